Context: an optimization exercise on an open-source flow, tuned for small area. The choices shown serve that exercise and are no tape-out recipe.
In this exercise RTL edits were held to simulation tests only and were not proved equivalent to the original.
Runs are listed by start time; runs that overlapped did not see each other's results, and the first one shown may already differ from the original design.
Some runs may be left out. An edit can pass the tests and still lose a function that they never use.

### design/flow/design.v
module diff_network (
		     input wire [6:0]   i,
		     output wire [6:0]  o,
		     input wire [6:0]   k
		     );
   assign o[0] = k[0] ^      ^ i[1] ^ i[2] ^ i[3] ^ i[4] ^ i[5] ^ i[6];
   assign o[1] = k[1] ^ i[0] ^      ^ i[2] ^ i[3] ^ i[4] ^ i[5] ^ i[6];
   assign o[2] = k[2] ^ i[0] ^ i[1] ^      ^ i[3] ^ i[4] ^ i[5] ^ i[6];
   assign o[3] = k[3] ^ i[0] ^ i[1] ^ i[2] ^      ^ i[4] ^ i[5] ^ i[6];
   assign o[4] = k[4] ^ i[0] ^ i[1] ^ i[2] ^ i[3] ^      ^ i[5] ^ i[6];
   assign o[5] = k[5] ^ i[0] ^ i[1] ^ i[2] ^ i[3] ^ i[4] ^      ^ i[6];
   assign o[6] = k[6] ^ i[0] ^ i[1] ^ i[2] ^ i[3] ^ i[4] ^ i[5] ^ i[6];
endmodule  
module shuffle_network (
			input wire clk,
			input wire reset,
			input wire din,
			input wire sel,
			input wire advance,
			input wire init_iv,
			output wire dout
			);
   reg 				    a, b;
   always @(posedge clk or posedge reset) begin
      if( reset == 1 ) begin
	 a <= 1'b0;
	 b <= 1'b1;
      end else begin
	 if( init_iv ) begin
	    a <= 1'b0;
	    b <= 1'b1;
	 end else if( advance ) begin
	    a <= sel ? din : b;
	    b <= sel ? a : din;
	 end else begin
	    a <= a;
	    b <= b;
	 end
      end  
   end  
   assign dout = sel ? b : a;
endmodule  
module hdcp_lfsr(
		   input wire    clk,
		   input wire    reset,            
		   input wire [55:0]  iv,               
		   input  wire   init_iv,          
		   input  wire   advance,          
		   output wire   onebit            
		   );
   reg [12:0] 			 lfsr0;
   reg [13:0] 			 lfsr1;
   reg [15:0] 			 lfsr2;
   reg [16:0] 			 lfsr3;
   wire [3:0] 			 comb_tap0;
   wire [3:0] 			 comb_tap1;
   wire [3:0] 			 comb_tap2;
   always @(posedge clk or posedge reset) begin
      if( reset == 1 ) begin
	 lfsr0 <= 13'b0;
	 lfsr1 <= 14'b0;
	 lfsr2 <= 16'b0;
	 lfsr3 <= 17'b0;
      end else begin
	 if( init_iv ) begin
	    lfsr0[12:0] <= {~iv[6],iv[11:0]};
	    lfsr1[13:0] <= {~iv[18],iv[24:12]};
	    lfsr2[15:0] <= {~iv[32],iv[39:25]};
	    lfsr3[16:0] <= {~iv[47],iv[55:40]};
	 end else if( advance ) begin
	    lfsr0[0 ] <= lfsr0[4] ^ lfsr0[8] ^ lfsr0[10] ^ lfsr0[12];
	    lfsr0[1 ] <= lfsr0[0 ];
	    lfsr0[2 ] <= lfsr0[1 ];
	    lfsr0[3 ] <= lfsr0[2 ];
	    lfsr0[4 ] <= lfsr0[3 ];
	    lfsr0[5 ] <= lfsr0[4 ];
	    lfsr0[6 ] <= lfsr0[5 ];
	    lfsr0[7 ] <= lfsr0[6 ];
	    lfsr0[8 ] <= lfsr0[7 ];
	    lfsr0[9 ] <= lfsr0[8 ];
	    lfsr0[10] <= lfsr0[9 ];
	    lfsr0[11] <= lfsr0[10];
	    lfsr0[12] <= lfsr0[11];
	    lfsr1[0 ] <= lfsr1[3] ^ lfsr1[5] ^ lfsr1[6] ^ lfsr1[9] ^ lfsr1[10] ^ lfsr1[13];
	    lfsr1[1 ] <= lfsr1[0 ];
	    lfsr1[2 ] <= lfsr1[1 ];
	    lfsr1[3 ] <= lfsr1[2 ];
	    lfsr1[4 ] <= lfsr1[3 ];
	    lfsr1[5 ] <= lfsr1[4 ];
	    lfsr1[6 ] <= lfsr1[5 ];
	    lfsr1[7 ] <= lfsr1[6 ];
	    lfsr1[8 ] <= lfsr1[7 ];
	    lfsr1[9 ] <= lfsr1[8 ];
	    lfsr1[10] <= lfsr1[9 ];
	    lfsr1[11] <= lfsr1[10];
	    lfsr1[12] <= lfsr1[11];
	    lfsr1[13] <= lfsr1[12];
	    lfsr2[0 ] <= lfsr2[4] ^ lfsr2[6] ^ lfsr2[7] ^ lfsr2[11] ^ lfsr2[14] ^ lfsr2[15];
	    lfsr2[1 ] <= lfsr2[0 ];
	    lfsr2[2 ] <= lfsr2[1 ];
	    lfsr2[3 ] <= lfsr2[2 ];
	    lfsr2[4 ] <= lfsr2[3 ];
	    lfsr2[5 ] <= lfsr2[4 ];
	    lfsr2[6 ] <= lfsr2[5 ];
	    lfsr2[7 ] <= lfsr2[6 ];
	    lfsr2[8 ] <= lfsr2[7 ];
	    lfsr2[9 ] <= lfsr2[8 ];
	    lfsr2[10] <= lfsr2[9 ];
	    lfsr2[11] <= lfsr2[10];
	    lfsr2[12] <= lfsr2[11];
	    lfsr2[13] <= lfsr2[12];
	    lfsr2[14] <= lfsr2[13];
	    lfsr2[15] <= lfsr2[14];
	    lfsr3[0 ] <= lfsr3[4] ^ lfsr3[10] ^ lfsr3[14] ^ lfsr3[16];
	    lfsr3[1 ] <= lfsr3[0 ];
	    lfsr3[2 ] <= lfsr3[1 ];
	    lfsr3[3 ] <= lfsr3[2 ];
	    lfsr3[4 ] <= lfsr3[3 ];
	    lfsr3[5 ] <= lfsr3[4 ];
	    lfsr3[6 ] <= lfsr3[5 ];
	    lfsr3[7 ] <= lfsr3[6 ];
	    lfsr3[8 ] <= lfsr3[7 ];
	    lfsr3[9 ] <= lfsr3[8 ];
	    lfsr3[10] <= lfsr3[9 ];
	    lfsr3[11] <= lfsr3[10];
	    lfsr3[12] <= lfsr3[11];
	    lfsr3[13] <= lfsr3[12];
	    lfsr3[14] <= lfsr3[13];
	    lfsr3[15] <= lfsr3[14];
	    lfsr3[16] <= lfsr3[15];
	 end else begin
	    lfsr0 <= lfsr0;
	    lfsr1 <= lfsr1;
	    lfsr2 <= lfsr2;
	    lfsr3 <= lfsr3;
	 end
      end  
   end  
   assign comb_tap0[0] = lfsr0[3];
   assign comb_tap0[1] = lfsr1[4];
   assign comb_tap0[2] = lfsr2[5];
   assign comb_tap0[3] = lfsr3[5];
   assign comb_tap1[0] = lfsr0[7];
   assign comb_tap1[1] = lfsr1[8];
   assign comb_tap1[2] = lfsr2[9];
   assign comb_tap1[3] = lfsr3[11];
   assign comb_tap2[0] = lfsr0[12];
   assign comb_tap2[1] = lfsr1[13];
   assign comb_tap2[2] = lfsr2[15];
   assign comb_tap2[3] = lfsr3[16];
   wire [3:0] sh_dout;
   shuffle_network sh0 ( .clk(clk), .reset(reset),
			 .din(comb_tap0[0] ^ comb_tap0[1] ^ comb_tap0[2] ^ comb_tap0[3]),
			 .sel(comb_tap1[0]),
			 .advance(advance),
			 .init_iv(init_iv),
			 .dout(sh_dout[0])
			 );
   shuffle_network sh1 ( .clk(clk), .reset(reset),
			 .din(sh_dout[0]),
			 .sel(comb_tap1[1]),
			 .advance(advance),
			 .init_iv(init_iv),
			 .dout(sh_dout[1])
			 );
   shuffle_network sh2 ( .clk(clk), .reset(reset),
			 .din(sh_dout[1]),
			 .sel(comb_tap1[2]),
			 .advance(advance),
			 .init_iv(init_iv),
			 .dout(sh_dout[2])
			 );
   shuffle_network sh3 ( .clk(clk), .reset(reset),
			 .din(sh_dout[2]),
			 .sel(comb_tap1[3]),
			 .advance(advance),
			 .init_iv(init_iv),
			 .dout(sh_dout[3])
			 );
   assign onebit = sh_dout[3] ^ comb_tap2[0] ^ comb_tap2[1] ^ comb_tap2[2] ^ comb_tap2[3];
endmodule  
module hdcp_block (
		   input wire clk,
		   input wire reset,
		   input wire load,
		   input wire [83:0] B,
		   input wire [83:0] K,
		   output wire [83:0] Bo,
		   input wire rekey,
		   input wire lfsr_in,
		   output reg [23:0] ostream,
		   input wire advance
		   );
   reg [27:0] 		      Bx;
   reg [27:0]		      By;
   reg [27:0] 		      Bz;
   wire [27:0] 		      o_Bx;
   wire [27:0]		      o_By;
   wire [27:0] 		      o_Bz;
   reg [27:0] 		      Kx;
   reg [27:0] 		      Ky;
   reg [27:0] 		      Kz;
   wire [27:0] 		      o_Kx;
   wire [27:0] 		      o_Ky;
   wire 		      o_Ky13;  
   wire [27:0] 		      o_Kz;
   wire [23:0] 		      ostream_r;
   wire [3:0] 		      SK0_in;
   wire [3:0] 		      SK1_in;
   wire [3:0] 		      SK2_in;
   wire [3:0] 		      SK3_in;
   wire [3:0] 		      SK4_in;
   wire [3:0] 		      SK5_in;
   wire [3:0] 		      SK6_in;
   reg [3:0] 		      SK0;
   reg [3:0] 		      SK1;
   reg [3:0] 		      SK2;
   reg [3:0] 		      SK3;
   reg [3:0] 		      SK4;
   reg [3:0] 		      SK5;
   reg [3:0] 		      SK6;
   wire [3:0] 		      SB0_in;
   wire [3:0] 		      SB1_in;
   wire [3:0] 		      SB2_in;
   wire [3:0] 		      SB3_in;
   wire [3:0] 		      SB4_in;
   wire [3:0] 		      SB5_in;
   wire [3:0] 		      SB6_in;
   reg [3:0] 		      SB0;
   reg [3:0] 		      SB1;
   reg [3:0] 		      SB2;
   reg [3:0] 		      SB3;
   reg [3:0] 		      SB4;
   reg [3:0] 		      SB5;
   reg [3:0] 		      SB6;
   assign Bo = {Bz[27:0],By[27:0],Bx[27:0]};
   always @(posedge clk or posedge reset) begin
      if( reset ) begin
	 Bx <= 28'b0;
	 By <= 28'b0;
	 Bz <= 28'b0;
	 Kx <= 28'b0;
	 Ky <= 28'b0;
	 Kz <= 28'b0;
	 ostream <= 24'b0;
      end else begin
	 if( load ) begin
	    Bz <= {19'b0,1'b0,B[63:56]};  
	    By <= B[55:28];
	    Bx <= B[27:0];
	    Kz <= K[83:56];
	    Ky <= K[55:28];
	    Kx <= K[27:0];
	    ostream <= 24'b0;
	 end else if( advance ) begin
	    Bx <= o_Bx;
	    By <= o_By;
	    Bz <= o_Bz;
	    Kx <= o_Kx;
	    Ky <= o_Ky;
	    Kz <= o_Kz;
	    ostream <= ostream_r;
	 end else begin
	    Bx <= Bx;
	    By <= By;
	    Bz <= Bz;
	    Kx <= Kx;
	    Ky <= Ky;
	    Kz <= Kz;
	    ostream <= ostream;
	 end
      end  
   end  
   diff_network bround1 ( .o({o_Bx[24],o_Bx[20],o_Bx[16],o_Bx[12],o_Bx[8],o_Bx[4],o_Bx[0]}),
			  .k({Ky[6],Ky[5],Ky[4],Ky[3],Ky[2],Ky[1],Ky[0]}),
			  .i({Bz[6],Bz[5],Bz[4],Bz[3],Bz[2],Bz[1],Bz[0]}) );
   diff_network bround2 ( .o({o_By[24],o_By[20],o_By[16],o_By[12],o_By[8],o_By[4],o_By[0]}),
			  .k({1'b0,1'b0,1'b0,1'b0,1'b0,1'b0,1'b0}),
			  .i({By[12],By[2],By[1],By[0],Bz[9],Bz[8],Bz[7]}) );
   diff_network bround3 ( .o({o_By[25],o_By[21],o_By[17],o_By[13],o_By[9],o_By[5],o_By[1]}),
			  .k({1'b0,1'b0,1'b0,1'b0,1'b0,1'b0,1'b0}),
			  .i({By[13],By[5],By[4],By[3],Bz[12],Bz[11],Bz[10]}) );
   diff_network bround4 ( .o({o_By[26],o_By[22],o_By[18],o_By[14],o_By[10],o_By[6],o_By[2]}),
			  .k({1'b0,1'b0,1'b0,1'b0,1'b0,1'b0,1'b0}),
			  .i({By[14],By[8],By[7],By[6],Bz[15],Bz[14],Bz[13]}) );
   diff_network bround5 ( .o({o_By[27],o_By[23],o_By[19],o_By[15],o_By[11],o_By[7],o_By[3]}),
			  .k({1'b0,1'b0,1'b0,1'b0,1'b0,1'b0,1'b0}),
			  .i({By[15],By[11],By[10],By[9],Bz[18],Bz[17],Bz[16]}) );
   diff_network bround6 ( .o({o_Bx[25],o_Bx[21],o_Bx[17],o_Bx[13],o_Bx[9],o_Bx[5],o_Bx[1]}),
			  .k({Ky[13],Ky[12],Ky[11],Ky[10],Ky[9],Ky[8],Ky[7]}),
			  .i({Bz[21],Bz[20],Bz[19],By[19],By[18],By[17],By[16]}) );
   diff_network bround7 ( .o({o_Bx[26],o_Bx[22],o_Bx[18],o_Bx[14],o_Bx[10],o_Bx[6],o_Bx[2]}),
			  .k({Ky[20],Ky[19],Ky[18],Ky[17],Ky[16],Ky[15],Ky[14]}),
			  .i({Bz[24],Bz[23],Bz[22],By[23],By[22],By[21],By[20]}) );
   diff_network bround8 ( .o({o_Bx[27],o_Bx[23],o_Bx[19],o_Bx[15],o_Bx[11],o_Bx[7],o_Bx[3]}),
			  .k({Ky[27],Ky[26],Ky[25],Ky[24],Ky[23],Ky[22],Ky[21]}),
			  .i({Bz[27],Bz[26],Bz[25],By[27],By[26],By[25],By[24]}) );
   diff_network kround1 ( .o({o_Kx[24],o_Kx[20],o_Kx[16],o_Kx[12],o_Kx[8],o_Kx[4],o_Kx[0]}),
			  .i({Kz[6],Kz[5],Kz[4],Kz[3],Kz[2],Kz[1],Kz[0]}),
			  .k(7'b0) );
   diff_network kround2 ( .o({o_Ky[24],o_Ky[20],o_Ky[16],o_Ky[12],o_Ky[8],o_Ky[4],o_Ky[0]}),
			  .i({Ky[12],Ky[2],Ky[1],Ky[0],Kz[9],Kz[8],Kz[7]}),
			  .k(7'b0) );
   diff_network kround3 ( .o({o_Ky[25],o_Ky[21],o_Ky[17],o_Ky13,o_Ky[9],o_Ky[5],o_Ky[1]}),
			  .i({Ky[13],Ky[5],Ky[4],Ky[3],Kz[12],Kz[11],Kz[10]}),
			  .k(7'b0) );
   assign o_Ky[13] = rekey ? lfsr_in : o_Ky13;
   diff_network kround4 ( .o({o_Ky[26],o_Ky[22],o_Ky[18],o_Ky[14],o_Ky[10],o_Ky[6],o_Ky[2]}),
			  .i({Ky[14],Ky[8],Ky[7],Ky[6],Kz[15],Kz[14],Kz[13]}),
			  .k(7'b0) );
   diff_network kround5 ( .o({o_Ky[27],o_Ky[23],o_Ky[19],o_Ky[15],o_Ky[11],o_Ky[7],o_Ky[3]}),
			  .i({Ky[15],Ky[11],Ky[10],Ky[9],Kz[18],Kz[17],Kz[16]}),
			  .k(7'b0) );
   diff_network kround6 ( .o({o_Kx[25],o_Kx[21],o_Kx[17],o_Kx[13],o_Kx[9],o_Kx[5],o_Kx[1]}),
			  .i({Kz[21],Kz[20],Kz[19],Ky[19],Ky[18],Ky[17],Ky[16]}),
			  .k(7'b0) );
   diff_network kround7 ( .o({o_Kx[26],o_Kx[22],o_Kx[18],o_Kx[14],o_Kx[10],o_Kx[6],o_Kx[2]}),
			  .i({Kz[24],Kz[23],Kz[22],Ky[23],Ky[22],Ky[21],Ky[20]}),
			  .k(7'b0) );
   diff_network kround8 ( .o({o_Kx[27],o_Kx[23],o_Kx[19],o_Kx[15],o_Kx[11],o_Kx[7],o_Kx[3]}),
			  .i({Kz[27],Kz[26],Kz[25],Ky[27],Ky[26],Ky[25],Ky[24]}),
			  .k(7'b0) );
   always @(SK0_in[3:0]) begin
      case (SK0_in[3:0])
	4'h0: SK0 = 4'd8;
	4'h1: SK0 = 4'd14;
	4'h2: SK0 = 4'd5;
	4'h3: SK0 = 4'd9;
	4'h4: SK0 = 4'd3;
	4'h5: SK0 = 4'd0;
	4'h6: SK0 = 4'd12;
	4'h7: SK0 = 4'd6;
	4'h8: SK0 = 4'd1;
	4'h9: SK0 = 4'd11;
	4'hA: SK0 = 4'd15;
	4'hB: SK0 = 4'd2;
	4'hC: SK0 = 4'd4;
	4'hD: SK0 = 4'd7;
	4'hE: SK0 = 4'd10;
	4'hF: SK0 = 4'd13;
      endcase  
   end  
   always @(SK1_in[3:0]) begin
      case (SK1_in[3:0])
	4'h0: SK1 = 4'd1;
	4'h1: SK1 = 4'd6;
	4'h2: SK1 = 4'd4;
	4'h3: SK1 = 4'd15;
	4'h4: SK1 = 4'd8;
	4'h5: SK1 = 4'd3;
	4'h6: SK1 = 4'd11;
	4'h7: SK1 = 4'd5;
	4'h8: SK1 = 4'd10;
	4'h9: SK1 = 4'd0;
	4'hA: SK1 = 4'd9;
	4'hB: SK1 = 4'd12;
	4'hC: SK1 = 4'd7;
	4'hD: SK1 = 4'd13;
	4'hE: SK1 = 4'd14;
	4'hF: SK1 = 4'd2;
      endcase  
   end  
   always @(SK2_in[3:0]) begin
      case (SK2_in[3:0])
	4'h0: SK2 = 4'd13;
	4'h1: SK2 = 4'd11;
	4'h2: SK2 = 4'd8;
	4'h3: SK2 = 4'd6;
	4'h4: SK2 = 4'd7;
	4'h5: SK2 = 4'd4;
	4'h6: SK2 = 4'd2;
	4'h7: SK2 = 4'd15;
	4'h8: SK2 = 4'd1;
	4'h9: SK2 = 4'd12;
	4'hA: SK2 = 4'd14;
	4'hB: SK2 = 4'd0;
	4'hC: SK2 = 4'd10;
	4'hD: SK2 = 4'd3;
	4'hE: SK2 = 4'd9;
	4'hF: SK2 = 4'd5;
      endcase  
   end  
   always @(SK3_in[3:0]) begin
      case (SK3_in[3:0])
	4'h0: SK3 = 4'd0;
	4'h1: SK3 = 4'd14;
	4'h2: SK3 = 4'd11;
	4'h3: SK3 = 4'd7;
	4'h4: SK3 = 4'd12;
	4'h5: SK3 = 4'd3;
	4'h6: SK3 = 4'd2;
	4'h7: SK3 = 4'd13;
	4'h8: SK3 = 4'd15;
	4'h9: SK3 = 4'd4;
	4'hA: SK3 = 4'd8;
	4'hB: SK3 = 4'd1;
	4'hC: SK3 = 4'd9;
	4'hD: SK3 = 4'd10;
	4'hE: SK3 = 4'd5;
	4'hF: SK3 = 4'd6;
      endcase  
   end  
   always @(SK4_in[3:0]) begin
      case (SK4_in[3:0])
	4'h0: SK4 = 4'd12;
	4'h1: SK4 = 4'd7;
	4'h2: SK4 = 4'd15;
	4'h3: SK4 = 4'd8;
	4'h4: SK4 = 4'd11;
	4'h5: SK4 = 4'd14;
	4'h6: SK4 = 4'd1;
	4'h7: SK4 = 4'd4;
	4'h8: SK4 = 4'd6;
	4'h9: SK4 = 4'd10;
	4'hA: SK4 = 4'd3;
	4'hB: SK4 = 4'd5;
	4'hC: SK4 = 4'd0;
	4'hD: SK4 = 4'd9;
	4'hE: SK4 = 4'd13;
	4'hF: SK4 = 4'd2;
      endcase  
   end  
   always @(SK5_in[3:0]) begin
      case (SK5_in[3:0])
	4'h0: SK5 = 4'd1;
	4'h1: SK5 = 4'd12;
	4'h2: SK5 = 4'd7;
	4'h3: SK5 = 4'd2;
	4'h4: SK5 = 4'd8;
	4'h5: SK5 = 4'd3;
	4'h6: SK5 = 4'd4;
	4'h7: SK5 = 4'd14;
	4'h8: SK5 = 4'd11;
	4'h9: SK5 = 4'd5;
	4'hA: SK5 = 4'd0;
	4'hB: SK5 = 4'd15;
	4'hC: SK5 = 4'd13;
	4'hD: SK5 = 4'd6;
	4'hE: SK5 = 4'd10;
	4'hF: SK5 = 4'd9;
      endcase  
   end  
   always @(SK6_in[3:0]) begin
      case (SK6_in[3:0])
	4'h0: SK6 = 4'd10;
	4'h1: SK6 = 4'd7;
	4'h2: SK6 = 4'd6;
	4'h3: SK6 = 4'd1;
	4'h4: SK6 = 4'd0;
	4'h5: SK6 = 4'd14;
	4'h6: SK6 = 4'd3;
	4'h7: SK6 = 4'd13;
	4'h8: SK6 = 4'd12;
	4'h9: SK6 = 4'd9;
	4'hA: SK6 = 4'd11;
	4'hB: SK6 = 4'd2;
	4'hC: SK6 = 4'd15;
	4'hD: SK6 = 4'd5;
	4'hE: SK6 = 4'd4;
	4'hF: SK6 = 4'd8;
      endcase  
   end  
   always @(SB0_in[3:0]) begin
      case (SB0_in[3:0])
	4'h0: SB0 = 4'd12;
	4'h1: SB0 = 4'd9;
	4'h2: SB0 = 4'd3;
	4'h3: SB0 = 4'd0;
	4'h4: SB0 = 4'd11;
	4'h5: SB0 = 4'd5;
	4'h6: SB0 = 4'd13;
	4'h7: SB0 = 4'd6;
	4'h8: SB0 = 4'd2;
	4'h9: SB0 = 4'd4;
	4'hA: SB0 = 4'd14;
	4'hB: SB0 = 4'd7;
	4'hC: SB0 = 4'd8;
	4'hD: SB0 = 4'd15;
	4'hE: SB0 = 4'd1;
	4'hF: SB0 = 4'd10;
      endcase  
   end  
   always @(SB1_in[3:0]) begin
      case (SB1_in[3:0])
	4'h0: SB1 = 4'd3;
	4'h1: SB1 = 4'd8;
	4'h2: SB1 = 4'd14;
	4'h3: SB1 = 4'd1;
	4'h4: SB1 = 4'd5;
	4'h5: SB1 = 4'd2;
	4'h6: SB1 = 4'd11;
	4'h7: SB1 = 4'd13;
	4'h8: SB1 = 4'd10;
	4'h9: SB1 = 4'd4;
	4'hA: SB1 = 4'd9;
	4'hB: SB1 = 4'd7;
	4'hC: SB1 = 4'd6;
	4'hD: SB1 = 4'd15;
	4'hE: SB1 = 4'd12;
	4'hF: SB1 = 4'd0;
      endcase  
   end  
   always @(SB2_in[3:0]) begin
      case (SB2_in[3:0])
	4'h0: SB2 = 4'd7;
	4'h1: SB2 = 4'd4;
	4'h2: SB2 = 4'd1;
	4'h3: SB2 = 4'd10;
	4'h4: SB2 = 4'd11;
	4'h5: SB2 = 4'd13;
	4'h6: SB2 = 4'd14;
	4'h7: SB2 = 4'd3;
	4'h8: SB2 = 4'd12;
	4'h9: SB2 = 4'd15;
	4'hA: SB2 = 4'd6;
	4'hB: SB2 = 4'd0;
	4'hC: SB2 = 4'd2;
	4'hD: SB2 = 4'd8;
	4'hE: SB2 = 4'd9;
	4'hF: SB2 = 4'd5;
      endcase  
   end  
   always @(SB3_in[3:0]) begin
      case (SB3_in[3:0])
	4'h0: SB3 = 4'd6;
	4'h1: SB3 = 4'd3;
	4'h2: SB3 = 4'd1;
	4'h3: SB3 = 4'd4;
	4'h4: SB3 = 4'd10;
	4'h5: SB3 = 4'd12;
	4'h6: SB3 = 4'd15;
	4'h7: SB3 = 4'd2;
	4'h8: SB3 = 4'd5;
	4'h9: SB3 = 4'd14;
	4'hA: SB3 = 4'd11;
	4'hB: SB3 = 4'd8;
	4'hC: SB3 = 4'd9;
	4'hD: SB3 = 4'd7;
	4'hE: SB3 = 4'd0;
	4'hF: SB3 = 4'd13;
      endcase  
   end  
   always @(SB4_in[3:0]) begin
      case (SB4_in[3:0])
	4'h0: SB4 = 4'd3;
	4'h1: SB4 = 4'd6;
	4'h2: SB4 = 4'd15;
	4'h3: SB4 = 4'd12;
	4'h4: SB4 = 4'd4;
	4'h5: SB4 = 4'd1;
	4'h6: SB4 = 4'd9;
	4'h7: SB4 = 4'd2;
	4'h8: SB4 = 4'd5;
	4'h9: SB4 = 4'd8;
	4'hA: SB4 = 4'd10;
	4'hB: SB4 = 4'd7;
	4'hC: SB4 = 4'd11;
	4'hD: SB4 = 4'd13;
	4'hE: SB4 = 4'd0;
	4'hF: SB4 = 4'd14;
      endcase  
   end  
   always @(SB5_in[3:0]) begin
      case (SB5_in[3:0])
	4'h0: SB5 = 4'd11;
	4'h1: SB5 = 4'd14;
	4'h2: SB5 = 4'd6;
	4'h3: SB5 = 4'd8;
	4'h4: SB5 = 4'd5;
	4'h5: SB5 = 4'd2;
	4'h6: SB5 = 4'd12;
	4'h7: SB5 = 4'd7;
	4'h8: SB5 = 4'd1;
	4'h9: SB5 = 4'd4;
	4'hA: SB5 = 4'd15;
	4'hB: SB5 = 4'd3;
	4'hC: SB5 = 4'd10;
	4'hD: SB5 = 4'd13;
	4'hE: SB5 = 4'd9;
	4'hF: SB5 = 4'd0;
      endcase  
   end  
   always @(SB6_in[3:0]) begin
      case (SB6_in[3:0])
	4'h0: SB6 = 4'd1;
	4'h1: SB6 = 4'd11;
	4'h2: SB6 = 4'd7;
	4'h3: SB6 = 4'd4;
	4'h4: SB6 = 4'd2;
	4'h5: SB6 = 4'd5;
	4'h6: SB6 = 4'd12;
	4'h7: SB6 = 4'd9;
	4'h8: SB6 = 4'd13;
	4'h9: SB6 = 4'd6;
	4'hA: SB6 = 4'd8;
	4'hB: SB6 = 4'd15;
	4'hC: SB6 = 4'd14;
	4'hD: SB6 = 4'd0;
	4'hE: SB6 = 4'd3;
	4'hF: SB6 = 4'd10;
      endcase  
   end  
   assign SB0_in[0] = Bx[0];
   assign SB0_in[1] = Bx[7];
   assign SB0_in[2] = Bx[14];
   assign SB0_in[3] = Bx[21];
   assign SK0_in[0] = Kx[0];
   assign SK0_in[1] = Kx[7];
   assign SK0_in[2] = Kx[14];
   assign SK0_in[3] = Kx[21];
   assign o_Bz[0] = SB0[0];
   assign o_Bz[7] = SB0[1];
   assign o_Bz[14] = SB0[2];
   assign o_Bz[21] = SB0[3];
   assign o_Kz[0] = SK0[0];
   assign o_Kz[7] = SK0[1];
   assign o_Kz[14] = SK0[2];
   assign o_Kz[21] = SK0[3];
   assign SB1_in[0] = Bx[1];
   assign SB1_in[1] = Bx[8];
   assign SB1_in[2] = Bx[15];
   assign SB1_in[3] = Bx[22];
   assign SK1_in[0] = Kx[1];
   assign SK1_in[1] = Kx[8];
   assign SK1_in[2] = Kx[15];
   assign SK1_in[3] = Kx[22];
   assign o_Bz[1] = SB1[0];
   assign o_Bz[8] = SB1[1];
   assign o_Bz[15] = SB1[2];
   assign o_Bz[22] = SB1[3];
   assign o_Kz[1] = SK1[0];
   assign o_Kz[8] = SK1[1];
   assign o_Kz[15] = SK1[2];
   assign o_Kz[22] = SK1[3];
   assign SB2_in[0] = Bx[2];
   assign SB2_in[1] = Bx[9];
   assign SB2_in[2] = Bx[16];
   assign SB2_in[3] = Bx[23];
   assign SK2_in[0] = Kx[2];
   assign SK2_in[1] = Kx[9];
   assign SK2_in[2] = Kx[16];
   assign SK2_in[3] = Kx[23];
   assign o_Bz[2] = SB2[0];
   assign o_Bz[9] = SB2[1];
   assign o_Bz[16] = SB2[2];
   assign o_Bz[23] = SB2[3];
   assign o_Kz[2] = SK2[0];
   assign o_Kz[9] = SK2[1];
   assign o_Kz[16] = SK2[2];
   assign o_Kz[23] = SK2[3];
   assign SB3_in[0] = Bx[3];
   assign SB3_in[1] = Bx[10];
   assign SB3_in[2] = Bx[17];
   assign SB3_in[3] = Bx[24];
   assign SK3_in[0] = Kx[3];
   assign SK3_in[1] = Kx[10];
   assign SK3_in[2] = Kx[17];
   assign SK3_in[3] = Kx[24];
   assign o_Bz[3] = SB3[0];
   assign o_Bz[10] = SB3[1];
   assign o_Bz[17] = SB3[2];
   assign o_Bz[24] = SB3[3];
   assign o_Kz[3] = SK3[0];
   assign o_Kz[10] = SK3[1];
   assign o_Kz[17] = SK3[2];
   assign o_Kz[24] = SK3[3];
   assign SB4_in[0] = Bx[4];
   assign SB4_in[1] = Bx[11];
   assign SB4_in[2] = Bx[18];
   assign SB4_in[3] = Bx[25];
   assign SK4_in[0] = Kx[4];
   assign SK4_in[1] = Kx[11];
   assign SK4_in[2] = Kx[18];
   assign SK4_in[3] = Kx[25];
   assign o_Bz[4] = SB4[0];
   assign o_Bz[11] = SB4[1];
   assign o_Bz[18] = SB4[2];
   assign o_Bz[25] = SB4[3];
   assign o_Kz[4] = SK4[0];
   assign o_Kz[11] = SK4[1];
   assign o_Kz[18] = SK4[2];
   assign o_Kz[25] = SK4[3];
   assign SB5_in[0] = Bx[5];
   assign SB5_in[1] = Bx[12];
   assign SB5_in[2] = Bx[19];
   assign SB5_in[3] = Bx[26];
   assign SK5_in[0] = Kx[5];
   assign SK5_in[1] = Kx[12];
   assign SK5_in[2] = Kx[19];
   assign SK5_in[3] = Kx[26];
   assign o_Bz[5] = SB5[0];
   assign o_Bz[12] = SB5[1];
   assign o_Bz[19] = SB5[2];
   assign o_Bz[26] = SB5[3];
   assign o_Kz[5] = SK5[0];
   assign o_Kz[12] = SK5[1];
   assign o_Kz[19] = SK5[2];
   assign o_Kz[26] = SK5[3];
   assign SB6_in[0] = Bx[6];
   assign SB6_in[1] = Bx[13];
   assign SB6_in[2] = Bx[20];
   assign SB6_in[3] = Bx[27];
   assign SK6_in[0] = Kx[6];
   assign SK6_in[1] = Kx[13];
   assign SK6_in[2] = Kx[20];
   assign SK6_in[3] = Kx[27];
   assign o_Bz[6] = SB6[0];
   assign o_Bz[13] = SB6[1];
   assign o_Bz[20] = SB6[2];
   assign o_Bz[27] = SB6[3];
   assign o_Kz[6] = SK6[0];
   assign o_Kz[13] = SK6[1];
   assign o_Kz[20] = SK6[2];
   assign o_Kz[27] = SK6[3];
assign ostream_r[0] = (Bz[17] & Kz[3]) ^ (Bz[26] & Kz[6]) ^ (Bz[22] & Kz[0]) ^ (Bz[27] & Kz[9]) ^ (Bz[21] & Kz[4]) ^ (Bz[18] & Kz[22]) ^ (Bz[2] & Kz[5]) ^ By[5] ^ Ky[10];
assign ostream_r[1] = (Bz[5] & Kz[20]) ^ (Bz[20] & Kz[18]) ^ (Bz[15] & Kz[7]) ^ (Bz[24] & Kz[23]) ^ (Bz[2] & Kz[15]) ^ (Bz[25] & Kz[5]) ^ (Bz[0] & Kz[3]) ^ By[16] ^ Ky[25];
assign ostream_r[2] = (Bz[22] & Kz[7]) ^ (Bz[5] & Kz[19]) ^ (Bz[14] & Kz[2]) ^ (Bz[16] & Kz[10]) ^ (Bz[25] & Kz[22]) ^ (Bz[17] & Kz[4]) ^ (Bz[20] & Kz[13]) ^ By[11] ^ Ky[21];
assign ostream_r[3] = (Bz[19] & Kz[6]) ^ (Bz[3] & Kz[14]) ^ (Bz[15] & Kz[9]) ^ (Bz[11] & Kz[8]) ^ (Bz[21] & Kz[17]) ^ (Bz[16] & Kz[18]) ^ (Bz[27] & Kz[12]) ^ By[1] ^ Ky[24];
assign ostream_r[4] = (Bz[19] & Kz[25]) ^ (Bz[6] & Kz[6]) ^ (Bz[17] & Kz[5]) ^ (Bz[18] & Kz[2]) ^ (Bz[22] & Kz[10]) ^ (Bz[7] & Kz[15]) ^ (Bz[9] & Kz[21]) ^ By[12] ^ Ky[8];
assign ostream_r[5] = (Bz[3] & Kz[27]) ^ (Bz[7] & Kz[14]) ^ (Bz[4] & Kz[2]) ^ (Bz[8] & Kz[4]) ^ (Bz[16] & Kz[24]) ^ (Bz[6] & Kz[19]) ^ (Bz[5] & Kz[1]) ^ By[17] ^ Ky[12];
assign ostream_r[6] = (Bz[8] & Kz[17]) ^ (Bz[21] & Kz[26]) ^ (Bz[27] & Kz[4]) ^ (Bz[2] & Kz[16]) ^ (Bz[11] & Kz[27]) ^ (Bz[24] & Kz[7]) ^ (Bz[12] & Kz[22]) ^ By[3] ^ Ky[11];
assign ostream_r[7] = (Bz[9] & Kz[9]) ^ (Bz[5] & Kz[10]) ^ (Bz[7] & Kz[19]) ^ (Bz[4] & Kz[11]) ^ (Bz[8] & Kz[7]) ^ (Bz[13] & Kz[6]) ^ (Bz[3] & Kz[8]) ^ By[15] ^ Ky[23];
assign ostream_r[8] = (Bz[26] & Kz[13]) ^ (Bz[13] & Kz[12]) ^ (Bz[23] & Kz[18]) ^ (Bz[10] & Kz[24]) ^ (Bz[11] & Kz[15]) ^ (Bz[7] & Kz[23]) ^ (Bz[15] & Kz[7]) ^ By[19] ^ Ky[16];
assign ostream_r[9] = (Bz[1] & Kz[0]) ^ (Bz[0] & Kz[5]) ^ (Bz[19] & Kz[20]) ^ (Bz[11] & Kz[25]) ^ (Bz[13] & Kz[1]) ^ (Bz[16] & Kz[24]) ^ (Bz[24] & Kz[9]) ^ By[18] ^ Ky[27];
assign ostream_r[10] = (Bz[26] & Kz[14]) ^ (Bz[13] & Kz[23]) ^ (Bz[9] & Kz[27]) ^ (Bz[14] & Kz[25]) ^ (Bz[10] & Kz[17]) ^ (Bz[4] & Kz[19]) ^ (Bz[1] & Kz[1]) ^ By[2] ^ Ky[22];
assign ostream_r[11] = (Bz[21] & Kz[6]) ^ (Bz[15] & Kz[21]) ^ (Bz[5] & Kz[17]) ^ (Bz[3] & Kz[15]) ^ (Bz[13] & Kz[26]) ^ (Bz[25] & Kz[11]) ^ (Bz[16] & Kz[16]) ^ By[27] ^ Ky[7];
assign ostream_r[12] = (Bz[20] & Kz[11]) ^ (Bz[7] & Kz[22]) ^ (Bz[18] & Kz[20]) ^ (Bz[12] & Kz[0]) ^ (Bz[17] & Kz[26]) ^ (Bz[1] & Kz[23]) ^ (Bz[16] & Kz[17]) ^ By[0] ^ Ky[2];
assign ostream_r[13] = (Bz[14] & Kz[8]) ^ (Bz[23] & Kz[4]) ^ (Bz[1] & Kz[3]) ^ (Bz[12] & Kz[14]) ^ (Bz[24] & Kz[20]) ^ (Bz[6] & Kz[26]) ^ (Bz[18] & Kz[23]) ^ By[9] ^ Ky[15];
assign ostream_r[14] = (Bz[19] & Kz[19]) ^ (Bz[6] & Kz[0]) ^ (Bz[21] & Kz[18]) ^ (Bz[25] & Kz[2]) ^ (Bz[23] & Kz[13]) ^ (Bz[1] & Kz[8]) ^ (Bz[10] & Kz[24]) ^ By[8] ^ Ky[14];
assign ostream_r[15] = (Bz[3] & Kz[16]) ^ (Bz[0] & Kz[21]) ^ (Bz[27] & Kz[24]) ^ (Bz[23] & Kz[25]) ^ (Bz[19] & Kz[12]) ^ (Bz[8] & Kz[27]) ^ (Bz[4] & Kz[15]) ^ By[7] ^ Ky[18];
assign ostream_r[16] = (Bz[6] & Kz[3]) ^ (Bz[5] & Kz[5]) ^ (Bz[14] & Kz[8]) ^ (Bz[22] & Kz[25]) ^ (Bz[24] & Kz[7]) ^ (Bz[18] & Kz[27]) ^ (Bz[2] & Kz[2]) ^ By[21] ^ Ky[26];
assign ostream_r[17] = (Bz[3] & Kz[11]) ^ (Bz[4] & Kz[14]) ^ (Bz[2] & Kz[23]) ^ (Bz[6] & Kz[17]) ^ (Bz[22] & Kz[22]) ^ (Bz[14] & Kz[13]) ^ (Bz[12] & Kz[19]) ^ By[26] ^ Ky[4];
assign ostream_r[18] = (Bz[25] & Kz[1]) ^ (Bz[21] & Kz[16]) ^ (Bz[19] & Kz[14]) ^ (Bz[9] & Kz[11]) ^ (Bz[10] & Kz[12]) ^ (Bz[15] & Kz[6]) ^ (Bz[13] & Kz[10]) ^ By[22] ^ Ky[19];
assign ostream_r[19] = (Bz[23] & Kz[21]) ^ (Bz[11] & Kz[1]) ^ (Bz[10] & Kz[10]) ^ (Bz[20] & Kz[20]) ^ (Bz[1] & Kz[18]) ^ (Bz[12] & Kz[26]) ^ (Bz[14] & Kz[9]) ^ By[4] ^ Ky[13];
assign ostream_r[20] = (Bz[11] & Kz[20]) ^ (Bz[26] & Kz[21]) ^ (Bz[20] & Kz[9]) ^ (Bz[17] & Kz[25]) ^ (Bz[8] & Kz[12]) ^ (Bz[23] & Kz[3]) ^ (Bz[0] & Kz[15]) ^ By[24] ^ Ky[0];
assign ostream_r[21] = (Bz[9] & Kz[18]) ^ (Bz[17] & Kz[12]) ^ (Bz[26] & Kz[21]) ^ (Bz[4] & Kz[27]) ^ (Bz[27] & Kz[1]) ^ (Bz[0] & Kz[16]) ^ (Bz[15] & Kz[24]) ^ By[6] ^ Ky[20];
assign ostream_r[22] = (Bz[22] & Kz[13]) ^ (Bz[12] & Kz[0]) ^ (Bz[2] & Kz[3]) ^ (Bz[10] & Kz[16]) ^ (Bz[7] & Kz[22]) ^ (Bz[20] & Kz[11]) ^ (Bz[25] & Kz[26]) ^ By[13] ^ Ky[9];
assign ostream_r[23] = (Bz[27] & Kz[2]) ^ (Bz[24] & Kz[0]) ^ (Bz[26] & Kz[13]) ^ (Bz[8] & Kz[5]) ^ (Bz[0] & Kz[4]) ^ (Bz[9] & Kz[8]) ^ (Bz[18] & Kz[10]) ^ By[23] ^ Ky[3];
endmodule  
module hdcp_cipher(
		   input wire    clk,
		   input         reset,
		   input [55:0]  Km,               
		   input [63:0]  An,               
		   input         hdcpBlockCipher_init,  
		   input         authentication,   
		   input         hdcpRekeyCipher,  
		   input         hdcpStreamCipher, 
		   output [23:0] pr_data,          
		   output reg    stream_ready      
		   );
   wire 			 lfsr_out;
   wire [23:0] 			 ostream;
   wire [83:0] 			 Bo_wire;
   parameter INIT =       12'b1 << 0;    
   parameter BLOCK_1 =    12'b1 << 1;    
   parameter BLOCK_2 =    12'b1 << 2;    
   parameter BLOCK_3 =    12'b1 << 3;    
   parameter BLOCK_4 =    12'b1 << 4;    
   parameter BLOCK_5 =    12'b1 << 5;    
   parameter BLOCK_6 =    12'b1 << 6;    
   parameter BLOCK_7 =    12'b1 << 7;    
   parameter BLOCK_8 =    12'b1 << 8;    
   parameter BLOCK_9 =    12'b1 << 9;    
   parameter GET_M   =    12'b1 << 10;   
   parameter STREAM  =    12'b1 << 11;   
   parameter REKEY   =    12'b1 << 12;   
   parameter nSTATES = 13;
   reg [(nSTATES-1):0] cstate;
   reg [(nSTATES-1):0] nstate;
   reg [5:0] 	       statecnt;
   reg 		       rekey;
   reg 		       load_block;
   reg 		       load_56;  
   reg 		       load_lfsr;
   reg 		       advance_lfsr;
   reg 		       advance_block;
   reg [83:0] 	       Ks;
   reg [83:0] 	       Ki;
   reg [63:0] 	       Mi;
   reg 		       load_ks;
   reg 		       auth_mode;
   reg [83:0] 	       Kmod;
   always @ (posedge clk or posedge reset) begin
      if (reset)
	cstate <= INIT;
            else
	cstate <= nstate;
   end
   hdcp_lfsr  lfsr( .clk(clk), .reset(reset),
		    .iv(auth_mode ? Ks[55:0] : Ki[55:0]),
		    .init_iv(load_lfsr),
		    .advance(advance_lfsr),
		    .onebit(lfsr_out));
   hdcp_block block( .clk(clk), .reset(reset),
		     .load(load_block),
		     .B(auth_mode ? {20'b0,An} : {20'b0,Mi}),
		     .K(Kmod),
		     .Bo(Bo_wire),
		     .rekey(rekey),
		     .lfsr_in(lfsr_out),
		     .ostream(ostream),
		     .advance(advance_block));
   assign pr_data = ostream;
   always @ (*) begin
      case ({auth_mode,load_56})  
	2'b00: begin   
	   Kmod = Ki;
	end
	2'b01: begin   
	   Kmod = {28'b0,Ks[55:0]};
	end
	2'b10: begin  
	   Kmod = Ks;
	end
	2'b11: begin  
	   Kmod = {28'b0,Km[55:0]};
	end
      endcase  
   end  
   always @ (*) begin
      case (cstate)  
	INIT: begin
	   nstate = hdcpBlockCipher_init ? BLOCK_1 : INIT;
	end
	BLOCK_1: begin
	   nstate = BLOCK_2;
	end
	BLOCK_2: begin
	   nstate = (statecnt >= 6'd47) ? BLOCK_3: BLOCK_2;
	end
	BLOCK_3: begin
	   nstate = BLOCK_4;
	end
	BLOCK_4: begin
	   nstate = BLOCK_5;
	end
	BLOCK_5: begin
	   nstate = BLOCK_6;
	end
	BLOCK_6: begin
	   nstate = BLOCK_7;
	end
	BLOCK_7: begin
	   nstate = BLOCK_8;
	end
	BLOCK_8: begin
	   nstate = (statecnt >= 6'd55) ? BLOCK_9: BLOCK_8;
	end
	BLOCK_9: begin
	   nstate = GET_M;
	end
	GET_M: begin
	   nstate = STREAM;
	end
	STREAM: begin
	   if( hdcpBlockCipher_init ) begin
	      nstate = BLOCK_1;
	   end else if( hdcpRekeyCipher ) begin
	      nstate = REKEY;
	   end else begin
	      nstate = STREAM;
	   end
	end
	REKEY: begin
	   if( hdcpBlockCipher_init ) begin
	      nstate = BLOCK_1;
	   end else begin
	      nstate = (statecnt >= 6'd55) ? STREAM : REKEY;
	   end
	end
	default: begin
	   nstate = INIT;
	end
      endcase  
   end
   always @ (posedge clk or posedge reset) begin
      if( reset ) begin
	 statecnt <= 6'b0;
	 rekey <= 1'b0;
	 load_block <= 1'b0;
	 advance_lfsr <= 1'b0;
	 advance_block <= 1'b0;
	 load_ks <= 1'b0;
	 auth_mode <= 1'b0;
	 load_lfsr <= 1'b0;
	 stream_ready <= 1'b0;
	 load_56 <= 1'b0;
      end else begin
	 case (cstate)  
	   INIT: begin
	      statecnt <= 6'b0;
	      rekey <= 1'b0;
	      load_block <= 1'b0;
	      advance_lfsr <= 1'b0;
	      advance_block <= 1'b0;
	      load_ks <= 1'b0;
	      auth_mode <= authentication;
	      load_lfsr <= 1'b0;
	      stream_ready <= 1'b0;
	      load_56 <= 1'b0;
	   end
	   BLOCK_1: begin
	      statecnt <= 6'b0;   
	      rekey <= 1'b0;
	      load_block <= 1'b1;  
	      advance_lfsr <= 1'b0;
	      advance_block <= 1'b0;
	      load_ks <= 1'b0;
	      auth_mode <= auth_mode;
	      load_lfsr <= 1'b0;
	      stream_ready <= 1'b0;
	      load_56 <= 1'b1;
	   end
	   BLOCK_2: begin
	      statecnt <= statecnt + 1;  
	      rekey <= 1'b0;
	      load_block <= 1'b0;
	      advance_lfsr <= 1'b0;
	      advance_block <= 1'b1;
	      load_ks <= 1'b0;
	      auth_mode <= auth_mode;
	      load_lfsr <= 1'b0;
	      stream_ready <= 1'b0;
	      load_56 <= 1'b0;
	   end
	   BLOCK_3: begin
	      statecnt <= 0;
	      rekey <= 1'b0;
	      load_block <= 1'b0;
	      advance_lfsr <= 1'b0;
	      advance_block <= 1'b0;
	      load_ks <= 1'b1;   
	      auth_mode <= auth_mode;
	      load_lfsr <= 1'b0;
	      stream_ready <= 1'b0;
	      load_56 <= 1'b0;
	   end
	   BLOCK_4: begin
	      statecnt <= 0;
	      rekey <= 1'b0;
	      load_block <= 1'b0;
	      advance_lfsr <= 1'b0;
	      advance_block <= 1'b0;
	      load_ks <= 1'b1;  
	      auth_mode <= auth_mode;
	      load_lfsr <= 1'b0;
	      stream_ready <= 1'b0;
	      load_56 <= 1'b0;
	   end
	   BLOCK_5: begin
	      statecnt <= 0;
	      rekey <= 1'b0;
	      load_block <= 1'b1;    
	      advance_lfsr <= 1'b0;
	      advance_block <= 1'b0;
	      load_ks <= 1'b0;
	      auth_mode <= auth_mode;
	      load_lfsr <= 1'b0;
	      stream_ready <= 1'b0;
	      load_56 <= 1'b0;
	   end
	   BLOCK_6: begin
	      statecnt <= 0;
	      rekey <= 1'b0;   
	      load_block <= 1'b0;
	      advance_lfsr <= 1'b0;
	      advance_block <= 1'b0;
	      load_ks <= 1'b0;
	      auth_mode <= auth_mode;
	      load_lfsr <= 1'b1;     
	      stream_ready <= 1'b0;
	      load_56 <= 1'b0;
	   end
	   BLOCK_7: begin
	      statecnt <= 0;
	      rekey <= 1'b1;          
	      load_block <= 1'b0;
	      advance_lfsr <= 1'b0;
	      advance_block <= 1'b0;
	      load_ks <= 1'b0;
	      auth_mode <= auth_mode;
	      load_lfsr <= 1'b0;
	      stream_ready <= 1'b0;
	      load_56 <= 1'b0;
	   end
	   BLOCK_8: begin
	      statecnt <= statecnt + 1;  
	      rekey <= 1'b1; 
	      load_block <= 1'b0;
	      advance_lfsr <= 1'b1;
	      advance_block <= 1'b1;
	      load_ks <= 1'b0;
	      auth_mode <= auth_mode;
	      load_lfsr <= 1'b0;
	      stream_ready <= 1'b0;
	      load_56 <= 1'b0;
	   end
	   BLOCK_9: begin
	      statecnt <= 0;
	      rekey <= 1'b0;     
	      load_block <= 1'b0;
	      advance_lfsr <= 1'b0;
	      advance_block <= 1'b0;
	      load_ks <= 1'b0;
	      auth_mode <= auth_mode;
	      load_lfsr <= 1'b0;
	      stream_ready <= 1'b0;
	      load_56 <= 1'b0;
	   end  
	   GET_M: begin    
	      statecnt <= 0;
	      rekey <= 1'b0;
	      load_block <= 1'b0;
	      advance_lfsr <= 1'b0;
	      advance_block <= 1'b0;
	      load_ks <= 1'b0;
	      auth_mode <= 1'b0;
	      load_lfsr <= 1'b0;
	      stream_ready <= 1'b0;
	      load_56 <= 1'b0;
	   end
	   STREAM: begin
	      if( !hdcpBlockCipher_init && hdcpRekeyCipher ) begin
		 statecnt <= statecnt + 1;
		 rekey <= 1'b1;
		 load_block <= 1'b0;
		 advance_lfsr <= 1'b1;
		 advance_block <= 1'b1;
		 load_ks <= 1'b0;
		 auth_mode <= auth_mode;
		 load_lfsr <= 1'b0;
		 stream_ready <= 1'b0;
		 load_56 <= 1'b0;
	      end else begin  
		 statecnt <= 0;
		 rekey <= 1'b0;
		 load_block <= 1'b0;
		 advance_lfsr <= hdcpStreamCipher;
		 advance_block <= hdcpStreamCipher;
		 load_ks <= 1'b0;
		 auth_mode <= authentication;
		 load_lfsr <= 1'b0;
		 stream_ready <= 1'b1;
		 load_56 <= 1'b0;
	      end
	   end
	   REKEY: begin
	      statecnt <= statecnt + 1;
	      rekey <= 1'b1;
	      load_block <= 1'b0;
	      advance_lfsr <= 1'b1;
	      advance_block <= 1'b1;
	      load_ks <= 1'b0;
	      auth_mode <= auth_mode;
	      load_lfsr <= 1'b0;
	      stream_ready <= 1'b0;
	      load_56 <= 1'b0;
	   end
	 endcase  
      end
   end  
   always @(posedge clk or posedge reset) begin
      if( reset ) begin
	 Ks <= 80'b0;
	 Ki <= 80'b0;
      end else begin
	 if( load_ks && auth_mode ) begin
	    Ks <= Bo_wire;
	    Ki <= 80'b0;
	 end else if( load_ks && !auth_mode ) begin
	    Ks <= Ks;
	    Ki <= Bo_wire;
	 end else begin
	    Ks <= Ks;
	    Ki <= Ki;
	 end
      end
   end  
   always @(posedge clk or posedge reset) begin
      if( reset ) begin
	 Mi <= 80'b0;
      end else begin
	 if( (cstate == BLOCK_8) || (cstate == BLOCK_9) || (cstate == GET_M) ) begin
	    Mi[15:0] <= ostream[15:0];
	    Mi[31:16] <= Mi[15:0];
	    Mi[47:32] <= Mi[31:16];
	    Mi[63:48] <= Mi[47:32];
	 end else begin
	    Mi <= Mi;
	 end
      end  
   end  
endmodule  
### design/flow/run.sh
#!/bin/bash
# synth_recipe.tcl (not shown) runs the flow's synth.tcl, then flattens the netlist and writes it again
# the make line also repeats each setting of config.mk as NAME=value (left out here)
make -C /OpenROAD-flow-scripts/flow DESIGN_CONFIG=/design/flow/config.mk WORK_HOME=/design/flow/orfs CLKGATE_MAP_FILE= SYNTH_SCRIPT=/design/flow/synth_recipe.tcl finish
### design/flow/config.mk
export PLATFORM = sky130hd
export DESIGN_NAME = hdcp_cipher
export DESIGN_NICKNAME = hdcp_cipher
export VERILOG_FILES = /design/flow/design.v
export SDC_FILE = /design/flow/constraint.sdc
export NUM_CORES = 4
export LEC_CHECK = 0
export CAP_MARGIN = 20
export CORE_MARGIN = 2
export CORE_UTILIZATION = 40
export SLEW_MARGIN = 20
### design/flow/constraint.sdc
create_clock -name core_clock -period 4.0 [get_ports {clk}]
set_input_delay 0.8000 -clock core_clock [delete_from_list [all_inputs] [get_ports {clk}]]
set_output_delay 0.8000 -clock core_clock [all_outputs]
set_load 0.01 [all_outputs]
==> reports/qor.csv, run 1 <==
stage;metric;value;unit
worst_setup_path;cells along the critical path;nor4_1 -> o2111ai_1 -> a21boi_0 -> or3_1 -> mux2_1;
sta;Fmax;369;MHz
worst_setup_path;crit-path max cell delay;700;ps
floorplan;std cell rows;105;
clock_network;clock latency (worst-skew pair);640;ps
synthesis;syn avg cell area;9.59;um2
worst_setup_path;CP max FO;9;
route;drt wl/cell;24.0;um
synthesis;ys flop type;dfrtp_1;
cells_and_area;synthesis-to-finish area growth;12.7;%
sta;final setup fails;0;
synthesis;share of the synthesized area in the top cell type;0.389;
sta;Worst Max-Slew Pin Slew;1170;ps
flow_run;max-cap viol count;0;
sta;fin. max-slew vios;0;
sta;minimum clock period;2710;ps
route;DR DRC count;0;
global_routing;largest net degree at the start of global routing;201;
clock_network;Longest Clk Path Bufs;3;
global_routing;first-pass GRT wire length;160000;um
clock_network;Clock transition at path regs;70;ps
clock_network;root buf cell;clkbuf_16;
global_routing;Total GRT Usage;0.250;
synthesis;register area share after synthesis;0.393;
floorplan;I/O pin count;151;
synthesis;post-synth top area cell;dfrtp_1;
cells_and_area;layout cell share with drive strength beyond 1;0.110;
cells_and_area;Fill cells;7818;
synthesis;number of distinct library cells after synthesis;59;
worst_setup_path;CP max-delay cell;nor4_1;
hold_path;min-delay worst type;reg -> reg;
global_routing;GRT overflow;0;
floorplan;die height;292;um
route;antenna-violating nets left;0;
clock_network;Sink Count;519;
clock_network;hold buffer count at cts;0;
floorplan;DIE AREA;85000;um2
global_routing;initial antenna violation count;5;
sta;setup tns final;0;ps
worst_setup_path;critical path type;reg -> reg;
floorplan;Die Width;292;um
route;Starting DRT DRC Count;2240;
synthesis;Post-synth ARST share;1.00;
worst_setup_path;Worst Path Arrival;3230;ps
clock_network;TritonCTS clock tree;done;
clock_network;post-CTS setup buffer count;0;
placed_design;Port Buffer Count;150;
floorplan;core area;82000;um2
route;vias per cell;5.59;
synthesis;Synth warnings;4;
synthesis;top cells by count, synth;514 x dfrtp_1, 377 x xnor2_1, 294 x nand2_1;
global_routing;via count of the first global-routing pass;24000;
synthesis;Post-synth EDFFs;0;
sta;Clock Skew;30.9;ps
cells_and_area;Ant. Diodes;0;
cells_and_area;Layout Nets;3570;
route;DRT Wirelength;108000;um
clock_network;H-tree level count;2;
floorplan;Initial Util;0.404;
clock_network;cts bufs inserted;57;
sta;final hold violations;0;
route;via count;25100;
route;DRT Pass-1 Iters;6;
sta;Worst slew margin;0.217;
clock_network;post-cts sizing count;0;
synthesis;Mapped Area;33100;um2
synthesis;largest cells by area after synthesis;dfrtp_1 39%, xnor2_1 10%, mux2i_1 6.8%;
synthesis;cells after synthesis;3450;
placed_design;DP Wirelength;76700;um
sta;worst setup slack after layout;1290;ps
synthesis;top-count cell post-synth;dfrtp_1;
synthesis;Syn Nets;3648;
sta;RSZ-0062 raised after global routing;no;
sta;Tcrit/Tclk final;0.678;
run_status;outcome;finished clean;
placed_design;routability cong.;0.973;
worst_setup_path;Worst setup SP type;register;
placed_design;Setup WS pre-CTS;1320;ps
synthesis;FF+latch count, synth;519;
worst_setup_path;endpoint class of the critical path;register;
worst_setup_path;CP required;4520;ps
[worst paths after layout]
| path | startpoint | end | slack [ps] | cells after the start |
|---|---|---|---|---|
| setup reg to reg | cstate[5] | advance_block | 1290 | 5 |
| min in group asynchronous | reset | advance_lfsr | 530 | 2 |
| setup / recovery | cstate[5] | advance_block | 1290 | 5 |
| max in group asynchronous | reset | block.Kz[4] | 2370 | 3 |
| hold reg to reg | Mi[63] | Mi[63] | 490 | 1 |
| hold / removal | Mi[63] | Mi[63] | 490 | 1 |
[cell type report]
| cell class | instances | area [um2] | share of cell area |
|---|---|---|---|
| inverters | 140 | 529 | 0.0142 |
| repair buffers | 190 | 2000 | 0.0537 |
| clock inverters | 28 | 429 | 0.0115 |
| multi-input cells | 2464 | 18300 | 0.491 |
| well taps | 1070 | 1340 | 0.0359 |
| flip-flops and latches | 519 | 13000 | 0.349 |
| clock buffers | 79 | 1650 | 0.0443 |
[worst max-delay path, delay by kind of cell (launching register included)]
| family | cells | cell delay [ps] |
|---|---|---|
| flip-flops | 1 | 450 |
| AND/OR/NAND/NOR | 2 | 1100 |
| multiplexers | 1 | 350 |
| AO/OA/AOI/OAI | 2 | 700 |
[cell usage in the layout, fill, tap and decap left out, drive strengths merged, types with 42 or more instances in the layout]
master | synthesis | final
nand3b | 84 | 84
ha | 72 | 72
o21ai | 291 | 291
inv | 139 | 139
mux2i | 224 | 224
nor2b | 96 | 96
xnor2 | 377 | 377
clkbuf | 275 | 79
xor2 | 93 | 93
clkdlybuf4s50 | 0 | 150
nor2 | 67 | 67
dfrtp | 514 | 514
nand2 | 294 | 294
a211oi | 120 | 120
nand2b | 42 | 42
mux2 | 196 | 196
nor3b | 57 | 57
a21oi | 214 | 214
o22ai | 47 | 47
[layer usage]
layer | global-route usage | vias up | wire length [um]
met4 | 0.0922 | 0 | 4300
met3 | 0.0419 | 195 | 6830
met2 | 0.404 | 763 | 50100
met5 | 0 | - | 0
li1 | - | 11600 | -
met1 | 0.337 | 12500 | 46600
[flip-flops by register name, indices dropped and copies added (netlist names), 24 cells and up]
name and cells:
Ki 84, Ks 84, Mi 64, block.Bx 28, block.By 28, block.Bz 28
block.Kx 28, block.Ky 28, block.Kz 28, block.ostream 24
[metrics by stage]
step	cell area [um2]	hold WS [ps]	instances	util
global route	37300	509	4490	0.455
finish	37300	494	4490	0.455
floorplan	33100	464	3450	-
detailed placement	35200	482	4383	0.430
CTS	37300	498	4490	0.455
global placement	35200	473	4383	0.430
[cells by family after synthesis]
logic type,after synthesis,share of synthesized area
adders and majority gates,72,0.0272
buffers and inverters,467,0.0537
DFF,519,0.393
xor gates and xnor gates,490,0.138
and+or+nand+nor,720,0.114
muxes,433,0.143
AOI/OAI and AO/OA,749,0.130
Power of run 1 is not shown: the default activity estimate is doubtful for this run.
==> run 2, diff against run 1 <==
==> design/flow/design.v (replaced) <==
module diff_network (
		     input wire [6:0]   i,
		     output wire [6:0]  o,
		     input wire [6:0]   k
		     );
   wire p = i[0] ^ i[1] ^ i[2] ^ i[3] ^ i[4] ^ i[5] ^ i[6];
   assign o[0] = k[0] ^ p ^ i[0];
   assign o[1] = k[1] ^ p ^ i[1];
   assign o[2] = k[2] ^ p ^ i[2];
   assign o[3] = k[3] ^ p ^ i[3];
   assign o[4] = k[4] ^ p ^ i[4];
   assign o[5] = k[5] ^ p ^ i[5];
   assign o[6] = k[6] ^ p;
endmodule  
module shuffle_network (
			input wire clk,
			input wire din,
			input wire sel,
			input wire advance,
			input wire init_iv,
			output wire dout
			);
   reg 				    a, b;
   always @(posedge clk) begin
      if( init_iv ) begin
	 a <= 1'b0;
	 b <= 1'b1;
      end else if( advance ) begin
	 a <= sel ? din : b;
	 b <= sel ? a : din;
      end
   end
   assign dout = sel ? b : a;
endmodule  
module hdcp_lfsr(
		   input wire    clk,
		   input wire [55:0]  iv,               
		   input  wire   init_iv,          
		   input  wire   advance,          
		   output wire   onebit            
		   );
   reg [12:0] 			 lfsr0;
   reg [13:0] 			 lfsr1;
   reg [15:0] 			 lfsr2;
   reg [16:0] 			 lfsr3;
   always @(posedge clk) begin
      if( init_iv ) begin
	 lfsr0[12:0] <= {~iv[6],iv[11:0]};
	 lfsr1[13:0] <= {~iv[18],iv[24:12]};
	 lfsr2[15:0] <= {~iv[32],iv[39:25]};
	 lfsr3[16:0] <= {~iv[47],iv[55:40]};
      end else if( advance ) begin
	 lfsr0 <= {lfsr0[11:0], lfsr0[4] ^ lfsr0[8] ^ lfsr0[10] ^ lfsr0[12]};
	 lfsr1 <= {lfsr1[12:0], lfsr1[3] ^ lfsr1[5] ^ lfsr1[6] ^ lfsr1[9] ^ lfsr1[10] ^ lfsr1[13]};
	 lfsr2 <= {lfsr2[14:0], lfsr2[4] ^ lfsr2[6] ^ lfsr2[7] ^ lfsr2[11] ^ lfsr2[14] ^ lfsr2[15]};
	 lfsr3 <= {lfsr3[15:0], lfsr3[4] ^ lfsr3[10] ^ lfsr3[14] ^ lfsr3[16]};
      end
   end
   wire [3:0] sh_dout;
   shuffle_network sh0 ( .clk(clk),
			 .din(lfsr0[3] ^ lfsr1[4] ^ lfsr2[5] ^ lfsr3[5]),
			 .sel(lfsr0[7]),
			 .advance(advance),
			 .init_iv(init_iv),
			 .dout(sh_dout[0])
			 );
   shuffle_network sh1 ( .clk(clk),
			 .din(sh_dout[0]),
			 .sel(lfsr1[8]),
			 .advance(advance),
			 .init_iv(init_iv),
			 .dout(sh_dout[1])
			 );
   shuffle_network sh2 ( .clk(clk),
			 .din(sh_dout[1]),
			 .sel(lfsr2[9]),
			 .advance(advance),
			 .init_iv(init_iv),
			 .dout(sh_dout[2])
			 );
   shuffle_network sh3 ( .clk(clk),
			 .din(sh_dout[2]),
			 .sel(lfsr3[11]),
			 .advance(advance),
			 .init_iv(init_iv),
			 .dout(sh_dout[3])
			 );
   assign onebit = sh_dout[3] ^ lfsr0[12] ^ lfsr1[13] ^ lfsr2[15] ^ lfsr3[16];
endmodule  
module hdcp_block (
		   input wire clk,
		   input wire load,          
		   input wire load56,        
		   input wire [63:0] bsrc,
		   input wire [55:0] ksrc,
		   output wire [55:0] Bo,    
		   output wire [55:0] Kcur,  
		   input wire rekey,
		   input wire lfsr_in,
		   output wire [23:0] ostream,
		   input wire advance
		   );
   reg [27:0] 		      Bx;
   reg [27:0]		      By;
   reg [27:0] 		      Bz;
   wire [27:0] 		      o_Bx;
   wire [27:0]		      o_By;
   wire [27:0] 		      o_Bz;
   reg [27:0] 		      Kx;
   reg [27:0] 		      Ky;
   reg [27:0] 		      Kz;
   wire [27:0] 		      o_Kx;
   wire [27:0] 		      o_Ky;
   wire 		      o_Ky13;  
   wire [27:0] 		      o_Kz;
   reg 			      st;      
   reg 			      rk_d;    
   reg 			      lf_d;    
   wire [23:0] 		      ostream_r;
   wire [3:0] 		      SK0_in;
   wire [3:0] 		      SK1_in;
   wire [3:0] 		      SK2_in;
   wire [3:0] 		      SK3_in;
   wire [3:0] 		      SK4_in;
   wire [3:0] 		      SK5_in;
   wire [3:0] 		      SK6_in;
   wire [3:0] 		      SK0;
   wire [3:0] 		      SK1;
   wire [3:0] 		      SK2;
   wire [3:0] 		      SK3;
   wire [3:0] 		      SK4;
   wire [3:0] 		      SK5;
   wire [3:0] 		      SK6;
   wire [3:0] 		      SB0_in;
   wire [3:0] 		      SB1_in;
   wire [3:0] 		      SB2_in;
   wire [3:0] 		      SB3_in;
   wire [3:0] 		      SB4_in;
   wire [3:0] 		      SB5_in;
   wire [3:0] 		      SB6_in;
   wire [3:0] 		      SB0;
   wire [3:0] 		      SB1;
   wire [3:0] 		      SB2;
   wire [3:0] 		      SB3;
   wire [3:0] 		      SB4;
   wire [3:0] 		      SB5;
   wire [3:0] 		      SB6;
   assign Bo = {o_By[27:0],o_Bx[27:0]};
   assign Kcur = {Ky[27:0],Kx[27:0]};
   assign ostream = ostream_r;
   always @(posedge clk) begin
      if( load ) begin
	 Bz <= {19'b0,1'b0,bsrc[63:56]};  
	 By <= bsrc[55:28];
	 Bx <= bsrc[27:0];
	 if( load56 ) begin
	    Kz <= 28'b0;
	    Ky <= ksrc[55:28];
	    Kx <= ksrc[27:0];
	 end else begin
	    Kz <= o_Bz;
	    Ky <= o_By;
	    Kx <= o_Bx;
	 end
	 st <= 1'b0;
      end else if( advance ) begin
	 if( st ) begin
	    Bx <= o_Bx;
	    By <= o_By;
	    Bz <= o_Bz;
	    Kx <= o_Kx;
	    Ky <= o_Ky;
	    Kz <= o_Kz;
	 end
	 st <= 1'b1;
	 rk_d <= rekey;
	 lf_d <= lfsr_in;
      end
   end
   diff_network bround1 ( .o({o_Bx[24],o_Bx[20],o_Bx[16],o_Bx[12],o_Bx[8],o_Bx[4],o_Bx[0]}),
			  .k({Ky[6],Ky[5],Ky[4],Ky[3],Ky[2],Ky[1],Ky[0]}),
			  .i({Bz[6],Bz[5],Bz[4],Bz[3],Bz[2],Bz[1],Bz[0]}) );
   diff_network bround2 ( .o({o_By[24],o_By[20],o_By[16],o_By[12],o_By[8],o_By[4],o_By[0]}),
			  .k({1'b0,1'b0,1'b0,1'b0,1'b0,1'b0,1'b0}),
			  .i({By[12],By[2],By[1],By[0],Bz[9],Bz[8],Bz[7]}) );
   diff_network bround3 ( .o({o_By[25],o_By[21],o_By[17],o_By[13],o_By[9],o_By[5],o_By[1]}),
			  .k({1'b0,1'b0,1'b0,1'b0,1'b0,1'b0,1'b0}),
			  .i({By[13],By[5],By[4],By[3],Bz[12],Bz[11],Bz[10]}) );
   diff_network bround4 ( .o({o_By[26],o_By[22],o_By[18],o_By[14],o_By[10],o_By[6],o_By[2]}),
			  .k({1'b0,1'b0,1'b0,1'b0,1'b0,1'b0,1'b0}),
			  .i({By[14],By[8],By[7],By[6],Bz[15],Bz[14],Bz[13]}) );
   diff_network bround5 ( .o({o_By[27],o_By[23],o_By[19],o_By[15],o_By[11],o_By[7],o_By[3]}),
			  .k({1'b0,1'b0,1'b0,1'b0,1'b0,1'b0,1'b0}),
			  .i({By[15],By[11],By[10],By[9],Bz[18],Bz[17],Bz[16]}) );
   diff_network bround6 ( .o({o_Bx[25],o_Bx[21],o_Bx[17],o_Bx[13],o_Bx[9],o_Bx[5],o_Bx[1]}),
			  .k({Ky[13],Ky[12],Ky[11],Ky[10],Ky[9],Ky[8],Ky[7]}),
			  .i({Bz[21],Bz[20],Bz[19],By[19],By[18],By[17],By[16]}) );
   diff_network bround7 ( .o({o_Bx[26],o_Bx[22],o_Bx[18],o_Bx[14],o_Bx[10],o_Bx[6],o_Bx[2]}),
			  .k({Ky[20],Ky[19],Ky[18],Ky[17],Ky[16],Ky[15],Ky[14]}),
			  .i({Bz[24],Bz[23],Bz[22],By[23],By[22],By[21],By[20]}) );
   diff_network bround8 ( .o({o_Bx[27],o_Bx[23],o_Bx[19],o_Bx[15],o_Bx[11],o_Bx[7],o_Bx[3]}),
			  .k({Ky[27],Ky[26],Ky[25],Ky[24],Ky[23],Ky[22],Ky[21]}),
			  .i({Bz[27],Bz[26],Bz[25],By[27],By[26],By[25],By[24]}) );
   diff_network kround1 ( .o({o_Kx[24],o_Kx[20],o_Kx[16],o_Kx[12],o_Kx[8],o_Kx[4],o_Kx[0]}),
			  .i({Kz[6],Kz[5],Kz[4],Kz[3],Kz[2],Kz[1],Kz[0]}),
			  .k(7'b0) );
   diff_network kround2 ( .o({o_Ky[24],o_Ky[20],o_Ky[16],o_Ky[12],o_Ky[8],o_Ky[4],o_Ky[0]}),
			  .i({Ky[12],Ky[2],Ky[1],Ky[0],Kz[9],Kz[8],Kz[7]}),
			  .k(7'b0) );
   diff_network kround3 ( .o({o_Ky[25],o_Ky[21],o_Ky[17],o_Ky13,o_Ky[9],o_Ky[5],o_Ky[1]}),
			  .i({Ky[13],Ky[5],Ky[4],Ky[3],Kz[12],Kz[11],Kz[10]}),
			  .k(7'b0) );
   assign o_Ky[13] = rk_d ? lf_d : o_Ky13;
   diff_network kround4 ( .o({o_Ky[26],o_Ky[22],o_Ky[18],o_Ky[14],o_Ky[10],o_Ky[6],o_Ky[2]}),
			  .i({Ky[14],Ky[8],Ky[7],Ky[6],Kz[15],Kz[14],Kz[13]}),
			  .k(7'b0) );
   diff_network kround5 ( .o({o_Ky[27],o_Ky[23],o_Ky[19],o_Ky[15],o_Ky[11],o_Ky[7],o_Ky[3]}),
			  .i({Ky[15],Ky[11],Ky[10],Ky[9],Kz[18],Kz[17],Kz[16]}),
			  .k(7'b0) );
   diff_network kround6 ( .o({o_Kx[25],o_Kx[21],o_Kx[17],o_Kx[13],o_Kx[9],o_Kx[5],o_Kx[1]}),
			  .i({Kz[21],Kz[20],Kz[19],Ky[19],Ky[18],Ky[17],Ky[16]}),
			  .k(7'b0) );
   diff_network kround7 ( .o({o_Kx[26],o_Kx[22],o_Kx[18],o_Kx[14],o_Kx[10],o_Kx[6],o_Kx[2]}),
			  .i({Kz[24],Kz[23],Kz[22],Ky[23],Ky[22],Ky[21],Ky[20]}),
			  .k(7'b0) );
   diff_network kround8 ( .o({o_Kx[27],o_Kx[23],o_Kx[19],o_Kx[15],o_Kx[11],o_Kx[7],o_Kx[3]}),
			  .i({Kz[27],Kz[26],Kz[25],Ky[27],Ky[26],Ky[25],Ky[24]}),
			  .k(7'b0) );
   function [3:0] sbox(input [63:0] table_, input [3:0] n);
      sbox = table_[n*4 +: 4];
   endfunction
   assign SK0 = sbox(64'hda742fb16c0395e8, SK0_in);
   assign SK1 = sbox(64'h2ed7c90a5b38f461, SK1_in);
   assign SK2 = sbox(64'h593a0ec1f24768bd, SK2_in);
   assign SK3 = sbox(64'h65a9184fd23c7be0, SK3_in);
   assign SK4 = sbox(64'h2d9053a641eb8f7c, SK4_in);
   assign SK5 = sbox(64'h9a6df05be43827c1, SK5_in);
   assign SK6 = sbox(64'h845f2b9cd3e0167a, SK6_in);
   assign SB0 = sbox(64'ha1f87e426d5b039c, SB0_in);
   assign SB1 = sbox(64'h0cf6794adb251e83, SB1_in);
   assign SB2 = sbox(64'h598206fc3edba147, SB2_in);
   assign SB3 = sbox(64'hd0798be52fca4136, SB3_in);
   assign SB4 = sbox(64'he0db7a852914cf63, SB4_in);
   assign SB5 = sbox(64'h09da3f417c2586eb, SB5_in);
   assign SB6 = sbox(64'ha30ef86d9c5247b1, SB6_in);
   assign SB0_in[0] = Bx[0];
   assign SB0_in[1] = Bx[7];
   assign SB0_in[2] = Bx[14];
   assign SB0_in[3] = Bx[21];
   assign SK0_in[0] = Kx[0];
   assign SK0_in[1] = Kx[7];
   assign SK0_in[2] = Kx[14];
   assign SK0_in[3] = Kx[21];
   assign o_Bz[0] = SB0[0];
   assign o_Bz[7] = SB0[1];
   assign o_Bz[14] = SB0[2];
   assign o_Bz[21] = SB0[3];
   assign o_Kz[0] = SK0[0];
   assign o_Kz[7] = SK0[1];
   assign o_Kz[14] = SK0[2];
   assign o_Kz[21] = SK0[3];
   assign SB1_in[0] = Bx[1];
   assign SB1_in[1] = Bx[8];
   assign SB1_in[2] = Bx[15];
   assign SB1_in[3] = Bx[22];
   assign SK1_in[0] = Kx[1];
   assign SK1_in[1] = Kx[8];
   assign SK1_in[2] = Kx[15];
   assign SK1_in[3] = Kx[22];
   assign o_Bz[1] = SB1[0];
   assign o_Bz[8] = SB1[1];
   assign o_Bz[15] = SB1[2];
   assign o_Bz[22] = SB1[3];
   assign o_Kz[1] = SK1[0];
   assign o_Kz[8] = SK1[1];
   assign o_Kz[15] = SK1[2];
   assign o_Kz[22] = SK1[3];
   assign SB2_in[0] = Bx[2];
   assign SB2_in[1] = Bx[9];
   assign SB2_in[2] = Bx[16];
   assign SB2_in[3] = Bx[23];
   assign SK2_in[0] = Kx[2];
   assign SK2_in[1] = Kx[9];
   assign SK2_in[2] = Kx[16];
   assign SK2_in[3] = Kx[23];
   assign o_Bz[2] = SB2[0];
   assign o_Bz[9] = SB2[1];
   assign o_Bz[16] = SB2[2];
   assign o_Bz[23] = SB2[3];
   assign o_Kz[2] = SK2[0];
   assign o_Kz[9] = SK2[1];
   assign o_Kz[16] = SK2[2];
   assign o_Kz[23] = SK2[3];
   assign SB3_in[0] = Bx[3];
   assign SB3_in[1] = Bx[10];
   assign SB3_in[2] = Bx[17];
   assign SB3_in[3] = Bx[24];
   assign SK3_in[0] = Kx[3];
   assign SK3_in[1] = Kx[10];
   assign SK3_in[2] = Kx[17];
   assign SK3_in[3] = Kx[24];
   assign o_Bz[3] = SB3[0];
   assign o_Bz[10] = SB3[1];
   assign o_Bz[17] = SB3[2];
   assign o_Bz[24] = SB3[3];
   assign o_Kz[3] = SK3[0];
   assign o_Kz[10] = SK3[1];
   assign o_Kz[17] = SK3[2];
   assign o_Kz[24] = SK3[3];
   assign SB4_in[0] = Bx[4];
   assign SB4_in[1] = Bx[11];
   assign SB4_in[2] = Bx[18];
   assign SB4_in[3] = Bx[25];
   assign SK4_in[0] = Kx[4];
   assign SK4_in[1] = Kx[11];
   assign SK4_in[2] = Kx[18];
   assign SK4_in[3] = Kx[25];
   assign o_Bz[4] = SB4[0];
   assign o_Bz[11] = SB4[1];
   assign o_Bz[18] = SB4[2];
   assign o_Bz[25] = SB4[3];
   assign o_Kz[4] = SK4[0];
   assign o_Kz[11] = SK4[1];
   assign o_Kz[18] = SK4[2];
   assign o_Kz[25] = SK4[3];
   assign SB5_in[0] = Bx[5];
   assign SB5_in[1] = Bx[12];
   assign SB5_in[2] = Bx[19];
   assign SB5_in[3] = Bx[26];
   assign SK5_in[0] = Kx[5];
   assign SK5_in[1] = Kx[12];
   assign SK5_in[2] = Kx[19];
   assign SK5_in[3] = Kx[26];
   assign o_Bz[5] = SB5[0];
   assign o_Bz[12] = SB5[1];
   assign o_Bz[19] = SB5[2];
   assign o_Bz[26] = SB5[3];
   assign o_Kz[5] = SK5[0];
   assign o_Kz[12] = SK5[1];
   assign o_Kz[19] = SK5[2];
   assign o_Kz[26] = SK5[3];
   assign SB6_in[0] = Bx[6];
   assign SB6_in[1] = Bx[13];
   assign SB6_in[2] = Bx[20];
   assign SB6_in[3] = Bx[27];
   assign SK6_in[0] = Kx[6];
   assign SK6_in[1] = Kx[13];
   assign SK6_in[2] = Kx[20];
   assign SK6_in[3] = Kx[27];
   assign o_Bz[6] = SB6[0];
   assign o_Bz[13] = SB6[1];
   assign o_Bz[20] = SB6[2];
   assign o_Bz[27] = SB6[3];
   assign o_Kz[6] = SK6[0];
   assign o_Kz[13] = SK6[1];
   assign o_Kz[20] = SK6[2];
   assign o_Kz[27] = SK6[3];
assign ostream_r[0] = (Bz[17] & Kz[3]) ^ (Bz[26] & Kz[6]) ^ (Bz[22] & Kz[0]) ^ (Bz[27] & Kz[9]) ^ (Bz[21] & Kz[4]) ^ (Bz[18] & Kz[22]) ^ (Bz[2] & Kz[5]) ^ By[5] ^ Ky[10];
assign ostream_r[1] = (Bz[5] & Kz[20]) ^ (Bz[20] & Kz[18]) ^ (Bz[15] & Kz[7]) ^ (Bz[24] & Kz[23]) ^ (Bz[2] & Kz[15]) ^ (Bz[25] & Kz[5]) ^ (Bz[0] & Kz[3]) ^ By[16] ^ Ky[25];
assign ostream_r[2] = (Bz[22] & Kz[7]) ^ (Bz[5] & Kz[19]) ^ (Bz[14] & Kz[2]) ^ (Bz[16] & Kz[10]) ^ (Bz[25] & Kz[22]) ^ (Bz[17] & Kz[4]) ^ (Bz[20] & Kz[13]) ^ By[11] ^ Ky[21];
assign ostream_r[3] = (Bz[19] & Kz[6]) ^ (Bz[3] & Kz[14]) ^ (Bz[15] & Kz[9]) ^ (Bz[11] & Kz[8]) ^ (Bz[21] & Kz[17]) ^ (Bz[16] & Kz[18]) ^ (Bz[27] & Kz[12]) ^ By[1] ^ Ky[24];
assign ostream_r[4] = (Bz[19] & Kz[25]) ^ (Bz[6] & Kz[6]) ^ (Bz[17] & Kz[5]) ^ (Bz[18] & Kz[2]) ^ (Bz[22] & Kz[10]) ^ (Bz[7] & Kz[15]) ^ (Bz[9] & Kz[21]) ^ By[12] ^ Ky[8];
assign ostream_r[5] = (Bz[3] & Kz[27]) ^ (Bz[7] & Kz[14]) ^ (Bz[4] & Kz[2]) ^ (Bz[8] & Kz[4]) ^ (Bz[16] & Kz[24]) ^ (Bz[6] & Kz[19]) ^ (Bz[5] & Kz[1]) ^ By[17] ^ Ky[12];
assign ostream_r[6] = (Bz[8] & Kz[17]) ^ (Bz[21] & Kz[26]) ^ (Bz[27] & Kz[4]) ^ (Bz[2] & Kz[16]) ^ (Bz[11] & Kz[27]) ^ (Bz[24] & Kz[7]) ^ (Bz[12] & Kz[22]) ^ By[3] ^ Ky[11];
assign ostream_r[7] = (Bz[9] & Kz[9]) ^ (Bz[5] & Kz[10]) ^ (Bz[7] & Kz[19]) ^ (Bz[4] & Kz[11]) ^ (Bz[8] & Kz[7]) ^ (Bz[13] & Kz[6]) ^ (Bz[3] & Kz[8]) ^ By[15] ^ Ky[23];
assign ostream_r[8] = (Bz[26] & Kz[13]) ^ (Bz[13] & Kz[12]) ^ (Bz[23] & Kz[18]) ^ (Bz[10] & Kz[24]) ^ (Bz[11] & Kz[15]) ^ (Bz[7] & Kz[23]) ^ (Bz[15] & Kz[7]) ^ By[19] ^ Ky[16];
assign ostream_r[9] = (Bz[1] & Kz[0]) ^ (Bz[0] & Kz[5]) ^ (Bz[19] & Kz[20]) ^ (Bz[11] & Kz[25]) ^ (Bz[13] & Kz[1]) ^ (Bz[16] & Kz[24]) ^ (Bz[24] & Kz[9]) ^ By[18] ^ Ky[27];
assign ostream_r[10] = (Bz[26] & Kz[14]) ^ (Bz[13] & Kz[23]) ^ (Bz[9] & Kz[27]) ^ (Bz[14] & Kz[25]) ^ (Bz[10] & Kz[17]) ^ (Bz[4] & Kz[19]) ^ (Bz[1] & Kz[1]) ^ By[2] ^ Ky[22];
assign ostream_r[11] = (Bz[21] & Kz[6]) ^ (Bz[15] & Kz[21]) ^ (Bz[5] & Kz[17]) ^ (Bz[3] & Kz[15]) ^ (Bz[13] & Kz[26]) ^ (Bz[25] & Kz[11]) ^ (Bz[16] & Kz[16]) ^ By[27] ^ Ky[7];
assign ostream_r[12] = (Bz[20] & Kz[11]) ^ (Bz[7] & Kz[22]) ^ (Bz[18] & Kz[20]) ^ (Bz[12] & Kz[0]) ^ (Bz[17] & Kz[26]) ^ (Bz[1] & Kz[23]) ^ (Bz[16] & Kz[17]) ^ By[0] ^ Ky[2];
assign ostream_r[13] = (Bz[14] & Kz[8]) ^ (Bz[23] & Kz[4]) ^ (Bz[1] & Kz[3]) ^ (Bz[12] & Kz[14]) ^ (Bz[24] & Kz[20]) ^ (Bz[6] & Kz[26]) ^ (Bz[18] & Kz[23]) ^ By[9] ^ Ky[15];
assign ostream_r[14] = (Bz[19] & Kz[19]) ^ (Bz[6] & Kz[0]) ^ (Bz[21] & Kz[18]) ^ (Bz[25] & Kz[2]) ^ (Bz[23] & Kz[13]) ^ (Bz[1] & Kz[8]) ^ (Bz[10] & Kz[24]) ^ By[8] ^ Ky[14];
assign ostream_r[15] = (Bz[3] & Kz[16]) ^ (Bz[0] & Kz[21]) ^ (Bz[27] & Kz[24]) ^ (Bz[23] & Kz[25]) ^ (Bz[19] & Kz[12]) ^ (Bz[8] & Kz[27]) ^ (Bz[4] & Kz[15]) ^ By[7] ^ Ky[18];
assign ostream_r[16] = (Bz[6] & Kz[3]) ^ (Bz[5] & Kz[5]) ^ (Bz[14] & Kz[8]) ^ (Bz[22] & Kz[25]) ^ (Bz[24] & Kz[7]) ^ (Bz[18] & Kz[27]) ^ (Bz[2] & Kz[2]) ^ By[21] ^ Ky[26];
assign ostream_r[17] = (Bz[3] & Kz[11]) ^ (Bz[4] & Kz[14]) ^ (Bz[2] & Kz[23]) ^ (Bz[6] & Kz[17]) ^ (Bz[22] & Kz[22]) ^ (Bz[14] & Kz[13]) ^ (Bz[12] & Kz[19]) ^ By[26] ^ Ky[4];
assign ostream_r[18] = (Bz[25] & Kz[1]) ^ (Bz[21] & Kz[16]) ^ (Bz[19] & Kz[14]) ^ (Bz[9] & Kz[11]) ^ (Bz[10] & Kz[12]) ^ (Bz[15] & Kz[6]) ^ (Bz[13] & Kz[10]) ^ By[22] ^ Ky[19];
assign ostream_r[19] = (Bz[23] & Kz[21]) ^ (Bz[11] & Kz[1]) ^ (Bz[10] & Kz[10]) ^ (Bz[20] & Kz[20]) ^ (Bz[1] & Kz[18]) ^ (Bz[12] & Kz[26]) ^ (Bz[14] & Kz[9]) ^ By[4] ^ Ky[13];
assign ostream_r[20] = (Bz[11] & Kz[20]) ^ (Bz[26] & Kz[21]) ^ (Bz[20] & Kz[9]) ^ (Bz[17] & Kz[25]) ^ (Bz[8] & Kz[12]) ^ (Bz[23] & Kz[3]) ^ (Bz[0] & Kz[15]) ^ By[24] ^ Ky[0];
assign ostream_r[21] = (Bz[9] & Kz[18]) ^ (Bz[17] & Kz[12]) ^ (Bz[26] & Kz[21]) ^ (Bz[4] & Kz[27]) ^ (Bz[27] & Kz[1]) ^ (Bz[0] & Kz[16]) ^ (Bz[15] & Kz[24]) ^ By[6] ^ Ky[20];
assign ostream_r[22] = (Bz[22] & Kz[13]) ^ (Bz[12] & Kz[0]) ^ (Bz[2] & Kz[3]) ^ (Bz[10] & Kz[16]) ^ (Bz[7] & Kz[22]) ^ (Bz[20] & Kz[11]) ^ (Bz[25] & Kz[26]) ^ By[13] ^ Ky[9];
assign ostream_r[23] = (Bz[27] & Kz[2]) ^ (Bz[24] & Kz[0]) ^ (Bz[26] & Kz[13]) ^ (Bz[8] & Kz[5]) ^ (Bz[0] & Kz[4]) ^ (Bz[9] & Kz[8]) ^ (Bz[18] & Kz[10]) ^ By[23] ^ Ky[3];
endmodule  
module hdcp_cipher(
		   input wire    clk,
		   input         reset,
		   input [55:0]  Km,               
		   input [63:0]  An,               
		   input         hdcpBlockCipher_init,  
		   input         authentication,   
		   input         hdcpRekeyCipher,  
		   input         hdcpStreamCipher, 
		   output [23:0] pr_data,          
		   output reg    stream_ready      
		   );
   wire 			 lfsr_out;
   wire [23:0] 			 ostream;
   wire [55:0] 			 Bo;
   wire [55:0] 			 Kcur;
   reg 				 run;        
   reg 				 is_init;    
   reg [6:0] 			 cnt;
   reg 				 adv_s;      
   reg 				 auth_mode;
   reg [55:0] 			 Ks;
   reg 				 ks_v;       
   reg [63:0] 			 Mi;
   reg 				 mi_v;       
   wire start_init  = hdcpBlockCipher_init & ~run;
   wire start_rekey = hdcpRekeyCipher & ~hdcpBlockCipher_init & stream_ready & ~run;
   wire start = start_init | start_rekey;
   wire k_ge56 = cnt[6] | (cnt[5] & cnt[4] & cnt[3]);
   wire win_init = (cnt >= 7'd3) & (cnt <= 7'd50);
   wire win_rekey = k_ge56 & (cnt <= 7'd111);
   wire advance = adv_s | (run & (win_init | win_rekey));
   wire rekey = run & k_ge56;
   wire load = run & ((cnt == 7'd2) | (cnt == 7'd53));
   wire load56 = ~cnt[5];
   wire ks_we = run & auth_mode & (cnt == 7'd51);
   wire load_lfsr = run & (cnt == 7'd54);
   wire mi_sh = run & is_init & (cnt >= 7'd109) & (cnt <= 7'd112);
   wire fin = run & (is_init ? (cnt == 7'd113) : (cnt == 7'd111));
   wire ready_nx = run ? fin : (stream_ready & ~start_rekey);
   always @(posedge clk or posedge reset) begin
      if( reset ) begin
	 run <= 1'b0;
	 stream_ready <= 1'b0;
	 adv_s <= 1'b0;
	 ks_v <= 1'b0;
	 mi_v <= 1'b0;
      end else begin
	 if( start )
	   run <= 1'b1;
	 else if( fin )
	   run <= 1'b0;
	 stream_ready <= ready_nx;
	 adv_s <= hdcpStreamCipher & ready_nx;
	 if( ks_we )
	   ks_v <= 1'b1;
	 if( mi_sh )
	   mi_v <= 1'b1;
      end
   end
   always @(posedge clk) begin
      if( start ) begin
	 cnt <= start_init ? 7'd1 : 7'd56;
	 is_init <= start_init;
      end else
	cnt <= cnt + 7'd1;
      if( start_init )
	auth_mode <= authentication;
      if( ks_we )
	Ks <= Bo;
      if( mi_sh )
	Mi <= {Mi[47:0], ostream[15:0]};
   end
   hdcp_lfsr  lfsr( .clk(clk),
		    .iv(Kcur),
		    .init_iv(load_lfsr),
		    .advance(advance),
		    .onebit(lfsr_out));
   hdcp_block block( .clk(clk),
		     .load(load),
		     .load56(load56),
		     .bsrc(auth_mode ? An : (Mi & {64{mi_v}})),
		     .ksrc(auth_mode ? Km : (Ks & {56{ks_v}})),
		     .Bo(Bo),
		     .Kcur(Kcur),
		     .rekey(rekey),
		     .lfsr_in(lfsr_out),
		     .ostream(ostream),
		     .advance(advance));
   assign pr_data = ostream;
endmodule  
==> run 2 against run 1 <==
Against the previous run: still clean; synthesized area down 30%; fmax down 30%; synthesized cell count down 34%; utilization up 1.1 points; die area down 30%; clock-buffer cell count down 21; cell area down 28%; sequential share of layout area up 5.6 points; worst hold slack worse by 70 ps; critical path depth unchanged; sequential cell count down 146; largest cell class unchanged.
==> reports/qor.csv, run 2 <==
stage;metric;value;unit;change
route;drt wl/cell;28.3;um;was 24.0 um
route;DRT Pass-1 Iters;6;;unchanged
worst_setup_path;most frequent CP cell;xnor2_1;;
route;DRT Wirelength;88800;um;was 108000 um
floorplan;die height;244;um;was 292 um
worst_setup_path;crit-path max cell delay;780;ps;was 700 ps
worst_setup_path;FF-to-FF End;block.By[25];;was advance_block
clock_network;clock latency (worst-skew pair);590;ps;was 640 ps
clock_network;Clock transition at path regs;60;ps;was 70 ps
synthesis;Post-Synth Simple-Gate Area;0.111;;was 0.114
hold_path;min-delay worst type;in -> async;;was reg -> reg
synthesis;top-count cell post-synth;nand2_1;;was dfrtp_1
synthesis;post-synthesis compound-gate area fraction;0.131;;was 0.130
flow_run;max-cap viol count;0;;unchanged
global_routing;via count of the first global-routing pass;17400;;was 24.0k
synthesis;largest cells by area after synthesis;edfxtp_1 43%, xnor2_1 13%, nand2_1 6.2%;;was dfrtp_1 39%, xnor2_1 10%, mux2i_1 6.8%
worst_setup_path;Worst Path Arrival;3080;ps;was 3230 ps
synthesis;Post-synth ARST share;0.0134;;was 1.00
floorplan;Initial Util;0.402;;was 0.404
cells_and_area;synthesis-to-finish area growth;15.8;%;was 12.7%
sta;fin. max-slew vios;0;;unchanged
synthesis;syn avg cell area;10.1;um2;was 9.59 um2
worst_setup_path;CP required;3200;ps;was 4520 ps
synthesis;FF+latch count, synth;373;;was 519
synthesis;register area share after synthesis;0.469;;was 0.393
global_routing;largest net degree at the start of global routing;123;;was 201
cells_and_area;Fill cells;5294;;was 7818
cells_and_area;top flop regs;Mi (64), Ks (56);;was Ki (84), Ks (84), Mi (64)
sta;Fmax;258;MHz;was 369 MHz
worst_setup_path;register-to-register setup slack;870;ps;was 1290 ps
synthesis;mux cell area share after synthesis;0.0281;;was 0.143
worst_setup_path;Worst setup SP type;register;;unchanged
clock_network;Longest Clk Path Bufs;3;;unchanged
synthesis;post-synth top area cell;edfxtp_1;;was dfrtp_1
cells_and_area;Layout Nets;2528;;was 3570
cells_and_area;layout cell share with drive strength beyond 1;0.0688;;was 0.110
global_routing;initial antenna violation count;0;;was 5
placed_design;routability cong.;1.00;;was 0.973
worst_setup_path;RR Startpoint;run;;was cstate[5]
cells_and_area;most frequent cells in the layout;381 x nand2_1, 338 x xnor2_1, 332 x edfxtp_1, 170 x nor2_1, 150 x clkdlybuf4s50_1;;was 507 x dfrtp_1, 377 x xnor2_1, 292 x nand2_1, 291 x o21ai_0, 224 x mux2i_1
worst_setup_path;CP max FO;8;;was 9
worst_setup_path;critical path type;reg -> out;;was reg -> reg
clock_network;post-cts sizing count;0;;unchanged
sta;Worst Max-Slew Pin Slew;1120;ps;was 1170 ps
cells_and_area;max reg flops;64;;
synthesis;main combinational cell family by area after synthesis;XOR/XNOR gates;;was multiplexers
clock_network;post-CTS setup buffer count;0;;unchanged
sta;final hold violations;0;;unchanged
placed_design;Port Buffer Count;150;;unchanged
worst_setup_path;cells along the critical path;nand2_1 -> xnor2_1 -> xnor2_1 -> xnor2_1 -> clkdlybuf4s50_1;;was nor4_1 -> o2111ai_1 -> a21boi_0 -> or3_1 -> mux2_1
synthesis;Synth warnings;4;;unchanged
clock_network;hold buffer count at cts;0;;unchanged
worst_setup_path;cell count of the worst reg-to-reg path;5;;unchanged
synthesis;ys flop type;edfxtp_1;;was dfrtp_1
placed_design;DP Wirelength;66400;um;was 76700 um
synthesis;Post-synth EDFFs;332;;was 0
synthesis;share of the synthesized area in the top cell type;0.432;;was 0.389
worst_setup_path;endpoint class of the critical path;primary output;;was register
clock_network;TritonCTS clock tree;done;;unchanged
cells_and_area;area of the multi-input gates;11300;um2;was 18300 um2
floorplan;DIE AREA;59600;um2;was 85000 um2
floorplan;core area;57400;um2;was 82000 um2
floorplan;std cell rows;88;;was 105
sta;minimum clock period;3880;ps;was 2710 ps
synthesis;top cells by count, synth;382 x nand2_1, 338 x xnor2_1, 332 x edfxtp_1;;was 514 x dfrtp_1, 377 x xnor2_1, 294 x nand2_1
cells_and_area;commonest non-fill, non-tap cell in the layout;nand2_1;;was dfrtp_1
cells_and_area;FF/Latch Area;10800;um2;was 13000 um2
cells_and_area;Final Instance Area;26700;um2;was 37300 um2
synthesis;cells after synthesis;2287;;was 3450
clock_network;root buf cell;clkbuf_16;;unchanged
global_routing;GRT overflow;0;;unchanged
route;via count;18300;;was 25.1k
sta;final setup fails;0;;unchanged
global_routing;Total GRT Usage;0.292;;was 0.250
global_routing;first-pass GRT wire length;125000;um;was 160000 um
cells_and_area;Biggest register;Mi;;
placed_design;area of placed instances;25400;um2;was 35200 um2
route;Starting DRT DRC Count;2392;;was 2240
clock_network;H-tree level count;2;;unchanged
worst_setup_path;CP max-delay cell;edfxtp_1;;was nor4_1
sta;WHS;424;ps;was 494 ps
synthesis;Syn Nets;2478;;was 3648
synthesis;Synth Area in Adders;0.0353;;was 0.0272
sta;Worst slew margin;0.252;;was 0.217
run_status;outcome;finished clean;;unchanged
floorplan;I/O pin count;151;;unchanged
cells_and_area;Ant. Diodes;0;;unchanged
synthesis;Mapped Area;23100;um2;was 33100 um2
sta;RSZ-0062 raised after global routing;no;;unchanged
route;DR DRC count;0;;unchanged
clock_network;Sink Count;373;;was 519
synthesis;number of distinct library cells after synthesis;70;;was 59
floorplan;Die Width;244;um;was 292 um
sta;Tcrit/Tclk final;0.969;;was 0.678
route;vias per cell;5.83;;was 5.59
sta;Clock Skew;14.0;ps;was 30.9 ps
clock_network;cts bufs inserted;44;;was 57
synthesis;xor/xnor share of the synthesized area;0.180;;was 0.138
route;antenna-violating nets left;0;;unchanged
run 2: cell types whose count changed in the layout (fill, tap and decap cells not counted), moves of 64 or more:
cell | before | now
a211oi_1 | 120 | 24
a21oi_1 | 214 | 120
a221oi_1 | 0 | 110
dfrtp_1 | 507 | 5
edfxtp_1 | 0 | 332
inv_1 | 138 | 74
mux2_2 | 192 | 4
mux2i_1 | 224 | 31
nand2_1 | 292 | 381
nand3b_1 | 84 | 2
nor2_1 | 67 | 170
nor2b_1 | 96 | 6
o21ai_0 | 291 | 90
run 2: kinds of logic after synthesis:
family / Yosys count
buffers and inverters: 271
and+or+nand+nor: 634
DFF: 373
xor gates and xnor gates: 447
AOI/OAI and AO/OA: 449
adders and majority gates: 65
muxes: 48
run 2: metal layers:
layer	part of all wire	track usage	up-vias
li1	-	-	8084
met1	0.43	0.420	9059
met2	0.45	0.449	983
met3	0.089	0.0459	137
met4	0.034	0.100	0
met5	0	0	-
run 2: worst max path at each step:
| stage | startpoint | to | slack [ps] | cells after the start |
|---|---|---|---|---|
| 3_3_place_gp | block.Bz[16] | pr_data[9] | 810 | 5 |
| 6_report | block.Kz[2] | pr_data[2] | 120 | 5 |
| 3_5_place_dp | block.Ky[11] | pr_data[6] | 830 | 5 |
| 4_1_cts | block.Ky[11] | pr_data[6] | 180 | 5 |
| 5_1_grt | block.Ky[11] | pr_data[6] | 80 | 5 |
| 2_1_floorplan | cnt[1] | block.Bx[0] | -90 | 6 |
run 2: critical path, delay by kind of cell, from the launching register on:
| kind | cells | cell delay [ps] |
|---|---|---|
| XOR/XNOR | 3 | 920 |
| buffers and inverters | 1 | 630 |
| flip-flops | 1 | 780 |
| AND/OR/NAND/NOR | 1 | 140 |
run 2: area by class of cell:
cell class | count | area share
clock inverter | 21 | 0.00614
sequential | 373 | 0.405
multi-input combinational | 1643 | 0.423
clock buffer | 58 | 0.0440
inverter | 77 | 0.0109
timing repair buffer | 198 | 0.0749
tap | 765 | 0.0358
run 2: per-stage QoR:
step                instances  utilization  setup WS (ps)  TNS (ps)
floorplan                2287            -          -86.3    -12770
global placement         3056        0.442            807         0
detailed placement       3056        0.442            834         0
CTS                      3135        0.466            177         0
global route             3135        0.466           82.3         0
finish                   3135        0.466            124         0
Power of run 2 is not shown: default switching activity piles up to over one toggle a cycle in this logic, so the estimate is an artifact.
==> run 3, diff against run 2 <==
==> design/flow/flow/run.sh (new file) <==
#!/bin/bash
cp standard.sh standard_sh_copy.txt
export BUFFER_PORTS_ARGS="-buffer_cell sky130_fd_sc_hd__buf_1"
bash standard.sh > standard.log 2>&1
==> design/flow/standard.sh (new file) <==
#!/bin/bash
# synth_recipe.tcl (not shown) runs the flow's synth.tcl, then flattens the netlist and writes it again
# the make line also repeats each setting of config.mk as NAME=value (left out here)
make -C /OpenROAD-flow-scripts/flow DESIGN_CONFIG=/design/flow/config.mk WORK_HOME=/design/flow/orfs CLKGATE_MAP_FILE= SYNTH_SCRIPT=/design/flow/synth_recipe.tcl "${@:-finish}"
removed: design/flow/run.sh
==> run 3 against run 2 <==
Against the previous run: register-to-register slack improved by 50 ps; sequential cell count did not move; global-route usage fell by 1.7 points; synthesized area did not move; non-clock buffer count fell by 4.
==> reports/qor.csv, run 3 <==
stage;metric;value;unit;change
route;drt wl/cell;26.8;um;was 28.3 um
sta;setup tns final;0;ps;unchanged
worst_setup_path;crit-path max cell delay;900;ps;was 780 ps
worst_setup_path;FF-to-FF End;block.Ky[15];;was block.By[25]
cells_and_area;most frequent cells in the layout;381 x nand2_1, 338 x xnor2_1, 332 x edfxtp_1, 170 x nor2_1, 150 x buf_1;;was 381 x nand2_1, 338 x xnor2_1, 332 x edfxtp_1, 170 x nor2_1, 150 x clkdlybuf4s50_1
worst_setup_path;cell count of the worst reg-to-reg path;8;;was 5
clock_network;TritonCTS clock tree;done;;unchanged
worst_setup_path;most frequent CP cell;xnor2_1;;unchanged
sta;worst setup slack after layout;462;ps;was 124 ps
sta;Worst slew margin;0.259;;was 0.252
sta;RSZ-0062 raised after global routing;no;;unchanged
floorplan;Initial Util;0.402;;unchanged
worst_setup_path;Top Family by Delay on Critical Path;flip-flops;;was XOR/XNOR gates
clock_network;Clock transition at path regs;60;ps;about the same
synthesis;share of the synthesized area in the top cell type;0.432;;unchanged
clock_network;Longest Clk Path Bufs;3;;unchanged
worst_setup_path;endpoint class of the critical path;primary output;;unchanged
worst_setup_path;CP required;3200;ps;about the same
worst_setup_path;register-to-register setup slack;920;ps;was 870 ps
cells_and_area;area of the multi-input gates;11300;um2;unchanged
global_routing;largest net degree at the start of global routing;84;;was 123
cells_and_area;Layout Nets;2522;;was 2528
hold_path;min-delay worst type;in -> async;;unchanged
flow_run;max-cap viol count;0;;unchanged
placed_design;DP Wirelength;62600;um;was 66400 um
clock_network;Sink Count;373;;unchanged
placed_design;area of placed instances;24400;um2;was 25400 um2
synthesis;syn avg cell area;10.1;um2;unchanged
route;via count;17900;;was 18.3k
worst_setup_path;cells along the critical path;nand2_1 -> xor2_1 -> xnor2_1 -> xnor2_1 -> buf_1;;was nand2_1 -> xnor2_1 -> xnor2_1 -> xnor2_1 -> clkdlybuf4s50_1
global_routing;Total GRT Usage;0.276;;was 0.292
floorplan;core area;57400;um2;unchanged
cells_and_area;Final Instance Area;25800;um2;was 26700 um2
sta;Tcrit/Tclk final;0.884;;was 0.969
clock_network;hold buffer count at cts;0;;unchanged
worst_setup_path;CP max FO;14;;was 8
cells_and_area;commonest non-fill, non-tap cell in the layout;nand2_1;;unchanged
synthesis;Post-synth ARST share;0.0134;;unchanged
placed_design;routability cong.;0.997;;was 1.00
sta;fin. max-slew vios;0;;unchanged
synthesis;largest cells by area after synthesis;edfxtp_1 43%, xnor2_1 13%, nand2_1 6.2%;;unchanged
floorplan;std cell rows;88;;unchanged
sta;minimum clock period;3540;ps;was 3880 ps
placed_design;Port Buffer Count;150;;unchanged
run_status;outcome;finished clean;;unchanged
synthesis;Synth warnings;4;;unchanged
sta;Worst Max-Slew Pin Slew;1100;ps;was 1120 ps
floorplan;Die Width;244;um;unchanged
global_routing;first-pass GRT wire length;119000;um;was 125000 um
synthesis;ys flop type;edfxtp_1;;unchanged
placed_design;Setup WS pre-CTS;861;ps;was 834 ps
worst_setup_path;WP buf/inv;1;;unchanged
sta;final setup fails;0;;unchanged
worst_setup_path;Worst Path Arrival;2740;ps;was 3080 ps
clock_network;cts bufs inserted;42;;was 44
synthesis;post-synth top area cell;edfxtp_1;;unchanged
sta;Fmax;283;MHz;was 258 MHz
cells_and_area;Fill cells;5440;;was 5294
floorplan;I/O pin count;151;;unchanged
global_routing;via count of the first global-routing pass;16900;;was 17.4k
global_routing;GRT overflow;0;;unchanged
clock_network;clock latency (worst-skew pair);580;ps;was 590 ps
floorplan;DIE AREA;59600;um2;unchanged
sta;final hold violations;0;;unchanged
worst_setup_path;RR Startpoint;block.Bz[18];;was run
cells_and_area;Finished Core Util;0.449;;was 0.466
route;vias per cell;5.73;;was 5.83
synthesis;Syn Nets;2478;;unchanged
global_routing;initial antenna violation count;1;;was 0
clock_network;root buf cell;clkbuf_16;;unchanged
synthesis;register area share after synthesis;0.469;;unchanged
route;Starting DRT DRC Count;2117;;was 2392
worst_setup_path;critical path type;reg -> out;;unchanged
cells_and_area;top flop regs;Mi (64), Ks (56);;unchanged
route;DR DRC count;0;;unchanged
cells_and_area;Ant. Diodes;0;;unchanged
clock_network;post-cts sizing count;0;;unchanged
cells_and_area;FF/Latch Area;10800;um2;unchanged
clock_network;H-tree level count;2;;unchanged
clock_network;post-CTS setup buffer count;0;;unchanged
cells_and_area;max reg flops;64;;unchanged
synthesis;top cells by count, synth;382 x nand2_1, 338 x xnor2_1, 332 x edfxtp_1;;unchanged
synthesis;Mapped Area;23100;um2;unchanged
route;antenna-violating nets left;0;;unchanged
worst_setup_path;Worst setup SP type;register;;unchanged
worst_setup_path;CP max-delay cell;dfxtp_1;;was edfxtp_1
sta;Clock Skew;21.7;ps;was 14.0 ps
worst_setup_path;Levels on crit path;5;;unchanged
floorplan;die height;244;um;unchanged
cells_and_area;synthesis-to-finish area growth;11.7;%;was 15.8%
synthesis;Post-synth EDFFs;332;;unchanged
route;DRT Wirelength;83800;um;was 88800 um
synthesis;top-count cell post-synth;nand2_1;;unchanged
worst_setup_path;Critical path origin;block.Bz[18];;was block.Kz[2]
synthesis;number of distinct library cells after synthesis;70;;unchanged
route;DRT Pass-1 Iters;6;;unchanged
cells_and_area;Biggest register;Mi;;unchanged
cells_and_area;layout cell share with drive strength beyond 1;0.0669;;was 0.0688
synthesis;cells after synthesis;2287;;unchanged
synthesis;FF+latch count, synth;373;;unchanged
run 3: changes by cell type in the layout (fill, tap and decap cells not counted):
cell | before | now
clkinvlp_4 | 3 | 1
buf_4 | 37 | 35
clkbuf_1 | 13 | 9
bufinv_16 | 2 | 6
buf_1 | 0 | 150
buf_16 | 0 | 1
buf_12 | 11 | 8
clkinv_4 | 1 | 0
clkdlybuf4s50_1 | 150 | 0
clkbuf_16 | 45 | 43
run 3: cells by family (layout without fill, tap and decap cells):
logic type | count (synthesis) | count (layout) | share of synthesized area
mux | 48 | 48 | 0.0281
compound gates | 449 | 449 | 0.131
flops | 373 | 373 | 0.469
simple gates | 634 | 634 | 0.111
xor+xnor | 447 | 447 | 0.180
fa+ha+maj | 65 | 65 | 0.0353
buf+inv | 271 | 345 | 0.0464
run 3: layout make-up:
cell class | instances | share of cell area
Inverter | 77 | 0.0113
Sequential cell | 373 | 0.420
Multi-Input combinational cell | 1643 | 0.439
Clock buffer | 52 | 0.0431
Tap cell | 765 | 0.0372
Clock inverter | 22 | 0.0101
Timing Repair Buffer | 194 | 0.0394
run 3: metal layers:
| metal | vias up | global-route usage | routed length, um |
|---|---|---|---|
| met2 | 888 | 0.416 | 36600 |
| met5 | - | 0 | 0 |
| met4 | 0 | 0.103 | 3340 |
| met1 | 8811 | 0.398 | 36500 |
| li1 | 8064 | - | - |
| met3 | 152 | 0.0437 | 7330 |
run 3: how the worst max path moves through the flow:
| stage | endpoint | slack [ps] |
|---|---|---|
| 4_1_cts | pr_data[13] | 480 |
| 2_1_floorplan | block.Bx[0] | -90 |
| 3_5_place_dp | lfsr.lfsr3[4] | 860 |
| 6_report | pr_data[0] | 460 |
| 3_3_place_gp | block.Ky[15] | 930 |
| 5_1_grt | pr_data[13] | 400 |
run 3: through the flow:
step,hold WS (ps),cells
3_5_place_dp,436,3051
4_1_cts,115,3125
2_1_floorplan,428,2287
5_1_grt,121,3126
3_3_place_gp,432,3051
6_report,124,3126
Power of run 3 is left out for the same reason.
==> run 4, diff against run 3 <==
--- a/design/flow/config.mk
+++ b/design/flow/config.mk
@@ -9,3 +9,4 @@
 export CORE_MARGIN = 2
 export CORE_UTILIZATION = 40
+export CTS_BUF_LIST = sky130_fd_sc_hd__clkbuf_8
 export SLEW_MARGIN = 20
==> run 4 against run 3 <==
Against the previous run: die area stayed put; non-clock buffer count up 1; worst hold slack better by 200 ps; largest cell class unchanged; fmax fell by 3.5%.
==> reports/qor.csv, run 4 <==
stage;metric;value;unit;change
sta;setup tns final;0;ps;unchanged
synthesis;largest cells by area after synthesis;edfxtp_1 43%, xnor2_1 13%, nand2_1 6.2%;;unchanged
route;drt wl/cell;26.6;um;was 26.8 um
synthesis;share of the synthesized area in the top cell type;0.432;;unchanged
global_routing;largest net degree at the start of global routing;84;;unchanged
floorplan;DIE AREA;59600;um2;unchanged
cells_and_area;layout cell share with drive strength beyond 1;0.0759;;was 0.0669
floorplan;Initial Util;0.402;;unchanged
placed_design;Port Buffer Count;150;;unchanged
route;DRT Pass-1 Iters;5;;was 6
sta;RSZ-0062 raised after global routing;no;;unchanged
sta;fin. max-slew vios;0;;unchanged
sta;Tcrit/Tclk final;0.917;;was 0.884
floorplan;std cell rows;88;;unchanged
route;DRT Wirelength;84500;um;was 83800 um
cells_and_area;Ant. Diodes;0;;unchanged
sta;Worst slew margin;0.252;;was 0.259
sta;final hold violations;0;;unchanged
clock_network;clock latency (worst-skew pair);680;ps;was 580 ps
cells_and_area;Final Instance Area;25600;um2;was 25800 um2
synthesis;Synth warnings;4;;unchanged
floorplan;I/O pin count;151;;unchanged
clock_network;Sink Count;373;;unchanged
worst_setup_path;CP required;3200;ps;about the same
cells_and_area;max reg flops;64;;unchanged
synthesis;top cells by count, synth;382 x nand2_1, 338 x xnor2_1, 332 x edfxtp_1;;unchanged
hold_path;min-delay worst type;in -> reg;;was in -> async
worst_setup_path;cells along the critical path;nand2_1 -> xor2_1 -> xnor2_1 -> xnor2_1 -> buf_1;;unchanged
sta;final setup fails;0;;unchanged
route;antenna-violating nets left;0;;unchanged
route;vias per cell;5.71;;was 5.73
placed_design;area of placed instances;24400;um2;unchanged
clock_network;post-CTS setup buffer count;0;;unchanged
floorplan;core area;57400;um2;unchanged
synthesis;Post-synth ARST share;0.0134;;unchanged
cells_and_area;Fill cells;5485;;was 5440
cells_and_area;Layout Nets;2550;;was 2522
route;DR DRC count;0;;unchanged
clock_network;TritonCTS clock tree;done;;unchanged
placed_design;DP Wirelength;62600;um;unchanged
worst_setup_path;CP max-delay cell;dfxtp_1;;unchanged
synthesis;syn avg cell area;10.1;um2;unchanged
global_routing;first-pass GRT wire length;120000;um;was 119000 um
floorplan;Die Width;244;um;unchanged
sta;Fmax;273;MHz;was 283 MHz
cells_and_area;most frequent cells in the layout;381 x nand2_1, 338 x xnor2_1, 332 x edfxtp_1, 170 x nor2_1, 150 x buf_1;;unchanged
clock_network;H-tree level count;3;;was 2
synthesis;top-count cell post-synth;nand2_1;;unchanged
sta;Clock Skew;34.8;ps;was 21.7 ps
route;via count;18100;;was 17.9k
floorplan;die height;244;um;unchanged
clock_network;root buf cell;clkbuf_8;;was clkbuf_16
clock_network;cts bufs inserted;69;;was 42
synthesis;FF+latch count, synth;373;;unchanged
cells_and_area;commonest non-fill, non-tap cell in the layout;nand2_1;;unchanged
global_routing;via count of the first global-routing pass;17200;;was 16.9k
run_status;outcome;finished clean;;unchanged
synthesis;Mapped Area;23100;um2;unchanged
worst_setup_path;endpoint class of the critical path;primary output;;unchanged
synthesis;Syn Nets;2478;;unchanged
route;Starting DRT DRC Count;2263;;was 2117
synthesis;cells after synthesis;2287;;unchanged
synthesis;register area share after synthesis;0.469;;unchanged
global_routing;initial antenna violation count;3;;was 1
worst_setup_path;Worst setup SP type;register;;unchanged
worst_setup_path;crit-path max cell delay;930;ps;was 900 ps
worst_setup_path;most frequent CP cell;xnor2_1;;unchanged
cells_and_area;synthesis-to-finish area growth;11.1;%;was 11.7%
synthesis;ys flop type;edfxtp_1;;unchanged
flow_run;max-cap viol count;0;;unchanged
worst_setup_path;register-to-register setup slack;880;ps;was 920 ps
cells_and_area;top flop regs;Mi (64), Ks (56);;unchanged
worst_setup_path;Worst Path Arrival;2870;ps;was 2740 ps
sta;Worst Max-Slew Pin Slew;1120;ps;was 1100 ps
worst_setup_path;CP max FO;14;;unchanged
worst_setup_path;critical path type;reg -> out;;unchanged
cells_and_area;Biggest register;Mi;;unchanged
synthesis;Post-synth EDFFs;332;;unchanged
synthesis;post-synth top area cell;edfxtp_1;;unchanged
placed_design;routability cong.;0.997;;unchanged
clock_network;Longest Clk Path Bufs;3;;unchanged
clock_network;Clock transition at path regs;60;ps;about the same
global_routing;Total GRT Usage;0.278;;was 0.276
sta;minimum clock period;3670;ps;was 3540 ps
sta;WHS;325;ps;was 124 ps
synthesis;number of distinct library cells after synthesis;70;;unchanged
global_routing;GRT overflow;0;;unchanged
==> run 4: cell counts after synthesis <==
No cell type changed its count.
==> run 4: kinds of logic (layout without fill, tap and decap cells) <==
family	after synthesis	after routing	share of synthesized area
muxes	48	48	0.0281
and+or+nand+nor	634	634	0.111
xor gates and xnor gates	447	447	0.180
AOI/OAI and AO/OA	449	449	0.131
adders and majority gates	65	65	0.0353
buffers and inverters	271	394	0.0464
DFF	373	373	0.469
==> run 4: worst max-delay path, delay by kind of cell (launching register included) <==
kind                   cells  cell delay (ps)
buffers and inverters      1              210
XOR/XNOR                   3              910
AND/OR/NAND/NOR            1              140
flip-flops                 1              930
==> run 4: final cells by class <==
cell class / count / area (um2) / share of cell area
Multi-Input combinational cell: 1643 / 11300 / 0.441
Sequential cell: 373 / 10800 / 0.423
Timing Repair Buffer: 195 / 1020 / 0.0400
Clock buffer: 73 / 1000 / 0.0392
Tap cell: 765 / 957 / 0.0374
Inverter: 77 / 292 / 0.0114
Clock inverter: 49 / 214 / 0.00835
==> run 4: layer usage <==
layer / part of all wire / routed length, um / GRT usage
met5: 0.00015 / 13 / 0
met4: 0.036 / 3040 / 0.102
met3: 0.091 / 7670 / 0.0532
met2: 0.44 / 37200 / 0.423
met1: 0.43 / 36600 / 0.394
==> run 4: timing repair <==
action                    4_1_cts  5_1_grt
hold endpoints to repair        1        0
gates resized for setup         0        0
hold buffers                    1        0
==> run 4: through the flow <==
step | cells | setup slack (ps) | util
after detailed placement | 3051 | 861 | 0.425
after global placement | 3051 | 934 | 0.425
after CTS | 3174 | 384 | 0.446
after floorplan | 2287 | -86.3 | -
after global routing | 3175 | 311 | 0.446
final | 3175 | 334 | 0.446
==> run 4: path summary, 6_finish.rpt <==
path	startpoint	to	cells after the start
setup / recovery	block.Bz[18]	pr_data[0]	5
hold / removal	authentication	auth_mode	1
setup reg to reg	block.Bz[18]	block.Ky[15]	8
hold reg to reg	Mi[37]	Mi[53]	0
max in group asynchronous	reset	adv_s	3
min in group asynchronous	reset	ks_v	3
Power of run 4 is left out for the same reason.
==> run 5, diff against run 4 <==
--- a/design/flow/config.mk
+++ b/design/flow/config.mk
@@ -9,4 +9,4 @@
 export CORE_MARGIN = 2
 export CORE_UTILIZATION = 40
-export CTS_BUF_LIST = sky130_fd_sc_hd__clkbuf_8
+export CTS_BUF_LIST = sky130_fd_sc_hd__clkbuf_4
 export SLEW_MARGIN = 20
==> run 5 against run 4 <==
Against the previous run: still clean on timing, DRC and antenna; utilization up 0.25 points; cell count up 1.8%; synthesized cell count unchanged; clock-buffer cell count up 72; non-clock buffer count stayed put; fmax fell by 5.6%; register-to-register slack hardly changed; cell area increased by 0.56%; sequential share of layout area fell by 0.23 points; die area unchanged; worst hold slack got worse by 210 ps; largest cell class unchanged; highest routed layer unchanged.
==> reports/qor.csv, run 5 <==
stage;metric;value;unit;change
sta;Clock Skew;52.4;ps;was 34.8 ps
synthesis;cells after synthesis;2287;;unchanged
synthesis;share of the synthesized area in the top cell type;0.432;;unchanged
cells_and_area;most frequent cells in the layout;381 x nand2_1, 338 x xnor2_1, 332 x edfxtp_1, 170 x nor2_1, 150 x buf_1;;unchanged
clock_network;Sink Count;373;;unchanged
hold_path;WHS Endpoint;auth_mode;;unchanged
synthesis;Mapped Area;23100;um2;unchanged
sta;Worst Max-Slew Pin Slew;1130;ps;was 1120 ps
synthesis;Post-synth EDFFs;332;;unchanged
floorplan;Initial Util;0.402;;unchanged
placed_design;routability cong.;0.997;;unchanged
synthesis;top-count cell post-synth;nand2_1;;unchanged
synthesis;register area share after synthesis;0.469;;unchanged
worst_setup_path;register-to-register setup slack;870;ps;was 880 ps
synthesis;FF+latch count, synth;373;;unchanged
synthesis;largest cells by area after synthesis;edfxtp_1 43%, xnor2_1 13%, nand2_1 6.2%;;unchanged
worst_setup_path;CP max-delay cell;dfxtp_1;;unchanged
global_routing;via count of the first global-routing pass;17400;;was 17.2k
clock_network;cts bufs inserted;100;;was 69
sta;final setup fails;0;;unchanged
clock_network;post-cts sizing count;0;;unchanged
clock_network;TritonCTS clock tree;done;;unchanged
cells_and_area;max reg flops;64;;unchanged
clock_network;H-tree level count;3;;unchanged
sta;RSZ-0062 raised after global routing;no;;unchanged
floorplan;Die Width;244;um;unchanged
worst_setup_path;RR Startpoint;block.Bz[18];;unchanged
global_routing;GRT overflow;0;;unchanged
placed_design;cell count after placement;3051;;unchanged
worst_setup_path;cell count of the worst reg-to-reg path;8;;unchanged
sta;fin. max-slew vios;0;;unchanged
synthesis;Syn Nets;2478;;unchanged
route;DRT Pass-1 Iters;7;;was 5
cells_and_area;top flop regs;Mi (64), Ks (56);;unchanged
clock_network;root buf cell;clkbuf_4;;was clkbuf_8
cells_and_area;Post-Layout Cell Count;3232;;was 3175
placed_design;DP Wirelength;62600;um;unchanged
sta;Fmax;258;MHz;was 273 MHz
floorplan;die height;244;um;unchanged
global_routing;first-pass GRT wire length;120000;um;about the same
cells_and_area;Biggest register;Mi;;unchanged
floorplan;std cell rows;88;;unchanged
route;DRT Wirelength;84600;um;was 84500 um
synthesis;number of distinct library cells after synthesis;70;;unchanged
worst_setup_path;WP buf/inv;1;;unchanged
sta;worst setup slack after layout;117;ps;was 334 ps
worst_setup_path;Worst Path Arrival;3080;ps;was 2870 ps
flow_run;max-cap viol count;0;;unchanged
worst_setup_path;cells along the critical path;nand2_1 -> xnor2_1 -> xnor2_1 -> xnor2_1 -> buf_1;;was nand2_1 -> xor2_1 -> xnor2_1 -> xnor2_1 -> buf_1
synthesis;Synth warnings;4;;unchanged
route;Starting DRT DRC Count;2065;;was 2263
cells_and_area;synthesis-to-finish area growth;11.7;%;was 11.1%
cells_and_area;layout cell share with drive strength beyond 1;0.105;;was 0.0759
worst_setup_path;critical path type;reg -> out;;unchanged
placed_design;Port Buffer Count;150;;unchanged
worst_setup_path;Top Family by Delay on Critical Path;flip-flops;;unchanged
floorplan;core area;57400;um2;unchanged
global_routing;largest net degree at the start of global routing;84;;unchanged
worst_setup_path;most frequent CP cell;xnor2_1;;unchanged
worst_setup_path;CP max FO;14;;unchanged
global_routing;Total GRT Usage;0.280;;was 0.278
hold_path;WHS Path Cells;1;;unchanged
global_routing;initial antenna violation count;3;;unchanged
synthesis;top cells by count, synth;382 x nand2_1, 338 x xnor2_1, 332 x edfxtp_1;;unchanged
cells_and_area;Layout Nets;2581;;was 2550
clock_network;Longest Clk Path Bufs;3;;unchanged
floorplan;DIE AREA;59600;um2;unchanged
clock_network;clock latency (worst-skew pair);880;ps;was 680 ps
synthesis;post-synth top area cell;edfxtp_1;;unchanged
route;antenna-violating nets left;0;;unchanged
worst_setup_path;endpoint class of the critical path;primary output;;unchanged
hold_path;hold path startpoint;authentication;;unchanged
synthesis;ys flop type;edfxtp_1;;unchanged
sta;final hold violations;0;;unchanged
sta;minimum clock period;3880;ps;was 3670 ps
worst_setup_path;FF-to-FF End;block.Ky[15];;unchanged
worst_setup_path;crit-path max cell delay;930;ps;about the same
placed_design;Setup WS pre-CTS;861;ps;unchanged
cells_and_area;Finished Core Util;0.449;;was 0.446
synthesis;syn avg cell area;10.1;um2;unchanged
worst_setup_path;Worst setup SP type;register;;unchanged
route;drt wl/cell;26.2;um;was 26.6 um
worst_setup_path;CP required;3200;ps;about the same
worst_setup_path;Levels on crit path;5;;unchanged
sta;Tcrit/Tclk final;0.971;;was 0.917
route;via count;18400;;was 18.1k
clock_network;Clock transition at path regs;70;ps;was 60 ps
hold_path;min-delay worst type;in -> reg;;unchanged
route;vias per cell;5.70;;was 5.71
route;DR DRC count;0;;unchanged
sta;WHS;114;ps;was 325 ps
sta;Worst slew margin;0.238;;was 0.252
synthesis;Post-synth ARST share;0.0134;;unchanged
run_status;outcome;finished clean;;unchanged
floorplan;I/O pin count;151;;unchanged
cells_and_area;commonest non-fill, non-tap cell in the layout;nand2_1;;unchanged
## run 5: cell counts after synthesis
Identical to the previous run, type by type.
## run 5: how the worst max path moves through the flow
stage	start	end	slack, ps
2_1_floorplan	cnt[1]	block.Bx[0]	-90
3_3_place_gp	block.Bz[18]	block.Ky[15]	930
3_5_place_dp	cnt[2]	lfsr.lfsr3[4]	860
4_1_cts	block.Bz[18]	pr_data[13]	160
5_1_grt	block.Bz[18]	pr_data[13]	50
6_report	block.Bz[18]	pr_data[13]	120
## run 5: what timing repair did
item	CTS	global route
endpoints found under the hold margin	5	0
setup endpoints to repair	0	0
hold buffers	1	0
setup buffers	0	0
## run 5: kinds of logic after synthesis
family | count (synthesis) | share of synthesized area
AOI/OAI and AO/OA | 449 | 0.131
xor gates and xnor gates | 447 | 0.180
adders and majority gates | 65 | 0.0353
buffers and inverters | 271 | 0.0464
DFF | 373 | 0.469
muxes | 48 | 0.0281
and+or+nand+nor | 634 | 0.111
## run 5: metal layers
metal / up-vias / part of all wire / track usage
met5: - / 0.00015 / 0
met4: 2 / 0.037 / 0.112
met3: 147 / 0.093 / 0.0584
met2: 1002 / 0.44 / 0.419
met1: 9006 / 0.43 / 0.394
li1: 8256 / - / -
## run 5: final cells by class
class	count	area, um2
antenna	1	2.50
clock buffer	145	1090
clock inverter	33	270
fill	5500	31600
inverter	77	292
multi-input combinational	1643	11300
sequential	373	10800
tap	765	957
timing repair buffer	195	1020
## run 5: through the flow
step	setup TNS [ps]	cell area, um2
final	0	25800
after global routing	0	25800
after CTS	0	25700
after detailed placement	0	24400
after global placement	0	24400
after floorplan	-12770	23200
Power of run 5 is left out for the same reason.
==> run 6, diff against run 5 <==
==> design/flow/flow/run.sh (replaced) <==
#!/bin/bash
# The standard synthesis, then an area-oriented re-mapping of the
# combinational logic (the flip-flops are kept as they are, with their
# names and cell types), then the standard layout with plain buf_1
# cells as the port buffers.
set -euo pipefail
W=$PWD
RES=$W/orfs/results/sky130hd/hdcp_cipher/base
LIB=$FLOW_HOME/platforms/sky130hd/lib/sky130_fd_sc_hd__tt_025C_1v80.lib

# 1. standard synthesis (up to the Yosys netlist)
bash standard.sh $RES/1_2_yosys.v > synth_standard.log 2>&1
cp $RES/1_2_yosys.v $W/netlist_standard.v

# 2. re-map the combinational logic for area
grep -oE "^\s*sky130_fd_sc_hd__\w+" $W/netlist_standard.v | tr -d ' ' | sort -u > $W/cells_used.txt
python3 $W/flow/mkcells.py $LIB $W/cells_used.txt > $W/cell_models.v
printf 'set_driving_cell sky130_fd_sc_hd__buf_1\nset_load 5\n' > $W/abc.constr
sed -e "s#@LIB@#$LIB#g" -e "s#@W@#$W#g" $W/flow/resyn.ys > $W/resyn_run.ys
yosys -s $W/resyn_run.ys > $W/resyn.log 2>&1
cp $W/netlist_resyn.v $RES/1_2_yosys.v

# 3. the rest of the standard flow
export BUFFER_PORTS_ARGS="-buffer_cell sky130_fd_sc_hd__buf_1"
bash standard.sh > standard.log 2>&1
==> design/flow/flow/mkcells.py (new file) <==
# generate Verilog models: combinational cells as assigns, sequential as blackboxes
import re,sys
lib=open(sys.argv[1]).read()
used=set(open(sys.argv[2]).read().split())
out=[]
# split into cells
for m in re.finditer(r'\n\s*cell\s*\(\s*"?(\w+)"?\s*\)\s*\{', lib):
    pass
pos=[(m.group(1),m.start()) for m in re.finditer(r'\n\s*cell\s*\(\s*"?(\w+)"?\s*\)\s*\{', lib)]
for i,(name,st) in enumerate(pos):
    if name not in used: continue
    en=pos[i+1][1] if i+1<len(pos) else len(lib)
    body=lib[st:en]
    seq = ('ff (' in body) or ('ff(' in body) or ('latch' in body) or ('statetable' in body)
    pins=[]
    for pm in re.finditer(r'\n\s*pin\s*\(\s*"?(\w+)"?\s*\)\s*\{', body):
        pst=pm.end()
        # find direction and function within this pin group (until next pin( )
        nxt=re.search(r'\n\s*pin\s*\(', body[pst:])
        pb=body[pst: pst+nxt.start()] if nxt else body[pst:]
        d=re.search(r'direction\s*:\s*"?(\w+)"?',pb).group(1)
        f=re.search(r'\bfunction\s*:\s*"([^"]*)"',pb)
        pins.append((pm.group(1),d,f.group(1) if f else None))
    ports=', '.join(p[0] for p in pins)
    lines=['module %s(%s);'%(name,ports)]
    for p,d,f in pins:
        lines.append('  %s %s;'%('input' if d=='input' else 'output',p))
    if seq:
        lines[0]='(* blackbox *)\n'+lines[0]
    else:
        for p,d,f in pins:
            if d=='output':
                e=f.replace('!','~')
                e=re.sub(r'\)\s*\(',') & (',e)
                e=re.sub(r'(\w)\s+(?=[\w(~])',r'\1 & ',e)
                lines.append('  assign %s = %s;'%(p,e))
    lines.append('endmodule')
    out.append('\n'.join(lines))
print('\n'.join(out))
==> design/flow/flow/resyn.abc (new file) <==
strash
dc2
dch -f
amap
==> design/flow/flow/resyn.ys (new file) <==
read_verilog @W@/cell_models.v
read_verilog @W@/netlist_standard.v
hierarchy -top hdcp_cipher
flatten
hierarchy -top hdcp_cipher
read_liberty -lib -ignore_redef @LIB@
techmap
opt -purge
abc -liberty @LIB@ -dont_use sky130_fd_sc_hd__probe_p_8 -dont_use sky130_fd_sc_hd__probec_p_8 -dont_use *lpflow* -constr @W@/abc.constr -script @W@/flow/resyn.abc
splitnets
opt_clean -purge
hilomap -singleton -hicell sky130_fd_sc_hd__conb_1 HI -locell sky130_fd_sc_hd__conb_1 LO
insbuf -buf sky130_fd_sc_hd__buf_4 A X
check -assert -mapped
stat -liberty @LIB@
write_verilog -noattr -nohex -nodec @W@/netlist_resyn.v
--- a/design/flow/config.mk
+++ b/design/flow/config.mk
@@ -9,4 +9,3 @@
 export CORE_MARGIN = 2
 export CORE_UTILIZATION = 40
-export CTS_BUF_LIST = sky130_fd_sc_hd__clkbuf_4
 export SLEW_MARGIN = 20
==> run 6 against run 5 <==
Against the previous run: cell count rose by 2.9%; worst hold slack got worse by 32 ps; sequential share of layout area rose by 2.7 points; synthesized cell count rose by 3.4%; synthesized area fell by 9.9%; fmax fell by 1.7%; global-route usage rose by 6.9 points; clock-buffer cell count fell by 83; register-to-register slack got worse by 650 ps; cell area fell by 6.1%.
==> reports/qor.csv, run 6 <==
stage;metric;value;unit;change
route;drt wl/cell;28.6;um;was 26.2 um
worst_setup_path;cell count of the worst reg-to-reg path;10;;was 8
sta;Clock Skew;22.8;ps;was 52.4 ps
sta;WHS;81.8;ps;was 114 ps
sta;fin. max-slew vios;0;;unchanged
route;via count;20700;;was 18.4k
worst_setup_path;Levels on crit path;9;;was 5
sta;final hold violations;0;;unchanged
global_routing;first-pass GRT wire length;133000;um;was 120000 um
cells_and_area;Finished Core Util;0.471;;was 0.449
cells_and_area;Final Instance Area;24200;um2;was 25800 um2
route;vias per cell;6.23;;was 5.70
cells_and_area;commonest non-fill, non-tap cell in the layout;nor2_1;;was nand2_1
global_routing;met3 Use GR;0.0673;;was 0.0584
worst_setup_path;cells along the critical path;clkinv_1 -> o22ai_1 -> nor2_1 -> a21oi_1 -> nor2_1 -> a21oi_1 -> nand2_1 -> o21ai_0 -> buf_1;;was nand2_1 -> xnor2_1 -> xnor2_1 -> xnor2_1 -> buf_1
global_routing;initial antenna violation count;4;;was 3
clock_network;Longest Clk Path Bufs;3;;unchanged
worst_setup_path;critical path type;reg -> out;;unchanged
global_routing;GR Util met2;0.536;;was 0.419
sta;RSZ-0062 raised after global routing;no;;unchanged
worst_setup_path;endpoint class of the critical path;primary output;;unchanged
synthesis;cells after synthesis;2365;;was 2287
sta;Worst slew margin;0.188;;was 0.238
global_routing;GR peak layer;met2;;unchanged
cells_and_area;synthesis-to-finish area growth;16.3;%;was 11.7%
route;antenna-violating nets left;0;;unchanged
cells_and_area;layout cell share with drive strength beyond 1;0.0556;;was 0.105
route;Starting DRT DRC Count;2826;;was 2065
sta;Worst Max-Slew Pin Slew;1210;ps;was 1130 ps
worst_setup_path;Worst Path Arrival;3150;ps;was 3080 ps
route;DRT Pass-1 Iters;7;;unchanged
hold_path;min-delay worst type;in -> async;;was in -> reg
worst_setup_path;WP buf/inv;2;;was 1
placed_design;Port Buffer Count;150;;unchanged
global_routing;Total GRT Usage;0.349;;was 0.280
global_routing;met1 Usage GRT;0.471;;was 0.394
synthesis;Mapped Area;20800;um2;was 23100 um2
placed_design;cell count after placement;3246;;was 3051
cells_and_area;top flop regs;Mi (64), Ks (56);;unchanged
synthesis;syn avg cell area;8.79;um2;was 10.1 um2
cells_and_area;most frequent cells in the layout;492 x nor2_1, 332 x edfxtp_1, 314 x o22ai_1, 301 x clkinv_1, 215 x a21oi_1;;was 381 x nand2_1, 338 x xnor2_1, 332 x edfxtp_1, 170 x nor2_1, 150 x buf_1
sta;minimum clock period;3950;ps;was 3880 ps
floorplan;Initial Util;0.405;;was 0.402
synthesis;Syn Nets;2491;;was 2478
global_routing;via count of the first global-routing pass;18800;;was 17.4k
floorplan;Die Width;232;um;was 244 um
clock_network;post-cts sizing count;0;;unchanged
route;DRT Wirelength;95200;um;was 84600 um
placed_design;routability cong.;1.01;;was 0.997
floorplan;die height;232;um;was 244 um
clock_network;root buf cell;clkbuf_16;;was clkbuf_4
floorplan;I/O pin count;151;;unchanged
placed_design;area of placed instances;22800;um2;was 24400 um2
synthesis;Synth warnings;4;;unchanged
cells_and_area;Biggest register;Mi;;unchanged
clock_network;post-CTS setup buffer count;0;;unchanged
clock_network;clock latency (worst-skew pair);580;ps;was 880 ps
worst_setup_path;CP max-delay cell;edfxtp_1;;was dfxtp_1
floorplan;DIE AREA;53800;um2;was 59600 um2
sta;Fmax;253;MHz;was 258 MHz
clock_network;Clock transition at path regs;60;ps;was 70 ps
global_routing;GRT overflow;0;;unchanged
cells_and_area;max reg flops;64;;unchanged
clock_network;TritonCTS clock tree;done;;unchanged
floorplan;std cell rows;83;;was 88
clock_network;hold buffer count at cts;0;;was 1
worst_setup_path;crit-path max cell delay;590;ps;was 930 ps
cells_and_area;Post-Layout Cell Count;3327;;was 3232
route;DR DRC count;0;;unchanged
sta;Tcrit/Tclk final;0.988;;was 0.971
worst_setup_path;Worst setup SP type;register;;unchanged
sta;final setup fails;0;;unchanged
clock_network;H-tree level count;2;;was 3
cells_and_area;Layout Nets;2738;;was 2581
worst_setup_path;CP max FO;5;;was 14
clock_network;Sink Count;373;;unchanged
worst_setup_path;CP required;3200;ps;about the same
placed_design;DP Wirelength;72600;um;was 62600 um
floorplan;core area;51300;um2;was 57400 um2
clock_network;cts bufs inserted;44;;was 100
flow_run;max-cap viol count;0;;unchanged
worst_setup_path;Top Family by Delay on Critical Path;compound AO/OA/AOI/OAI gates;;was flip-flops
global_routing;largest net degree at the start of global routing;98;;was 84
run_status;outcome;finished clean;;unchanged
run 6: metrics by stage:
step,setup TNS [ps],setup WS (ps)
floorplan,-1223610,-4850
global placement,0,401
detailed placement,0,409
CTS,0,131
global route,0,52.2
finish,0,49.3
run 6: path summary, 6_finish.rpt:
path | startpoint | end | slack, ps
worst max register to register | block.Bz[15] | block.Ky[10] | 220
worst min register to register | Mi[18] | Mi[34] | 440
worst min-delay path | reset | mi_v | 80
worst max-delay path | block.Ky[0] | pr_data[20] | 50
min in group core_clock | authentication | auth_mode | 400
max in group asynchronous | reset | ks_v | 3760
run 6: layer usage:
metal | vias to the layer above | wire (um)
met1 | 9747 | 37900
met3 | 277 | 9850
li1 | 9411 | -
met2 | 1272 | 41800
met4 | 4 | 5650
met5 | - | 24
run 6: final cells by class:
type / instances / area [um2]
Timing Repair Buffer: 225 / 1260
Clock buffer: 62 / 1210
Antenna cell: 3 / 7.51
Inverter: 299 / 1140
Tap cell: 680 / 851
Multi-Input combinational cell: 1669 / 8740
Clock inverter: 16 / 155
Sequential cell: 373 / 10800
Fill cell: 5026 / 27100
Power of run 6 is not shown: the default activity estimate is doubtful for this run.
==> run 7, diff against run 6 <==
==> design/flow/flow/run.sh (replaced) <==
#!/bin/bash
cp standard.sh standard_sh_copy.txt
export BUFFER_PORTS_ARGS="-buffer_cell sky130_fd_sc_hd__buf_1"
bash standard.sh > standard.log 2>&1
--- a/design/flow/config.mk
+++ b/design/flow/config.mk
@@ -9,3 +9,6 @@
 export CORE_MARGIN = 2
 export CORE_UTILIZATION = 40
+export CTS_BUF_LIST = sky130_fd_sc_hd__clkbuf_8
+export CTS_CLUSTER_DIAMETER = 50
+export CTS_CLUSTER_SIZE = 14
 export SLEW_MARGIN = 20
removed: design/flow/flow/mkcells.py
removed: design/flow/flow/resyn.abc
removed: design/flow/flow/resyn.ys
==> run 7 against run 6 <==
Against the previous run: still clean on timing, DRC and antenna; synthesized area is 11% higher; register-to-register slack improved by 670 ps; die area is 11% higher; clock-buffer cell count down 14; critical path depth fell by 4; sequential cell count unchanged; via count is 13% lower; critical path type unchanged.
==> reports/qor.csv, run 7 <==
stage;metric;value;unit;change
sta;RSZ-0062 raised after global routing;no;;unchanged
worst_setup_path;CP max FO;14;;was 5
sta;final hold violations;0;;unchanged
route;DR DRC count;0;;unchanged
worst_setup_path;Worst setup SP type;register;;unchanged
placed_design;Setup WS pre-CTS;861;ps;was 409 ps
sta;final setup fails;0;;unchanged
sta;Tcrit/Tclk final;0.917;;was 0.988
worst_setup_path;Critical path origin;block.Bz[18];;was block.Ky[0]
cells_and_area;Layout Nets;2526;;was 2738
global_routing;Total GRT Usage;0.275;;was 0.349
synthesis;Syn Nets;2478;;was 2491
worst_setup_path;CP required;3200;ps;about the same
hold_path;min-delay worst type;in -> async;;unchanged
global_routing;GRT overflow;0;;unchanged
synthesis;number of distinct library cells after synthesis;70;;
cells_and_area;max reg flops;64;;unchanged
clock_network;clock latency (worst-skew pair);690;ps;was 580 ps
clock_network;hold buffer count at cts;0;;unchanged
synthesis;largest cells by area after synthesis;edfxtp_1 43%, xnor2_1 13%, nand2_1 6.2%;;
clock_network;Clock transition at path regs;90;ps;was 60 ps
floorplan;Die Width;244;um;was 232 um
sta;minimum clock period;3670;ps;was 3950 ps
floorplan;std cell rows;88;;was 83
cells_and_area;layout cell share with drive strength beyond 1;0.0734;;was 0.0556
global_routing;largest net degree at the start of global routing;84;;was 98
route;drt wl/cell;26.8;um;was 28.6 um
cells_and_area;synthesis-to-finish area growth;9.90;%;was 16.3%
clock_network;Longest Clk Path Bufs;3;;unchanged
placed_design;Port Buffer Count;150;;unchanged
clock_network;TritonCTS clock tree;done;;unchanged
synthesis;Post-Synth Simple-Gate Area;0.111;;
worst_setup_path;RR Startpoint;block.Bz[18];;was block.Bz[15]
sta;Worst Max-Slew Pin Slew;1160;ps;was 1210 ps
cells_and_area;most frequent cells in the layout;381 x nand2_1, 338 x xnor2_1, 332 x edfxtp_1, 170 x nor2_1, 150 x buf_1;;was 492 x nor2_1, 332 x edfxtp_1, 314 x o22ai_1, 301 x clkinv_1, 215 x a21oi_1
clock_network;post-cts sizing count;0;;unchanged
synthesis;xor/xnor share of the synthesized area;0.180;;
synthesis;top cells by count, synth;382 x nand2_1, 338 x xnor2_1, 332 x edfxtp_1;;
synthesis;mux cell area share after synthesis;0.0281;;
synthesis;share of the synthesized area in the top cell type;0.432;;
cells_and_area;Fill cells;5504;;was 5026
global_routing;first-pass GRT wire length;119000;um;was 133000 um
sta;fin. max-slew vios;0;;unchanged
synthesis;post-synthesis compound-gate area fraction;0.131;;
global_routing;via count of the first global-routing pass;17000;;was 18.8k
clock_network;post-CTS setup buffer count;0;;unchanged
sta;worst setup slack after layout;333;ps;was 49.3 ps
sta;Fmax;273;MHz;was 253 MHz
sta;WHS;31.1;ps;was 81.8 ps
clock_network;H-tree level count;2;;unchanged
route;Starting DRT DRC Count;2329;;was 2826
floorplan;die height;244;um;was 232 um
route;DRT Wirelength;83900;um;was 95200 um
floorplan;core area;57400;um2;was 51300 um2
route;DRT Pass-1 Iters;6;;was 7
synthesis;Synth Area in Adders;0.0353;;
cells_and_area;Biggest register;Mi;;unchanged
worst_setup_path;register-to-register setup slack;890;ps;was 220 ps
placed_design;routability cong.;0.997;;was 1.01
flow_run;max-cap viol count;0;;unchanged
synthesis;cells after synthesis;2287;;was 2365
worst_setup_path;critical path type;reg -> out;;unchanged
synthesis;FF+latch count, synth;373;;
placed_design;DP Wirelength;62600;um;was 72600 um
sta;Worst slew margin;0.219;;was 0.188
synthesis;syn avg cell area;10.1;um2;was 8.79 um2
worst_setup_path;FF-to-FF End;block.Ky[15];;was block.Ky[10]
floorplan;Initial Util;0.402;;was 0.405
global_routing;initial antenna violation count;1;;was 4
run_status;outcome;finished clean;;unchanged
synthesis;Post-synth EDFFs;332;;
cells_and_area;commonest non-fill, non-tap cell in the layout;nand2_1;;was nor2_1
clock_network;Sink Count;373;;unchanged
worst_setup_path;cell count of the worst reg-to-reg path;8;;was 10
worst_setup_path;Worst Path Arrival;2870;ps;was 3150 ps
synthesis;register area share after synthesis;0.469;;
route;antenna-violating nets left;0;;unchanged
clock_network;root buf cell;clkbuf_8;;was clkbuf_16
synthesis;ys flop type;edfxtp_1;;
worst_setup_path;endpoint class of the critical path;primary output;;unchanged
synthesis;main combinational cell family by area after synthesis;XOR/XNOR gates;;
synthesis;Post-synth ARST share;0.0134;;
floorplan;I/O pin count;151;;unchanged
sta;Clock Skew;53.8;ps;was 22.8 ps
clock_network;cts bufs inserted;46;;was 44
route;via count;17900;;was 20.7k
floorplan;DIE AREA;59600;um2;was 53800 um2
cells_and_area;top flop regs;Mi (64), Ks (56);;unchanged
synthesis;post-synth top area cell;edfxtp_1;;
route;vias per cell;5.72;;was 6.23
synthesis;Mapped Area;23100;um2;was 20800 um2
synthesis;Synth warnings;4;;unchanged
synthesis;top-count cell post-synth;nand2_1;;
run 7: changes by cell type in the layout (fill, tap and decap cells not counted), sizes merged, moves of 101 or more:
cell,change
o21ai,-103
nand2,+217
a221oi,+101
clkinv,-294
o22ai,-307
nor2,-322
xnor2,+343
run 7: per-stage QoR:
stage / util / cells / TNS (ps) / cell area, um2
floorplan: - / 2287 / -12770 / 23200
global placement: 0.425 / 3051 / 0 / 24400
detailed placement: 0.425 / 3051 / 0 / 24400
CTS: 0.441 / 3135 / 0 / 25300
global route: 0.442 / 3136 / 0 / 25300
finish: 0.442 / 3137 / 0 / 25300
run 7: how the worst max path moves through the flow:
stage	endpoint	cells past startpoint
CTS	pr_data[13]	5
global route	pr_data[13]	5
global placement	block.Ky[15]	8
floorplan	block.Bx[0]	6
finish	pr_data[0]	5
detailed placement	lfsr.lfsr3[4]	5
run 7: cell families (layout without fill, tap and decap cells):
logic type | after synthesis | after routing
and+or+nand+nor | 634 | 634
DFF | 373 | 373
adders and majority gates | 65 | 65
xor gates and xnor gates | 447 | 447
buffers and inverters | 271 | 355
other | 0 | 1
muxes | 48 | 48
AOI/OAI and AO/OA | 449 | 449
run 7: area by class of cell:
class / count / area (um2) / area share
Multi-Input combinational cell: 1643 / 11300 / 0.446
Sequential cell: 373 / 10800 / 0.427
Timing Repair Buffer: 194 / 1010 / 0.0400
Tap cell: 765 / 957 / 0.0378
Clock buffer: 48 / 661 / 0.0261
Clock inverter: 36 / 297 / 0.0117
Inverter: 77 / 292 / 0.0115
Antenna cell: 1 / 2.50 / 0.0000987
run 7: critical path, cell delays in order (launching register included):
cell and delay [ps]:
dfxtp_1 920, nand2_1 140, xor2_1 190, xnor2_1 140, xnor2_1 570, buf_1 210
run 7: layer usage:
metal | global-route usage | vias up | wire [um]
met5 | 0 | - | 0
met1 | 0.393 | 8733 | 35600
met2 | 0.417 | 988 | 36800
li1 | - | 8083 | -
met4 | 0.0995 | 0 | 3200
met3 | 0.0506 | 142 | 8420
Power of run 7 is not shown: default switching activity piles up to over one toggle a cycle in this logic, so the estimate is an artifact.
==> run 8, diff against run 7 <==
--- a/design/flow/config.mk
+++ b/design/flow/config.mk
@@ -9,6 +9,6 @@
 export CORE_MARGIN = 2
 export CORE_UTILIZATION = 40
-export CTS_BUF_LIST = sky130_fd_sc_hd__clkbuf_8
-export CTS_CLUSTER_DIAMETER = 50
-export CTS_CLUSTER_SIZE = 14
+export CTS_BUF_LIST = sky130_fd_sc_hd__clkbuf_16
+export CTS_CLUSTER_DIAMETER = 60
+export CTS_CLUSTER_SIZE = 20
 export SLEW_MARGIN = 20
==> run 8 against run 7 <==
Against the previous run: still clean; worst hold slack improved by 74 ps; critical path depth unchanged; routed wire length decreased by 0.41%; non-clock buffer count unchanged; cell area increased by 1.2%; fmax increased by 1.4%; die area unchanged; cell count decreased by 0.67%; worst setup slack improved by 51 ps; sequential share of layout area decreased by 0.53 points; register-to-register slack got worse by 50 ps; largest cell class unchanged; highest routed layer unchanged.
==> reports/qor.csv, run 8 <==
stage;metric;value;unit;change
run_status;outcome;finished clean;;unchanged
worst_setup_path;endpoint class of the critical path;primary output;;unchanged
sta;worst setup slack after layout;384;ps;was 333 ps
placed_design;Port Buffer Count;150;;unchanged
synthesis;ys flop type;edfxtp_1;;unchanged
worst_setup_path;Worst Path Arrival;2820;ps;was 2870 ps
synthesis;Syn Nets;2478;;unchanged
worst_setup_path;WP buf/inv;1;;unchanged
synthesis;FF+latch count, synth;373;;unchanged
global_routing;Total GRT Usage;0.276;;was 0.275
cells_and_area;layout cell share with drive strength beyond 1;0.0685;;was 0.0734
clock_network;Sink Count;373;;unchanged
floorplan;core area;57400;um2;unchanged
global_routing;largest net degree at the start of global routing;84;;unchanged
worst_setup_path;Critical path origin;block.Bz[18];;unchanged
placed_design;cell count after placement;3051;;unchanged
worst_setup_path;crit-path max cell delay;990;ps;was 920 ps
placed_design;Setup WS pre-CTS;861;ps;unchanged
worst_setup_path;cells along the critical path;nand2_1 -> xnor2_1 -> xnor2_1 -> xnor2_1 -> buf_1;;was nand2_1 -> xor2_1 -> xnor2_1 -> xnor2_1 -> buf_1
synthesis;post-synth top area cell;edfxtp_1;;unchanged
placed_design;DP Wirelength;62600;um;unchanged
sta;Clock Skew;25.4;ps;was 53.8 ps
cells_and_area;max reg flops;64;;unchanged
synthesis;share of the synthesized area in the top cell type;0.432;;unchanged
floorplan;die height;244;um;unchanged
global_routing;first-pass GRT wire length;119000;um;about the same
clock_network;clock latency (worst-skew pair);580;ps;was 690 ps
cells_and_area;Post-Layout Cell Count;3116;;was 3137
route;vias per cell;5.73;;was 5.72
floorplan;Die Width;244;um;unchanged
route;drt wl/cell;26.8;um;about the same
floorplan;DIE AREA;59600;um2;unchanged
worst_setup_path;most frequent CP cell;xnor2_1;;unchanged
flow_run;max-cap viol count;0;;unchanged
route;via count;17900;;about the same
synthesis;Mapped Area;23100;um2;unchanged
synthesis;top cells by count, synth;382 x nand2_1, 338 x xnor2_1, 332 x edfxtp_1;;unchanged
synthesis;syn avg cell area;10.1;um2;unchanged
synthesis;register area share after synthesis;0.469;;unchanged
clock_network;H-tree level count;2;;unchanged
placed_design;routability cong.;0.997;;unchanged
worst_setup_path;RR Startpoint;block.Bz[18];;unchanged
sta;fin. max-slew vios;0;;unchanged
worst_setup_path;Worst setup SP type;register;;unchanged
cells_and_area;synthesis-to-finish area growth;11.3;%;was 9.90%
sta;final hold violations;0;;unchanged
clock_network;Longest Clk Path Bufs;3;;unchanged
floorplan;std cell rows;88;;unchanged
cells_and_area;commonest non-fill, non-tap cell in the layout;nand2_1;;unchanged
route;Starting DRT DRC Count;2197;;was 2329
cells_and_area;Ant. Diodes;0;;was 1
global_routing;initial antenna violation count;0;;was 1
sta;setup tns final;0;ps;unchanged
cells_and_area;Layout Nets;2516;;was 2526
synthesis;Post-synth ARST share;0.0134;;unchanged
cells_and_area;Biggest register;Mi;;unchanged
synthesis;top-count cell post-synth;nand2_1;;unchanged
synthesis;number of distinct library cells after synthesis;70;;unchanged
sta;RSZ-0062 raised after global routing;no;;unchanged
worst_setup_path;CP required;3200;ps;about the same
clock_network;root buf cell;clkbuf_16;;was clkbuf_8
sta;Tcrit/Tclk final;0.904;;was 0.917
synthesis;Synth warnings;4;;unchanged
floorplan;Initial Util;0.402;;unchanged
route;antenna-violating nets left;0;;unchanged
sta;minimum clock period;3620;ps;was 3670 ps
hold_path;min-delay worst type;in -> async;;unchanged
route;DR DRC count;0;;unchanged
global_routing;GRT overflow;0;;unchanged
clock_network;Clock transition at path regs;80;ps;was 90 ps
clock_network;post-CTS setup buffer count;0;;unchanged
cells_and_area;top flop regs;Mi (64), Ks (56);;unchanged
sta;Worst slew margin;0.235;;was 0.219
sta;final setup fails;0;;unchanged
clock_network;post-cts sizing count;0;;unchanged
synthesis;Post-synth EDFFs;332;;unchanged
worst_setup_path;critical path type;reg -> out;;unchanged
clock_network;hold buffer count at cts;0;;unchanged
floorplan;I/O pin count;151;;unchanged
clock_network;cts bufs inserted;36;;was 46
clock_network;TritonCTS clock tree;done;;unchanged
global_routing;via count of the first global-routing pass;16900;;was 17.0k
route;DRT Pass-1 Iters;5;;was 6
sta;Fmax;277;MHz;was 273 MHz
synthesis;cells after synthesis;2287;;unchanged
route;DRT Wirelength;83600;um;was 83900 um
synthesis;largest cells by area after synthesis;edfxtp_1 43%, xnor2_1 13%, nand2_1 6.2%;;unchanged
sta;Worst Max-Slew Pin Slew;1140;ps;was 1160 ps
worst_setup_path;CP max-delay cell;dfxtp_1;;unchanged
worst_setup_path;CP max FO;14;;unchanged
worst_setup_path;Top Family by Delay on Critical Path;flip-flops;;unchanged
cells_and_area;most frequent cells in the layout;381 x nand2_1, 338 x xnor2_1, 332 x edfxtp_1, 170 x nor2_1, 150 x buf_1;;unchanged
==> run 8: path summary, 6_finish.rpt <==
kind	endpoint	slack [ps]	cells after the start
max	pr_data[13]	380	5
min	run	100	2
max reg2reg	block.Ky[15]	840	8
min reg2reg	Mi[53]	460	0
max in group asynchronous	ks_v	3690	2
min in group core_clock	auth_mode	410	1
==> run 8: logic make-up (layout without fill, tap and decap cells) <==
logic type               Yosys count  in the layout  share of synthesized area
AND/OR/NAND/NOR                  634            634                      0.111
AO/OA/AOI/OAI                    449            449                      0.131
XOR/XNOR                         447            447                      0.180
flip-flops                       373            373                      0.469
buffers and inverters            271            335                     0.0464
adder cells (fa/ha/maj)           65             65                     0.0353
multiplexers                      48             48                     0.0281
==> run 8: routing by layer <==
metal  GRT usage  wire length, um  share of wire  vias up
li1            -                -              -     8065
met1       0.396            36400           0.44     8763
met2       0.416            36600           0.44      901
met4      0.0965             3060          0.037        0
met3      0.0505             7510          0.090      133
met5           0                0              0        -
==> run 8: final cells by class <==
class,instances,area (um2)
multi-input combinational,1643,11300
tap,765,957
sequential,373,10800
timing repair buffer,194,1010
fill,5435,31700
inverter,77,292
clock buffer,38,951
clock inverter,26,324
==> run 8: worst register-to-register path, delay by kind of cell (launching register included) <==
kind,cells,cell delay (ps)
buffers and inverters,1,160
flip-flops,1,990
XOR/XNOR,4,1440
AND/OR/NAND/NOR,1,130
AO/OA/AOI/OAI,2,220
==> run 8: through the flow <==
stage / instance area (um2) / util / hold slack [ps]
floorplan: 23200 / - / 428
global placement: 24400 / 0.425 / 432
detailed placement: 24400 / 0.425 / 436
CTS: 25600 / 0.447 / 101
global route: 25700 / 0.447 / 105
finish: 25700 / 0.447 / 105
Power of run 8 is left out for the same reason.
==> run 9, diff against run 8 <==
--- a/design/flow/design.v
+++ b/design/flow/design.v
@@ -90,9 +90,9 @@
 module hdcp_block (
 		   input wire clk,
-		   input wire load,          
-		   input wire load56,        
-		   input wire [63:0] bsrc,
-		   input wire [55:0] ksrc,
-		   output wire [55:0] Bo,    
+		   input wire loadB,         
+		   input wire loadK,         
+		   input wire catchup,       
+		   input wire [63:0] src,
+		   output wire [55:0] Bcur,  
 		   output wire [55:0] Kcur,  
 		   input wire rekey,
@@ -146,31 +146,30 @@
    wire [3:0] 		      SB5;
    wire [3:0] 		      SB6;
-   assign Bo = {o_By[27:0],o_Bx[27:0]};
+   assign Bcur = {By[27:0],Bx[27:0]};
    assign Kcur = {Ky[27:0],Kx[27:0]};
    assign ostream = ostream_r;
+   wire step = advance & st;
    always @(posedge clk) begin
-      if( load ) begin
-	 Bz <= {19'b0,1'b0,bsrc[63:56]};  
-	 By <= bsrc[55:28];
-	 Bx <= bsrc[27:0];
-	 if( load56 ) begin
-	    Kz <= 28'b0;
-	    Ky <= ksrc[55:28];
-	    Kx <= ksrc[27:0];
-	 end else begin
-	    Kz <= o_Bz;
-	    Ky <= o_By;
-	    Kx <= o_Bx;
-	 end
-	 st <= 1'b0;
-      end else if( advance ) begin
-	 if( st ) begin
-	    Bx <= o_Bx;
-	    By <= o_By;
-	    Bz <= o_Bz;
-	    Kx <= o_Kx;
-	    Ky <= o_Ky;
-	    Kz <= o_Kz;
-	 end
+      if( loadB ) begin
+	 Bz <= {19'b0,1'b0,src[63:56]};  
+	 By <= src[55:28];
+	 Bx <= src[27:0];
+      end else if( step | catchup ) begin
+	 Bx <= o_Bx;
+	 By <= o_By;
+	 Bz <= o_Bz;
+      end
+      if( loadK ) begin
+	 Kz <= Bz;
+	 Ky <= By;
+	 Kx <= Bx;
+      end else if( step ) begin
+	 Kx <= o_Kx;
+	 Ky <= o_Ky;
+	 Kz <= o_Kz;
+      end
+      if( loadK )
+	st <= 1'b0;
+      else if( advance ) begin
 	 st <= 1'b1;
 	 rk_d <= rekey;
@@ -395,5 +394,5 @@
    wire 			 lfsr_out;
    wire [23:0] 			 ostream;
-   wire [55:0] 			 Bo;
+   wire [55:0] 			 Bcur;
    wire [55:0] 			 Kcur;
    reg 				 run;        
@@ -414,7 +413,8 @@
    wire advance = adv_s | (run & (win_init | win_rekey));
    wire rekey = run & k_ge56;
-   wire load = run & ((cnt == 7'd2) | (cnt == 7'd53));
-   wire load56 = ~cnt[5];
-   wire ks_we = run & auth_mode & (cnt == 7'd51);
+   wire k1 = run & (cnt == 7'd1);
+   wire loadK = run & ((cnt == 7'd2) | (cnt == 7'd53));
+   wire catchup = run & (cnt == 7'd52);
+   wire ks_we = run & auth_mode & (cnt == 7'd53);
    wire load_lfsr = run & (cnt == 7'd54);
    wire mi_sh = run & is_init & (cnt >= 7'd109) & (cnt <= 7'd112);
@@ -450,5 +450,5 @@
 	auth_mode <= authentication;
       if( ks_we )
-	Ks <= Bo;
+	Ks <= Bcur;
       if( mi_sh )
 	Mi <= {Mi[47:0], ostream[15:0]};
@@ -460,9 +460,10 @@
 		    .onebit(lfsr_out));
    hdcp_block block( .clk(clk),
-		     .load(load),
-		     .load56(load56),
-		     .bsrc(auth_mode ? An : (Mi & {64{mi_v}})),
-		     .ksrc(auth_mode ? Km : (Ks & {56{ks_v}})),
-		     .Bo(Bo),
+		     .loadB(k1 | loadK),
+		     .loadK(loadK),
+		     .catchup(catchup),
+		     .src(k1 ? {8'b0, auth_mode ? Km : (Ks & {56{ks_v}})}
+			     : (auth_mode ? An : (Mi & {64{mi_v}}))),
+		     .Bcur(Bcur),
 		     .Kcur(Kcur),
 		     .rekey(rekey),
==> design/flow/flow/run.sh (replaced) <==
#!/bin/bash
# The standard synthesis, then an area-oriented re-mapping of the
# combinational logic (the flip-flops are kept as they are, with their
# names and cell types), then the standard layout with plain buf_1
# cells as the port buffers.
set -euo pipefail
W=$PWD
RES=$W/orfs/results/sky130hd/hdcp_cipher/base
LIB=$FLOW_HOME/platforms/sky130hd/lib/sky130_fd_sc_hd__tt_025C_1v80.lib

# 1. standard synthesis (up to the Yosys netlist)
bash standard.sh $RES/1_2_yosys.v > synth_standard.log 2>&1
cp $RES/1_2_yosys.v $W/netlist_standard.v

# 2. re-map the combinational logic for area
grep -oE "^\s*sky130_fd_sc_hd__\w+" $W/netlist_standard.v | tr -d ' ' | sort -u > $W/cells_used.txt
python3 $W/flow/mkcells.py $LIB $W/cells_used.txt > $W/cell_models.v
printf 'set_driving_cell sky130_fd_sc_hd__buf_1\nset_load 5\n' > $W/abc.constr
sed -e "s#@LIB@#$LIB#g" -e "s#@W@#$W#g" $W/flow/resyn.ys > $W/resyn_run.ys
yosys -s $W/resyn_run.ys > $W/resyn.log 2>&1
cp $W/netlist_resyn.v $RES/1_2_yosys.v

# 3. the rest of the standard flow
export BUFFER_PORTS_ARGS="-buffer_cell sky130_fd_sc_hd__buf_1"
bash standard.sh > standard.log 2>&1
==> design/flow/flow/mkcells.py (new file) <==
# generate Verilog models: combinational cells as assigns, sequential as blackboxes
import re,sys
lib=open(sys.argv[1]).read()
used=set(open(sys.argv[2]).read().split())
out=[]
# split into cells
for m in re.finditer(r'\n\s*cell\s*\(\s*"?(\w+)"?\s*\)\s*\{', lib):
    pass
pos=[(m.group(1),m.start()) for m in re.finditer(r'\n\s*cell\s*\(\s*"?(\w+)"?\s*\)\s*\{', lib)]
for i,(name,st) in enumerate(pos):
    if name not in used: continue
    en=pos[i+1][1] if i+1<len(pos) else len(lib)
    body=lib[st:en]
    seq = ('ff (' in body) or ('ff(' in body) or ('latch' in body) or ('statetable' in body)
    pins=[]
    for pm in re.finditer(r'\n\s*pin\s*\(\s*"?(\w+)"?\s*\)\s*\{', body):
        pst=pm.end()
        # find direction and function within this pin group (until next pin( )
        nxt=re.search(r'\n\s*pin\s*\(', body[pst:])
        pb=body[pst: pst+nxt.start()] if nxt else body[pst:]
        d=re.search(r'direction\s*:\s*"?(\w+)"?',pb).group(1)
        f=re.search(r'\bfunction\s*:\s*"([^"]*)"',pb)
        pins.append((pm.group(1),d,f.group(1) if f else None))
    ports=', '.join(p[0] for p in pins)
    lines=['module %s(%s);'%(name,ports)]
    for p,d,f in pins:
        lines.append('  %s %s;'%('input' if d=='input' else 'output',p))
    if seq:
        lines[0]='(* blackbox *)\n'+lines[0]
    else:
        for p,d,f in pins:
            if d=='output':
                e=f.replace('!','~')
                e=re.sub(r'\)\s*\(',') & (',e)
                e=re.sub(r'(\w)\s+(?=[\w(~])',r'\1 & ',e)
                lines.append('  assign %s = %s;'%(p,e))
    lines.append('endmodule')
    out.append('\n'.join(lines))
print('\n'.join(out))
==> design/flow/flow/resyn.abc (new file) <==
strash
dc2
dch -f
amap
==> design/flow/flow/resyn.ys (new file) <==
read_verilog @W@/cell_models.v
read_verilog @W@/netlist_standard.v
hierarchy -top hdcp_cipher
flatten
hierarchy -top hdcp_cipher
read_liberty -lib -ignore_redef @LIB@
techmap
opt -purge
abc -liberty @LIB@ -dont_use sky130_fd_sc_hd__probe_p_8 -dont_use sky130_fd_sc_hd__probec_p_8 -dont_use *lpflow* -constr @W@/abc.constr -script @W@/flow/resyn.abc
splitnets
opt_clean -purge
hilomap -singleton -hicell sky130_fd_sc_hd__conb_1 HI -locell sky130_fd_sc_hd__conb_1 LO
insbuf -buf sky130_fd_sc_hd__buf_4 A X
check -assert -mapped
stat -liberty @LIB@
write_verilog -noattr -nohex -nodec @W@/netlist_resyn.v
--- a/design/flow/config.mk
+++ b/design/flow/config.mk
@@ -9,6 +9,6 @@
 export CORE_MARGIN = 2
 export CORE_UTILIZATION = 40
-export CTS_BUF_LIST = sky130_fd_sc_hd__clkbuf_16
-export CTS_CLUSTER_DIAMETER = 60
-export CTS_CLUSTER_SIZE = 20
+export CTS_BUF_LIST = sky130_fd_sc_hd__clkbuf_8
+export CTS_CLUSTER_DIAMETER = 50
+export CTS_CLUSTER_SIZE = 14
 export SLEW_MARGIN = 20
==> run 9 against run 8 <==
Against the previous run: via count increased by 13%; clock skew increased by 11 ps; worst hold slack improved by 170 ps; clock-buffer cell count increased by 13; synthesized cell count decreased by 2.3%; first-iteration DRC count increased by 59%.
==> reports/qor.csv, run 9 <==
stage;metric;value;unit;change
route;DRT Pass-1 Iters;7;;was 5
route;vias per cell;6.32;;was 5.73
global_routing;initial antenna violation count;7;;was 0
cells_and_area;Fill cells;4832;;was 5435
cells_and_area;most frequent cells in the layout;456 x nor2_1, 332 x edfxtp_1, 265 x o22ai_1, 257 x clkinv_1, 235 x a21oi_1;;was 381 x nand2_1, 338 x xnor2_1, 332 x edfxtp_1, 170 x nor2_1, 150 x buf_1
route;DR DRC count;0;;unchanged
run_status;outcome;finished clean;;unchanged
cells_and_area;Layout Nets;2621;;was 2516
sta;final hold violations;0;;unchanged
worst_setup_path;crit-path max cell delay;580;ps;was 990 ps
worst_setup_path;critical path type;reg -> out;;unchanged
floorplan;Die Width;230;um;was 244 um
cells_and_area;area of the multi-input gates;8600;um2;was 11300 um2
worst_setup_path;Worst Path Arrival;3110;ps;was 2820 ps
global_routing;Total GRT Usage;0.339;;was 0.276
worst_setup_path;CP required;3200;ps;about the same
sta;minimum clock period;3910;ps;was 3620 ps
cells_and_area;Biggest register;Mi;;unchanged
floorplan;std cell rows;82;;was 88
route;DRT Wirelength;91700;um;was 83600 um
cells_and_area;FF/Latch Area;10800;um2;about the same
global_routing;largest net degree at the start of global routing;121;;was 84
flow_run;max-cap viol count;0;;unchanged
sta;Fmax;256;MHz;was 277 MHz
route;Starting DRT DRC Count;3489;;was 2197
route;antenna-violating nets left;0;;unchanged
cells_and_area;synthesis-to-finish area growth;15.5;%;was 11.3%
cells_and_area;max reg flops;64;;unchanged
floorplan;DIE AREA;53000;um2;was 59600 um2
sta;RSZ-0062 raised after global routing;no;;unchanged
clock_network;Longest Clk Path Bufs;3;;unchanged
worst_setup_path;cells along the critical path;clkinv_1 -> nor2_1 -> nor2_1 -> a21oi_1 -> a21oi_1 -> o21ai_0 -> buf_1;;was nand2_1 -> xnor2_1 -> xnor2_1 -> xnor2_1 -> buf_1
worst_setup_path;endpoint class of the critical path;primary output;;unchanged
worst_setup_path;CP max FO;10;;was 14
clock_network;cts bufs inserted;49;;was 36
global_routing;via count of the first global-routing pass;18300;;was 16.9k
placed_design;Port Buffer Count;150;;unchanged
clock_network;H-tree level count;2;;unchanged
clock_network;Clock transition at path regs;90;ps;was 80 ps
placed_design;cell count after placement;3115;;was 3051
cells_and_area;top flop regs;Mi (64), Ks (56);;unchanged
floorplan;die height;230;um;was 244 um
synthesis;cells after synthesis;2234;;was 2287
sta;Worst Max-Slew Pin Slew;1070;ps;was 1140 ps
route;via count;20300;;was 17.9k
sta;Worst slew margin;0.284;;was 0.235
clock_network;TritonCTS clock tree;done;;unchanged
clock_network;Sink Count;373;;unchanged
placed_design;routability cong.;1.07;;was 0.997
sta;Clock Skew;36.0;ps;was 25.4 ps
floorplan;I/O pin count;151;;unchanged
cells_and_area;Post-Layout Cell Count;3208;;was 3116
placed_design;DP Wirelength;69000;um;was 62600 um
floorplan;Initial Util;0.407;;was 0.402
cells_and_area;commonest non-fill, non-tap cell in the layout;nor2_1;;was nand2_1
sta;final setup fails;0;;unchanged
sta;Tcrit/Tclk final;0.978;;was 0.904
clock_network;post-CTS setup buffer count;0;;unchanged
global_routing;first-pass GRT wire length;129000;um;was 119000 um
synthesis;syn avg cell area;9.17;um2;was 10.1 um2
synthesis;Mapped Area;20500;um2;was 23100 um2
worst_setup_path;CP max-delay cell;o21ai_0;;was dfxtp_1
clock_network;root buf cell;clkbuf_8;;was clkbuf_16
route;drt wl/cell;28.6;um;was 26.8 um
clock_network;clock latency (worst-skew pair);700;ps;was 580 ps
synthesis;Synth warnings;4;;unchanged
synthesis;Syn Nets;2360;;was 2478
cells_and_area;layout cell share with drive strength beyond 1;0.0769;;was 0.0685
floorplan;core area;50400;um2;was 57400 um2
hold_path;min-delay worst type;in -> reg;;was in -> async
sta;fin. max-slew vios;0;;unchanged
worst_setup_path;Worst setup SP type;register;;unchanged
global_routing;GRT overflow;0;;unchanged
[run 9: critical path: cells and delay by family, from the launching register on]
family	cells	cell delay, ps
compound gates	3	920
buf+inv	2	740
simple gates	2	440
flops	1	320
[run 9: through the flow]
step           setup WS, ps   util  cell area (um2)  hold WS [ps]  setup TNS [ps]
5_1_grt                19.2  0.470            23700           274               0
2_1_floorplan         -4300      -            20500           427         -754970
3_3_place_gp            509  0.447            22500           431               0
3_5_place_dp            507  0.447            22500           440               0
4_1_cts                5.90  0.469            23600           252               0
6_report               86.4  0.470            23700           275               0
[run 9: layout make-up]
| type | count | share of cell area |
|---|---|---|
| inverters | 265 | 0.0433 |
| clock buffers | 51 | 0.0297 |
| multi-input cells | 1572 | 0.363 |
| repair buffers | 234 | 0.0553 |
| diodes | 1 | 0.000106 |
| flip-flops and latches | 373 | 0.457 |
| well taps | 672 | 0.0355 |
| clock inverters | 40 | 0.0154 |
[run 9: path summary, 6_finish.rpt]
path,depth (start not counted),end,slack (ps),startpoint
min in group asynchronous,3,stream_ready,520,reset
worst min-delay path,1,auth_mode,270,authentication
worst max-delay path,7,pr_data[7],90,block.Bz[13]
worst max register to register,10,block.Kx[7],420,block.Kz[25]
worst min register to register,0,Mi[51],460,Mi[35]
max in group asynchronous,3,ks_v,3310,reset
[run 9: repair_timing]
item | CTS | global route
endpoints found under the hold margin | 5 | 0
endpoints found under the setup margin | 1 | 6
hold buffers | 1 | 0
pin swaps | 0 | 0
gates resized for setup | 4 | 12
[run 9: per-layer routing]
layer / track usage / wire length (um) / up-vias
li1: - / - / 9177
met1: 0.479 / 37800 / 9513
met2: 0.497 / 39100 / 1335
met3: 0.0723 / 10200 / 230
met4: 0.157 / 4650 / 4
met5: 0 / 20 / -
Power of run 9 is not shown: the default activity estimate is doubtful for this run.
==> run 10, diff against run 9 <==
--- a/design/flow/flow/resyn.ys
+++ b/design/flow/flow/resyn.ys
@@ -4,4 +4,5 @@
 flatten
 hierarchy -top hdcp_cipher
+rename -hide w:_*_.*
 read_liberty -lib -ignore_redef @LIB@
 techmap
==> run 10 against run 9 <==
Against the previous run: worst setup slack improved by 18 ps; register-to-register slack got worse by 230 ps; cell count fell by 0.50%.
==> reports/qor.csv, run 10 <==
stage;metric;value;unit;change
run_status;outcome;finished clean;;unchanged
global_routing;met1 Usage GRT;0.478;;was 0.479
clock_network;cts bufs inserted;47;;was 49
clock_network;root buf cell;clkbuf_8;;unchanged
worst_setup_path;register-to-register setup slack;190;ps;was 420 ps
floorplan;Die Width;229;um;was 230 um
synthesis;cells after synthesis;2210;;was 2234
global_routing;GR peak layer;met2;;unchanged
worst_setup_path;Worst setup SP type;register;;unchanged
worst_setup_path;CP max-delay cell;dfxtp_1;;was o21ai_0
sta;minimum clock period;3900;ps;was 3910 ps
worst_setup_path;cell count of the worst reg-to-reg path;12;;was 10
clock_network;Sink Count;373;;unchanged
cells_and_area;top flop regs;Mi (64), Ks (56);;unchanged
global_routing;first-pass GRT wire length;132000;um;was 129000 um
worst_setup_path;Worst Path Arrival;3100;ps;was 3110 ps
route;DRT Pass-1 Iters;9;;was 7
worst_setup_path;RR Startpoint;block.Bz[14];;was block.Kz[25]
clock_network;Longest Clk Path Bufs;3;;unchanged
route;DRT Wirelength;92700;um;was 91700 um
worst_setup_path;most frequent CP cell;nor2_1;;
sta;Worst Max-Slew Pin Slew;1170;ps;was 1070 ps
worst_setup_path;CP required;3200;ps;about the same
cells_and_area;Biggest register;Mi;;unchanged
sta;worst setup slack after layout;105;ps;was 86.4 ps
cells_and_area;most frequent cells in the layout;457 x nor2_1, 332 x edfxtp_1, 267 x o22ai_1, 263 x clkinv_1, 235 x a21oi_1;;was 456 x nor2_1, 332 x edfxtp_1, 265 x o22ai_1, 257 x clkinv_1, 235 x a21oi_1
placed_design;routability cong.;1.09;;was 1.07
synthesis;Synth warnings;4;;unchanged
worst_setup_path;Critical path origin;block.Bz[14];;was block.Bz[13]
route;antenna-violating nets left;0;;unchanged
route;drt wl/cell;29.0;um;was 28.6 um
global_routing;largest net degree at the start of global routing;89;;was 121
clock_network;TritonCTS clock tree;done;;unchanged
sta;final hold violations;0;;unchanged
worst_setup_path;CP Capture Point;pr_data[19];;was pr_data[7]
worst_setup_path;endpoint class of the critical path;primary output;;unchanged
sta;Worst slew margin;0.212;;was 0.284
global_routing;Total GRT Usage;0.347;;was 0.339
synthesis;syn avg cell area;9.19;um2;was 9.17 um2
synthesis;Mapped Area;20300;um2;was 20500 um2
global_routing;GRT overflow;0;;unchanged
worst_setup_path;CP max FO;8;;was 10
clock_network;post-CTS setup buffer count;0;;unchanged
floorplan;I/O pin count;151;;unchanged
placed_design;Port Buffer Count;150;;unchanged
clock_network;Clock transition at path regs;80;ps;was 90 ps
floorplan;DIE AREA;52600;um2;was 53000 um2
floorplan;std cell rows;82;;unchanged
sta;Tcrit/Tclk final;0.974;;was 0.978
global_routing;initial antenna violation count;3;;was 7
sta;final setup fails;0;;unchanged
route;DR DRC count;0;;unchanged
placed_design;Setup WS pre-CTS;233;ps;was 507 ps
cells_and_area;Layout Nets;2608;;was 2621
worst_setup_path;critical path type;reg -> out;;unchanged
worst_setup_path;crit-path max cell delay;520;ps;was 580 ps
global_routing;via count of the first global-routing pass;18800;;was 18.3k
hold_path;min-delay worst type;in -> reg;;unchanged
clock_network;clock latency (worst-skew pair);690;ps;was 700 ps
floorplan;core area;50200;um2;was 50400 um2
global_routing;GR Util met2;0.525;;was 0.497
synthesis;Syn Nets;2336;;was 2360
flow_run;max-cap viol count;0;;unchanged
worst_setup_path;FF-to-FF End;block.By[10];;was block.Kx[7]
sta;RSZ-0062 raised after global routing;no;;unchanged
cells_and_area;synthesis-to-finish area growth;15.9;%;was 15.5%
sta;Clock Skew;44.2;ps;was 36.0 ps
route;vias per cell;6.39;;was 6.32
route;Starting DRT DRC Count;2965;;was 3489
route;via count;20400;;was 20.3k
cells_and_area;layout cell share with drive strength beyond 1;0.0687;;was 0.0769
cells_and_area;max reg flops;64;;unchanged
clock_network;H-tree level count;2;;unchanged
floorplan;die height;229;um;was 230 um
cells_and_area;commonest non-fill, non-tap cell in the layout;nor2_1;;unchanged
global_routing;met3 Use GR;0.0578;;was 0.0723
placed_design;DP Wirelength;69200;um;was 69000 um
worst_setup_path;cells along the critical path;clkinv_1 -> nor2_1 -> nor2_1 -> a21oi_1 -> nor2_1 -> a21oi_1 -> nand2_1 -> o21ai_0 -> buf_1;;was clkinv_1 -> nor2_1 -> nor2_1 -> a21oi_1 -> a21oi_1 -> o21ai_0 -> buf_1
floorplan;Initial Util;0.405;;was 0.407
sta;Fmax;257;MHz;was 256 MHz
sta;fin. max-slew vios;0;;unchanged
==> run 10: metrics by stage <==
stage	cells	utilization	hold WS (ps)	instance area (um2)	TNS [ps]
finish	3192	0.469	296	23500	0
global placement	3104	0.447	429	22400	0
floorplan	2210	-	427	20300	-754970
global route	3191	0.469	292	23500	0
CTS	3191	0.469	266	23500	0
detailed placement	3104	0.447	434	22400	0
==> run 10: how the worst min path moves through the flow <==
stage	cells past startpoint	startpoint	to
4_1_cts	1	authentication	auth_mode
6_report	1	authentication	auth_mode
2_1_floorplan	0	Mi[6]	Mi[22]
5_1_grt	1	authentication	auth_mode
3_3_place_gp	0	Mi[13]	Mi[29]
3_5_place_dp	0	Mi[47]	Mi[63]
==> run 10: layout make-up <==
class / instances / area, um2
fill: 4851 / 26600
tap: 672 / 841
inverter: 265 / 1010
clock buffer: 47 / 647
multi-input combinational: 1572 / 8570
clock inverter: 39 / 429
antenna: 1 / 2.50
timing repair buffer: 223 / 1210
sequential: 373 / 10800
==> run 10: repair_timing <==
item / in CTS / in global routing
gates resized for setup: 0 / 3
hold endpoints to repair: 5 / 0
setup endpoints to repair: 0 / 3
hold buffers: 1 / 0
==> run 10: critical path: cells and delay by family, from the launching register on <==
kind	cells	cell delay [ps]
flops	1	520
simple gates	4	710
buf+inv	2	730
compound gates	3	480
==> run 10: metal layers <==
metal  routed length, um  up-vias
met5                  13        -
met4                5530        2
met3                9480      238
met2               40300     1276
met1               37300     9733
li1                    -     9136
Power of run 10 is not shown: the default activity estimate is doubtful for this run.
==> run 11, diff against run 10 <==
--- a/design/flow/config.mk
+++ b/design/flow/config.mk
@@ -6,5 +6,5 @@
 export NUM_CORES = 4
 export LEC_CHECK = 0
-export CAP_MARGIN = 20
+export CAP_MARGIN = 5
 export CORE_MARGIN = 2
 export CORE_UTILIZATION = 40
@@ -12,3 +12,3 @@
 export CTS_CLUSTER_DIAMETER = 50
 export CTS_CLUSTER_SIZE = 14
-export SLEW_MARGIN = 20
+export SLEW_MARGIN = 5
==> run 11 against run 10 <==
Against the previous run: fmax unchanged; routed wire length unchanged; via count unchanged; global-route usage unchanged; critical path depth unchanged; clock-buffer cell count unchanged; die area unchanged; synthesized area unchanged; sequential share of layout area unchanged; cell count unchanged; synthesized cell count unchanged; register-to-register slack about the same; critical endpoint unchanged; largest cell class unchanged.
==> reports/qor.csv, run 11 <==
stage;metric;value;unit;change
cells_and_area;commonest non-fill, non-tap cell in the layout;nor2_1;;unchanged
route;Starting DRT DRC Count;2965;;unchanged
worst_setup_path;Worst setup SP type;register;;unchanged
worst_setup_path;RR Startpoint;block.Bz[14];;unchanged
sta;Worst Max-Slew Pin Slew;1170;ps;unchanged
floorplan;die height;229;um;unchanged
placed_design;DP Wirelength;69200;um;unchanged
cells_and_area;layout cell share with drive strength beyond 1;0.0687;;unchanged
clock_network;post-CTS setup buffer count;0;;unchanged
worst_setup_path;CP max-delay cell;dfxtp_1;;unchanged
worst_setup_path;Worst Path Arrival;3100;ps;about the same
sta;setup tns final;0;ps;unchanged
worst_setup_path;endpoint class of the critical path;primary output;;unchanged
worst_setup_path;crit-path max cell delay;520;ps;about the same
route;vias per cell;6.39;;unchanged
worst_setup_path;Critical path origin;block.Bz[14];;unchanged
cells_and_area;top flop regs;Mi (64), Ks (56);;unchanged
synthesis;cells after synthesis;2210;;unchanged
hold_path;WHS Path Cells;1;;unchanged
synthesis;Synth warnings;4;;unchanged
cells_and_area;max reg flops;64;;unchanged
synthesis;syn avg cell area;9.19;um2;unchanged
cells_and_area;Biggest register;Mi;;unchanged
global_routing;Total GRT Usage;0.347;;unchanged
clock_network;clock latency (worst-skew pair);690;ps;about the same
worst_setup_path;CP required;3200;ps;about the same
clock_network;root buf cell;clkbuf_8;;unchanged
sta;Tcrit/Tclk final;0.974;;unchanged
clock_network;Longest Clk Path Bufs;3;;unchanged
global_routing;first-pass GRT wire length;132000;um;unchanged
global_routing;GRT overflow;0;;unchanged
sta;Worst slew margin;0.212;;unchanged
route;DR DRC count;0;;unchanged
sta;RSZ-0062 raised after global routing;no;;unchanged
synthesis;Mapped Area;20300;um2;unchanged
cells_and_area;Layout Nets;2608;;unchanged
route;via count;20400;;unchanged
route;DRT Wirelength;92700;um;unchanged
worst_setup_path;cell count of the worst reg-to-reg path;12;;unchanged
worst_setup_path;FF-to-FF End;block.By[10];;unchanged
cells_and_area;synthesis-to-finish area growth;15.9;%;unchanged
route;DRT Pass-1 Iters;9;;unchanged
floorplan;std cell rows;82;;unchanged
floorplan;I/O pin count;151;;unchanged
sta;final setup fails;0;;unchanged
placed_design;routability cong.;1.09;;unchanged
clock_network;cts bufs inserted;47;;unchanged
placed_design;Port Buffer Count;150;;unchanged
run_status;outcome;finished clean;;unchanged
sta;Fmax;257;MHz;unchanged
worst_setup_path;most frequent CP cell;nor2_1;;unchanged
cells_and_area;Fill cells;4851;;unchanged
flow_run;max-cap viol count;0;;unchanged
floorplan;core area;50200;um2;unchanged
sta;fin. max-slew vios;0;;unchanged
route;antenna-violating nets left;0;;unchanged
floorplan;Initial Util;0.405;;unchanged
global_routing;largest net degree at the start of global routing;89;;unchanged
worst_setup_path;cells along the critical path;clkinv_1 -> nor2_1 -> nor2_1 -> a21oi_1 -> nor2_1 -> a21oi_1 -> nand2_1 -> o21ai_0 -> buf_1;;unchanged
worst_setup_path;CP max FO;8;;unchanged
sta;final hold violations;0;;unchanged
route;drt wl/cell;29.0;um;unchanged
worst_setup_path;CP Capture Point;pr_data[19];;unchanged
clock_network;TritonCTS clock tree;done;;unchanged
worst_setup_path;critical path type;reg -> out;;unchanged
sta;Clock Skew;44.2;ps;unchanged
floorplan;DIE AREA;52600;um2;unchanged
worst_setup_path;register-to-register setup slack;190;ps;about the same
clock_network;Clock transition at path regs;80;ps;about the same
hold_path;min-delay worst type;in -> reg;;unchanged
synthesis;Syn Nets;2336;;unchanged
clock_network;H-tree level count;2;;unchanged
clock_network;Sink Count;373;;unchanged
global_routing;initial antenna violation count;3;;unchanged
cells_and_area;most frequent cells in the layout;457 x nor2_1, 332 x edfxtp_1, 267 x o22ai_1, 263 x clkinv_1, 235 x a21oi_1;;unchanged
floorplan;Die Width;229;um;unchanged
sta;minimum clock period;3900;ps;unchanged
global_routing;via count of the first global-routing pass;18800;;unchanged
-- run 11: worst min-delay path by stage --
stage / start / end
after floorplan: Mi[6] / Mi[22]
final: authentication / auth_mode
after global routing: authentication / auth_mode
after detailed placement: Mi[47] / Mi[63]
after CTS: authentication / auth_mode
after global placement: Mi[13] / Mi[29]
-- run 11: critical path: cells and delay by family, from the launching register on --
| kind | cells | cell delay (ps) |
|---|---|---|
| AO/OA/AOI/OAI | 3 | 480 |
| buffers and inverters | 2 | 730 |
| flip-flops | 1 | 520 |
| AND/OR/NAND/NOR | 4 | 710 |
-- run 11: timing repair --
| item | CTS | global route |
|---|---|---|
| setup endpoints to repair | 0 | 3 |
| hold endpoints to repair | 5 | 0 |
| resized for setup | 0 | 3 |
| hold buffers | 1 | 0 |
-- run 11: cell type report --
| type | count | area, um2 | area share |
|---|---|---|---|
| Inverter | 265 | 1010 | 0.0429 |
| Clock buffer | 47 | 647 | 0.0275 |
| Tap cell | 672 | 841 | 0.0357 |
| Timing Repair Buffer | 223 | 1210 | 0.0516 |
| Sequential cell | 373 | 10800 | 0.460 |
| Multi-Input combinational cell | 1572 | 8570 | 0.364 |
| Antenna cell | 1 | 2.50 | 0.000106 |
| Clock inverter | 39 | 429 | 0.0182 |
-- run 11: layer usage --
metal | share of wire | track usage | vias to the layer above
li1 | - | - | 9136
met1 | 0.40 | 0.478 | 9733
met2 | 0.44 | 0.525 | 1276
met3 | 0.10 | 0.0578 | 238
met4 | 0.060 | 0.183 | 2
met5 | 0.00014 | 0 | -
-- run 11: stage by stage --
stage / cells / util / instance area (um2) / worst slack [ps] / hold WS, ps
floorplan: 2210 / - / 20300 / -4300 / 427
global placement: 3104 / 0.447 / 22400 / 317 / 429
detailed placement: 3104 / 0.447 / 22400 / 233 / 434
CTS: 3191 / 0.469 / 23500 / 113 / 266
global route: 3191 / 0.469 / 23500 / 13.2 / 292
finish: 3192 / 0.469 / 23500 / 105 / 296
Power of run 11 is not shown: the default activity estimate is doubtful for this run.
==> run 12, diff against run 11 <==
==> design/flow/config.mk (replaced) <==
export PLATFORM = sky130hd
export DESIGN_NAME = hdcp_cipher
export DESIGN_NICKNAME = hdcp_cipher
export VERILOG_FILES = /design/flow/design.v
export SDC_FILE = /design/flow/constraint.sdc
export NUM_CORES = 4
export LEC_CHECK = 0
export CAP_MARGIN = 20
export CORE_MARGIN = 2
export CORE_UTILIZATION = 40
export CTS_BUF_LIST = sky130_fd_sc_hd__clkbuf_4
export CTS_CLUSTER_DIAMETER = 40
export CTS_CLUSTER_SIZE = 8
export SLEW_MARGIN = 20
==> run 12 against run 11 <==
Against the previous run: sequential share of layout area shrank 0.26 points; non-clock buffer count increased by 5; via count up 0.66%; fmax shrank 1.1%; worst hold slack worse by 180 ps; critical path type unchanged; largest cell class unchanged.
==> reports/qor.csv, run 12 <==
stage;metric;value;unit;change
sta;worst setup slack after layout;63.2;ps;was 105 ps
clock_network;Clock transition at path regs;80;ps;about the same
sta;Worst slew margin;0.236;;was 0.212
sta;RSZ-0062 raised after global routing;no;;unchanged
global_routing;first-pass GRT wire length;132000;um;about the same
worst_setup_path;Top Family by Delay on Critical Path;compound AO/OA/AOI/OAI gates;;was buffers and inverters
worst_setup_path;CP max FO;6;;was 8
global_routing;Total GRT Usage;0.350;;was 0.347
placed_design;routability cong.;1.09;;unchanged
global_routing;initial antenna violation count;3;;unchanged
synthesis;Syn Nets;2336;;unchanged
clock_network;cts bufs inserted;72;;was 47
worst_setup_path;crit-path max cell delay;590;ps;was 520 ps
sta;Tcrit/Tclk final;0.984;;was 0.974
cells_and_area;Biggest register;Mi;;unchanged
worst_setup_path;CP max-delay cell;edfxtp_1;;was dfxtp_1
worst_setup_path;most frequent CP cell;a21oi_1;;was nor2_1
worst_setup_path;CP required;3200;ps;about the same
cells_and_area;commonest non-fill, non-tap cell in the layout;nor2_1;;unchanged
clock_network;TritonCTS clock tree;done;;unchanged
worst_setup_path;Critical path origin;block.Ky[23];;was block.Bz[14]
cells_and_area;synthesis-to-finish area growth;16.5;%;was 15.9%
placed_design;DP Wirelength;69200;um;unchanged
route;antenna-violating nets left;0;;unchanged
clock_network;Longest Clk Path Bufs;3;;unchanged
cells_and_area;top flop regs;Mi (64), Ks (56);;unchanged
synthesis;Synth warnings;4;;unchanged
run_status;outcome;finished clean;;unchanged
worst_setup_path;endpoint class of the critical path;primary output;;unchanged
worst_setup_path;Worst Path Arrival;3140;ps;was 3100 ps
route;DRT Wirelength;93200;um;was 92700 um
route;vias per cell;6.34;;was 6.39
hold_path;min-delay worst type;in -> reg;;unchanged
cells_and_area;most frequent cells in the layout;454 x nor2_1, 332 x edfxtp_1, 266 x o22ai_1, 254 x clkinv_1, 234 x a21oi_1;;was 457 x nor2_1, 332 x edfxtp_1, 267 x o22ai_1, 263 x clkinv_1, 235 x a21oi_1
floorplan;Initial Util;0.405;;unchanged
sta;fin. max-slew vios;0;;unchanged
placed_design;Port Buffer Count;150;;unchanged
synthesis;Mapped Area;20300;um2;unchanged
global_routing;via count of the first global-routing pass;19000;;was 18.8k
floorplan;core area;50200;um2;unchanged
synthesis;syn avg cell area;9.19;um2;unchanged
synthesis;cells after synthesis;2210;;unchanged
cells_and_area;Layout Nets;2638;;was 2608
clock_network;root buf cell;clkbuf_4;;was clkbuf_8
sta;Fmax;254;MHz;was 257 MHz
placed_design;Setup WS pre-CTS;233;ps;unchanged
floorplan;Die Width;229;um;unchanged
clock_network;Sink Count;373;;unchanged
route;DR DRC count;0;;unchanged
worst_setup_path;RR Startpoint;block.Bz[14];;unchanged
route;via count;20500;;was 20.4k
cells_and_area;max reg flops;64;;unchanged
cells_and_area;layout cell share with drive strength beyond 1;0.0920;;was 0.0687
sta;minimum clock period;3940;ps;was 3900 ps
route;Starting DRT DRC Count;2846;;was 2965
sta;final setup fails;0;;unchanged
floorplan;std cell rows;82;;unchanged
clock_network;clock latency (worst-skew pair);850;ps;was 690 ps
sta;Worst Max-Slew Pin Slew;1140;ps;was 1170 ps
floorplan;die height;229;um;unchanged
route;drt wl/cell;28.8;um;was 29.0 um
sta;final hold violations;0;;unchanged
global_routing;GRT overflow;0;;unchanged
route;DRT Pass-1 Iters;8;;was 9
clock_network;H-tree level count;3;;was 2
worst_setup_path;WP buf/inv;2;;unchanged
hold_path;hold path startpoint;authentication;;unchanged
global_routing;largest net degree at the start of global routing;89;;unchanged
flow_run;max-cap viol count;0;;unchanged
floorplan;DIE AREA;52600;um2;unchanged
worst_setup_path;cells along the critical path;clkinv_1 -> o22ai_1 -> nor2_1 -> a21oi_1 -> a21oi_1 -> o21ai_0 -> buf_1;;was clkinv_1 -> nor2_1 -> nor2_1 -> a21oi_1 -> nor2_1 -> a21oi_1 -> nand2_1 -> o21ai_0 -> buf_1
worst_setup_path;Worst setup SP type;register;;unchanged
floorplan;I/O pin count;151;;unchanged
sta;Clock Skew;48.9;ps;was 44.2 ps
worst_setup_path;critical path type;reg -> out;;unchanged
-- run 12: changes by cell type in the layout (fill, tap and decap cells not counted), moves of 4 or more --
cell | before | now
clkbuf_4 | 0 | 88
clkinvlp_4 | 7 | 20
inv_6 | 10 | 0
buf_4 | 64 | 69
inv_8 | 4 | 0
clkinv_2 | 9 | 14
clkinv_1 | 263 | 254
clkbuf_8 | 47 | 0
-- run 12: area by class of cell --
| class | instances | area, um2 |
|---|---|---|
| multi-input combinational | 1572 | 8600 |
| clock buffer | 88 | 661 |
| inverter | 265 | 1070 |
| fill | 4882 | 26500 |
| timing repair buffer | 228 | 1250 |
| sequential | 373 | 10800 |
| clock inverter | 40 | 428 |
| tap | 672 | 841 |
| antenna | 1 | 2.50 |
-- run 12: routing by layer --
layer | share of wire | vias up | GRT usage
li1 | - | 9229 | -
met1 | 0.40 | 9731 | 0.475
met2 | 0.43 | 1293 | 0.518
met3 | 0.11 | 265 | 0.0745
met4 | 0.065 | 2 | 0.198
met5 | 0.00014 | - | 0
-- run 12: metrics by stage --
stage,hold slack [ps],cells,instance area [um2],util,TNS (ps)
floorplan,427,2210,20300,-,-754970
global placement,429,3104,22400,0.447,0
detailed placement,434,3104,22400,0.447,0
CTS,55.5,3233,23500,0.469,0
global route,76.7,3239,23700,0.472,0
finish,119,3239,23700,0.472,0
-- run 12: path summary, 6_finish.rpt --
kind,endpoint,slack (ps),cells past startpoint
hold / removal,auth_mode,120,1
setup / recovery,pr_data[7],60,7
max in group asynchronous,mi_v,3510,3
min in group asynchronous,ks_v,340,3
setup reg to reg,block.By[10],210,12
hold reg to reg,Mi[26],450,0
-- run 12: repair_timing --
item,in CTS,in global routing
setup endpoints to repair,5,15
pin swaps,0,0
hold buffers,1,0
resized for setup,3,26
endpoints found under the hold margin,5,0
setup buffers,0,5
gates cloned,0,0
Power of run 12 is not shown: the default activity estimate is doubtful for this run.
==> run 13, diff against run 12 <==
--- a/design/flow/flow/run.sh
+++ b/design/flow/flow/run.sh
@@ -2,6 +2,7 @@
 # The standard synthesis, then an area-oriented re-mapping of the
 # combinational logic (the flip-flops are kept as they are, with their
-# names and cell types), then the standard layout with plain buf_1
-# cells as the port buffers.
+# names and cell types; a few ABC scripts are tried and the smallest
+# netlist is kept), then the standard layout with plain buf_1 cells
+# as the port buffers.
 set -euo pipefail
 W=$PWD
@@ -17,7 +18,20 @@
 python3 $W/flow/mkcells.py $LIB $W/cells_used.txt > $W/cell_models.v
 printf 'set_driving_cell sky130_fd_sc_hd__buf_1\nset_load 5\n' > $W/abc.constr
-sed -e "s#@LIB@#$LIB#g" -e "s#@W@#$W#g" $W/flow/resyn.ys > $W/resyn_run.ys
-yosys -s $W/resyn_run.ys > $W/resyn.log 2>&1
-cp $W/netlist_resyn.v $RES/1_2_yosys.v
+for i in 1 2 3 4; do
+  sed -e "s#@LIB@#$LIB#g" -e "s#@W@#$W#g" -e "s#@ABC@#$W/flow/resyn$i.abc#" \
+      -e "s#@OUT@#$W/netlist_resyn$i.v#" $W/flow/resyn.ys > $W/resyn$i.ys
+  yosys -s $W/resyn$i.ys > $W/resyn$i.log 2>&1 &
+done
+wait || true
+best=""; bestarea=""
+for i in 1 2 3 4; do
+  if [[ -f $W/netlist_resyn$i.v ]]; then
+    a=$(grep "Chip area" $W/resyn$i.log | tail -1 | awk '{print $NF}')
+    echo "script $i: area $a" >> $W/resyn_choice.log
+    if [[ -z "$best" ]] || awk "BEGIN{exit !($a < $bestarea)}"; then best=$i; bestarea=$a; fi
+  fi
+done
+echo "chosen: script $best ($bestarea)" >> $W/resyn_choice.log
+cp $W/netlist_resyn$best.v $RES/1_2_yosys.v
 
 # 3. the rest of the standard flow
==> design/flow/flow/resyn.ys (replaced) <==
read_verilog @W@/cell_models.v
read_verilog @W@/netlist_standard.v
hierarchy -top hdcp_cipher
flatten
hierarchy -top hdcp_cipher
rename -hide w:_*_.*
read_liberty -lib -ignore_redef @LIB@
techmap
opt -purge
abc -liberty @LIB@ -dont_use sky130_fd_sc_hd__probe_p_8 -dont_use sky130_fd_sc_hd__probec_p_8 -dont_use *lpflow* -constr @W@/abc.constr -script @ABC@
splitnets
opt_clean -purge
hilomap -singleton -hicell sky130_fd_sc_hd__conb_1 HI -locell sky130_fd_sc_hd__conb_1 LO
insbuf -buf sky130_fd_sc_hd__buf_4 A X
check -assert -mapped
stat -liberty @LIB@
write_verilog -noattr -nohex -nodec @OUT@
==> design/flow/flow/resyn1.abc (new file) <==
strash
dc2
dch -f
amap
==> design/flow/flow/resyn2.abc (new file) <==
&get -n
&st
&b
&dc2
&put
dch -f
amap
==> design/flow/flow/resyn3.abc (new file) <==
&get -n
&st
&syn2
&dc2
&put
dch -f
amap
==> design/flow/flow/resyn4.abc (new file) <==
&get -n
&st
&b
&syn2
&dc2
&put
dch -f
amap
--- a/design/flow/config.mk
+++ b/design/flow/config.mk
@@ -9,6 +9,6 @@
 export CORE_MARGIN = 2
 export CORE_UTILIZATION = 40
-export CTS_BUF_LIST = sky130_fd_sc_hd__clkbuf_4
-export CTS_CLUSTER_DIAMETER = 40
-export CTS_CLUSTER_SIZE = 8
+export CTS_BUF_LIST = sky130_fd_sc_hd__clkbuf_8
+export CTS_CLUSTER_DIAMETER = 50
+export CTS_CLUSTER_SIZE = 14
 export SLEW_MARGIN = 20
removed: design/flow/flow/resyn.abc
==> run 13 against run 12 <==
Against the previous run: still clean; worst hold slack better by 170 ps; cell area down 1.7%; register-to-register slack gained 110 ps; critical path type unchanged; critical endpoint is now pr_data[1]; highest routed layer unchanged.
==> reports/qor.csv, run 13 <==
stage;metric;value;unit;change
run_status;outcome;finished clean;;unchanged
clock_network;H-tree level count;2;;was 3
global_routing;GR peak layer;met2;;unchanged
global_routing;initial antenna violation count;4;;was 3
sta;final setup fails;0;;unchanged
floorplan;core area;49800;um2;was 50200 um2
synthesis;Mapped Area;20000;um2;was 20300 um2
worst_setup_path;CP max FO;5;;was 6
sta;Worst slew margin;0.338;;was 0.236
synthesis;Synth warnings;4;;unchanged
cells_and_area;Finished Core Util;0.467;;was 0.472
clock_network;Clock transition at path regs;90;ps;was 80 ps
route;Starting DRT DRC Count;2775;;was 2846
worst_setup_path;critical path type;reg -> out;;unchanged
floorplan;std cell rows;82;;unchanged
cells_and_area;layout cell share with drive strength beyond 1;0.0725;;was 0.0920
clock_network;Longest Clk Path Bufs;3;;unchanged
global_routing;GR Util met2;0.511;;was 0.518
sta;final hold violations;0;;unchanged
global_routing;first-pass GRT wire length;129000;um;was 132000 um
route;DRT Wirelength;89900;um;was 93200 um
floorplan;I/O pin count;151;;unchanged
cells_and_area;FF/Latch Area;10800;um2;unchanged
cells_and_area;Post-Layout Cell Count;3168;;was 3239
route;DR DRC count;0;;unchanged
flow_run;max-cap viol count;0;;unchanged
worst_setup_path;register-to-register setup slack;320;ps;was 210 ps
global_routing;largest net degree at the start of global routing;121;;was 89
sta;Worst Max-Slew Pin Slew;990;ps;was 1140 ps
route;DRT Pass-1 Iters;6;;was 8
cells_and_area;max reg flops;64;;unchanged
cells_and_area;commonest non-fill, non-tap cell in the layout;nor2_1;;unchanged
sta;Clock Skew;36.6;ps;was 48.9 ps
sta;minimum clock period;3960;ps;was 3940 ps
synthesis;syn avg cell area;9.15;um2;was 9.19 um2
global_routing;GRT overflow;0;;unchanged
clock_network;root buf cell;clkbuf_8;;was clkbuf_4
global_routing;via count of the first global-routing pass;18500;;was 19.0k
floorplan;Die Width;228;um;was 229 um
synthesis;cells after synthesis;2190;;was 2210
sta;RSZ-0062 raised after global routing;yes;;was no
floorplan;Initial Util;0.403;;was 0.405
cells_and_area;area of the multi-input gates;8420;um2;was 8600 um2
cells_and_area;Biggest register;Mi;;unchanged
worst_setup_path;Worst Path Arrival;3160;ps;was 3140 ps
clock_network;clock latency (worst-skew pair);690;ps;was 850 ps
cells_and_area;top flop regs;Mi (64), Ks (56);;unchanged
global_routing;met1 Usage GRT;0.465;;was 0.475
route;drt wl/cell;28.4;um;was 28.8 um
placed_design;Setup WS pre-CTS;528;ps;was 233 ps
clock_network;Sink Count;373;;unchanged
floorplan;DIE AREA;51900;um2;was 52600 um2
cells_and_area;synthesis-to-finish area growth;16.1;%;was 16.5%
cells_and_area;Layout Nets;2584;;was 2638
sta;worst setup slack after layout;41.4;ps;was 63.2 ps
synthesis;Syn Nets;2316;;was 2336
sta;fin. max-slew vios;0;;unchanged
global_routing;met3 Use GR;0.0674;;was 0.0745
placed_design;routability cong.;1.08;;was 1.09
cells_and_area;most frequent cells in the layout;462 x nor2_1, 332 x edfxtp_1, 331 x o22ai_1, 250 x clkinv_1, 239 x a21oi_1;;was 454 x nor2_1, 332 x edfxtp_1, 266 x o22ai_1, 254 x clkinv_1, 234 x a21oi_1
cells_and_area;Fill cells;4847;;was 4882
route;vias per cell;6.22;;was 6.34
placed_design;cell count after placement;3081;;was 3104
sta;Fmax;253;MHz;was 254 MHz
global_routing;Total GRT Usage;0.340;;was 0.350
placed_design;Port Buffer Count;150;;unchanged
worst_setup_path;endpoint class of the critical path;primary output;;unchanged
placed_design;DP Wirelength;68200;um;was 69200 um
clock_network;cts bufs inserted;46;;was 72
route;via count;19700;;was 20.5k
worst_setup_path;CP required;3200;ps;about the same
route;antenna-violating nets left;0;;unchanged
hold_path;min-delay worst type;in -> reg;;unchanged
worst_setup_path;Worst setup SP type;register;;unchanged
sta;Tcrit/Tclk final;0.990;;was 0.984
clock_network;TritonCTS clock tree;done;;unchanged
floorplan;die height;228;um;was 229 um
-- run 13: critical path, stage by stage (launching register included) --
cell	delay, ps
edfxtp_1	630
clkinv_1	300
o22ai_2	390
nor2_1	70
a21oi_1	250
nor2_1	90
a21oi_1	160
nor2_1	70
a21oi_1	300
buf_1	200
-- run 13: layer usage --
metal	vias up	part of all wire	routed length (um)
met5	-	0.00012	11
met4	2	0.058	5210
met3	225	0.10	9050
met2	1165	0.43	39100
met1	9338	0.41	36600
li1	8990	-	-
-- run 13: repair_timing --
action | CTS | global route
endpoints found under the setup margin | 3 | 11
cloned | 0 | 0
buffers inserted | 0 | 0
gates resized for setup | 3 | 12
hold buffers | 1 | 0
endpoints found under the hold margin | 5 | 0
-- run 13: metrics by stage --
stage / TNS [ps] / cell area [um2] / hold slack, ps
3_5_place_dp: 0 / 22200 / 438
3_3_place_gp: 0 / 22200 / 431
2_1_floorplan: -515620 / 20100 / 427
5_1_grt: -9.06 / 23300 / 274
6_report: 0 / 23300 / 286
4_1_cts: 0 / 23200 / 264
-- run 13: cell type report --
| type | instances | share of cell area |
|---|---|---|
| multi-input cells | 1561 | 0.362 |
| inverters | 256 | 0.0421 |
| clock buffers | 46 | 0.0272 |
| well taps | 672 | 0.0361 |
| flip-flops and latches | 373 | 0.465 |
| repair buffers | 220 | 0.0517 |
| diodes | 1 | 0.000108 |
| clock inverters | 39 | 0.0157 |
-- run 13: path summary, 6_finish.rpt --
check,start,end,cells past startpoint
min in group asynchronous,reset,mi_v,3
max in group asynchronous,reset,ks_v,3
max reg2reg,block.Ky[18],block.Kx[21],12
min,authentication,auth_mode,1
min reg2reg,Mi[44],Mi[60],0
max,block.By[16],pr_data[1],9
Power of run 13 is not shown: the default activity estimate is doubtful for this run.
==> run 14, diff against run 13 <==
--- a/design/flow/design.v
+++ b/design/flow/design.v
@@ -44,16 +44,20 @@
    reg [15:0] 			 lfsr2;
    reg [16:0] 			 lfsr3;
+   wire sI = init_iv;
+   wire sA = ~init_iv & advance;
+   wire sH = ~init_iv & ~advance;
    always @(posedge clk) begin
-      if( init_iv ) begin
-	 lfsr0[12:0] <= {~iv[6],iv[11:0]};
-	 lfsr1[13:0] <= {~iv[18],iv[24:12]};
-	 lfsr2[15:0] <= {~iv[32],iv[39:25]};
-	 lfsr3[16:0] <= {~iv[47],iv[55:40]};
-      end else if( advance ) begin
-	 lfsr0 <= {lfsr0[11:0], lfsr0[4] ^ lfsr0[8] ^ lfsr0[10] ^ lfsr0[12]};
-	 lfsr1 <= {lfsr1[12:0], lfsr1[3] ^ lfsr1[5] ^ lfsr1[6] ^ lfsr1[9] ^ lfsr1[10] ^ lfsr1[13]};
-	 lfsr2 <= {lfsr2[14:0], lfsr2[4] ^ lfsr2[6] ^ lfsr2[7] ^ lfsr2[11] ^ lfsr2[14] ^ lfsr2[15]};
-	 lfsr3 <= {lfsr3[15:0], lfsr3[4] ^ lfsr3[10] ^ lfsr3[14] ^ lfsr3[16]};
-      end
+      lfsr0 <= ({13{sI}} & {~iv[6],iv[11:0]}) |
+	       ({13{sA}} & {lfsr0[11:0], lfsr0[4] ^ lfsr0[8] ^ lfsr0[10] ^ lfsr0[12]}) |
+	       ({13{sH}} & lfsr0);
+      lfsr1 <= ({14{sI}} & {~iv[18],iv[24:12]}) |
+	       ({14{sA}} & {lfsr1[12:0], lfsr1[3] ^ lfsr1[5] ^ lfsr1[6] ^ lfsr1[9] ^ lfsr1[10] ^ lfsr1[13]}) |
+	       ({14{sH}} & lfsr1);
+      lfsr2 <= ({16{sI}} & {~iv[32],iv[39:25]}) |
+	       ({16{sA}} & {lfsr2[14:0], lfsr2[4] ^ lfsr2[6] ^ lfsr2[7] ^ lfsr2[11] ^ lfsr2[14] ^ lfsr2[15]}) |
+	       ({16{sH}} & lfsr2);
+      lfsr3 <= ({17{sI}} & {~iv[47],iv[55:40]}) |
+	       ({17{sA}} & {lfsr3[15:0], lfsr3[4] ^ lfsr3[10] ^ lfsr3[14] ^ lfsr3[16]}) |
+	       ({17{sH}} & lfsr3);
    end
    wire [3:0] sh_dout;
@@ -93,5 +97,5 @@
 		   input wire loadK,         
 		   input wire catchup,       
-		   input wire [63:0] src,
+		   input wire [63:0] src,   
 		   output wire [55:0] Bcur,  
 		   output wire [55:0] Kcur,  
@@ -150,23 +154,16 @@
    assign ostream = ostream_r;
    wire step = advance & st;
+   wire bA = ~loadB & (step | catchup);
+   wire bH = ~loadB & ~(step | catchup);
+   wire kL = loadK;
+   wire kA = ~loadK & step;
+   wire kH = ~loadK & ~step;
    always @(posedge clk) begin
-      if( loadB ) begin
-	 Bz <= {19'b0,1'b0,src[63:56]};  
-	 By <= src[55:28];
-	 Bx <= src[27:0];
-      end else if( step | catchup ) begin
-	 Bx <= o_Bx;
-	 By <= o_By;
-	 Bz <= o_Bz;
-      end
-      if( loadK ) begin
-	 Kz <= Bz;
-	 Ky <= By;
-	 Kx <= Bx;
-      end else if( step ) begin
-	 Kx <= o_Kx;
-	 Ky <= o_Ky;
-	 Kz <= o_Kz;
-      end
+      Bz <= {20'b0,src[63:56]} | ({28{bA}} & o_Bz) | ({28{bH}} & Bz);  
+      By <= src[55:28] | ({28{bA}} & o_By) | ({28{bH}} & By);
+      Bx <= src[27:0] | ({28{bA}} & o_Bx) | ({28{bH}} & Bx);
+      Kz <= ({28{kL}} & Bz) | ({28{kA}} & o_Kz) | ({28{kH}} & Kz);
+      Ky <= ({28{kL}} & By) | ({28{kA}} & o_Ky) | ({28{kH}} & Ky);
+      Kx <= ({28{kL}} & Bx) | ({28{kA}} & o_Kx) | ({28{kH}} & Kx);
       if( loadK )
 	st <= 1'b0;
@@ -420,4 +417,10 @@
    wire mi_sh = run & is_init & (cnt >= 7'd109) & (cnt <= 7'd112);
    wire fin = run & (is_init ? (cnt == 7'd113) : (cnt == 7'd111));
+   wire sKm = k1 & auth_mode;
+   wire sKs = k1 & ~auth_mode & ks_v;
+   wire sAn = loadK & auth_mode;
+   wire sMi = loadK & ~auth_mode & mi_v;
+   wire [63:0] src = ({64{sKm}} & {8'b0, Km}) | ({64{sKs}} & {8'b0, Ks}) |
+		     ({64{sAn}} & An) | ({64{sMi}} & Mi);
    wire ready_nx = run ? fin : (stream_ready & ~start_rekey);
    always @(posedge clk or posedge reset) begin
@@ -463,6 +466,5 @@
 		     .loadK(loadK),
 		     .catchup(catchup),
-		     .src(k1 ? {8'b0, auth_mode ? Km : (Ks & {56{ks_v}})}
-			     : (auth_mode ? An : (Mi & {64{mi_v}}))),
+		     .src(src),
 		     .Bcur(Bcur),
 		     .Kcur(Kcur),
--- a/design/flow/config.mk
+++ b/design/flow/config.mk
@@ -12,3 +12,4 @@
 export CTS_CLUSTER_DIAMETER = 50
 export CTS_CLUSTER_SIZE = 14
+export SETUP_SLACK_MARGIN = 0.03
 export SLEW_MARGIN = 20
==> run 14 against run 13 <==
Against the previous run: still clean on timing, DRC and antenna; critical path depth fell by 2; synthesized cell count up 6.5%; non-clock buffer count grew 10; global-route usage is 0.77 points higher; sequential share of layout area decreased by 7.2 points; cell area down 4.5%; register-to-register slack improved by 160 ps; fmax is 1.8% higher.
==> reports/qor.csv, run 14 <==
stage;metric;value;unit;change
route;antenna-violating nets left;0;;unchanged
worst_setup_path;CP required;3200;ps;about the same
sta;WHS;318;ps;was 286 ps
worst_setup_path;critical path type;reg -> out;;unchanged
global_routing;Total GRT Usage;0.348;;was 0.340
global_routing;first-pass GRT wire length;126000;um;was 129000 um
floorplan;Die Width;223;um;was 228 um
clock_network;Clock transition at path regs;90;ps;about the same
worst_setup_path;endpoint class of the critical path;primary output;;unchanged
route;DRT Pass-1 Iters;12;;was 6
route;DR DRC count;0;;unchanged
run_status;outcome;finished clean;;unchanged
worst_setup_path;Top Family by Delay on Critical Path;compound AO/OA/AOI/OAI gates;;unchanged
route;drt wl/cell;27.2;um;was 28.4 um
cells_and_area;Layout Nets;2734;;was 2584
sta;Tcrit/Tclk final;0.972;;was 0.990
cells_and_area;commonest non-fill, non-tap cell in the layout;nor2_1;;unchanged
synthesis;Syn Nets;2459;;was 2316
synthesis;Mapped Area;19100;um2;was 20000 um2
clock_network;Sink Count;373;;unchanged
worst_setup_path;cells along the critical path;clkinvlp_4 -> nor2_1 -> nor2_1 -> a21oi_1 -> a21oi_1 -> o21ai_0 -> buf_1;;was clkinv_1 -> o22ai_2 -> nor2_1 -> a21oi_1 -> nor2_1 -> a21oi_1 -> nor2_1 -> a21oi_1 -> buf_1
sta;RSZ-0062 raised after global routing;no;;was yes
worst_setup_path;CP max FO;10;;was 5
worst_setup_path;crit-path max cell delay;610;ps;was 630 ps
clock_network;Longest Clk Path Bufs;3;;unchanged
global_routing;GRT overflow;0;;unchanged
flow_run;max-cap viol count;0;;unchanged
cells_and_area;top flop regs;Mi (64), Ks (56);;unchanged
cells_and_area;Biggest register;Mi;;unchanged
floorplan;std cell rows;80;;was 82
route;DRT Wirelength;88500;um;was 89900 um
worst_setup_path;Worst setup SP type;register;;unchanged
cells_and_area;max reg flops;64;;unchanged
clock_network;clock latency (worst-skew pair);670;ps;was 690 ps
synthesis;cells after synthesis;2333;;was 2190
cells_and_area;synthesis-to-finish area growth;16.3;%;was 16.1%
placed_design;Port Buffer Count;150;;unchanged
synthesis;syn avg cell area;8.19;um2;was 9.15 um2
placed_design;DP Wirelength;67700;um;was 68200 um
worst_setup_path;CP max-delay cell;o21ai_0;;was edfxtp_1
clock_network;H-tree level count;2;;unchanged
floorplan;I/O pin count;151;;unchanged
sta;final setup fails;0;;unchanged
sta;minimum clock period;3890;ps;was 3960 ps
global_routing;initial antenna violation count;3;;was 4
floorplan;DIE AREA;49500;um2;was 51900 um2
sta;fin. max-slew vios;0;;unchanged
worst_setup_path;WP buf/inv;2;;unchanged
synthesis;Synth warnings;4;;unchanged
route;vias per cell;6.40;;was 6.22
global_routing;largest net degree at the start of global routing;77;;was 121
sta;Clock Skew;51.9;ps;was 36.6 ps
cells_and_area;Fill cells;4756;;was 4847
sta;setup tns final;0;ps;unchanged
cells_and_area;layout cell share with drive strength beyond 1;0.0656;;was 0.0725
clock_network;TritonCTS clock tree;done;;unchanged
sta;Fmax;257;MHz;was 253 MHz
floorplan;core area;47400;um2;was 49800 um2
hold_path;min-delay worst type;in -> reg;;unchanged
sta;final hold violations;0;;unchanged
sta;Worst slew margin;0.376;;was 0.338
cells_and_area;most frequent cells in the layout;478 x nor2_1, 333 x clkinv_1, 271 x a21oi_1, 244 x dfxtp_1, 208 x o22ai_1;;was 462 x nor2_1, 332 x edfxtp_1, 331 x o22ai_1, 250 x clkinv_1, 239 x a21oi_1
sta;Worst Max-Slew Pin Slew;936;ps;was 990 ps
clock_network;cts bufs inserted;43;;was 46
floorplan;die height;223;um;was 228 um
clock_network;root buf cell;clkbuf_8;;unchanged
route;via count;20800;;was 19.7k
floorplan;Initial Util;0.403;;about the same
placed_design;routability cong.;1.05;;was 1.08
worst_setup_path;Worst Path Arrival;3090;ps;was 3160 ps
global_routing;via count of the first global-routing pass;18600;;was 18.5k
clock_network;post-CTS setup buffer count;0;;unchanged
route;Starting DRT DRC Count;3105;;was 2775
[run 14: cell count changes in the layout (fill, tap and decap cells not counted), moves of 17 or more]
cell	delta
edfxtp_1	-208
nand2_1	-17
a221oi_1	+41
o22ai_1	-123
a21oi_1	+32
a222oi_1	+114
clkinv_1	+83
a22oi_1	-46
dfxtp_1	+211
[run 14: path summary, 6_finish.rpt]
kind | start | to | slack, ps | cells after the start
max | block.Bz[1] | pr_data[9] | 110 | 7
min | authentication | auth_mode | 320 | 1
max reg2reg | cnt[4] | block.Bz[2] | 480 | 11
min reg2reg | lfsr.lfsr2[1] | lfsr.lfsr2[1] | 450 | 2
max in group asynchronous | reset | mi_v | 3320 | 3
min in group asynchronous | reset | stream_ready | 540 | 3
[run 14: worst register-to-register path, delay by kind of cell (launching register included)]
kind	cells	cell delay, ps
compound gates	3	1000
buf+inv	3	510
flops	1	350
simple gates	5	1480
[run 14: per-layer routing]
layer  share of wire  GRT usage
met2            0.43      0.516
met3            0.10     0.0598
met5         0.00011          0
met1            0.40      0.471
met4           0.069      0.215
[run 14: what timing repair did]
item	CTS	global route
endpoints found under the setup margin	0	30
hold buffers	1	0
gates resized for setup	0	8
hold endpoints to repair	5	0
[run 14: metrics by stage]
stage | cell area (um2) | utilization | cells | setup slack, ps
final | 22200 | 0.468 | 3256 | 112
after detailed placement | 21200 | 0.446 | 3177 | 456
after global placement | 21200 | 0.446 | 3177 | 374
after floorplan | 19200 | - | 2333 | 18.0
after global routing | 22200 | 0.468 | 3255 | 59.4
after CTS | 22200 | 0.467 | 3254 | 47.7
[run 14: cell type report]
cell class | count | area (um2) | share of cell area
diodes | 2 | 5.00 | 0.000225
inverters | 340 | 1290 | 0.0583
well taps | 615 | 769 | 0.0346
clock buffers | 48 | 661 | 0.0297
flip-flops and latches | 373 | 8730 | 0.393
multi-input cells | 1620 | 9200 | 0.414
repair buffers | 230 | 1240 | 0.0559
clock inverters | 28 | 318 | 0.0143
Power of run 14 is not shown: the default activity estimate is doubtful for this run.
==> run 15, diff against run 14 <==
--- a/design/flow/config.mk
+++ b/design/flow/config.mk
@@ -12,4 +12,4 @@
 export CTS_CLUSTER_DIAMETER = 50
 export CTS_CLUSTER_SIZE = 14
-export SETUP_SLACK_MARGIN = 0.03
+export SETUP_SLACK_MARGIN = 0.12
 export SLEW_MARGIN = 20
==> run 15 against run 14 <==
Against the previous run: clock skew up 0.59 ps; worst setup slack worse by 9.8 ps; first-iteration DRC count decreased by 0.13%; critical path depth grew 2; routed wire length barely moved; global-route usage stayed put; worst hold slack got worse by 3.3 ps; utilization is 0.074 points higher; cell count unchanged; die area is the same; sequential share of layout area shrank 0.062 points; register-to-register slack worse by 80 ps.
==> reports/qor.csv, run 15 <==
stage;metric;value;unit;change
global_routing;initial antenna violation count;3;;unchanged
synthesis;syn avg cell area;8.19;um2;unchanged
cells_and_area;max reg flops;64;;unchanged
clock_network;H-tree level count;2;;unchanged
sta;Clock Skew;52.5;ps;was 51.9 ps
floorplan;DIE AREA;49500;um2;unchanged
cells_and_area;layout cell share with drive strength beyond 1;0.0686;;was 0.0656
floorplan;core area;47400;um2;unchanged
synthesis;cells after synthesis;2333;;unchanged
sta;final hold violations;0;;unchanged
placed_design;routability cong.;1.05;;unchanged
worst_setup_path;register-to-register setup slack;400;ps;was 480 ps
route;DRT Wirelength;88600;um;was 88500 um
sta;worst setup slack after layout;102;ps;was 112 ps
route;DRT Pass-1 Iters;9;;was 12
worst_setup_path;WP buf/inv;2;;unchanged
floorplan;std cell rows;80;;unchanged
hold_path;min-delay worst type;in -> reg;;unchanged
worst_setup_path;Worst setup SP type;register;;unchanged
worst_setup_path;crit-path max cell delay;550;ps;was 610 ps
route;drt wl/cell;27.2;um;about the same
sta;final setup fails;0;;unchanged
worst_setup_path;Top Family by Delay on Critical Path;compound AO/OA/AOI/OAI gates;;unchanged
clock_network;cts bufs inserted;43;;unchanged
global_routing;first-pass GRT wire length;126000;um;unchanged
route;antenna-violating nets left;0;;unchanged
cells_and_area;synthesis-to-finish area growth;16.5;%;was 16.3%
sta;Worst slew margin;0.369;;was 0.376
cells_and_area;commonest non-fill, non-tap cell in the layout;nor2_1;;unchanged
global_routing;via count of the first global-routing pass;18600;;unchanged
clock_network;clock latency (worst-skew pair);670;ps;about the same
placed_design;Setup WS pre-CTS;456;ps;unchanged
global_routing;Total GRT Usage;0.348;;unchanged
floorplan;I/O pin count;151;;unchanged
sta;fin. max-slew vios;0;;unchanged
placed_design;Port Buffer Count;150;;unchanged
floorplan;Die Width;223;um;unchanged
synthesis;Synth warnings;4;;unchanged
floorplan;die height;223;um;unchanged
cells_and_area;top flop regs;Mi (64), Ks (56);;unchanged
sta;minimum clock period;3900;ps;was 3890 ps
flow_run;max-cap viol count;0;;unchanged
worst_setup_path;cells along the critical path;clkinv_1 -> o22ai_1 -> nor2_1 -> a21oi_1 -> nor2_1 -> a21oi_1 -> nor2_1 -> a21oi_1 -> buf_1;;was clkinvlp_4 -> nor2_1 -> nor2_1 -> a21oi_1 -> a21oi_1 -> o21ai_0 -> buf_1
sta;RSZ-0062 raised after global routing;yes;;was no
run_status;outcome;finished clean;;unchanged
floorplan;Initial Util;0.403;;unchanged
clock_network;TritonCTS clock tree;done;;unchanged
placed_design;DP Wirelength;67700;um;unchanged
sta;Tcrit/Tclk final;0.975;;was 0.972
clock_network;Clock transition at path regs;90;ps;about the same
sta;WHS;315;ps;was 318 ps
worst_setup_path;CP required;3200;ps;about the same
worst_setup_path;critical path type;reg -> out;;unchanged
cells_and_area;Layout Nets;2734;;unchanged
synthesis;Syn Nets;2459;;unchanged
global_routing;largest net degree at the start of global routing;77;;unchanged
route;DR DRC count;0;;unchanged
route;vias per cell;6.39;;was 6.40
worst_setup_path;CP max-delay cell;dfxtp_1;;was o21ai_0
route;via count;20800;;about the same
sta;Fmax;257;MHz;about the same
clock_network;Sink Count;373;;unchanged
cells_and_area;most frequent cells in the layout;478 x nor2_1, 327 x clkinv_1, 271 x a21oi_1, 244 x dfxtp_1, 206 x o22ai_1;;was 478 x nor2_1, 333 x clkinv_1, 271 x a21oi_1, 244 x dfxtp_1, 208 x o22ai_1
worst_setup_path;CP max FO;6;;was 10
worst_setup_path;endpoint class of the critical path;primary output;;unchanged
global_routing;GRT overflow;0;;unchanged
synthesis;Mapped Area;19100;um2;unchanged
route;Starting DRT DRC Count;3101;;was 3105
sta;setup tns final;0;ps;unchanged
clock_network;Longest Clk Path Bufs;3;;unchanged
clock_network;root buf cell;clkbuf_8;;unchanged
sta;Worst Max-Slew Pin Slew;946;ps;was 936 ps
worst_setup_path;Worst Path Arrival;3100;ps;was 3090 ps
clock_network;post-CTS setup buffer count;0;;unchanged
cells_and_area;Biggest register;Mi;;unchanged
[run 15: what timing repair did]
| item | in CTS | in global routing |
|---|---|---|
| resized for setup | 2 | 15 |
| hold buffers | 1 | 0 |
| endpoints found under the setup margin | 2 | 91 |
| hold endpoints to repair | 5 | 0 |
[run 15: path summary, 6_finish.rpt]
path                                 endpoint      startpoint  cells after the start
min in group asynchronous        stream_ready           reset                      3
worst max register to register    block.Bz[2]          cnt[4]                     11
worst min register to register  lfsr.lfsr1[1]   lfsr.lfsr1[1]                      2
worst min-delay path                auth_mode  authentication                      1
max in group asynchronous                mi_v           reset                      3
worst max-delay path               pr_data[2]    block.Ky[21]                      9
[run 15: metrics by stage]
stage	instances	area, um2	util
6_report	3256	22300	0.469
5_1_grt	3255	22300	0.469
4_1_cts	3254	22200	0.467
3_5_place_dp	3177	21200	0.446
3_3_place_gp	3177	21200	0.446
2_1_floorplan	2333	19200	-
[run 15: final cells by class]
class                   instances  area [um2]
well taps                     615         769
clock buffers                  48         661
flip-flops and latches        373        8730
diodes                          2        5.00
repair buffers                230        1240
inverters                     340        1320
clock inverters                28         318
fillers                      4752       25200
multi-input cells            1620        9210
[run 15: routing by layer]
metal  wire length [um]  global-route usage
met1              35900               0.471
met5                 23                   0
met2              37700               0.516
met4               6310               0.215
met3               8690              0.0598
Power of run 15 is not shown: the default activity estimate is doubtful for this run.
==> run 16, diff against run 15 <==
--- a/design/flow/config.mk
+++ b/design/flow/config.mk
@@ -9,7 +9,7 @@
 export CORE_MARGIN = 2
 export CORE_UTILIZATION = 40
-export CTS_BUF_LIST = sky130_fd_sc_hd__clkbuf_8
-export CTS_CLUSTER_DIAMETER = 50
-export CTS_CLUSTER_SIZE = 14
+export CTS_BUF_LIST = sky130_fd_sc_hd__clkbuf_4 sky130_fd_sc_hd__clkbuf_8 sky130_fd_sc_hd__clkbuf_16
+export CTS_CLUSTER_DIAMETER = 55
+export CTS_CLUSTER_SIZE = 16
 export SETUP_SLACK_MARGIN = 0.12
 export SLEW_MARGIN = 20
==> run 16 against run 15 <==
Against the previous run: die area unchanged; clock-buffer cell count up 2; still clean; via count down 0.35%; highest routed layer is now met4; sequential cell count unchanged; global-route usage up 0.15 points; non-clock buffer count down 1; worst hold slack worse by 260 ps; fmax up 1.9%; first-iteration DRC count down 5.7%; cell area up 2.0%.
==> reports/qor.csv, run 16 <==
stage;metric;value;unit;change
global_routing;via count of the first global-routing pass;18600;;about the same
placed_design;DP Wirelength;67700;um;unchanged
cells_and_area;Fill cells;4726;;was 4752
floorplan;DIE AREA;49500;um2;unchanged
sta;fin. max-slew vios;0;;unchanged
worst_setup_path;CP max-delay cell;dfxtp_1;;unchanged
worst_setup_path;crit-path max cell delay;550;ps;about the same
floorplan;I/O pin count;151;;unchanged
floorplan;Die Width;223;um;unchanged
route;via count;20700;;was 20.8k
sta;RSZ-0062 raised after global routing;no;;was yes
route;antenna-violating nets left;0;;unchanged
route;DRT Wirelength;88700;um;was 88600 um
route;vias per cell;6.37;;was 6.39
floorplan;std cell rows;80;;unchanged
cells_and_area;commonest non-fill, non-tap cell in the layout;nor2_1;;unchanged
worst_setup_path;Worst setup SP type;register;;unchanged
worst_setup_path;CP max FO;6;;unchanged
worst_setup_path;cell count of the worst reg-to-reg path;11;;unchanged
worst_setup_path;cells along the critical path;clkinv_1 -> o22ai_1 -> nor2_1 -> a21oi_1 -> nor2_1 -> a21oi_1 -> nor2_1 -> a21oi_1 -> buf_1;;unchanged
clock_network;TritonCTS clock tree;done;;unchanged
hold_path;min-delay worst type;in -> async;;was in -> reg
cells_and_area;synthesis-to-finish area growth;18.8;%;was 16.5%
clock_network;cts bufs inserted;41;;was 43
worst_setup_path;endpoint class of the critical path;primary output;;unchanged
sta;setup tns final;0;ps;unchanged
global_routing;largest net degree at the start of global routing;77;;unchanged
sta;Fmax;261;MHz;was 257 MHz
sta;Worst Max-Slew Pin Slew;944;ps;was 946 ps
clock_network;H-tree level count;2;;unchanged
clock_network;hold buffer count at cts;0;;was 1
synthesis;Synth warnings;4;;unchanged
worst_setup_path;critical path type;reg -> out;;unchanged
run_status;outcome;finished clean;;unchanged
worst_setup_path;Top Family by Delay on Critical Path;compound AO/OA/AOI/OAI gates;;unchanged
cells_and_area;most frequent cells in the layout;478 x nor2_1, 333 x clkinv_1, 271 x a21oi_1, 244 x dfxtp_1, 207 x o22ai_1;;was 478 x nor2_1, 327 x clkinv_1, 271 x a21oi_1, 244 x dfxtp_1, 206 x o22ai_1
global_routing;first-pass GRT wire length;127000;um;was 126000 um
route;drt wl/cell;27.2;um;about the same
sta;Worst slew margin;0.370;;was 0.369
clock_network;Longest Clk Path Bufs;3;;unchanged
floorplan;core area;47400;um2;unchanged
sta;Clock Skew;33.3;ps;was 52.5 ps
floorplan;Initial Util;0.403;;unchanged
clock_network;clock latency (worst-skew pair);600;ps;was 670 ps
route;Starting DRT DRC Count;2923;;was 3101
sta;final setup fails;0;;unchanged
global_routing;GRT overflow;0;;unchanged
worst_setup_path;Worst Path Arrival;3020;ps;was 3100 ps
clock_network;Sink Count;373;;unchanged
flow_run;max-cap viol count;0;;unchanged
sta;final hold violations;0;;unchanged
worst_setup_path;WP buf/inv;2;;unchanged
global_routing;initial antenna violation count;1;;was 3
clock_network;post-cts sizing count;0;;was 2
floorplan;die height;223;um;unchanged
placed_design;Port Buffer Count;150;;unchanged
clock_network;Clock transition at path regs;70;ps;was 90 ps
route;DR DRC count;0;;unchanged
global_routing;Total GRT Usage;0.349;;was 0.348
worst_setup_path;Levels on crit path;9;;unchanged
synthesis;syn avg cell area;8.19;um2;unchanged
cells_and_area;layout cell share with drive strength beyond 1;0.0675;;was 0.0686
synthesis;Syn Nets;2459;;unchanged
worst_setup_path;CP required;3200;ps;about the same
clock_network;post-CTS setup buffer count;0;;unchanged
synthesis;cells after synthesis;2333;;unchanged
cells_and_area;max reg flops;64;;unchanged
route;DRT Pass-1 Iters;10;;was 9
cells_and_area;top flop regs;Mi (64), Ks (56);;unchanged
placed_design;routability cong.;1.05;;unchanged
sta;minimum clock period;3820;ps;was 3900 ps
synthesis;Mapped Area;19100;um2;unchanged
sta;Tcrit/Tclk final;0.956;;was 0.975
cells_and_area;Layout Nets;2731;;was 2734
cells_and_area;Biggest register;Mi;;unchanged
clock_network;root buf cell;clkbuf_16;;was clkbuf_8
[run 16: cell count changes in the layout (fill, tap and decap cells not counted), moves of 2 or more]
| cell | delta |
|---|---|
| clkbuf_4 | +6 |
| inv_1 | -4 |
| clkbuf_16 | +43 |
| clkbuf_8 | -47 |
| inv_4 | +2 |
| clkinv_8 | +3 |
| clkinv_1 | +6 |
| clkinvlp_4 | -8 |
[run 16: area by class of cell]
| class | count | area (um2) | area share |
|---|---|---|---|
| Timing Repair Buffer | 229 | 1230 | 0.0543 |
| Sequential cell | 373 | 8730 | 0.385 |
| Clock inverter | 26 | 317 | 0.0140 |
| Antenna cell | 3 | 7.51 | 0.000331 |
| Tap cell | 615 | 769 | 0.0339 |
| Clock buffer | 50 | 1130 | 0.0500 |
| Inverter | 340 | 1290 | 0.0571 |
| Multi-Input combinational cell | 1620 | 9200 | 0.406 |
[run 16: through the flow]
step / std cells / hold WS [ps] / utilization / setup WS [ps] / cell area, um2
2_1_floorplan: 2333 / 420 / - / 18.0 / 19200
5_1_grt: 3253 / 53.8 / 0.478 / 132 / 22700
4_1_cts: 3253 / 49.4 / 0.477 / 145 / 22600
3_5_place_dp: 3177 / 434 / 0.446 / 456 / 21200
6_report: 3256 / 54.5 / 0.478 / 175 / 22700
3_3_place_gp: 3177 / 427 / 0.446 / 374 / 21200
[run 16: per-layer routing]
metal  vias to the layer above  wire (um)  GRT usage
met4                         0       5860      0.205
met1                      9680      35100      0.471
met5                         -          0          0
met3                       228       9490     0.0648
met2                      1292      38200      0.523
li1                       9542          -          -
[run 16: final timing paths]
check / slack, ps / to / start
worst max-delay path: 180 / pr_data[2] / block.Ky[21]
worst min-delay path: 50 / stream_ready / reset
worst max register to register: 480 / block.Bz[2] / cnt[4]
worst min register to register: 450 / lfsr.lfsr1[1] / lfsr.lfsr1[1]
max in group asynchronous: 3800 / mi_v / reset
min in group core_clock: 390 / auth_mode / authentication
[run 16: worst register-to-register path: cells and delay by family (launching register included)]
family          cells  cell delay, ps
compound gates      3            1030
buf+inv             3             500
flops               1             350
simple gates        5            1490
Power of run 16 is not shown: the default activity estimate is doubtful for this run.
==> run 17, diff against run 16 <==
--- a/design/flow/config.mk
+++ b/design/flow/config.mk
@@ -8,6 +8,6 @@
 export CAP_MARGIN = 20
 export CORE_MARGIN = 2
-export CORE_UTILIZATION = 40
-export CTS_BUF_LIST = sky130_fd_sc_hd__clkbuf_4 sky130_fd_sc_hd__clkbuf_8 sky130_fd_sc_hd__clkbuf_16
+export CORE_UTILIZATION = 36
+export CTS_BUF_LIST = sky130_fd_sc_hd__clkbuf_8
 export CTS_CLUSTER_DIAMETER = 55
 export CTS_CLUSTER_SIZE = 16
==> run 17 against run 16 <==
Against the previous run: global-route usage shrank 1.7 points; clock skew grew 0.90 ps; critical path depth unchanged; clock-buffer cell count is 9 lower; via count rose by 0.68%; fmax rose by 0.60%; synthesized cell count is the same; routed wire length grew 4.8%; non-clock buffer count is 21 higher; critical endpoint is now pr_data[21].
==> reports/qor.csv, run 17 <==
stage;metric;value;unit;change
run_status;outcome;finished clean;;unchanged
route;DRT Wirelength;92900;um;was 88700 um
cells_and_area;Layout Nets;2750;;was 2731
route;antenna-violating nets left;0;;unchanged
sta;Clock Skew;34.2;ps;was 33.3 ps
route;drt wl/cell;27.8;um;was 27.2 um
sta;fin. max-slew vios;0;;unchanged
worst_setup_path;cell count of the worst reg-to-reg path;12;;was 11
worst_setup_path;FF-to-FF End;block.Kx[14];;was block.Bz[2]
cells_and_area;commonest non-fill, non-tap cell in the layout;nor2_1;;unchanged
route;vias per cell;6.24;;was 6.37
placed_design;DP Wirelength;71900;um;was 67700 um
worst_setup_path;CP max FO;6;;unchanged
global_routing;via count of the first global-routing pass;18800;;was 18.6k
clock_network;Longest Clk Path Bufs;3;;unchanged
worst_setup_path;endpoint class of the critical path;primary output;;unchanged
worst_setup_path;crit-path max cell delay;570;ps;was 550 ps
route;DR DRC count;0;;unchanged
hold_path;min-delay worst type;in -> async;;unchanged
floorplan;Die Width;234;um;was 223 um
global_routing;largest net degree at the start of global routing;67;;was 77
cells_and_area;most frequent cells in the layout;479 x nor2_1, 324 x clkinv_1, 269 x a21oi_1, 244 x dfxtp_1, 204 x o22ai_1;;was 478 x nor2_1, 333 x clkinv_1, 271 x a21oi_1, 244 x dfxtp_1, 207 x o22ai_1
sta;final hold violations;0;;unchanged
clock_network;root buf cell;clkbuf_8;;was clkbuf_16
cells_and_area;max reg flops;64;;unchanged
sta;minimum clock period;3800;ps;was 3820 ps
clock_network;Sink Count;373;;unchanged
synthesis;Mapped Area;19100;um2;unchanged
sta;setup tns final;0;ps;unchanged
synthesis;Synth warnings;4;;unchanged
route;via count;20900;;was 20.7k
global_routing;first-pass GRT wire length;131000;um;was 127000 um
worst_setup_path;Worst Path Arrival;3000;ps;was 3020 ps
sta;Fmax;263;MHz;was 261 MHz
placed_design;routability cong.;1.02;;was 1.05
sta;Tcrit/Tclk final;0.950;;was 0.956
worst_setup_path;Worst setup SP type;register;;unchanged
route;Starting DRT DRC Count;3213;;was 2923
route;DRT Pass-1 Iters;10;;unchanged
cells_and_area;layout cell share with drive strength beyond 1;0.0754;;was 0.0675
synthesis;syn avg cell area;8.19;um2;unchanged
floorplan;DIE AREA;54900;um2;was 49500 um2
worst_setup_path;Critical path origin;block.Ky[20];;was block.Ky[21]
floorplan;std cell rows;84;;was 80
cells_and_area;Fill cells;5329;;was 4726
worst_setup_path;cells along the critical path;clkinv_1 -> o22ai_1 -> nor2_1 -> a21oi_1 -> nor2_1 -> a21oi_1 -> nand2_1 -> o21ai_0 -> buf_1;;was clkinv_1 -> o22ai_1 -> nor2_1 -> a21oi_1 -> nor2_1 -> a21oi_1 -> nor2_1 -> a21oi_1 -> buf_1
synthesis;cells after synthesis;2333;;unchanged
worst_setup_path;CP max-delay cell;dfxtp_1;;unchanged
global_routing;Total GRT Usage;0.332;;was 0.349
clock_network;cts bufs inserted;39;;was 41
global_routing;initial antenna violation count;2;;was 1
global_routing;GRT overflow;0;;unchanged
clock_network;clock latency (worst-skew pair);650;ps;was 600 ps
worst_setup_path;RR Startpoint;block.Ky[20];;was cnt[4]
sta;Worst slew margin;0.321;;was 0.370
clock_network;hold buffer count at cts;0;;unchanged
synthesis;Syn Nets;2459;;unchanged
sta;Worst Max-Slew Pin Slew;1020;ps;was 944 ps
clock_network;Clock transition at path regs;110;ps;was 70 ps
floorplan;I/O pin count;151;;unchanged
floorplan;core area;52600;um2;was 47400 um2
clock_network;H-tree level count;2;;unchanged
clock_network;TritonCTS clock tree;done;;unchanged
cells_and_area;synthesis-to-finish area growth;17.5;%;was 18.8%
sta;RSZ-0062 raised after global routing;no;;unchanged
floorplan;die height;234;um;was 223 um
placed_design;Port Buffer Count;150;;unchanged
sta;final setup fails;0;;unchanged
worst_setup_path;register-to-register setup slack;480;ps;about the same
cells_and_area;top flop regs;Mi (64), Ks (56);;unchanged
worst_setup_path;critical path type;reg -> out;;unchanged
floorplan;Initial Util;0.363;;was 0.403
cells_and_area;Biggest register;Mi;;unchanged
flow_run;max-cap viol count;0;;unchanged
worst_setup_path;CP required;3200;ps;about the same
==> run 17: critical path, delay by kind of cell, from the launching register on <==
family                 cells  cell delay [ps]
buffers and inverters      2              630
DFF                        1              570
AOI/OAI and AO/OA          4              950
and+or+nand+nor            3              200
==> run 17: routing by layer <==
layer | track usage | wire length, um
met4 | 0.191 | 6070
met5 | 0 | 0
met2 | 0.506 | 40400
met1 | 0.451 | 38000
met3 | 0.0461 | 8500
==> run 17: metrics by stage <==
step	setup WS, ps	cell area (um2)	hold WS (ps)	instances	util
3_3_place_gp	585	21400	427	3267	0.408
6_report	198	22400	21.6	3344	0.427
5_1_grt	125	22400	19.1	3341	0.427
2_1_floorplan	18.0	19200	420	2333	-
3_5_place_dp	631	21400	434	3267	0.408
4_1_cts	148	22300	3.84	3337	0.425
==> run 17: layout make-up <==
cell class | count | area, um2 | area share
well taps | 688 | 861 | 0.0384
diodes | 3 | 7.51 | 0.000335
multi-input cells | 1620 | 9230 | 0.411
inverters | 340 | 1320 | 0.0590
repair buffers | 250 | 1410 | 0.0630
clock buffers | 41 | 564 | 0.0252
flip-flops and latches | 373 | 8730 | 0.389
clock inverters | 29 | 308 | 0.0137
==> run 17: how the worst max path moves through the flow <==
stage          slack, ps           end  cells after the start
2_1_floorplan         20  block.By[26]                     11
3_3_place_gp         580  block.Kx[14]                     12
3_5_place_dp         630  block.Kx[14]                     12
4_1_cts              150   pr_data[11]                     10
5_1_grt              120    pr_data[2]                     10
6_report             200   pr_data[21]                      9
==> run 17: timing repair <==
action	4_1_cts	5_1_grt
buffers inserted	0	4
cloned	0	0
endpoints found under the setup margin	5	14
resized for setup	4	19
Power of run 17 is not shown: the default activity estimate is doubtful for this run.
==> run 18, diff against run 17 <==
--- a/design/flow/config.mk
+++ b/design/flow/config.mk
@@ -8,5 +8,5 @@
 export CAP_MARGIN = 20
 export CORE_MARGIN = 2
-export CORE_UTILIZATION = 36
+export CORE_UTILIZATION = 40
 export CTS_BUF_LIST = sky130_fd_sc_hd__clkbuf_8
 export CTS_CLUSTER_DIAMETER = 55
==> run 18 against run 17 <==
Against the previous run: still clean on timing, DRC and antenna; cell area is 0.93% lower; cell count is 2.7% lower; via count is 0.64% lower; routed wire length is 4.7% lower; first-iteration DRC count is 3.8% lower; critical path depth stayed put; clock skew is 42 ps higher; synthesized area stayed put; register-to-register slack hardly changed; clock-buffer cell count is 3 higher; critical path type unchanged; largest cell class unchanged.
==> reports/qor.csv, run 18 <==
stage;metric;value;unit;change
run_status;outcome;finished clean;;unchanged
synthesis;cells after synthesis;2333;;unchanged
hold_path;hold path startpoint;authentication;;
worst_setup_path;Critical path origin;block.Ky[21];;was block.Ky[20]
sta;Worst Max-Slew Pin Slew;942;ps;was 1020 ps
placed_design;DP Wirelength;67700;um;was 71900 um
floorplan;I/O pin count;151;;unchanged
cells_and_area;synthesis-to-finish area growth;16.4;%;was 17.5%
sta;minimum clock period;3830;ps;was 3800 ps
clock_network;root buf cell;clkbuf_8;;unchanged
cells_and_area;commonest non-fill, non-tap cell in the layout;nor2_1;;unchanged
clock_network;Sink Count;373;;unchanged
global_routing;GRT overflow;0;;unchanged
worst_setup_path;Worst Path Arrival;3030;ps;was 3000 ps
synthesis;Mapped Area;19100;um2;unchanged
route;DR DRC count;0;;unchanged
route;DRT Wirelength;88600;um;was 92900 um
route;highest metal used;met4;;unchanged
global_routing;via count of the first global-routing pass;18600;;was 18.8k
floorplan;die height;223;um;was 234 um
global_routing;largest net degree at the start of global routing;77;;was 67
placed_design;routability cong.;1.05;;was 1.02
sta;fin. max-slew vios;0;;unchanged
cells_and_area;Final Instance Area;22200;um2;was 22400 um2
route;antenna-violating nets left;0;;unchanged
sta;Worst slew margin;0.372;;was 0.321
synthesis;Syn Nets;2459;;unchanged
floorplan;std cell rows;80;;was 84
worst_setup_path;RR Startpoint;cnt[4];;was block.Ky[20]
worst_setup_path;cells along the critical path;clkinv_1 -> o22ai_1 -> nor2_1 -> a21oi_1 -> nor2_1 -> a21oi_1 -> nor2_1 -> a21oi_1 -> buf_1;;was clkinv_1 -> o22ai_1 -> nor2_1 -> a21oi_1 -> nor2_1 -> a21oi_1 -> nand2_1 -> o21ai_0 -> buf_1
sta;setup tns final;0;ps;unchanged
cells_and_area;layout cell share with drive strength beyond 1;0.0690;;was 0.0754
global_routing;initial antenna violation count;1;;was 2
cells_and_area;most frequent cells in the layout;478 x nor2_1, 326 x clkinv_1, 270 x a21oi_1, 244 x dfxtp_1, 205 x o22ai_1;;was 479 x nor2_1, 324 x clkinv_1, 269 x a21oi_1, 244 x dfxtp_1, 204 x o22ai_1
route;via count;20700;;was 20.9k
placed_design;Port Buffer Count;150;;unchanged
worst_setup_path;critical path type;reg -> out;;unchanged
worst_setup_path;crit-path max cell delay;540;ps;was 570 ps
clock_network;H-tree level count;2;;unchanged
cells_and_area;max reg flops;64;;unchanged
worst_setup_path;CP required;3200;ps;about the same
cells_and_area;top flop regs;Mi (64), Ks (56);;unchanged
synthesis;syn avg cell area;8.19;um2;unchanged
worst_setup_path;CP max FO;6;;unchanged
global_routing;first-pass GRT wire length;127000;um;was 131000 um
floorplan;DIE AREA;49500;um2;was 54900 um2
floorplan;Die Width;223;um;was 234 um
clock_network;clock latency (worst-skew pair);680;ps;was 650 ps
sta;final setup fails;0;;unchanged
route;vias per cell;6.37;;was 6.24
route;drt wl/cell;27.2;um;was 27.8 um
worst_setup_path;endpoint class of the critical path;primary output;;unchanged
cells_and_area;Biggest register;Mi;;unchanged
cells_and_area;FF/Latch Area;8730;um2;unchanged
clock_network;Longest Clk Path Bufs;3;;unchanged
cells_and_area;Layout Nets;2732;;was 2750
clock_network;post-CTS setup buffer count;0;;unchanged
clock_network;cts bufs inserted;41;;was 39
global_routing;Total GRT Usage;0.349;;was 0.332
route;DR WL met2;37900;um;was 40400 um
clock_network;Clock transition at path regs;100;ps;was 110 ps
route;DRT Pass-1 Iters;9;;was 10
sta;Clock Skew;76.6;ps;was 34.2 ps
placed_design;area of placed instances;21200;um2;was 21400 um2
hold_path;min-delay worst type;in -> reg;;was in -> async
worst_setup_path;CP max-delay cell;dfxtp_1;;unchanged
worst_setup_path;Worst setup SP type;register;;unchanged
cells_and_area;area of the multi-input gates;9220;um2;was 9230 um2
sta;RSZ-0062 raised after global routing;yes;;was no
sta;final hold violations;0;;unchanged
synthesis;Synth warnings;4;;unchanged
flow_run;max-cap viol count;0;;unchanged
route;Metal-1 WL;35900;um;was 38000 um
clock_network;TritonCTS clock tree;done;;unchanged
cells_and_area;Fill cells;4774;;was 5329
floorplan;Initial Util;0.403;;was 0.363
route;Starting DRT DRC Count;3091;;was 3213
cells_and_area;Post-Layout Cell Count;3255;;was 3344
sta;Tcrit/Tclk final;0.957;;was 0.950
sta;Fmax;261;MHz;was 263 MHz
floorplan;core area;47400;um2;was 52600 um2
route;met3 wire len;8620;um;was 8500 um
placed_design;cell count after placement;3177;;was 3267
[run 18: worst max-delay path: cells and delay by family (launching register included)]
kind | cells | cell delay [ps]
AO/OA/AOI/OAI | 4 | 1220
AND/OR/NAND/NOR | 3 | 230
flip-flops | 1 | 540
buffers and inverters | 2 | 350
[run 18: stage by stage]
step	util	setup WS (ps)	hold slack [ps]
2_1_floorplan	-	18.0	420
3_5_place_dp	0.446	456	434
4_1_cts	0.467	143	308
6_report	0.469	174	315
5_1_grt	0.468	52.1	285
3_3_place_gp	0.446	374	427
[run 18: worst paths after layout]
check / endpoint / slack, ps / depth (start not counted)
worst max register to register: block.Bz[2] / 470 / 11
worst min register to register: lfsr.lfsr1[1] / 450 / 2
min in group asynchronous: stream_ready / 530 / 3
worst max-delay path: pr_data[2] / 170 / 9
max in group asynchronous: mi_v / 3330 / 3
worst min-delay path: auth_mode / 310 / 1
[run 18: layout make-up]
| class | count | share of cell area |
|---|---|---|
| flip-flops and latches | 373 | 0.393 |
| clock inverters | 32 | 0.0152 |
| multi-input cells | 1620 | 0.415 |
| well taps | 615 | 0.0346 |
| repair buffers | 230 | 0.0558 |
| inverters | 340 | 0.0594 |
| clock buffers | 44 | 0.0272 |
| diodes | 1 | 0.000113 |
[run 18: metal layers]
metal	GRT usage	vias up
li1	-	9499
met1	0.473	9703
met2	0.522	1308
met3	0.0575	239
met4	0.209	0
met5	0	-
[run 18: what timing repair did]
item                                   CTS  global route
endpoints found under the hold margin    5             0
gates resized for setup                  2            19
hold buffers                             1             0
setup endpoints to repair                2            91
cloned                                   0             0
Power of run 18 is not shown: the default activity estimate is doubtful for this run.
==> run 19, diff against run 18 <==
--- a/design/flow/config.mk
+++ b/design/flow/config.mk
@@ -12,4 +12,5 @@
 export CTS_CLUSTER_DIAMETER = 55
 export CTS_CLUSTER_SIZE = 16
+export PLACE_DENSITY = 0.75
 export SETUP_SLACK_MARGIN = 0.12
 export SLEW_MARGIN = 20
==> run 19 against run 18 <==
Against the previous run: clock-buffer cell count fell by 1; cell area is essentially flat; clock skew decreased by 41 ps; critical path depth did not move; synthesized area unchanged; synthesized cell count unchanged.
==> reports/qor.csv, run 19 <==
stage;metric;value;unit;change
synthesis;Syn Nets;2459;;unchanged
sta;setup tns final;0;ps;unchanged
global_routing;Total GRT Usage;0.347;;was 0.349
sta;minimum clock period;3880;ps;was 3830 ps
floorplan;std cell rows;80;;unchanged
cells_and_area;most frequent cells in the layout;478 x nor2_1, 328 x clkinv_1, 268 x a21oi_1, 243 x dfxtp_1, 207 x o22ai_1;;was 478 x nor2_1, 326 x clkinv_1, 270 x a21oi_1, 244 x dfxtp_1, 205 x o22ai_1
route;via count;21300;;was 20.7k
sta;Tcrit/Tclk final;0.971;;was 0.957
route;DR DRC count;0;;unchanged
sta;Worst Max-Slew Pin Slew;1060;ps;was 942 ps
sta;Fmax;257;MHz;was 261 MHz
route;DRT Pass-1 Iters;10;;was 9
cells_and_area;synthesis-to-finish area growth;16.4;%;about the same
cells_and_area;Biggest register;Mi;;unchanged
worst_setup_path;endpoint class of the critical path;primary output;;unchanged
flow_run;max-cap viol count;0;;unchanged
synthesis;Synth warnings;4;;unchanged
synthesis;Mapped Area;19100;um2;unchanged
sta;Clock Skew;35.4;ps;was 76.6 ps
route;DRT Wirelength;88400;um;was 88600 um
floorplan;Die Width;223;um;unchanged
cells_and_area;top flop regs;Mi (64), Ks (56);;unchanged
global_routing;first-pass GRT wire length;127000;um;about the same
floorplan;core area;47400;um2;unchanged
route;vias per cell;6.52;;was 6.37
worst_setup_path;RR Startpoint;block.Ky[9];;was cnt[4]
route;antenna-violating nets left;0;;unchanged
floorplan;die height;223;um;unchanged
worst_setup_path;CP max FO;5;;was 6
sta;final setup fails;0;;unchanged
placed_design;Port Buffer Count;150;;unchanged
clock_network;Longest Clk Path Bufs;3;;unchanged
cells_and_area;max reg flops;64;;unchanged
sta;worst setup slack after layout;115;ps;was 174 ps
clock_network;H-tree level count;2;;unchanged
clock_network;Sink Count;373;;unchanged
worst_setup_path;Worst setup SP type;register;;unchanged
floorplan;I/O pin count;151;;unchanged
run_status;outcome;finished clean;;unchanged
synthesis;cells after synthesis;2333;;unchanged
route;Starting DRT DRC Count;3329;;was 3091
sta;RSZ-0062 raised after global routing;yes;;unchanged
hold_path;hold path startpoint;authentication;;unchanged
worst_setup_path;Critical path origin;block.By[11];;was block.Ky[21]
clock_network;cts bufs inserted;39;;was 41
floorplan;DIE AREA;49500;um2;unchanged
clock_network;Clock transition at path regs;100;ps;about the same
global_routing;initial antenna violation count;3;;was 1
placed_design;Setup WS pre-CTS;571;ps;was 456 ps
global_routing;GRT overflow;0;;unchanged
clock_network;clock latency (worst-skew pair);650;ps;was 680 ps
sta;fin. max-slew vios;0;;unchanged
hold_path;min-delay worst type;in -> reg;;unchanged
cells_and_area;commonest non-fill, non-tap cell in the layout;nor2_1;;unchanged
worst_setup_path;Worst Path Arrival;3080;ps;was 3030 ps
global_routing;largest net degree at the start of global routing;67;;was 77
placed_design;DP Wirelength;68300;um;was 67700 um
route;drt wl/cell;27.1;um;was 27.2 um
floorplan;Initial Util;0.403;;unchanged
sta;Worst slew margin;0.297;;was 0.372
clock_network;TritonCTS clock tree;done;;unchanged
worst_setup_path;CP required;3200;ps;about the same
worst_setup_path;critical path type;reg -> out;;unchanged
placed_design;routability cong.;1.06;;was 1.05
cells_and_area;layout cell share with drive strength beyond 1;0.0725;;was 0.0690
clock_network;root buf cell;clkbuf_8;;unchanged
global_routing;via count of the first global-routing pass;19300;;was 18.6k
sta;final hold violations;0;;unchanged
synthesis;syn avg cell area;8.19;um2;unchanged
cells_and_area;Layout Nets;2748;;was 2732
==> run 19: routing by layer <==
layer  track usage  share of wire  vias to the layer above
met2         0.517           0.42                     1494
li1              -              -                     9542
met4         0.244          0.082                        0
met1         0.450           0.38                     9961
met3        0.0709           0.11                      303
met5             0              0                        -
==> run 19: worst max-delay path, stage by stage (launching register included) <==
cell	delay, ps
dfxtp_1	480
clkinv_1	280
o22ai_1	460
nor2_1	70
a21oi_1	210
nor2_1	70
a21oi_1	160
nor2_1	70
a21oi_1	420
buf_1	220
==> run 19: cell type report <==
cell class | count | area [um2]
Fill cell | 4754 | 25200
Multi-Input combinational cell | 1620 | 9210
Sequential cell | 373 | 8730
Timing Repair Buffer | 248 | 1390
Inverter | 340 | 1310
Tap cell | 615 | 769
Clock buffer | 43 | 592
Clock inverter | 25 | 223
Antenna cell | 2 | 5.00
==> run 19: path summary, 6_finish.rpt <==
path / end / slack, ps / cells past startpoint
worst max-delay path: pr_data[2] / 120 / 9
worst min-delay path: auth_mode / 340 / 1
worst max register to register: block.Ky[15] / 330 / 11
worst min register to register: lfsr.lfsr0[6] / 440 / 2
max in group asynchronous: mi_v / 3270 / 3
min in group asynchronous: run / 590 / 3
==> run 19: per-stage QoR <==
step	area, um2	std cells	utilization	hold WS (ps)
global placement	21300	3195	0.450	428
finish	22200	3266	0.469	342
global route	22200	3265	0.469	321
floorplan	19200	2333	-	420
CTS	22200	3264	0.467	313
detailed placement	21300	3195	0.450	433
==> run 19: what timing repair did <==
item	CTS	global route
hold buffers	1	0
endpoints found under the setup margin	3	14
resized for setup	3	14
cloned	0	0
hold endpoints to repair	5	0
buffers inserted	0	0
Power of run 19 is left out: the tool's default activity adds up to more than one toggle a clock period on the data nets, which glitch-free logic cannot reach.
==> run 20, diff against run 19 <==
--- a/design/flow/config.mk
+++ b/design/flow/config.mk
@@ -10,7 +10,6 @@
 export CORE_UTILIZATION = 40
 export CTS_BUF_LIST = sky130_fd_sc_hd__clkbuf_8
-export CTS_CLUSTER_DIAMETER = 55
-export CTS_CLUSTER_SIZE = 16
-export PLACE_DENSITY = 0.75
+export CTS_CLUSTER_DIAMETER = 60
+export CTS_CLUSTER_SIZE = 20
 export SETUP_SLACK_MARGIN = 0.12
 export SLEW_MARGIN = 20
==> run 20 against run 19 <==
Against the previous run: sequential share of layout area grew 0.23 points; synthesized cell count is the same; utilization shrank 0.27 points; register-to-register slack gained 160 ps; cell area shrank 0.59%; highest routed layer is now met5.
==> reports/qor.csv, run 20 <==
stage;metric;value;unit;change
run_status;outcome;finished clean;;unchanged
global_routing;GRT overflow;0;;unchanged
worst_setup_path;crit-path max cell delay;540;ps;was 480 ps
worst_setup_path;Worst Path Arrival;3050;ps;was 3080 ps
worst_setup_path;Critical path origin;block.Ky[21];;was block.By[11]
synthesis;syn avg cell area;8.19;um2;unchanged
cells_and_area;commonest non-fill, non-tap cell in the layout;nor2_1;;unchanged
placed_design;routability cong.;1.05;;was 1.06
sta;Tcrit/Tclk final;0.964;;was 0.971
cells_and_area;top flop regs;Mi (64), Ks (56);;unchanged
worst_setup_path;endpoint class of the critical path;primary output;;unchanged
cells_and_area;most frequent cells in the layout;478 x nor2_1, 327 x clkinv_1, 271 x a21oi_1, 244 x dfxtp_1, 205 x o22ai_1;;was 478 x nor2_1, 328 x clkinv_1, 268 x a21oi_1, 243 x dfxtp_1, 207 x o22ai_1
worst_setup_path;cells along the critical path;clkinv_1 -> o22ai_1 -> nor2_1 -> a21oi_1 -> nor2_1 -> a21oi_1 -> nor2_1 -> a21oi_1 -> buf_1;;unchanged
global_routing;via count of the first global-routing pass;18500;;was 19.3k
cells_and_area;Biggest register;Mi;;unchanged
cells_and_area;Finished Core Util;0.466;;was 0.469
worst_setup_path;Top Family by Delay on Critical Path;compound AO/OA/AOI/OAI gates;;unchanged
sta;Fmax;259;MHz;was 257 MHz
sta;setup tns final;0;ps;unchanged
route;DR DRC count;0;;unchanged
cells_and_area;layout cell share with drive strength beyond 1;0.0640;;was 0.0725
worst_setup_path;Worst setup SP type;register;;unchanged
global_routing;Total GRT Usage;0.349;;was 0.347
route;drt wl/cell;27.3;um;was 27.1 um
cells_and_area;synthesis-to-finish area growth;15.7;%;was 16.4%
global_routing;first-pass GRT wire length;127000;um;about the same
sta;Worst slew margin;0.373;;was 0.297
synthesis;cells after synthesis;2333;;unchanged
floorplan;core area;47400;um2;unchanged
route;antenna-violating nets left;0;;unchanged
route;DRT Wirelength;88400;um;about the same
sta;minimum clock period;3850;ps;was 3880 ps
global_routing;largest net degree at the start of global routing;77;;was 67
clock_network;Longest Clk Path Bufs;3;;unchanged
floorplan;Initial Util;0.403;;unchanged
worst_setup_path;register-to-register setup slack;490;ps;was 330 ps
clock_network;TritonCTS clock tree;done;;unchanged
worst_setup_path;FF-to-FF End;block.Bz[2];;was block.Ky[15]
sta;final setup fails;0;;unchanged
floorplan;std cell rows;80;;unchanged
global_routing;met3 Use GR;0.0574;;was 0.0709
sta;Worst Max-Slew Pin Slew;940;ps;was 1060 ps
route;DRT Pass-1 Iters;7;;was 10
clock_network;Sink Count;373;;unchanged
placed_design;cell count after placement;3177;;was 3195
worst_setup_path;cell count of the worst reg-to-reg path;11;;unchanged
route;via count;20600;;was 21.3k
sta;Clock Skew;45.8;ps;was 35.4 ps
clock_network;clock latency (worst-skew pair);660;ps;was 650 ps
sta;RSZ-0062 raised after global routing;yes;;unchanged
placed_design;Port Buffer Count;150;;unchanged
clock_network;root buf cell;clkbuf_8;;unchanged
worst_setup_path;critical path type;reg -> out;;unchanged
flow_run;max-cap viol count;0;;unchanged
floorplan;die height;223;um;unchanged
sta;final hold violations;0;;unchanged
worst_setup_path;CP required;3200;ps;about the same
cells_and_area;Post-Layout Cell Count;3243;;was 3266
hold_path;min-delay worst type;in -> reg;;unchanged
clock_network;cts bufs inserted;34;;was 39
floorplan;DIE AREA;49500;um2;unchanged
clock_network;Clock transition at path regs;100;ps;about the same
global_routing;GR peak layer;met2;;unchanged
cells_and_area;Layout Nets;2725;;was 2748
hold_path;WHS Path Cells;1;;unchanged
global_routing;GR Util met2;0.522;;was 0.517
worst_setup_path;RR Startpoint;cnt[4];;was block.Ky[9]
worst_setup_path;CP max FO;6;;was 5
global_routing;initial antenna violation count;3;;unchanged
synthesis;Mapped Area;19100;um2;unchanged
worst_setup_path;WP buf/inv;2;;unchanged
sta;fin. max-slew vios;0;;unchanged
floorplan;Die Width;223;um;unchanged
worst_setup_path;CP max-delay cell;dfxtp_1;;unchanged
clock_network;H-tree level count;2;;unchanged
hold_path;hold path startpoint;authentication;;unchanged
cells_and_area;max reg flops;64;;unchanged
synthesis;Synth warnings;4;;unchanged
synthesis;Syn Nets;2459;;unchanged
placed_design;DP Wirelength;67700;um;was 68300 um
hold_path;WHS Endpoint;auth_mode;;unchanged
route;Starting DRT DRC Count;3211;;was 3329
sta;worst setup slack after layout;145;ps;was 115 ps
floorplan;I/O pin count;151;;unchanged
global_routing;met1 Usage GRT;0.472;;was 0.450
placed_design;Setup WS pre-CTS;456;ps;was 571 ps
route;vias per cell;6.35;;was 6.52
clock_network;post-CTS setup buffer count;0;;unchanged
-- run 20: area by class of cell --
class	count	area [um2]
Antenna cell	3	7.51
Clock buffer	38	523
Clock inverter	24	295
Fill cell	4795	25300
Inverter	340	1320
Multi-Input combinational cell	1620	9210
Sequential cell	373	8730
Tap cell	615	769
Timing Repair Buffer	230	1240
-- run 20: timing repair --
item	in CTS	in global routing
endpoints found under the setup margin	2	87
hold buffers	1	0
resized for setup	2	16
hold endpoints to repair	5	0
pin swaps	0	0
-- run 20: worst max path at each step --
| stage | slack (ps) | to | depth (start not counted) |
|---|---|---|---|
| after floorplan | 20 | block.By[26] | 11 |
| after global placement | 370 | block.Bx[15] | 13 |
| after detailed placement | 460 | block.Bx[20] | 13 |
| after CTS | 160 | pr_data[0] | 9 |
| after global routing | 70 | pr_data[6] | 9 |
| final | 150 | pr_data[2] | 9 |
-- run 20: metal layers --
metal,vias to the layer above,routed length [um]
met5,-,32
li1,9492,-
met3,227,8750
met2,1256,38000
met4,6,6050
met1,9620,35600
-- run 20: worst register-to-register path, cell delays in order, from the launching register on --
cell and delay (ps):
dfxtp_1 360, clkinv_1 150, nor2_1 210, clkinv_1 130, or4_1 500, or3_1 440
o21ai_4 200, or2_0 240, nor2_1 100, buf_4 220, a222oi_1 590, o21ai_0 210
-- run 20: per-stage QoR --
stage          hold WS, ps  cell area (um2)
2_1_floorplan          420            19200
4_1_cts                317            22000
3_5_place_dp           434            21200
6_report               330            22100
3_3_place_gp           427            21200
5_1_grt                332            22100
Power of run 20 is not shown: the default activity estimate is doubtful for this run.
==> run 21, diff against run 20 <==
--- a/design/flow/config.mk
+++ b/design/flow/config.mk
@@ -10,6 +10,6 @@
 export CORE_UTILIZATION = 40
 export CTS_BUF_LIST = sky130_fd_sc_hd__clkbuf_8
-export CTS_CLUSTER_DIAMETER = 60
-export CTS_CLUSTER_SIZE = 20
+export CTS_CLUSTER_DIAMETER = 52
+export CTS_CLUSTER_SIZE = 22
 export SETUP_SLACK_MARGIN = 0.12
 export SLEW_MARGIN = 20
==> run 21 against run 20 <==
Against the previous run: still clean on timing, DRC and antenna; critical path depth is the same; via count increased by 1.1%; worst setup slack better by 12 ps; critical endpoint unchanged; largest cell class unchanged; highest routed layer is now met4.
==> reports/qor.csv, run 21 <==
stage;metric;value;unit;change
cells_and_area;Post-Layout Cell Count;3258;;was 3243
sta;RSZ-0062 raised after global routing;no;;was yes
clock_network;TritonCTS clock tree;done;;unchanged
route;via count;20800;;was 20.6k
clock_network;cts bufs inserted;43;;was 34
floorplan;die height;223;um;unchanged
cells_and_area;commonest non-fill, non-tap cell in the layout;nor2_1;;unchanged
worst_setup_path;endpoint class of the critical path;primary output;;unchanged
clock_network;Longest Clk Path Bufs;3;;unchanged
worst_setup_path;Worst setup SP type;register;;unchanged
worst_setup_path;CP max FO;6;;unchanged
placed_design;DP Wirelength;67700;um;unchanged
hold_path;min-delay worst type;in -> reg;;unchanged
route;Starting DRT DRC Count;3320;;was 3211
cells_and_area;Layout Nets;2734;;was 2725
synthesis;syn avg cell area;8.19;um2;unchanged
sta;Tcrit/Tclk final;0.961;;was 0.964
worst_setup_path;critical path type;reg -> out;;unchanged
synthesis;Synth warnings;4;;unchanged
route;antenna-violating nets left;0;;unchanged
placed_design;Port Buffer Count;150;;unchanged
sta;final hold violations;0;;unchanged
sta;setup tns final;0;ps;unchanged
route;DRT Pass-1 Iters;11;;was 7
floorplan;core area;47400;um2;unchanged
worst_setup_path;register-to-register setup slack;430;ps;was 490 ps
sta;fin. max-slew vios;0;;unchanged
placed_design;area of placed instances;21200;um2;unchanged
global_routing;first-pass GRT wire length;127000;um;about the same
worst_setup_path;Worst Path Arrival;3040;ps;was 3050 ps
cells_and_area;Fill cells;4767;;was 4795
global_routing;largest net degree at the start of global routing;77;;unchanged
flow_run;max-cap viol count;0;;unchanged
sta;Fmax;260;MHz;was 259 MHz
global_routing;Total GRT Usage;0.349;;about the same
floorplan;Die Width;223;um;unchanged
route;DRT Wirelength;88500;um;was 88400 um
clock_network;H-tree level count;2;;unchanged
cells_and_area;Ant. Diodes;0;;was 3
cells_and_area;max reg flops;64;;unchanged
clock_network;root buf cell;clkbuf_8;;unchanged
route;drt wl/cell;27.2;um;was 27.3 um
clock_network;Sink Count;373;;unchanged
global_routing;initial antenna violation count;1;;was 3
placed_design;routability cong.;1.05;;unchanged
floorplan;std cell rows;80;;unchanged
floorplan;DIE AREA;49500;um2;unchanged
cells_and_area;synthesis-to-finish area growth;16.9;%;was 15.7%
worst_setup_path;CP required;3200;ps;about the same
sta;final setup fails;0;;unchanged
cells_and_area;layout cell share with drive strength beyond 1;0.0708;;was 0.0640
route;DR DRC count;0;;unchanged
clock_network;Clock transition at path regs;100;ps;about the same
floorplan;I/O pin count;151;;unchanged
sta;Worst slew margin;0.380;;was 0.373
cells_and_area;top flop regs;Mi (64), Ks (56);;unchanged
sta;minimum clock period;3840;ps;was 3850 ps
cells_and_area;Biggest register;Mi;;unchanged
sta;Worst Max-Slew Pin Slew;930;ps;was 940 ps
clock_network;clock latency (worst-skew pair);680;ps;was 660 ps
run_status;outcome;finished clean;;unchanged
floorplan;Initial Util;0.403;;unchanged
sta;Clock Skew;79.8;ps;was 45.8 ps
placed_design;cell count after placement;3177;;unchanged
cells_and_area;most frequent cells in the layout;478 x nor2_1, 329 x clkinv_1, 269 x a21oi_1, 244 x dfxtp_1, 205 x o22ai_1;;was 478 x nor2_1, 327 x clkinv_1, 271 x a21oi_1, 244 x dfxtp_1, 205 x o22ai_1
synthesis;Syn Nets;2459;;unchanged
global_routing;via count of the first global-routing pass;18700;;was 18.5k
synthesis;cells after synthesis;2333;;unchanged
cells_and_area;Final Instance Area;22300;um2;was 22100 um2
route;vias per cell;6.39;;was 6.35
global_routing;GRT overflow;0;;unchanged
synthesis;Mapped Area;19100;um2;unchanged
-- run 21: cell types whose count changed in the layout (fill, tap and decap cells not counted), sizes merged --
cell and delta:
clkinv +12, inv -6, clkinvlp +3, clkbuf +8, bufinv +1, diode -3
-- run 21: cell type report --
class,instances,area (um2),area share
Multi-Input combinational cell,1620,9220,0.413
Sequential cell,373,8730,0.391
Inverter,340,1320,0.0590
Timing Repair Buffer,230,1240,0.0556
Tap cell,615,769,0.0344
Clock buffer,46,633,0.0283
Clock inverter,34,420,0.0188
-- run 21: worst paths after layout --
check,startpoint,to,cells past startpoint
max,block.Ky[21],pr_data[2],9
min,authentication,auth_mode,1
max reg2reg,cnt[4],block.Bz[2],11
min reg2reg,lfsr.lfsr1[1],lfsr.lfsr1[1],2
max in group asynchronous,reset,mi_v,3
min in group asynchronous,reset,stream_ready,3
-- run 21: per-stage QoR --
stage	worst slack [ps]	util	hold slack [ps]
6_report	157	0.471	320
5_1_grt	121	0.471	302
4_1_cts	132	0.469	288
3_5_place_dp	456	0.446	434
3_3_place_gp	374	0.446	427
2_1_floorplan	18.0	-	420
-- run 21: critical path, cell delays in order (launching register included) --
cell	delay (ps)
dfxtp_1	550
clkinv_1	160
o22ai_1	440
nor2_1	80
a21oi_1	180
nor2_1	70
a21oi_1	200
nor2_1	80
a21oi_1	400
buf_1	210
-- run 21: what timing repair did --
item                                    4_1_cts  5_1_grt
buffers inserted                              0        0
endpoints found under the setup margin        2       91
gates resized for setup                       2       19
hold buffers                                  1        0
endpoints found under the hold margin         5        0
cloned                                        0        0
-- run 21: routing by layer --
| layer | GRT usage | wire length, um | up-vias |
|---|---|---|---|
| met2 | 0.523 | 37900 | 1354 |
| met4 | 0.217 | 6290 | 0 |
| met1 | 0.473 | 35100 | 9690 |
| li1 | - | - | 9532 |
| met5 | 0 | 0 | - |
| met3 | 0.0521 | 9210 | 250 |
Power of run 21 is not shown: the default activity estimate is doubtful for this run.

## re-timing with driven ports
How much do the figures lean on ideal ports? The routed layouts below were timed once more, with nothing changed but the port constraints. Step 1, drivers: a clkbuf_16 drives clk and a buf_2 each remaining input, both assumed. Step 2, shift: input delay + t, output delay - t, t = (earliest + latest rising clock arrival at the registers) / 2. This alone moves slack from input paths to output paths. Three values: no drivers, after step 1, after step 2; two values: the first two.
run	t (ns)	setup slack, ns	hold WS [ns]	worst setup path after step 2	cell pins on the clock port's net
run 1	0.688	1.288 / 1.288 / 1.288	0.494 / 0.492 / 0.494	register to register	1
run 2	0.649	0.124 / 0.059 / 0.708	0.424 / 0.380 / 0.452	register to output	1
run 3	0.629	0.462 / 0.402 / 0.917	0.124 / 0.083 / 0.452	register to register	1
run 4	0.721	0.334 / 0.274 / 0.881	0.325 / 0.287 / 0.434	register to register	1
run 5	0.916	0.117 / 0.059 / 0.875	0.114 / 0.078 / 0.438	register to register	1
run 6	0.638	0.049 / -0.017 / 0.220	0.082 / 0.037 / 0.443	register to register	1
run 7	0.716	0.333 / 0.275 / 0.894	0.031 / -0.008 / 0.458	register to register	1
run 8	0.623	0.384 / 0.322 / 0.839	0.105 / 0.062 / 0.456	register to register	1
run 9	0.738	0.086 / 0.027 / 0.420	0.275 / 0.236 / 0.459	register to register	1
run 10	0.723	0.105 / 0.048 / 0.189	0.296 / 0.264 / 0.456	register to register	1
run 11	0.723	0.105 / 0.048 / 0.189	0.296 / 0.264 / 0.456	register to register	1
run 12	0.888	0.063 / 0.004 / 0.212	0.119 / 0.084 / 0.449	register to register	1
run 13	0.732	0.041 / -0.014 / 0.320	0.286 / 0.255 / 0.453	register to register	1
run 14	0.697	0.112 / 0.056 / 0.483	0.318 / 0.296 / 0.449	register to register	1
run 15	0.702	0.102 / 0.046 / 0.397	0.315 / 0.293 / 0.448	register to register	1
run 16	0.638	0.175 / 0.117 / 0.475	0.054 / 0.016 / 0.446	register to register	1
run 17	0.692	0.198 / 0.142 / 0.483	0.022 / -0.014 / 0.448	register to register	1
run 18	0.700	0.174 / 0.118 / 0.473	0.315 / 0.292 / 0.449	register to register	1
run 19	0.681	0.115 / 0.062 / 0.330	0.342 / 0.317 / 0.436	register to register	1
run 20	0.691	0.145 / 0.089 / 0.492	0.330 / 0.307 / 0.450	register to register	1
run 21	0.696	0.157 / 0.103 / 0.435	0.320 / 0.299 / 0.448	register to register	1
After both steps setup and hold are still met in every run listed.
